From an optimization exercise on the open Yosys and OpenROAD flow, aimed at small area; shortcuts taken in it are not production practice.
At most, simulation tests tie the RTL to the original design; equivalence was not proved.
Order is by start time. A run may have started before the one above it ended, and the first run may already hold edits.
Not every run is shown, and edits may drop behaviour that the tests do not exercise.
No functional check of the RTL was part of runs 3, 4 and 6 to 8.

==> flow/run.sh <==
#!/bin/bash
# synth_recipe.tcl (not shown) runs the flow's synth.tcl, then flattens the netlist and writes it again
# the make line also repeats each setting of config.mk as NAME=value (left out here)
make -C /OpenROAD-flow-scripts/flow DESIGN_CONFIG=/design/flow/config.mk WORK_HOME=/design/flow/orfs CLKGATE_MAP_FILE= SYNTH_SCRIPT=/design/flow/synth_recipe.tcl finish
==> flow/config.mk <==
export PLATFORM = sky130hd
export DESIGN_NAME = CPU
export DESIGN_NICKNAME = CPU
export VERILOG_FILES = /design/flow/design.v
export SDC_FILE = /design/flow/constraint.sdc
export NUM_CORES = 4
export LEC_CHECK = 0
export CAP_MARGIN = 20
export CORE_MARGIN = 2
export CORE_UTILIZATION = 40
export PLACE_DENSITY = 0.6
export SLEW_MARGIN = 20
==> flow/constraint.sdc <==
create_clock -name core_clock -period 30.0 [get_ports {clk}]
set_input_delay 6.0000 -clock core_clock [delete_from_list [all_inputs] [get_ports {clk}]]
set_output_delay 6.0000 -clock core_clock [all_outputs]
set_load 0.01 [all_outputs]
==> flow/design.v <==
module setHexValue (output reg [6:0] display, input [3:0] value);
always @(*)begin 
	case(value)
		0: display  <= 7'b0000001;
		1: display  <= 7'b1001111;
		2: display  <= 7'b0010010;
		3: display  <= 7'b0000110;
		4: display  <= 7'b1001100;
		5: display  <= 7'b0100100;
		6: display  <= 7'b0100000;
		7: display  <= 7'b0001111;
		8: display  <= 7'b0000000;
		9: display  <= 7'b0001100;
		10: display  <= 7'b0001000;
		11: display  <= 7'b1100000;
		12: display  <= 7'b0110001;
		14: display  <= 7'b0110000;
		15: display  <= 7'b0111000;
		default: display <= 7'b1111111;  
		endcase
end
endmodule
module displayHex(output [6:0] Out0, Out1, Out2, Out3, 
					output reg [6:0]Out4, Out5, 
					 Out6, Out7, Out8, Out9, Out10, Out11, Out12, Out13,
					 input [13:0] inputBinary);
reg [3:0] temp0, temp1, temp2, temp3;
wire [6:0] tempOut0, tempOut1, tempOut2, tempOut3;
always @(*)begin
	temp0 <= (inputBinary[0]*1) + (inputBinary[1]*2) +
			(inputBinary[2]*4)+ (inputBinary[3]*8);		
	temp1 <= (inputBinary[4]*1) + (inputBinary[5]*2) +
			(inputBinary[6]*4)+ (inputBinary[7]*8);			
	temp2 <= (inputBinary[8]*1) + (inputBinary[9]*2) +
			(inputBinary[10]*4)+ (inputBinary[11]*8);		
	temp3 <= (inputBinary[12]*1) + (inputBinary[13]*2);	
	Out4 <= 7'b1111111;
	Out5 <= 7'b1111111;
	Out6 <= 7'b1111111;
	Out7 <= 7'b1111111;
	Out8 <= 7'b1111111;
	Out9 <= 7'b1111111;
	Out10 <= 7'b1111111;
	Out11 <= 7'b1111111;
	Out12 <= 7'b1111111;
	Out13 <= 7'b1111111;	
end
setHexValue u1(tempOut0, temp0);
setHexValue u2(tempOut1, temp1);
setHexValue u3(tempOut2, temp2);
setHexValue u4(tempOut3, temp3);
assign Out0 = tempOut0;
assign Out1 = tempOut1;
assign Out2 = tempOut2;
assign Out3 = tempOut3;
endmodule
module displayBinary(output reg [6:0] Out0, Out1, Out2, Out3, Out4, Out5, 
					 Out6, Out7, Out8, Out9, Out10, Out11, Out12, Out13,
					input [13:0] inputBinary);
always @(*)begin
	Out0 <= (inputBinary[0] == 1'b0)?(7'b0000001):(7'b1001111);
	Out1 <= (inputBinary[1] == 1'b0)?(7'b0000001):(7'b1001111);
	Out2 <= (inputBinary[2] == 1'b0)?(7'b0000001):(7'b1001111);
	Out3 <= (inputBinary[3] == 1'b0)?(7'b0000001):(7'b1001111);
	Out4 <= (inputBinary[4] == 1'b0)?(7'b0000001):(7'b1001111);
	Out5 <= (inputBinary[5] == 1'b0)?(7'b0000001):(7'b1001111);
	Out6 <= (inputBinary[6] == 1'b0)?(7'b0000001):(7'b1001111);
	Out7 <= (inputBinary[7] == 1'b0)?(7'b0000001):(7'b1001111);
	Out8 <= (inputBinary[8] == 1'b0)?(7'b0000001):(7'b1001111);
	Out9 <= (inputBinary[9] == 1'b0)?(7'b0000001):(7'b1001111);
	Out10 <= (inputBinary[10] == 1'b0)?(7'b0000001):(7'b1001111);
	Out11 <= (inputBinary[11] == 1'b0)?(7'b0000001):(7'b1001111);
	Out12 <= (inputBinary[12] == 1'b0)?(7'b0000001):(7'b1001111);
	Out13 <= (inputBinary[13] == 1'b0)?(7'b0000001):(7'b1001111);
end 
endmodule
module mux21( 
output reg [6:0] disp0, disp1, disp2, disp3, disp4, disp5, disp6, disp7,  
				disp8, disp9, disp10, disp11, disp12, disp13,
input [13:0] inputBinary, 
input DispSelect);
wire [6:0]Out0, Out1, Out2, Out3, Out4, Out5, Out6, 
	Out7, Out8, Out9, Out10, Out11, Out12, Out13, 
	Out14, Out15, Out16, Out17, Out18, Out19, Out20, 
	Out21, Out22, Out23, Out24, Out25, Out26, Out27;
displayHex hex(Out0, Out1, Out2, Out3, Out4, Out5, Out6, Out7, Out8, 
			Out9, Out10, Out11, Out12, Out13,inputBinary);
displayBinary binary(Out14, Out15, Out16, Out17, Out18, Out19, Out20, 
			Out21, Out22, Out23, Out24, Out25, Out26, Out27, inputBinary);	
always@ (*)begin
	if (DispSelect == 1'b1)begin 
		disp0 <= Out0;
		disp1 <= Out1;
		disp2 <= Out2;
		disp3 <= Out3;
		disp4 <= Out4;
		disp5 <= Out5;
		disp6 <= Out6;
		disp7 <= Out7;
		disp8 <= Out8;
		disp9 <= Out9;
		disp10 <= Out10;
		disp11 <= Out11;
		disp12 <= Out12;
		disp13 <= Out13;
		end
	else begin 
		disp0 <= Out14;
		disp1 <= Out15;
		disp2 <= Out16;
		disp3 <= Out17;
		disp4 <= Out18;
		disp5 <= Out19;
		disp6 <= Out20;
		disp7 <= Out21;
		disp8 <= Out22;
		disp9 <= Out23;
		disp10 <= Out24;
		disp11 <= Out25;
		disp12 <= Out26;
		disp13 <= Out27;
		end
end
endmodule
module MUX81 (
    output reg [13:0] dout,
    input [2:0] sel,
    input [13:0] d1, d2, d3, d4, d5, d6, d7, d8,
    input clk);
    always @ (posedge clk) begin
        casez(sel)
            3'b000: dout <= d1;
            3'b001: dout <= d2;
            3'b010: dout <= d3;
            3'b011: dout <= d4;
            3'b100: dout <= d5;
            3'b101: dout <= d6;
            3'b110: dout <= d7;
            3'b111: dout <= d8;
            default: dout <= 14'bz;
        endcase
    end
endmodule
module register(
    output reg [13:0] q,
    input [13:0] R, ALUout,
    input clk, ldR, ldALU, rst);
    always @ (posedge clk) begin
        if (rst == 1'b1) q <= 14'b0;
        else if (ldR == 1'b1) q <= R;
        else if (ldALU == 1'b1) q <= ALUout;
    end
endmodule
module registerArray(
    output [13:0] rout1, rout2, ramOut,
    input [13:0] rin, ALUin,
    input [7:0] ldR, ldALU,
    input [2:0] selrd1, selrd2, selram,
    input clk, rst);
    wire [13:0] rd0, rd1, rd2, rd3, rd4, rd5, rd6, rd7;
    register R0 (rd0, rin, ALUin, clk, ldR[0], ldALU[0], rst);  
    register R1 (rd1, rin, ALUin, clk, ldR[1], ldALU[1], rst);  
    register R2 (rd2, rin, ALUin, clk, ldR[2], ldALU[2], rst);  
    register R3 (rd3, rin, ALUin, clk, ldR[3], ldALU[3], rst);  
    register R4 (rd4, rin, ALUin, clk, ldR[4], ldALU[4], rst);  
    register R5 (rd5, rin, ALUin, clk, ldR[5], ldALU[5], rst);  
    register R6 (rd6, rin, ALUin, clk, ldR[6], ldALU[6], rst);  
    register R7 (rd7, rin, ALUin, clk, ldR[7], ldALU[7], rst);  
    MUX81 M1 (rout1, selrd1, rd0, rd1, rd2, rd3, rd4, rd5, rd6, rd7, clk);
    MUX81 M2 (rout2, selrd2, rd0, rd1, rd2, rd3, rd4, rd5, rd6, rd7, clk);
    MUX81 M3 (ramOut, selram, rd0, rd1, rd2, rd3, rd4, rd5, rd6, rd7, clk);
endmodule
module ALU (ALU_OUTPUT, ALU_FLAGS, A, B, ALU_OpCode, en, rstFlags, clk);
	output reg [13:0] ALU_OUTPUT;
	output reg [2:0] ALU_FLAGS;
	input [13:0] A, B;
	input [4:0] ALU_OpCode;
	input en, rstFlags, clk;
	reg [27:0] tempMult;
	reg [14:0] tempOver;
	always @(posedge clk or posedge rstFlags) begin
		if (rstFlags == 1'b1) begin  
			ALU_OUTPUT <= 14'd0;
			ALU_FLAGS <= 2'd0;
			tempMult <= 15'd0;
			tempOver <= 15'd0;
		end
		else if (en) case (ALU_OpCode)
			5'b00000: ALU_OUTPUT <= 14'b0;  
			5'b00001: ALU_OUTPUT <= 14'b0;  
			5'b00010: ALU_OUTPUT <= 14'b0;  
			5'b00011: begin  
					tempOver = A + B;
					if (tempOver[14] == 1'b1) ALU_FLAGS <= 3'd3;  
					ALU_OUTPUT <= tempOver[13:0];
			end
			5'b00100: begin  
					if (A < B) begin
						ALU_FLAGS <= 3'd4;  
						ALU_OUTPUT <= 14'b0;
					end
					else ALU_OUTPUT <= A - B; 
			end
			5'b00101: begin  
					tempMult = A * B;
					if (tempMult > 14'd255) ALU_FLAGS <= 3'd3;  
					ALU_OUTPUT <= tempMult[13:0];
			end
			5'b00110: begin  
					if (B == 1'd0) begin
						ALU_FLAGS <= 3'd5;  
						ALU_OUTPUT <= A;
					end
					else ALU_OUTPUT <= A / B; 
			end
			5'b00111: ALU_FLAGS <= (A < B) ? 3'd1:3'd2;  
			5'b01000: ALU_FLAGS <= (A > B) ? 3'd1:3'd2;  
			5'b01001: ALU_FLAGS <= (A <= B) ? 3'd1:3'd2;  
			5'b01010: ALU_FLAGS <= (A >= B) ? 3'd1:3'd2;  
			5'b01011: ALU_FLAGS <= (A == B) ? 3'd1:3'd2;  
			5'b01100: ALU_FLAGS <= (A != B) ? 3'd1:3'd2;  
			5'b01101: ALU_OUTPUT <= A & B;  
			5'b01110: ALU_OUTPUT <= A | B;  
			5'b01111: ALU_OUTPUT <= ~A;  
			5'b10000: ALU_OUTPUT <= A ^ B;  
			5'b10001: begin  
					tempOver = (~A) + 1; 
					if (tempOver[14] == 1'b1) ALU_FLAGS <= 3'd3;  
					ALU_OUTPUT <= tempOver[13:0];
			end
			5'b10010: ALU_OUTPUT <= A << B;  
			5'b10011: ALU_OUTPUT <= A >> B;  
			5'b10100: ALU_OUTPUT <= A << 1;  
			5'b10101: ALU_OUTPUT <= A >> 1;  
			5'b10110: ALU_OUTPUT <= A <<< 1;  
			5'b10111: ALU_OUTPUT <= A >>> 1;  
			5'b11000: ALU_OUTPUT <= {A[12:0], A[13]};  
			5'b11001: ALU_OUTPUT <= {A[0], A[13:1]};  
			5'b11010: ALU_OUTPUT <= 14'b0;  
			5'b11011: ALU_OUTPUT <= 14'b0;  
			5'b11100: begin 
					if((A % 2'd2)== 0) ALU_FLAGS <= 3'd6;
					else ALU_FLAGS <= 3'd7;
			end	
			5'b11101: ALU_OUTPUT <= A;  
			5'b11110: ALU_OUTPUT <= 14'b0;  
			5'b11111: ALU_OUTPUT <= 14'b0;  
			default: ALU_FLAGS <= 3'd0;
		endcase
	end
endmodule
module controlUnit (
    output reg readRAM, writeRAM, ldA, ldB,
    output reg [5:0] address,
    output reg [4:0] opcode,
    output reg [7:0] ldALU, ldR,
    output reg [2:0] result, rega, regb, selram,
    output reg displaySelect,
    output aluEn, halted,
    input [13:0] RAMdata,
    input clk, rst);
    reg [3:0] state;
    reg [5:0] pc;
    reg [13:0] currentInstruction;
    assign aluEn = (state == 4'b0011) || (state == 4'b0110);
    assign halted = (state == 4'b1111);
    always @ (posedge clk, posedge rst) begin
        if (rst == 1'b1) begin
            state <= 4'b0000;
            readRAM <= 1'b0;
            writeRAM <= 1'b0;
            ldA <= 1'b0;
            ldB <= 1'b0;
            displaySelect <= 1'b0;
            selram <= 3'b000;
            opcode <= 5'b00000;
            address <= 6'b000000;
            result <= 3'b000;
            rega <= 3'b000;
            regb <= 3'b000;
            ldALU <= 8'b00000000;
            ldR <= 8'b00000000;
            pc <= 6'b000000;
            currentInstruction <= 14'b0;
        end
        else begin
            case(state)
                4'b0000: begin  
                    readRAM <= 1'b1;
                    state <= 4'b0001;
                    address <= pc;
                end
                4'b0001: begin  
                    readRAM <= 1'b0;
                    opcode <= RAMdata[13:9];
                    result <= RAMdata[8:6];
                    rega <= RAMdata[5:3];
                    regb <= RAMdata[2:0];
                    currentInstruction <= RAMdata[13:0];
                    state <= 4'b0010;
                end
                4'b0010: begin  
                    case (opcode)
                        5'b00000:     state <= 4'b0110;
                        5'b00001:       state <= 4'b0110;
                        5'b00010:      state <= 4'b0110;
                        5'b00011:       state <= 4'b0011;
                        5'b00100:       state <= 4'b0011;
                        5'b00101:       state <= 4'b0011;
                        5'b00110:       state <= 4'b0011;
                        5'b00111:     state <= 4'b0110;
                        5'b01000:     state <= 4'b0110;
                        5'b01001:     state <= 4'b0110;
                        5'b01010:     state <= 4'b0110;
                        5'b01011:     state <= 4'b0110;
                        5'b01100:     state <= 4'b0110;
                        5'b01101:      state <= 4'b0011;
                        5'b01110:       state <= 4'b0011;
                        5'b01111:      state <= 4'b0011;
                        5'b10000:      state <= 4'b0011;
                        5'b10001:   state <= 4'b0011;
                        5'b10010:      state <= 4'b0011;
                        5'b10011:      state <= 4'b0011;
                        5'b10100:       state <= 4'b0011;
                        5'b10101:       state <= 4'b0011;
                        5'b10110:       state <= 4'b0011;
                        5'b10111:       state <= 4'b0011;
                        5'b11000:       state <= 4'b0011;
                        5'b11001:       state <= 4'b0011;
                        5'b11010:     state <= 4'b1100;
                        5'b11011:     state <= 4'b1101;
                        5'b11100:       state <= 4'b0110;
                        5'b11101:       state <= 4'b0011;
                        5'b11110:       state <= 4'b0100;
                        5'b11111:       state <= 4'b0101;
                        default:    state <= 4'b0000;
                    endcase
                end
                4'b0011: begin  
                    case(result)
                        3'b000: ldALU <= 8'b00000001;
                        3'b001: ldALU <= 8'b00000010;
                        3'b010: ldALU <= 8'b00000100;
                        3'b011: ldALU <= 8'b00001000;
                        3'b100: ldALU <= 8'b00010000;
                        3'b101: ldALU <= 8'b00100000;
                        3'b110: ldALU <= 8'b01000000;
                        3'b111: ldALU <= 8'b10000000;
                        default: ldALU <= 8'b00000000;
                    endcase
                    state <= 4'b0111;
                end
                4'b0100: begin  
                    readRAM <= 1'b1;
                    address <= RAMdata[5:0];
                    case(result)
                        3'b000: ldR <= 8'b00000001;
                        3'b001: ldR <= 8'b00000010;
                        3'b010: ldR <= 8'b00000100;
                        3'b011: ldR <= 8'b00001000;
                        3'b100: ldR <= 8'b00010000;
                        3'b101: ldR <= 8'b00100000;
                        3'b110: ldR <= 8'b01000000;
                        3'b111: ldR <= 8'b10000000;
                        default: ldR <= 8'b00000000;
                    endcase
                    state <= 4'b0111;
                end
                4'b0101: begin  
                    address <= RAMdata[5:0];
                    selram <= result;
                    state <= 4'b0111;
                end
                4'b0110: begin  
                    if (opcode == 5'b00001) state <= 4'b1111;
                    else state <= 4'b0111;
                end
                4'b0111: begin  
                    if (opcode == 5'b11111) writeRAM <= 1'b1;
                    if (opcode == 5'b11010) displaySelect <= 1'b0;
                    if (opcode == 5'b11011) displaySelect <= 1'b1;
                    state <= 4'b1000;
                end 
                4'b1000: begin  
                    state <= 4'b1011;
                end
                4'b1001: begin
                end
                4'b1010: begin
                end
                4'b1011: begin  
                    ldALU <= 8'b00000000;
                    readRAM <= 1'b0;
                    ldR <= 8'b00000000;
                    writeRAM <= 1'b0;
                    ldA <= 1'b0;
                    pc <= pc + 1;
                    state <= 4'b0000;
                end
                4'b1100: begin  
                    ldA <= 1'b1;
                    state <= 4'b0111;
                end
                4'b1101: begin  
                    ldA <= 1'b1;
                    state <= 4'b0111;
                end
                4'b1111: begin  
                    state <= 4'b1111;
                end
                default: state <= 4'b0000;
            endcase
        end
    end
endmodule
module CPU (
    output [6:0] disp0, disp1, disp2, disp3, disp4, disp5, disp6, disp7, disp8, disp9, disp10, disp11, disp12, disp13,
    output [2:0] flags,
    output halted,
    output [5:0] mem_addr,
    output mem_wr,
    output [13:0] mem_wdata,
    input [13:0] mem_rdata,
    input clk, rst);
    wire [13:0] data_o, A, B, ALUout, ramOut, inputBinary;
    wire [7:0] ldR, ldALU;
    wire [5:0] address;
    wire [4:0] opcode;
    wire [2:0] result, rega, regb, selram;
    wire readRAM, writeRAM, displaySelect, ldA, ldB, aluEn;
    assign data_o = mem_rdata;
    assign mem_addr = address;
    assign mem_wr = writeRAM;
    assign mem_wdata = ramOut;
    registerArray RA1 (A, B, ramOut, data_o, ALUout, ldR, ldALU, rega, regb, selram, clk, rst);
    ALU A1 (ALUout, flags, A, B, opcode, aluEn, rst, clk);
    controlUnit CU1 (readRAM, writeRAM, ldA, ldB, address, opcode, ldALU, ldR, result, rega, regb, selram, displaySelect, aluEn, halted, data_o, clk, rst);
    register disreg (inputBinary, A, B, clk, ldA, ldB, rst);
    mux21 display (disp0, disp1, disp2, disp3, disp4, disp5, disp6, disp7, disp8, disp9, disp10, disp11, disp12, disp13, inputBinary, displaySelect); 
endmodule
==> impl_metrics.prom, run 1 <==
# TYPE chip_impl_metric gauge
chip_impl_metric{name="synth-seq-area-share",unit="%"} 17.3
chip_impl_info{name="critPathTopFamily",value="compound AO/OA/AOI/OAI gates"} 1
chip_impl_metric{name="num-fill-cells",unit=""} 7446
chip_impl_metric{name="design.final.nets",unit=""} 4077
chip_impl_info{name="netlist_top_cells_area",value="sky130_fd_sc_hd__dfxtp_1 11%, sky130_fd_sc_hd__ha_1 11%, sky130_fd_sc_hd__fa_1 9.7%, sky130_fd_sc_hd__nor2_1 7.0%, sky130_fd_sc_hd__dfrtp_1 5.9%"} 1
chip_impl_metric{name="gr-usage-all-layers",unit="%"} 27.8
chip_impl_metric{name="synthesis.area_per_instance",unit="um^2"} 7.84
chip_impl_metric{name="detail_route.iter0.violations",unit=""} 2619
chip_impl_info{name="cts_tree",value="built"} 1
chip_impl_metric{name="syn-instance-count",unit=""} 3753
chip_impl_info{name="endpoint_kind",value="flip-flop"} 1
chip_impl_metric{name="first_global_vias",unit=""} 26300
chip_impl_metric{name="yosysUniqueCellTypes",unit=""} 99
chip_impl_info{name="cell_occurring_most_often_along_the_worst_timing_path",value="sky130_fd_sc_hd__ha_1"} 1
chip_impl_metric{name="postSynthRegisterBits",unit=""} 237
chip_impl_metric{name="ios",unit=""} 139
chip_impl_metric{name="die_h",unit="um"} 275
chip_impl_metric{name="required",unit="ns"} 30.41
chip_impl_metric{name="ys.warnings.count",unit=""} 9
chip_impl_metric{name="worstPathMaxFanout",unit=""} 41
chip_impl_metric{name="wire_length_per_cell_after_detailed_routing",unit="um"} 23.2
chip_impl_metric{name="multi_input_area",unit="um^2"} 21900
chip_impl_metric{name="initial_utilization",unit="%"} 40.4
chip_impl_metric{name="tightestPinTransition",unit="ns"} 1.16
chip_impl_info{name="clock_tree.root_cell",value="sky130_fd_sc_hd__clkbuf_16"} 1
chip_impl_info{name="postSynth.topFlopCell",value="sky130_fd_sc_hd__dfxtp_1"} 1
chip_impl_metric{name="antennaDiodeCount",unit=""} 0
chip_impl_metric{name="post-synth-top-area-fraction",unit="%"} 11.4
chip_impl_metric{name="wirelength",unit="um"} 108000
chip_impl_metric{name="setup_viol_count_final",unit=""} 0
chip_impl_info{name="unrepaired_setup_endpoints_after_global_routing",value="false"} 1
chip_impl_info{name="cp_slowest_cell",value="sky130_fd_sc_hd__a41o_1"} 1
chip_impl_metric{name="number_of_buffers_inserted_during_clock_tree_synthesis",unit=""} 25
chip_impl_metric{name="final-hold-violation-count",unit=""} 0
chip_impl_info{name="run_status",value="complete, no violations"} 1
chip_impl_metric{name="cts_max_path_buffers",unit=""} 3
chip_impl_metric{name="clock_sinks",unit=""} 237
chip_impl_metric{name="critPathArrivalTime",unit="ns"} 26.61
chip_impl_metric{name="synth.cell_area",unit="um^2"} 29400
chip_impl_metric{name="fin_worst_skew",unit="ns"} 0.0151
chip_impl_metric{name="htreeDepth",unit=""} 1
chip_impl_metric{name="post-cts-setup-buffer-count",unit=""} 0
chip_impl_metric{name="synth_async_reset_ratio",unit="%"} 29.1
chip_impl_metric{name="fp.dieW",unit="um"} 275
chip_impl_metric{name="rows",unit=""} 99
chip_impl_metric{name="final_layout_size_suffix_gt1_share",unit="%"} 8.43
chip_impl_metric{name="cts-resized-gates",unit=""} 0
chip_impl_metric{name="finalCritPeriodShare",unit="%"} 87.3
chip_impl_info{name="setup.worst_path.class",value="reg -> reg"} 1
chip_impl_metric{name="detailroute.via_count",unit=""} 27800
chip_impl_info{name="critical_path.startpoint_type",value="flip-flop"} 1
chip_impl_metric{name="critical_path.max_stage_delay",unit="ns"} 0.71
chip_impl_metric{name="detailedRoute.firstPassIterationCount",unit=""} 6
chip_impl_metric{name="grt_pass1_wl",unit="um"} 163000
chip_impl_metric{name="die-area",unit="um^2"} 75700
chip_impl_metric{name="drc",unit=""} 0
chip_impl_metric{name="numPlacedInstances",unit=""} 4590
chip_impl_metric{name="hold_fix_buffer_count_after_cts",unit=""} 0
chip_impl_metric{name="number_of_max_capacitance_violations_reported",unit=""} 0
chip_impl_metric{name="syn_to_final_growth",unit="%"} 8.37
chip_impl_metric{name="clock_latency_late_sink",unit="ns"} 0.56
chip_impl_metric{name="gp_routability_congestion",unit=""} 1.01
chip_impl_metric{name="fmaxAchievable",unit="MHz"} 38.2
chip_impl_metric{name="detailedPlacementHpwl",unit="um"} 76700
chip_impl_info{name="yosys.area.top_type",value="sky130_fd_sc_hd__dfxtp_1"} 1
chip_impl_metric{name="grt_overflow",unit=""} 0
chip_impl_metric{name="worst-path-buf-inv",unit=""} 7
chip_impl_metric{name="period_needed",unit="ns"} 26.20
chip_impl_metric{name="regArea",unit="um^2"} 5090
chip_impl_metric{name="drtAntennaViolNets",unit=""} 0
chip_impl_info{name="synth.most_common_cell",value="sky130_fd_sc_hd__nor2_1"} 1
chip_impl_metric{name="fin_worst_hold_slack",unit="ns"} 0.466
chip_impl_metric{name="grt_start_max_net_pins",unit=""} 72
chip_impl_metric{name="setup-tns-final",unit="ns"} 0
chip_impl_metric{name="clk_pin_slew",unit="ns"} 0.07
chip_impl_metric{name="instances_no_fill",unit=""} 4636
chip_impl_metric{name="portBuffers",unit=""} 127
chip_impl_metric{name="via_per_inst",unit=""} 6.00
chip_impl_metric{name="worst_slew_margin_rel",unit="%"} 20.6
chip_impl_info{name="holdCritPathClass",value="reg -> reg"} 1
chip_impl_info{name="yosys-top-cells-count",value="550 x sky130_fd_sc_hd__nor2_1, 328 x sky130_fd_sc_hd__nand2_1, 270 x sky130_fd_sc_hd__a21oi_1"} 1
chip_impl_metric{name="core-area",unit="um^2"} 72800
chip_impl_metric{name="synth-edff-count",unit=""} 0
chip_impl_metric{name="final-max-slew-violation-count",unit=""} 0
chip_impl_metric{name="initial_antenna_violation_count",unit=""} 4
cells in the final DEF (no fill, tap or decap), types with 29 or more instances in the layout:
cell,netlist,final
sky130_fd_sc_hd__a21o_1,32,32
sky130_fd_sc_hd__a21oi_1,270,270
sky130_fd_sc_hd__a31oi_1,33,33
sky130_fd_sc_hd__buf_4,62,77
sky130_fd_sc_hd__clkdlybuf4s50_1,0,126
sky130_fd_sc_hd__dfrtp_1,69,67
sky130_fd_sc_hd__dfxtp_1,168,166
sky130_fd_sc_hd__fa_1,143,143
sky130_fd_sc_hd__ha_1,260,260
sky130_fd_sc_hd__inv_1,246,245
sky130_fd_sc_hd__mux2_2,66,66
sky130_fd_sc_hd__mux2i_1,166,166
sky130_fd_sc_hd__mux4_2,54,54
sky130_fd_sc_hd__nand2_1,328,328
sky130_fd_sc_hd__nand3_1,49,49
sky130_fd_sc_hd__nor2_1,550,550
sky130_fd_sc_hd__nor2b_1,35,35
sky130_fd_sc_hd__nor3_1,91,91
sky130_fd_sc_hd__o21a_1,55,55
sky130_fd_sc_hd__o21ai_0,191,190
sky130_fd_sc_hd__or2_2,32,32
sky130_fd_sc_hd__xnor2_1,47,47
sky130_fd_sc_hd__xor2_1,29,29
routing by layer:
| layer | global-route usage [%] | up-vias | routed length [um] |
|---|---|---|---|
| met5 | 0 | - | 17 |
| met4 | 12.0 | 2 | 5460 |
| met3 | 3.81 | 286 | 8560 |
| met2 | 44.7 | 1289 | 48400 |
| met1 | 37.2 | 13300 | 45100 |
| li1 | - | 12900 | - |
final cells by class:
| class | instances | area share [%] |
|---|---|---|
| multi-input combinational | 2931 | 68.7 |
| sequential | 237 | 16.0 |
| timing repair buffer | 203 | 5.77 |
| tap | 959 | 3.76 |
| inverter | 260 | 3.06 |
| clock buffer | 28 | 2.13 |
| clock inverter | 18 | 0.597 |
kinds of logic after synthesis:
logic type / count (synthesis) / synth area share (%)
buffers and inverters: 594 / 8.38
AOI/OAI and AO/OA: 904 / 20.0
other: 2 / 0.0255
muxes: 287 / 12.4
xor gates and xnor gates: 76 / 2.26
adders and majority gates: 403 / 20.8
and+or+nand+nor: 1250 / 18.8
DFF: 237 / 17.3
final timing paths:
path	startpoint	to	slack, ns	cells past startpoint
worst max-delay path	RA1.M2.dout[0]$_DFF_P_	A1.ALU_OUTPUT[0]$_DFFE_PP0P_	3.80	106
worst min-delay path	CU1.pc[5]$_DFFE_PP0P_	CU1.pc[5]$_DFFE_PP0P_	0.47	1
worst max register to register	RA1.M2.dout[0]$_DFF_P_	A1.ALU_OUTPUT[0]$_DFFE_PP0P_	3.80	106
worst min register to register	CU1.pc[5]$_DFFE_PP0P_	CU1.pc[5]$_DFFE_PP0P_	0.47	1
max in group asynchronous	rst	CU1.selram[1]$_DFFE_PP0P_	23.28	3
min in group asynchronous	rst	A1.ALU_FLAGS[0]$_DFFE_PP0P_	6.05	3
through the flow:
step | instance area, um^2 | setup WS (ns) | utilization, %
finish | 31900 | 3.80 | 43.8
global route | 31900 | 1.61 | 43.8
CTS | 31900 | 3.99 | 43.8
detailed placement | 31000 | 4.08 | 42.6
global placement | 31000 | 4.66 | 42.6
floorplan | 29400 | 6.11 | -
worst reg2reg max path: cells and delay by family, from the launching register on:
family / cells / cell delay (ns)
compound gates: 56 / 12.89
simple gates: 23 / 4.58
fa+ha+maj: 14 / 4.27
mux: 6 / 2.39
buf+inv: 7 / 1.62
flops: 1 / 0.31
Power of run 1 is left out: the tool's default activity adds up to more than one toggle a clock period on the data nets, which glitch-free logic cannot reach.
==> run 2: changes to the inputs <==
==> flow/design.v (replaced) <==
module CPU (
    output [6:0] disp0, disp1, disp2, disp3, disp4, disp5, disp6, disp7, disp8, disp9, disp10, disp11, disp12, disp13,
    output [2:0] flags,
    output halted,
    output [5:0] mem_addr,
    output mem_wr,
    output [13:0] mem_wdata,
    input [13:0] mem_rdata,
    input clk, rst);
    reg [2:0] ph;             
    reg [3:0] cnt;            
    reg clr;                  
    reg halt;
    reg mLD, mST;             
    reg [5:0] pc, ma;
    reg [2:0] flg;
    reg [13:0] dv;            
    reg dm;                   
    reg [111:0] rf;           
    reg [13:0] T, U;          
    reg c;                    
    reg z;                    
    reg dT, dU;               
    reg mb;                   
    wire ph0 = (ph == 3'd0);
    wire ph6 = (ph == 3'd6);
    wire msel = mLD | mST;
    wire act = ~clr & ~halt & ~msel;
    assign mem_addr = msel ? ma : pc;
    assign mem_wr = mST & ph0;
    assign mem_wdata = T;
    assign flags = flg;
    assign halted = halt;
    wire [4:0] op = mem_rdata[13:9];
    wire [2:0] fd = mem_rdata[8:6];
    wire [2:0] fa = mem_rdata[5:3];
    wire [2:0] fb = mem_rdata[2:0];
    wire oNOP  = (op == 5'b00000) | (op == 5'b00010);
    wire oEND  = (op == 5'b00001);
    wire oADD  = (op == 5'b00011);
    wire oSUB  = (op == 5'b00100);
    wire oMUL  = (op == 5'b00101);
    wire oDIV  = (op == 5'b00110);
    wire oLT   = (op == 5'b00111);
    wire oGT   = (op == 5'b01000);
    wire oLE   = (op == 5'b01001);
    wire oGE   = (op == 5'b01010);
    wire oEQ   = (op == 5'b01011);
    wire oNE   = (op == 5'b01100);
    wire oCMP  = oLT | oGT | oLE | oGE | oEQ | oNE;
    wire oAND  = (op == 5'b01101);
    wire oOR   = (op == 5'b01110);
    wire oNOT  = (op == 5'b01111);
    wire oXOR  = (op == 5'b10000);
    wire oTWO  = (op == 5'b10001);
    wire oLSLN = (op == 5'b10010);
    wire oLSRN = (op == 5'b10011);
    wire oSHN  = oLSLN | oLSRN;
    wire oSH1  = (op >= 5'b10100) & (op <= 5'b11001);
    wire oROT  = (op == 5'b11000) | (op == 5'b11001);
    wire oDISP = (op == 5'b11010) | (op == 5'b11011);
    wire oMOD  = (op == 5'b11100);
    wire oCPY  = (op == 5'b11101);
    wire oLDR  = (op == 5'b11110);
    wire oSTR  = (op == 5'b11111);
    wire oMD   = oMUL | oDIV;
    wire oLOG  = oAND | oOR | oNOT | oXOR | oCPY;
    wire c0  = (cnt == 4'd0);
    wire c1  = (cnt == 4'd1);
    wire [2:0] asel = oSTR ? fd : fa;
    reg [1:0] av, bv;
    integer i;
    always @(*) begin
        av = 2'b00;
        bv = 2'b00;
        for (i = 0; i < 8; i = i + 1) begin
            if (asel == i) av = rf[14*i +: 2];
            if (fb == i) bv = rf[14*i +: 2];
        end
    end
    wire shLeft = oMD | oLSLN | (oSH1 & ~op[0]);
    wire lin = oROT ? T[13] : (oDIV ? U[13] : 1'b0);
    wire [1:0] shl = {T[0], ph0 ? lin : dT};
    wire [1:0] shr = {(ph6 & ~oROT) ? 1'b0 : T[2], T[1]};
    wire [1:0] sh = shLeft ? shl : shr;
    wire [1:0] ushl = {U[0], ph0 ? (oDIV & ~mb) : dU};
    wire mbx = ph0 ? U[13] : mb;
    wire sub = ~mb;
    reg [1:0] x, y;
    reg yinv, cin0;
    always @(*) begin
        x = av; y = bv; yinv = 1'b1; cin0 = 1'b1;
        if (oADD) begin yinv = 1'b0; cin0 = 1'b0; end
        if (oGT | oLE) begin x = bv; y = av; end
        if (oTWO) begin x = 2'b00; y = av; end
        if (oMUL) begin x = shl; y = {2{mbx}} & bv; yinv = 1'b0; cin0 = 1'b0; end
        if (oDIV) begin x = shl; yinv = sub; cin0 = sub; end
    end
    wire cin = ph0 ? cin0 : c;
    wire [2:0] sum = {1'b0, x} + {1'b0, y ^ {2{yinv}}} + {2'b00, cin};
    wire [1:0] s = sum[1:0];
    wire co = sum[2];
    wire zbase = ph0 ? 1'b0 : z;
    wire big = (|U[13:4]) | (&U[3:1]);
    wire zcmp = zbase | (|(av ^ bv));
    wire zb = zbase | (|bv);
    reg z_n;
    always @(*) begin
        z_n = z;
        if (oEQ | oNE) z_n = zcmp;
        if ((oDIV | oSHN) & c0) z_n = zb;
        if (oSHN & ~c0 & ph0) z_n = big;
        if (oMUL) begin
            if (c0) z_n = 1'b0;
            else z_n = z | (ph6 & (co | T[1])) | ((cnt == 4'd14) & (ph >= 3'd4) & (|s));
        end
    end
    wire fin_act =
          (c0 & (oNOP | oADD | oLOG | oCMP | oMOD | oTWO | oDISP | (oSUB & co) | (oSHN & ~zb)))
        | (c1 & (oSUB | oSH1))
        | ((cnt == 4'd2) & oLDR)
        | ((cnt == 4'd14) & oMUL)
        | ((cnt == 4'd15) & oDIV)
        | (~c0 & oSHN & (z | (U[5:2] == cnt)));
    wire fin = mST | (act & fin_act);
    wire we_act =
          (c0 & (oADD | oSUB | oLOG | oTWO | oSHN))
        | (c1 & (oSUB | oSH1))
        | ((cnt == 4'd2) & oLDR)
        | ((cnt == 4'd14) & oMUL)
        | ((cnt == 4'd15) & oDIV)
        | (~c0 & oSHN);
    wire we = act & we_act;
    reg [1:0] wv;
    always @(*) begin
        wv = s;
        if (oAND) wv = av & bv;
        if (oOR)  wv = av | bv;
        if (oXOR) wv = av ^ bv;
        if (oNOT) wv = ~av;
        if (oCPY) wv = av;
        if (oSUB & c1) wv = 2'b00;
        if (oSH1) wv = sh;
        if (oSHN) wv = c0 ? av : ((ph0 ? big : z) ? 2'b00 : sh);
        if (oDIV) wv = z ? ushl : av;
        if (oLDR) wv = T[1:0];
        if (clr) wv = 2'b00;
    end
    reg [1:0] mbits;
    always @(*) begin
        case (ph)
            3'd0: mbits = mem_rdata[1:0];
            3'd1: mbits = mem_rdata[3:2];
            3'd2: mbits = mem_rdata[5:4];
            3'd3: mbits = mem_rdata[7:6];
            3'd4: mbits = mem_rdata[9:8];
            3'd5: mbits = mem_rdata[11:10];
            default: mbits = mem_rdata[13:12];
        endcase
    end
    reg [1:0] tin, uin;
    always @(*) begin
        tin = T[1:0];
        uin = U[1:0];
        if (mLD) tin = mbits;
        else if (act) begin
            if (c0) begin
                if (oMD) tin = 2'b00;
                else tin = av;
                if (oMD) uin = av;
                if (oSHN) uin = bv;
            end else begin
                if (oMD) begin tin = s; uin = ushl; end
                if (oSHN) tin = sh;
            end
        end
    end
    always @(posedge clk) begin
        for (i = 0; i < 8; i = i + 1)
            rf[14*i +: 14] <= {((we & (fd == i)) | clr) ? wv : rf[14*i +: 2], rf[14*i + 2 +: 12]};
        T <= {tin, T[13:2]};
        U <= {uin, U[13:2]};
        c <= co;
        dT <= T[1];
        dU <= U[1];
        if (act) z <= z_n;
        if (act & oMUL & ph0) mb <= U[13];
        if (act & oDIV & ph6) mb <= c0 ? 1'b0 : (T[1] ^ sub ^ co);
        if (~msel) ma <= mem_rdata[5:0];
    end
    always @(posedge clk or posedge rst) begin
        if (rst) begin
            ph <= 3'd0;
            cnt <= 4'd0;
            clr <= 1'b1;
            halt <= 1'b0;
            mLD <= 1'b0;
            mST <= 1'b0;
            pc <= 6'd0;
            flg <= 3'd0;
            dv <= 14'd0;
            dm <= 1'b0;
        end else begin
            ph <= ph6 ? 3'd0 : ph + 3'd1;
            if (act & oEND) halt <= 1'b1;
            if (ph6) begin
                if (clr) clr <= 1'b0;
                if (fin) begin
                    pc <= pc + 6'd1;
                    cnt <= 4'd0;
                end else if (~clr & ~halt) cnt <= cnt + 4'd1;
                mLD <= act & oLDR & c0;
                mST <= act & oSTR & c0;
            end
            if (act & ph6) begin
                if (c0 & oADD & co) flg <= 3'd3;
                if (c0 & oSUB & ~co) flg <= 3'd4;
                if (c0 & oTWO & ~co) flg <= 3'd3;
                if (c0 & oCMP) flg <= (((oLT | oGT) & ~co) | ((oLE | oGE) & co) | (oEQ & ~zcmp) | (oNE & zcmp)) ? 3'd1 : 3'd2;
                if ((cnt == 4'd14) & oMUL & z_n) flg <= 3'd3;
                if ((cnt == 4'd15) & oDIV & ~z) flg <= 3'd5;
            end
            if (act & ph0 & oMOD) flg <= av[0] ? 3'd7 : 3'd6;
            if (act & ph6 & oDISP) begin
                dv <= {av, T[13:2]};
                dm <= op[0];
            end
        end
    end
    function [6:0] hex7(input [3:0] v);
        case (v)
            4'h0: hex7 = 7'b0000001;
            4'h1: hex7 = 7'b1001111;
            4'h2: hex7 = 7'b0010010;
            4'h3: hex7 = 7'b0000110;
            4'h4: hex7 = 7'b1001100;
            4'h5: hex7 = 7'b0100100;
            4'h6: hex7 = 7'b0100000;
            4'h7: hex7 = 7'b0001111;
            4'h8: hex7 = 7'b0000000;
            4'h9: hex7 = 7'b0001100;
            4'hA: hex7 = 7'b0001000;
            4'hB: hex7 = 7'b1100000;
            4'hC: hex7 = 7'b0110001;
            4'hE: hex7 = 7'b0110000;
            4'hF: hex7 = 7'b0111000;
            default: hex7 = 7'b1111111;
        endcase
    endfunction
    function [6:0] bin7(input b, input h);
        bin7 = {b | h, h, h, b | h, b | h, b | h, 1'b1};
    endfunction
    assign disp0 = dm ? hex7(dv[3:0]) : bin7(dv[0], 1'b0);
    assign disp1 = dm ? hex7(dv[7:4]) : bin7(dv[1], 1'b0);
    assign disp2 = dm ? hex7(dv[11:8]) : bin7(dv[2], 1'b0);
    assign disp3 = dm ? hex7({2'b00, dv[13:12]}) : bin7(dv[3], 1'b0);
    assign disp4 = bin7(dv[4], dm);
    assign disp5 = bin7(dv[5], dm);
    assign disp6 = bin7(dv[6], dm);
    assign disp7 = bin7(dv[7], dm);
    assign disp8 = bin7(dv[8], dm);
    assign disp9 = bin7(dv[9], dm);
    assign disp10 = bin7(dv[10], dm);
    assign disp11 = bin7(dv[11], dm);
    assign disp12 = bin7(dv[12], dm);
    assign disp13 = bin7(dv[13], dm);
endmodule
==> impl_metrics.prom, run 2 <==
# TYPE chip_impl_metric gauge
chip_impl_info{name="run_status",value="complete, no violations"} 1
chip_impl_metric{name="hold_fix_buffer_count_after_cts",unit=""} 0
chip_impl_metric{name="clock_latency_late_sink",unit="ns"} 0.44
chip_impl_metric{name="yosysUniqueCellTypes",unit=""} 81
chip_impl_info{name="critPathTopFamily",value="compound AO/OA/AOI/OAI gates"} 1
chip_impl_info{name="synth.most_common_cell",value="sky130_fd_sc_hd__dfxtp_1"} 1
chip_impl_metric{name="ys.warnings.count",unit=""} 1
chip_impl_info{name="cell_occurring_most_often_along_the_worst_timing_path",value="sky130_fd_sc_hd__fa_1"} 1
chip_impl_info{name="holdCritPathClass",value="reg -> reg"} 1
chip_impl_metric{name="worstPathMaxFanout",unit=""} 28
chip_impl_metric{name="cts-resized-gates",unit=""} 0
chip_impl_info{name="clock_tree.root_cell",value="sky130_fd_sc_hd__clkbuf_16"} 1
chip_impl_metric{name="fin_worst_skew",unit="ns"} 0.0151
chip_impl_metric{name="htreeDepth",unit=""} 4
chip_impl_metric{name="detailedRoute.firstPassIterationCount",unit=""} 5
chip_impl_metric{name="grt_pass1_wl",unit="um"} 34000
chip_impl_info{name="cts_tree",value="built"} 1
chip_impl_metric{name="clock_sinks",unit=""} 186
chip_impl_metric{name="period_needed",unit="ns"} 11.47
chip_impl_metric{name="grt_overflow",unit=""} 0
chip_impl_metric{name="gr-usage-all-layers",unit="%"} 19.3
chip_impl_info{name="yosys.area.top_type",value="sky130_fd_sc_hd__dfxtp_1"} 1
chip_impl_metric{name="final-hold-violation-count",unit=""} 0
chip_impl_metric{name="worst-path-buf-inv",unit=""} 2
chip_impl_info{name="leading_cell_type_in_the_layout_fill_and_taps_excluded",value="sky130_fd_sc_hd__dfxtp_1"} 1
chip_impl_metric{name="synth.cell_area",unit="um^2"} 8700
chip_impl_metric{name="die-area",unit="um^2"} 22900
chip_impl_metric{name="syn-instance-count",unit=""} 928
chip_impl_metric{name="drc",unit=""} 0
chip_impl_metric{name="number_of_buffers_inserted_during_clock_tree_synthesis",unit=""} 17
chip_impl_metric{name="critical_path.max_stage_delay",unit="ns"} 0.52
chip_impl_info{name="worstHoldStart",value="rf[102]$_DFF_P_"} 1
chip_impl_metric{name="hold_depth",unit=""} 0
chip_impl_metric{name="postPlaceCellArea",unit="um^2"} 9710
chip_impl_metric{name="fmaxAchievable",unit="MHz"} 87.2
chip_impl_metric{name="post-synth-top-area-fraction",unit="%"} 32.9
chip_impl_metric{name="finalCritPeriodShare",unit="%"} 38.2
chip_impl_metric{name="syn_to_final_growth",unit="%"} 19.0
chip_impl_metric{name="portBuffers",unit=""} 127
chip_impl_metric{name="final_layout_size_suffix_gt1_share",unit="%"} 10.5
chip_impl_metric{name="ios",unit=""} 139
chip_impl_metric{name="detailroute.via_count",unit=""} 6873
chip_impl_info{name="critical_path.startpoint_type",value="input pin"} 1
chip_impl_metric{name="post-cts-setup-buffer-count",unit=""} 0
chip_impl_info{name="setup.worst_path.class",value="in -> reg"} 1
chip_impl_metric{name="clk_pin_slew",unit="ns"} 0.07
chip_impl_metric{name="synthesis.area_per_instance",unit="um^2"} 9.37
chip_impl_metric{name="initial_antenna_violation_count",unit=""} 0
chip_impl_metric{name="setup-tns-final",unit="ns"} 0
chip_impl_metric{name="required",unit="ns"} 30.32
chip_impl_metric{name="worst_slew_margin_rel",unit="%"} 29.7
chip_impl_metric{name="wirelength",unit="um"} 22300
chip_impl_metric{name="r2r.worst_path.cells",unit=""} 13
chip_impl_metric{name="num-fill-cells",unit=""} 1966
chip_impl_metric{name="design.final.nets",unit=""} 1017
chip_impl_info{name="max_flop_register",value="rf"} 1
chip_impl_info{name="worst_r2r_startpoint",value="ph[2]$_DFF_PP0_"} 1
chip_impl_info{name="endpoint_kind",value="flip-flop"} 1
chip_impl_metric{name="cts_max_path_buffers",unit=""} 2
chip_impl_metric{name="critPathArrivalTime",unit="ns"} 11.78
chip_impl_metric{name="wire_length_per_cell_after_detailed_routing",unit="um"} 17.6
chip_impl_metric{name="gp_routability_congestion",unit=""} 0.914
chip_impl_metric{name="design_area",unit="um^2"} 10400
chip_impl_metric{name="largest_register_ffs",unit=""} 112
chip_impl_info{name="reg2reg_to",value="pc[1]$_DFFE_PP0P_"} 1
chip_impl_metric{name="detail_route.iter0.violations",unit=""} 707
chip_impl_info{name="yosys-top-cells-count",value="143 x sky130_fd_sc_hd__dfxtp_1, 72 x sky130_fd_sc_hd__nand2_1, 71 x sky130_fd_sc_hd__nor2_1"} 1
chip_impl_metric{name="number_of_max_capacitance_violations_reported",unit=""} 0
chip_impl_info{name="netlist_top_cells_area",value="sky130_fd_sc_hd__dfxtp_1 33%, sky130_fd_sc_hd__dfrtp_1 9.8%, sky130_fd_sc_hd__buf_4 5.4%, sky130_fd_sc_hd__mux2_2 3.5%, sky130_fd_sc_hd__ha_1 3.3%"} 1
chip_impl_metric{name="drtAntennaViolNets",unit=""} 0
chip_impl_metric{name="rows",unit=""} 53
chip_impl_info{name="commonest_cells_after_routing_fill_and_taps_aside",value="143 x sky130_fd_sc_hd__dfxtp_1, 127 x sky130_fd_sc_hd__clkdlybuf4s50_1, 72 x sky130_fd_sc_hd__nand2_1"} 1
chip_impl_info{name="holdPathEnd",value="rf[100]$_DFF_P_"} 1
chip_impl_info{name="postSynth.topFlopCell",value="sky130_fd_sc_hd__dfxtp_1"} 1
chip_impl_metric{name="synth-edff-count",unit=""} 8
chip_impl_metric{name="synth_async_reset_ratio",unit="%"} 18.8
chip_impl_metric{name="die_h",unit="um"} 151
chip_impl_metric{name="final-max-slew-violation-count",unit=""} 0
chip_impl_info{name="unrepaired_setup_endpoints_after_global_routing",value="false"} 1
chip_impl_metric{name="setup_viol_count_final",unit=""} 0
chip_impl_metric{name="postSynthRegisterBits",unit=""} 186
chip_impl_metric{name="first_global_vias",unit=""} 6194
chip_impl_metric{name="grt_start_max_net_pins",unit=""} 60
chip_impl_metric{name="antennaDiodeCount",unit=""} 0
chip_impl_metric{name="reg2reg_slack",unit="ns"} 25.15
chip_impl_metric{name="detailedPlacementHpwl",unit="um"} 16100
chip_impl_metric{name="core-area",unit="um^2"} 21200
chip_impl_metric{name="synth-seq-area-share",unit="%"} 45.8
chip_impl_metric{name="via_per_inst",unit=""} 5.44
chip_impl_metric{name="tightestPinTransition",unit="ns"} 1.05
chip_impl_info{name="crit_path_cell_chain",value="clkdlybuf4s50_1 > buf_4 > and2_1 > a21boi_0 > o21a_1 > a2111o_1 > a31oi_4 > o22ai_1 > xnor2_1 > fa_1 > fa_1 > or2_2 > a21oi_1 > nor3_1 > o21ai_0 > a221oi_1 > o21bai_1 > nor2b_1 > mux2_2"} 1
chip_impl_metric{name="initial_utilization",unit="%"} 41.1
chip_impl_metric{name="fp.dieW",unit="um"} 151
chip_impl_info{name="cp_slowest_cell",value="sky130_fd_sc_hd__nor2b_1"} 1
## run 2: changes by cell type after synthesis, moves of 39 or more
| cell | previous run | this run |
|---|---|---|
| sky130_fd_sc_hd__clkbuf_1 | 233 | 40 |
| sky130_fd_sc_hd__inv_1 | 246 | 31 |
| sky130_fd_sc_hd__nor2_1 | 550 | 71 |
| sky130_fd_sc_hd__mux2_2 | 66 | 27 |
| sky130_fd_sc_hd__mux4_2 | 54 | 2 |
| sky130_fd_sc_hd__fa_1 | 143 | 2 |
| sky130_fd_sc_hd__o21a_1 | 55 | 1 |
| sky130_fd_sc_hd__nand2_1 | 328 | 72 |
| sky130_fd_sc_hd__ha_1 | 260 | 23 |
| sky130_fd_sc_hd__o21ai_0 | 191 | 56 |
| sky130_fd_sc_hd__mux2i_1 | 166 | 15 |
| sky130_fd_sc_hd__a21oi_1 | 270 | 51 |
| sky130_fd_sc_hd__nor3_1 | 91 | 23 |
## run 2: area by class of cell
class	instances	area (um^2)	area share [%]
Clock buffer	18	439	4.24
Clock inverter	14	203	1.96
Timing Repair Buffer	136	1340	12.9
Multi-Input combinational cell	602	3930	37.9
Sequential cell	186	3980	38.4
Tap cell	275	344	3.32
Inverter	33	124	1.20
## run 2: worst max-delay path by stage
stage | startpoint | cells past startpoint | endpoint | slack (ns)
after CTS | mem_rdata[10] | 19 | pc[1]$_DFFE_PP0P_ | 18.57
after global placement | mem_rdata[10] | 19 | pc[1]$_DFFE_PP0P_ | 18.20
after floorplan | mem_rdata[12] | 20 | pc[1]$_DFFE_PP0P_ | 19.64
final | mem_rdata[10] | 19 | pc[1]$_DFFE_PP0P_ | 18.53
after global routing | mem_rdata[10] | 19 | pc[1]$_DFFE_PP0P_ | 18.17
after detailed placement | mem_rdata[10] | 19 | pc[1]$_DFFE_PP0P_ | 18.14
## run 2: worst register-to-register path: cells and delay by family, from the launching register on
family / cells / cell delay [ns]
fa+ha+maj: 2 / 0.93
flops: 1 / 0.53
compound gates: 6 / 1.38
mux: 1 / 0.40
simple gates: 4 / 1.50
## run 2: cells by family (layout without fill, tap and decap cells)
family	Yosys count	count (layout)	synth area share, %
and+or+nand+nor	287	287	16.8
buffers and inverters	149	201	9.51
muxes	44	44	5.74
xor gates and xnor gates	19	19	1.91
other	2	11	0.0863
AOI/OAI and AO/OA	215	215	16.4
adders and majority gates	26	26	3.88
DFF	186	186	45.8
## run 2: per-stage QoR
step	utilization (%)	hold slack, ns	worst slack, ns	std cells
after CTS	48.9	0.326	18.57	1264
after global placement	45.9	0.310	18.20	1232
final	48.9	0.326	18.53	1264
after global routing	48.9	0.328	18.17	1264
after detailed placement	45.9	0.312	18.14	1232
after floorplan	-	0.310	19.64	937
## run 2: layer usage
layer / vias up / GRT usage [%] / wire length (um)
li1: 3278 / - / -
met1: 3200 / 26.5 / 9980
met2: 351 / 29.9 / 9790
met3: 44 / 3.74 / 1960
met4: 0 / 8.13 / 574
met5: - / 0 / 0
Power of run 2 is not shown: the default activity estimate is doubtful for this run.
==> run 3: changes to the inputs <==
--- a/flow/design.v
+++ b/flow/design.v
@@ -64,88 +64,92 @@
     wire oLDR  = (op == 5'b11110);
     wire oSTR  = (op == 5'b11111);
     wire oMD   = oMUL | oDIV;
-    wire oLOG  = oAND | oOR | oNOT | oXOR | oCPY;
+    wire oLOG  = oAND | oOR | oXOR;
     wire c0  = (cnt == 4'd0);
     wire c1  = (cnt == 4'd1);
-    wire [2:0] asel = oSTR ? fd : fa;
-    reg [1:0] av, bv;
+    wire c2  = (cnt == 4'd2);
+    wire c14 = (cnt == 4'd14);
+    wire c15 = (cnt == 4'd15);
+    wire [2:0] psel = oSTR ? fd : (c0 ? fa : fb);
+    reg [1:0] pv;
     integer i;
     always @(*) begin
-        av = 2'b00;
-        bv = 2'b00;
-        for (i = 0; i < 8; i = i + 1) begin
-            if (asel == i) av = rf[14*i +: 2];
-            if (fb == i) bv = rf[14*i +: 2];
-        end
-    end
+        pv = 2'b00;
+        for (i = 0; i < 8; i = i + 1)
+            if (psel == i) pv = rf[14*i +: 2];
+    end
+    wire [1:0] tv = T[1:0];
     wire shLeft = oMD | oLSLN | (oSH1 & ~op[0]);
     wire lin = oROT ? T[13] : (oDIV ? U[13] : 1'b0);
     wire [1:0] shl = {T[0], ph0 ? lin : dT};
     wire [1:0] shr = {(ph6 & ~oROT) ? 1'b0 : T[2], T[1]};
     wire [1:0] sh = shLeft ? shl : shr;
     wire [1:0] ushl = {U[0], ph0 ? (oDIV & ~mb) : dU};
+    wire big = (|U[13:4]) | (&U[3:1]);
+    wire zeff = ph0 ? big : z;
     wire mbx = ph0 ? U[13] : mb;
     wire sub = ~mb;
     reg [1:0] x, y;
     reg yinv, cin0;
     always @(*) begin
-        x = av; y = bv; yinv = 1'b1; cin0 = 1'b1;
-        if (oADD) begin yinv = 1'b0; cin0 = 1'b0; end
-        if (oGT | oLE) begin x = bv; y = av; end
-        if (oTWO) begin x = 2'b00; y = av; end
-        if (oMUL) begin x = shl; y = {2{mbx}} & bv; yinv = 1'b0; cin0 = 1'b0; end
-        if (oDIV) begin x = shl; yinv = sub; cin0 = sub; end
-    end
-    wire cin = ph0 ? cin0 : c;
-    wire [2:0] sum = {1'b0, x} + {1'b0, y ^ {2{yinv}}} + {2'b00, cin};
-    wire [1:0] s = sum[1:0];
-    wire co = sum[2];
+        x = tv; y = 2'b00; yinv = 1'b0; cin0 = 1'b0;
+        if (c0) begin
+            x = 2'b00;
+            y = oMD ? 2'b00 : pv;
+            if (oNOT | oTWO) yinv = 1'b1;
+            if (oTWO) cin0 = 1'b1;
+        end else begin
+            if (oADD | oSUB | oCMP | oLOG) y = pv;
+            if (oSUB | oCMP) begin yinv = 1'b1; cin0 = 1'b1; end
+            if (oGT | oLE) begin x = pv; y = tv; end
+            if (oSUB & c2) begin x = 2'b00; y = 2'b00; yinv = 1'b0; cin0 = 1'b0; end
+            if (oSH1) x = sh;
+            if (oSHN & ~c1) x = zeff ? 2'b00 : sh;
+            if (oMUL) begin x = sh; y = {2{mbx}} & pv; end
+            if (oDIV) begin
+                if (c15) x = z ? ushl : tv;
+                else begin x = sh; y = pv; yinv = sub; cin0 = sub; end
+            end
+        end
+    end
+    wire [1:0] yy = y ^ {2{yinv}};
+    wire [1:0] p = x ^ yy;
+    wire [1:0] g = x & yy;
+    wire ci = ph0 ? cin0 : c;
+    wire ci1 = g[0] | (p[0] & ci);
+    wire co = g[1] | (p[1] & ci1);
+    wire [1:0] s = p ^ {ci1, ci};
     wire zbase = ph0 ? 1'b0 : z;
-    wire big = (|U[13:4]) | (&U[3:1]);
-    wire zcmp = zbase | (|(av ^ bv));
-    wire zb = zbase | (|bv);
+    wire zcmp = zbase | ~(&p);       
+    wire zb = zbase | (|pv);
     reg z_n;
     always @(*) begin
         z_n = z;
         if (oEQ | oNE) z_n = zcmp;
-        if ((oDIV | oSHN) & c0) z_n = zb;
-        if (oSHN & ~c0 & ph0) z_n = big;
+        if ((oDIV | oSHN) & c1) z_n = zb;
+        if (oSHN & ~c0 & ~c1 & ph0) z_n = big;
         if (oMUL) begin
             if (c0) z_n = 1'b0;
-            else z_n = z | (ph6 & (co | T[1])) | ((cnt == 4'd14) & (ph >= 3'd4) & (|s));
+            else z_n = z | (ph6 & (co | T[1])) | (c14 & (ph >= 3'd4) & (|s));
         end
     end
     wire fin_act =
-          (c0 & (oNOP | oADD | oLOG | oCMP | oMOD | oTWO | oDISP | (oSUB & co) | (oSHN & ~zb)))
-        | (c1 & (oSUB | oSH1))
-        | ((cnt == 4'd2) & oLDR)
-        | ((cnt == 4'd14) & oMUL)
-        | ((cnt == 4'd15) & oDIV)
-        | (~c0 & oSHN & (z | (U[5:2] == cnt)));
+          (c0 & (oNOP | oNOT | oCPY | oMOD | oTWO | oDISP))
+        | (c1 & (oADD | oLOG | oCMP | (oSUB & co) | oSH1 | (oSHN & ~zb)))
+        | (c2 & (oSUB | oLDR))
+        | (c14 & oMUL)
+        | (c15 & oDIV)
+        | (~c0 & ~c1 & oSHN & (z | (U[5:2] + 4'd1 == cnt)));
     wire fin = mST | (act & fin_act);
     wire we_act =
-          (c0 & (oADD | oSUB | oLOG | oTWO | oSHN))
-        | (c1 & (oSUB | oSH1))
-        | ((cnt == 4'd2) & oLDR)
-        | ((cnt == 4'd14) & oMUL)
-        | ((cnt == 4'd15) & oDIV)
-        | (~c0 & oSHN);
+          (c0 & (oNOT | oCPY | oTWO))
+        | (c1 & (oADD | oSUB | oLOG | oSH1 | oSHN))
+        | (c2 & (oSUB | oLDR))
+        | (c14 & oMUL)
+        | (c15 & oDIV)
+        | (~c0 & ~c1 & oSHN);
     wire we = act & we_act;
-    reg [1:0] wv;
-    always @(*) begin
-        wv = s;
-        if (oAND) wv = av & bv;
-        if (oOR)  wv = av | bv;
-        if (oXOR) wv = av ^ bv;
-        if (oNOT) wv = ~av;
-        if (oCPY) wv = av;
-        if (oSUB & c1) wv = 2'b00;
-        if (oSH1) wv = sh;
-        if (oSHN) wv = c0 ? av : ((ph0 ? big : z) ? 2'b00 : sh);
-        if (oDIV) wv = z ? ushl : av;
-        if (oLDR) wv = T[1:0];
-        if (clr) wv = 2'b00;
-    end
+    wire [1:0] wv = clr ? 2'b00 : (oAND ? g : (oOR ? (p | g) : (oXOR ? p : s)));
     reg [1:0] mbits;
     always @(*) begin
         case (ph)
@@ -158,23 +162,11 @@
             default: mbits = mem_rdata[13:12];
         endcase
     end
-    reg [1:0] tin, uin;
-    always @(*) begin
-        tin = T[1:0];
-        uin = U[1:0];
-        if (mLD) tin = mbits;
-        else if (act) begin
-            if (c0) begin
-                if (oMD) tin = 2'b00;
-                else tin = av;
-                if (oMD) uin = av;
-                if (oSHN) uin = bv;
-            end else begin
-                if (oMD) begin tin = s; uin = ushl; end
-                if (oSHN) tin = sh;
-            end
-        end
-    end
+    wire thold = ~act | (oSH1 & c1);
+    wire [1:0] tin = mLD ? mbits : (thold ? T[1:0] : s);
+    wire uload = act & ((oMD & c0) | (oSHN & c1));
+    wire ushift = act & oMD & ~c0;
+    wire [1:0] uin = uload ? pv : (ushift ? ushl : U[1:0]);
     always @(posedge clk) begin
         for (i = 0; i < 8; i = i + 1)
             rf[14*i +: 14] <= {((we & (fd == i)) | clr) ? wv : rf[14*i +: 2], rf[14*i + 2 +: 12]};
@@ -213,16 +205,16 @@
                 mST <= act & oSTR & c0;
             end
             if (act & ph6) begin
-                if (c0 & oADD & co) flg <= 3'd3;
-                if (c0 & oSUB & ~co) flg <= 3'd4;
+                if (c1 & oADD & co) flg <= 3'd3;
+                if (c1 & oSUB & ~co) flg <= 3'd4;
                 if (c0 & oTWO & ~co) flg <= 3'd3;
-                if (c0 & oCMP) flg <= (((oLT | oGT) & ~co) | ((oLE | oGE) & co) | (oEQ & ~zcmp) | (oNE & zcmp)) ? 3'd1 : 3'd2;
-                if ((cnt == 4'd14) & oMUL & z_n) flg <= 3'd3;
-                if ((cnt == 4'd15) & oDIV & ~z) flg <= 3'd5;
-            end
-            if (act & ph0 & oMOD) flg <= av[0] ? 3'd7 : 3'd6;
+                if (c1 & oCMP) flg <= (((oLT | oGT) & ~co) | ((oLE | oGE) & co) | (oEQ & ~zcmp) | (oNE & zcmp)) ? 3'd1 : 3'd2;
+                if (c14 & oMUL & z_n) flg <= 3'd3;
+                if (c15 & oDIV & ~z) flg <= 3'd5;
+            end
+            if (act & ph0 & oMOD) flg <= pv[0] ? 3'd7 : 3'd6;
             if (act & ph6 & oDISP) begin
-                dv <= {av, T[13:2]};
+                dv <= {pv, T[13:2]};
                 dm <= op[0];
             end
         end
==> flow/flow/run.sh (new file) <==
#!/bin/bash
export BUFFER_PORTS_ARGS="-buffer_cell sky130_fd_sc_hd__buf_1"
export CTS_ARGS="-sink_clustering_enable -repair_clock_nets -buf_list {sky130_fd_sc_hd__clkbuf_8} -dont_use_dummy_load"
bash standard.sh > standard.log 2>&1
==> flow/standard.sh (new file) <==
#!/bin/bash
# synth_recipe.tcl (not shown) runs the flow's synth.tcl, then flattens the netlist and writes it again
# the make line also repeats each setting of config.mk as NAME=value (left out here)
make -C /OpenROAD-flow-scripts/flow DESIGN_CONFIG=/design/flow/config.mk WORK_HOME=/design/flow/orfs CLKGATE_MAP_FILE= SYNTH_SCRIPT=/design/flow/synth_recipe.tcl "${@:-finish}"
--- a/flow/config.mk
+++ b/flow/config.mk
@@ -5,6 +5,7 @@
 export SDC_FILE = /design/flow/constraint.sdc
 export NUM_CORES = 4
 export LEC_CHECK = 0
+export ABC_AREA = 1
 export CAP_MARGIN = 20
 export CORE_MARGIN = 2
 export CORE_UTILIZATION = 40
removed: flow/run.sh
==> impl_metrics.prom, run 3 <==
# TYPE chip_impl_metric gauge
chip_impl_info{name="unrepaired_setup_endpoints_after_global_routing",value="false"} 1
chip_impl_metric{name="drc",unit=""} 0
chip_impl_info{name="yosys.area.top_type",value="sky130_fd_sc_hd__dfxtp_1"} 1
chip_impl_metric{name="wire_length_per_cell_after_detailed_routing",unit="um"} 14.7
chip_impl_metric{name="syn-instance-count",unit=""} 982
chip_impl_metric{name="synth_mux_area_share",unit="%"} 0.415
chip_impl_metric{name="core-area",unit="um^2"} 20100
chip_impl_info{name="commonest_cells_after_routing_fill_and_taps_aside",value="212 x sky130_fd_sc_hd__nand2_1, 143 x sky130_fd_sc_hd__dfxtp_1, 127 x sky130_fd_sc_hd__buf_1"} 1
chip_impl_metric{name="gr-usage-all-layers",unit="%"} 18.3
chip_impl_metric{name="cts-resized-gates",unit=""} 0
chip_impl_metric{name="via_per_inst",unit=""} 4.93
chip_impl_metric{name="final_layout_size_suffix_gt1_share",unit="%"} 4.82
chip_impl_info{name="yosys-top-cells-count",value="212 x sky130_fd_sc_hd__nand2_1, 143 x sky130_fd_sc_hd__dfxtp_1, 107 x sky130_fd_sc_hd__inv_1"} 1
chip_impl_metric{name="synth-edff-count",unit=""} 8
chip_impl_metric{name="drtAntennaViolNets",unit=""} 0
chip_impl_metric{name="largest_register_ffs",unit=""} 112
chip_impl_metric{name="gp_routability_congestion",unit=""} 1.01
chip_impl_metric{name="number_of_max_capacitance_violations_reported",unit=""} 0
chip_impl_metric{name="detailedPlacementHpwl",unit="um"} 15100
chip_impl_info{name="critical_path.startpoint_type",value="input pin"} 1
chip_impl_info{name="worstHoldStart",value="rf[31]$_DFF_P_"} 1
chip_impl_metric{name="detailroute.via_count",unit=""} 6550
chip_impl_metric{name="worst_slew_margin_rel",unit="%"} 54.8
chip_impl_info{name="worst_r2r_startpoint",value="cnt[0]$_DFFE_PP0P_"} 1
chip_impl_metric{name="antennaDiodeCount",unit=""} 0
chip_impl_metric{name="clk_pin_slew",unit="ns"} 0.12
chip_impl_metric{name="post-cts-setup-buffer-count",unit=""} 0
chip_impl_metric{name="post-synth-top-area-fraction",unit="%"} 35.1
chip_impl_metric{name="die_h",unit="um"} 147
chip_impl_metric{name="grt_start_max_net_pins",unit=""} 47
chip_impl_metric{name="yosysUniqueCellTypes",unit=""} 52
chip_impl_metric{name="setup-tns-final",unit="ns"} 0
chip_impl_info{name="run_status",value="complete, no violations"} 1
chip_impl_metric{name="fp.dieW",unit="um"} 147
chip_impl_metric{name="synthSimpleGateAreaFrac",unit="%"} 21.1
chip_impl_metric{name="final-max-slew-violation-count",unit=""} 0
chip_impl_metric{name="final_util",unit="%"} 43.4
chip_impl_metric{name="finalCritPeriodShare",unit="%"} 34.9
chip_impl_metric{name="grt_overflow",unit=""} 0
chip_impl_info{name="synth.most_common_cell",value="sky130_fd_sc_hd__nand2_1"} 1
chip_impl_metric{name="clock_sinks",unit=""} 186
chip_impl_metric{name="tightestPinTransition",unit="ns"} 0.677
chip_impl_metric{name="postSynthRegisterBits",unit=""} 186
chip_impl_info{name="clock_tree.root_cell",value="sky130_fd_sc_hd__clkbuf_8"} 1
chip_impl_metric{name="grt_pass1_wl",unit="um"} 31200
chip_impl_info{name="netlist_top_cells_area",value="sky130_fd_sc_hd__dfxtp_1 35%, sky130_fd_sc_hd__dfrtp_1 10%, sky130_fd_sc_hd__nand2_1 9.8%, sky130_fd_sc_hd__buf_4 5.7%, sky130_fd_sc_hd__inv_1 4.9%"} 1
chip_impl_info{name="holdCritPathClass",value="reg -> reg"} 1
chip_impl_metric{name="detail_route.iter0.violations",unit=""} 423
chip_impl_metric{name="num-fill-cells",unit=""} 2103
chip_impl_metric{name="final-hold-violation-count",unit=""} 0
chip_impl_metric{name="synthAdderAreaFrac",unit="%"} 4.48
chip_impl_metric{name="die-area",unit="um^2"} 21500
chip_impl_metric{name="fin_worst_skew",unit="ns"} 0.0638
chip_impl_info{name="setup.worst_path.start",value="mem_rdata[13]"} 1
chip_impl_info{name="leading_cell_type_in_the_layout_fill_and_taps_excluded",value="sky130_fd_sc_hd__nand2_1"} 1
chip_impl_metric{name="synth.cell_area",unit="um^2"} 8150
chip_impl_metric{name="portBuffers",unit=""} 127
chip_impl_metric{name="cts_max_path_buffers",unit=""} 2
chip_impl_info{name="cts_tree",value="built"} 1
chip_impl_metric{name="synthesis.area_per_instance",unit="um^2"} 8.30
chip_impl_metric{name="detailedRoute.firstPassIterationCount",unit=""} 7
chip_impl_metric{name="fmaxAchievable",unit="MHz"} 95.6
chip_impl_metric{name="synth-compound-area-share",unit="%"} 11.8
chip_impl_metric{name="hold_fix_buffer_count_after_cts",unit=""} 0
chip_impl_metric{name="setup_viol_count_final",unit=""} 0
chip_impl_metric{name="first_global_vias",unit=""} 5867
chip_impl_metric{name="ys.warnings.count",unit=""} 1
chip_impl_metric{name="hold_depth",unit=""} 0
chip_impl_metric{name="ios",unit=""} 139
chip_impl_metric{name="rows",unit=""} 52
chip_impl_info{name="endpoint_kind",value="flip-flop"} 1
chip_impl_metric{name="initial_antenna_violation_count",unit=""} 0
chip_impl_metric{name="worstPathMaxFanout",unit=""} 14
chip_impl_metric{name="period_needed",unit="ns"} 10.46
chip_impl_metric{name="synth_xor_area_share",unit="%"} 1.29
chip_impl_metric{name="required",unit="ns"} 30.30
chip_impl_metric{name="htreeDepth",unit=""} 4
chip_impl_info{name="largest_family_of_logic_cells_by_synthesized_area",value="simple AND/OR/NAND/NOR gates"} 1
chip_impl_info{name="postSynth.topFlopCell",value="sky130_fd_sc_hd__dfxtp_1"} 1
chip_impl_metric{name="initial_utilization",unit="%"} 40.5
chip_impl_info{name="setup.worst_path.class",value="in -> reg"} 1
chip_impl_info{name="max_flop_register",value="rf"} 1
chip_impl_metric{name="number_of_buffers_inserted_during_clock_tree_synthesis",unit=""} 17
chip_impl_metric{name="synth_async_reset_ratio",unit="%"} 18.8
chip_impl_metric{name="clock_latency_late_sink",unit="ns"} 0.47
chip_impl_metric{name="synth-seq-area-share",unit="%"} 48.9
chip_impl_metric{name="critPathArrivalTime",unit="ns"} 10.76
chip_impl_metric{name="r2r.worst_path.cells",unit=""} 29
chip_impl_metric{name="design.final.nets",unit=""} 1105
chip_impl_metric{name="wirelength",unit="um"} 19600
chip_impl_metric{name="syn_to_final_growth",unit="%"} 7.00
-- run 3: kinds of logic (layout without fill, tap and decap cells) --
kind of cell               Yosys count  after routing
DFF                                186            186
adders and majority gates           28             28
other                                2             11
muxes                                3              3
and+or+nand+nor                    393            393
xor gates and xnor gates            12             12
buffers and inverters              191            259
AOI/OAI and AO/OA                  167            167
-- run 3: final timing paths --
kind                                      end  slack, ns
max in group asynchronous  flg[0]$_DFFE_PP0P_      24.00
min reg2reg                    rf[29]$_DFF_P_       0.31
min                            rf[29]$_DFF_P_       0.31
min in group asynchronous  cnt[0]$_DFFE_PP0P_       5.63
max                        flg[1]$_DFFE_PP0P_      19.54
max reg2reg                flg[1]$_DFFE_PP0P_      24.78
-- run 3: layer usage --
metal  vias up  wire length (um)  global-route usage (%)
li1       3267                 -                       -
met1      2979              8980                    24.5
met2       268              8870                    29.6
met3        36              1180                    3.17
met4         0               556                    7.14
met5         -                 0                       0
-- run 3: worst max-delay path: stages --
cell                      delay, ns
sky130_fd_sc_hd__buf_1         0.48
sky130_fd_sc_hd__inv_2         0.17
sky130_fd_sc_hd__nor2_4        0.20
sky130_fd_sc_hd__nand2_4       0.10
sky130_fd_sc_hd__a21oi_1       0.55
sky130_fd_sc_hd__inv_1         0.19
sky130_fd_sc_hd__nand2_1       0.11
sky130_fd_sc_hd__inv_1         0.05
sky130_fd_sc_hd__nand2_1       0.09
sky130_fd_sc_hd__inv_1         0.07
sky130_fd_sc_hd__nor3_4        0.31
sky130_fd_sc_hd__o21ai_0       0.20
sky130_fd_sc_hd__nand3_1       0.12
sky130_fd_sc_hd__nand2_1       0.10
sky130_fd_sc_hd__fa_1          0.42
sky130_fd_sc_hd__fa_1          0.53
sky130_fd_sc_hd__inv_1         0.06
sky130_fd_sc_hd__o21ai_0       0.19
sky130_fd_sc_hd__o21ai_0       0.10
sky130_fd_sc_hd__nand2_1       0.06
sky130_fd_sc_hd__inv_1         0.05
sky130_fd_sc_hd__nand2_1       0.05
sky130_fd_sc_hd__nand2_1       0.04
sky130_fd_sc_hd__inv_1         0.04
sky130_fd_sc_hd__a21oi_1       0.08
sky130_fd_sc_hd__nor2_1        0.14
sky130_fd_sc_hd__inv_1         0.07
sky130_fd_sc_hd__o21a_1        0.17
-- run 3: cell type report --
type | count | area [um^2] | share of cell area, %
inverters | 110 | 413 | 4.74
flip-flops and latches | 186 | 3980 | 45.7
repair buffers | 132 | 518 | 5.94
clock buffers | 17 | 234 | 2.68
well taps | 270 | 338 | 3.88
multi-input cells | 614 | 3230 | 37.1
-- run 3: per-stage QoR --
| step | worst slack (ns) | cell area [um^2] | hold slack [ns] | std cells |
|---|---|---|---|---|
| detailed placement | 19.14 | 8470 | 0.312 | 1311 |
| CTS | 19.59 | 8700 | 0.305 | 1328 |
| global route | 19.08 | 8720 | 0.302 | 1329 |
| floorplan | 20.46 | 8180 | 0.310 | 991 |
| finish | 19.54 | 8720 | 0.307 | 1329 |
| global placement | 19.31 | 8470 | 0.310 | 1311 |
Power of run 3 is not shown: the default activity estimate is doubtful for this run.
==> run 4: changes to the inputs <==
--- a/flow/config.mk
+++ b/flow/config.mk
@@ -8,6 +8,6 @@
 export ABC_AREA = 1
 export CAP_MARGIN = 20
 export CORE_MARGIN = 2
-export CORE_UTILIZATION = 40
-export PLACE_DENSITY = 0.6
+export CORE_UTILIZATION = 55
+export PLACE_DENSITY = 0.7
 export SLEW_MARGIN = 20
==> impl_metrics.prom, run 4 <==
# TYPE chip_impl_metric gauge
chip_impl_metric{name="first_global_vias",unit=""} 5919
chip_impl_metric{name="via_per_inst",unit=""} 5.26
chip_impl_metric{name="detailedPlacementHpwl",unit="um"} 14200
chip_impl_metric{name="yosysUniqueCellTypes",unit=""} 52
chip_impl_metric{name="portBuffers",unit=""} 127
chip_impl_metric{name="ys.warnings.count",unit=""} 1
chip_impl_metric{name="met1_usage",unit="%"} 32.5
chip_impl_metric{name="initial_utilization",unit="%"} 56.3
chip_impl_metric{name="fp.dieW",unit="um"} 126
chip_impl_metric{name="tightestPinTransition",unit="ns"} 0.689
chip_impl_metric{name="design.final.nets",unit=""} 1104
chip_impl_metric{name="setup_viol_count_final",unit=""} 0
chip_impl_metric{name="fmaxAchievable",unit="MHz"} 96.1
chip_impl_metric{name="wire_length_per_cell_after_detailed_routing",unit="um"} 15.0
chip_impl_metric{name="final-max-slew-violation-count",unit=""} 0
chip_impl_metric{name="critPathArrivalTime",unit="ns"} 10.75
chip_impl_info{name="cts_tree",value="built"} 1
chip_impl_metric{name="initial_antenna_violation_count",unit=""} 0
chip_impl_metric{name="syn_to_final_growth",unit="%"} 5.53
chip_impl_info{name="holdCritPathClass",value="reg -> reg"} 1
chip_impl_info{name="yosys.area.top_type",value="sky130_fd_sc_hd__dfxtp_1"} 1
chip_impl_info{name="worst_r2r_startpoint",value="cnt[0]$_DFFE_PP0P_"} 1
chip_impl_info{name="end_point_of_the_critical_path",value="flg[2]$_DFFE_PP0P_"} 1
chip_impl_info{name="commonest_cells_after_routing_fill_and_taps_aside",value="212 x sky130_fd_sc_hd__nand2_1, 143 x sky130_fd_sc_hd__dfxtp_1, 127 x sky130_fd_sc_hd__buf_1"} 1
chip_impl_metric{name="gp_routability_congestion",unit=""} 0.985
chip_impl_info{name="leading_cell_type_in_the_layout_fill_and_taps_excluded",value="sky130_fd_sc_hd__nand2_1"} 1
chip_impl_metric{name="detailedRoute.firstPassIterationCount",unit=""} 7
chip_impl_metric{name="gr-usage-all-layers",unit="%"} 24.1
chip_impl_metric{name="period_needed",unit="ns"} 10.40
chip_impl_metric{name="drtAntennaViolNets",unit=""} 0
chip_impl_info{name="reg2reg_to",value="flg[2]$_DFFE_PP0P_"} 1
chip_impl_info{name="max_flop_register",value="rf"} 1
chip_impl_metric{name="finalCritPeriodShare",unit="%"} 34.7
chip_impl_metric{name="fin_worst_skew",unit="ns"} 0.0506
chip_impl_metric{name="final_layout_size_suffix_gt1_share",unit="%"} 4.73
chip_impl_info{name="setup.worst_path.class",value="in -> reg"} 1
chip_impl_metric{name="number_of_buffers_inserted_during_clock_tree_synthesis",unit=""} 17
chip_impl_metric{name="synth-edff-count",unit=""} 8
chip_impl_metric{name="htreeDepth",unit=""} 4
chip_impl_metric{name="grt_use_met3",unit="%"} 4.93
chip_impl_info{name="endpoint_kind",value="flip-flop"} 1
chip_impl_metric{name="post-cts-setup-buffer-count",unit=""} 0
chip_impl_metric{name="cts-resized-gates",unit=""} 0
chip_impl_metric{name="multi_input_area",unit="um^2"} 3230
chip_impl_metric{name="postSynthRegisterBits",unit=""} 186
chip_impl_metric{name="number_of_max_capacitance_violations_reported",unit=""} 0
chip_impl_metric{name="grt_start_max_net_pins",unit=""} 47
chip_impl_metric{name="syn-instance-count",unit=""} 982
chip_impl_metric{name="setup-tns-final",unit="ns"} 0
chip_impl_metric{name="num-fill-cells",unit=""} 1352
chip_impl_metric{name="ios",unit=""} 139
chip_impl_info{name="synth.most_common_cell",value="sky130_fd_sc_hd__nand2_1"} 1
chip_impl_metric{name="die_h",unit="um"} 126
chip_impl_metric{name="post-synth-top-area-fraction",unit="%"} 35.1
chip_impl_info{name="yosys-top-cells-count",value="212 x sky130_fd_sc_hd__nand2_1, 143 x sky130_fd_sc_hd__dfxtp_1, 107 x sky130_fd_sc_hd__inv_1"} 1
chip_impl_info{name="run_status",value="complete, no violations"} 1
chip_impl_metric{name="cts_max_path_buffers",unit=""} 2
chip_impl_metric{name="required",unit="ns"} 30.35
chip_impl_metric{name="final-hold-violation-count",unit=""} 0
chip_impl_metric{name="wirelength",unit="um"} 18600
chip_impl_info{name="global_route.peak_usage_layer",value="met2"} 1
chip_impl_info{name="critical_path.startpoint_type",value="input pin"} 1
chip_impl_info{name="unrepaired_setup_endpoints_after_global_routing",value="false"} 1
chip_impl_metric{name="grtUsageMet2",unit="%"} 37.9
chip_impl_metric{name="reg2reg_slack",unit="ns"} 24.80
chip_impl_metric{name="r2r.worst_path.cells",unit=""} 28
chip_impl_metric{name="core-area",unit="um^2"} 14500
chip_impl_metric{name="synth-seq-area-share",unit="%"} 48.9
chip_impl_metric{name="drc",unit=""} 0
chip_impl_metric{name="worstPathMaxFanout",unit=""} 14
chip_impl_metric{name="detail_route.iter0.violations",unit=""} 587
chip_impl_info{name="setup.worst_path.start",value="mem_rdata[13]"} 1
chip_impl_metric{name="largest_register_ffs",unit=""} 112
chip_impl_metric{name="clk_pin_slew",unit="ns"} 0.09
chip_impl_metric{name="clock_sinks",unit=""} 186
chip_impl_metric{name="antennaDiodeCount",unit=""} 0
chip_impl_metric{name="worst_slew_margin_rel",unit="%"} 54.1
chip_impl_info{name="netlist_top_cells_area",value="sky130_fd_sc_hd__dfxtp_1 35%, sky130_fd_sc_hd__dfrtp_1 10%, sky130_fd_sc_hd__nand2_1 9.8%, sky130_fd_sc_hd__buf_4 5.7%, sky130_fd_sc_hd__inv_1 4.9%"} 1
chip_impl_metric{name="rows",unit=""} 44
chip_impl_metric{name="synthesis.area_per_instance",unit="um^2"} 8.30
chip_impl_metric{name="synth.cell_area",unit="um^2"} 8150
chip_impl_metric{name="clock_latency_late_sink",unit="ns"} 0.48
chip_impl_info{name="postSynth.topFlopCell",value="sky130_fd_sc_hd__dfxtp_1"} 1
chip_impl_metric{name="grt_pass1_wl",unit="um"} 30200
chip_impl_metric{name="die-area",unit="um^2"} 15800
chip_impl_metric{name="regArea",unit="um^2"} 3980
chip_impl_metric{name="hold_fix_buffer_count_after_cts",unit=""} 0
chip_impl_metric{name="synth_async_reset_ratio",unit="%"} 18.8
chip_impl_metric{name="grt_overflow",unit=""} 0
chip_impl_metric{name="detailroute.via_count",unit=""} 6538
chip_impl_info{name="clock_tree.root_cell",value="sky130_fd_sc_hd__clkbuf_8"} 1
## run 4: worst min-delay path by stage
stage	startpoint	endpoint	slack [ns]	depth (start not counted)
after global routing	rf[5]$_DFF_P_	rf[3]$_DFF_P_	0.32	0
after global placement	rf[36]$_DFF_P_	rf[34]$_DFF_P_	0.31	0
after floorplan	rf[2]$_DFF_P_	rf[0]$_DFF_P_	0.31	0
after CTS	rf[90]$_DFF_P_	rf[88]$_DFF_P_	0.32	0
final	rf[60]$_DFF_P_	rf[58]$_DFF_P_	0.31	0
after detailed placement	rf[37]$_DFF_P_	rf[35]$_DFF_P_	0.31	0
## run 4: kinds of logic after synthesis
family,after synthesis,share of synthesized area [%]
simple gates,393,21.1
buf+inv,191,11.9
flops,186,48.9
compound gates,167,11.8
fa+ha+maj,28,4.48
xor+xnor,12,1.29
mux,3,0.415
other cells,2,0.0922
## run 4: through the flow
stage,std cells,utilization (%),hold WS [ns],setup slack (ns),cell area (um^2)
final,1242,59.4,0.315,19.60,8600
after global routing,1242,59.4,0.320,19.06,8600
after CTS,1242,59.4,0.319,19.72,8590
after detailed placement,1225,57.7,0.312,19.24,8360
after global placement,1225,57.7,0.310,19.33,8360
after floorplan,991,-,0.310,20.46,8180
## run 4: worst max-delay path, cell delays in order
cell and delay, ns:
sky130_fd_sc_hd__buf_1 0.45, sky130_fd_sc_hd__inv_2 0.16, sky130_fd_sc_hd__nor2_4 0.20, sky130_fd_sc_hd__nand2_4 0.10, sky130_fd_sc_hd__a21oi_1 0.58, sky130_fd_sc_hd__inv_1 0.18
sky130_fd_sc_hd__nand2_1 0.12, sky130_fd_sc_hd__inv_1 0.05, sky130_fd_sc_hd__nand2_1 0.09, sky130_fd_sc_hd__inv_1 0.07, sky130_fd_sc_hd__nor3_4 0.32, sky130_fd_sc_hd__o21ai_0 0.21
sky130_fd_sc_hd__nand3_1 0.13, sky130_fd_sc_hd__nand2_1 0.09, sky130_fd_sc_hd__fa_1 0.41, sky130_fd_sc_hd__fa_1 0.47, sky130_fd_sc_hd__inv_1 0.09, sky130_fd_sc_hd__o21ai_0 0.08
sky130_fd_sc_hd__o21ai_0 0.16, sky130_fd_sc_hd__nand2_1 0.06, sky130_fd_sc_hd__inv_1 0.08, sky130_fd_sc_hd__nand2_1 0.05, sky130_fd_sc_hd__nand2_1 0.05, sky130_fd_sc_hd__inv_1 0.03
sky130_fd_sc_hd__a21oi_1 0.21, sky130_fd_sc_hd__inv_1 0.09, sky130_fd_sc_hd__o22a_1 0.20
## run 4: final cells by class
class / instances / area share [%]
sequential: 186 / 46.3
multi-input combinational: 614 / 37.6
timing repair buffer: 131 / 5.89
inverter: 110 / 4.80
clock buffer: 17 / 2.72
tap: 184 / 2.68
## run 4: per-layer routing
layer	vias to the layer above	wire (um)
met5	-	0
met4	0	555
met3	36	1430
met2	282	8430
met1	2956	8220
li1	3264	-
Power of run 4 is not shown: the default activity estimate is doubtful for this run.
==> run 5: changes to the inputs <==
--- a/flow/design.v
+++ b/flow/design.v
@@ -133,6 +133,13 @@
             else z_n = z | (ph6 & (co | T[1])) | (c14 & (ph >= 3'd4) & (|s));
         end
     end
+    wire fset = act & ((ph6 & ((c1 & ((oADD & co) | (oSUB & ~co) | oCMP)) | (c0 & oTWO & ~co)
+                                | (c14 & oMUL & z_n) | (c15 & oDIV & ~z)))
+                       | (ph0 & oMOD));
+    wire cond = ((oLT | oGT | oLE | oGE) & (co ^ (oLT | oGT))) | (oEQ & ~zcmp) | (oNE & zcmp);
+    wire [2:0] fv = {oSUB | oDIV | oMOD,
+                     oADD | oTWO | oMUL | (oCMP & ~cond) | oMOD,
+                     oADD | oTWO | oMUL | oDIV | (oCMP & cond) | (oMOD & pv[0])};
     wire fin_act =
           (c0 & (oNOP | oNOT | oCPY | oMOD | oTWO | oDISP))
         | (c1 & (oADD | oLOG | oCMP | (oSUB & co) | oSH1 | (oSHN & ~zb)))
@@ -204,15 +211,7 @@
                 mLD <= act & oLDR & c0;
                 mST <= act & oSTR & c0;
             end
-            if (act & ph6) begin
-                if (c1 & oADD & co) flg <= 3'd3;
-                if (c1 & oSUB & ~co) flg <= 3'd4;
-                if (c0 & oTWO & ~co) flg <= 3'd3;
-                if (c1 & oCMP) flg <= (((oLT | oGT) & ~co) | ((oLE | oGE) & co) | (oEQ & ~zcmp) | (oNE & zcmp)) ? 3'd1 : 3'd2;
-                if (c14 & oMUL & z_n) flg <= 3'd3;
-                if (c15 & oDIV & ~z) flg <= 3'd5;
-            end
-            if (act & ph0 & oMOD) flg <= pv[0] ? 3'd7 : 3'd6;
+            if (fset) flg <= fv;
             if (act & ph6 & oDISP) begin
                 dv <= {pv, T[13:2]};
                 dm <= op[0];
==> impl_metrics.prom, run 5 <==
# TYPE chip_impl_metric gauge
chip_impl_metric{name="final_util",unit="%"} 59.3
chip_impl_metric{name="post-cts-setup-buffer-count",unit=""} 0
chip_impl_metric{name="detail_route.iter0.violations",unit=""} 538
chip_impl_metric{name="tightestPinTransition",unit="ns"} 0.870
chip_impl_metric{name="ios",unit=""} 139
chip_impl_metric{name="required",unit="ns"} 30.34
chip_impl_metric{name="synth-edff-count",unit=""} 8
chip_impl_metric{name="via_per_inst",unit=""} 5.23
chip_impl_info{name="leading_cell_type_in_the_layout_fill_and_taps_excluded",value="sky130_fd_sc_hd__nand2_1"} 1
chip_impl_metric{name="syn-instance-count",unit=""} 963
chip_impl_metric{name="detailedPlacementHpwl",unit="um"} 14800
chip_impl_metric{name="rows",unit=""} 44
chip_impl_metric{name="detailedRoute.firstPassIterationCount",unit=""} 5
chip_impl_metric{name="clk_pin_slew",unit="ns"} 0.11
chip_impl_metric{name="first_global_vias",unit=""} 5845
chip_impl_metric{name="synth_async_reset_ratio",unit="%"} 18.8
chip_impl_metric{name="die-area",unit="um^2"} 15800
chip_impl_metric{name="synthesis.area_per_instance",unit="um^2"} 8.45
chip_impl_metric{name="setup-tns-final",unit="ns"} 0
chip_impl_metric{name="initial_utilization",unit="%"} 56.2
chip_impl_metric{name="final_layout_size_suffix_gt1_share",unit="%"} 6.54
chip_impl_metric{name="worstPathMaxFanout",unit=""} 13
chip_impl_info{name="global_route.peak_usage_layer",value="met2"} 1
chip_impl_metric{name="number_of_max_capacitance_violations_reported",unit=""} 0
chip_impl_metric{name="number_of_buffers_inserted_during_clock_tree_synthesis",unit=""} 17
chip_impl_info{name="max_flop_register",value="rf"} 1
chip_impl_metric{name="gp_routability_congestion",unit=""} 0.983
chip_impl_metric{name="period_needed",unit="ns"} 10.34
chip_impl_info{name="run_status",value="complete, no violations"} 1
chip_impl_info{name="postSynth.topFlopCell",value="sky130_fd_sc_hd__dfxtp_1"} 1
chip_impl_metric{name="final-max-slew-violation-count",unit=""} 0
chip_impl_metric{name="finalCritPeriodShare",unit="%"} 34.5
chip_impl_metric{name="post-synth-top-area-fraction",unit="%"} 35.2
chip_impl_info{name="yosys.area.top_type",value="sky130_fd_sc_hd__dfxtp_1"} 1
chip_impl_metric{name="die_h",unit="um"} 126
chip_impl_info{name="holdCritPathClass",value="reg -> reg"} 1
chip_impl_metric{name="wire_length_per_cell_after_detailed_routing",unit="um"} 15.7
chip_impl_metric{name="met1_usage",unit="%"} 32.2
chip_impl_metric{name="postPlaceCellArea",unit="um^2"} 8350
chip_impl_metric{name="initial_antenna_violation_count",unit=""} 0
chip_impl_metric{name="design_area",unit="um^2"} 8590
chip_impl_metric{name="grt_start_max_net_pins",unit=""} 45
chip_impl_metric{name="largest_register_ffs",unit=""} 112
chip_impl_metric{name="ys.warnings.count",unit=""} 1
chip_impl_metric{name="grt_pass1_wl",unit="um"} 30700
chip_impl_metric{name="portBuffers",unit=""} 127
chip_impl_info{name="synth.most_common_cell",value="sky130_fd_sc_hd__nand2_1"} 1
chip_impl_info{name="clock_tree.root_cell",value="sky130_fd_sc_hd__clkbuf_8"} 1
chip_impl_metric{name="grtUsageMet2",unit="%"} 40.3
chip_impl_metric{name="final-hold-violation-count",unit=""} 0
chip_impl_metric{name="wirelength",unit="um"} 19200
chip_impl_info{name="setup.worst_path.class",value="in -> reg"} 1
chip_impl_metric{name="fin_worst_hold_slack",unit="ns"} 0.290
chip_impl_metric{name="htreeDepth",unit=""} 4
chip_impl_info{name="cts_tree",value="built"} 1
chip_impl_metric{name="drc",unit=""} 0
chip_impl_metric{name="critPathArrivalTime",unit="ns"} 10.68
chip_impl_info{name="critical_path.startpoint_type",value="input pin"} 1
chip_impl_metric{name="grt_overflow",unit=""} 0
chip_impl_metric{name="postSynthRegisterBits",unit=""} 186
chip_impl_metric{name="hold_fix_buffer_count_after_cts",unit=""} 0
chip_impl_metric{name="gr-usage-all-layers",unit="%"} 24.8
chip_impl_metric{name="design.final.nets",unit=""} 1086
chip_impl_metric{name="clock_latency_late_sink",unit="ns"} 0.47
chip_impl_metric{name="grt_use_met3",unit="%"} 5.35
chip_impl_metric{name="fmaxAchievable",unit="MHz"} 96.7
chip_impl_metric{name="antennaDiodeCount",unit=""} 0
chip_impl_info{name="endpoint_kind",value="flip-flop"} 1
chip_impl_metric{name="cts-resized-gates",unit=""} 0
chip_impl_metric{name="setup_viol_count_final",unit=""} 0
chip_impl_metric{name="detailroute.via_count",unit=""} 6404
chip_impl_metric{name="yosysUniqueCellTypes",unit=""} 57
chip_impl_metric{name="syn_to_final_growth",unit="%"} 5.60
chip_impl_info{name="unrepaired_setup_endpoints_after_global_routing",value="false"} 1
chip_impl_metric{name="fp.dieW",unit="um"} 126
chip_impl_metric{name="synth.cell_area",unit="um^2"} 8130
chip_impl_metric{name="cts_max_path_buffers",unit=""} 2
chip_impl_metric{name="clock_sinks",unit=""} 186
chip_impl_metric{name="core-area",unit="um^2"} 14500
chip_impl_info{name="yosys-top-cells-count",value="174 x sky130_fd_sc_hd__nand2_1, 143 x sky130_fd_sc_hd__dfxtp_1, 113 x sky130_fd_sc_hd__inv_1"} 1
chip_impl_info{name="commonest_cells_after_routing_fill_and_taps_aside",value="174 x sky130_fd_sc_hd__nand2_1, 143 x sky130_fd_sc_hd__dfxtp_1, 127 x sky130_fd_sc_hd__buf_1"} 1
chip_impl_info{name="netlist_top_cells_area",value="sky130_fd_sc_hd__dfxtp_1 35%, sky130_fd_sc_hd__dfrtp_1 10%, sky130_fd_sc_hd__nand2_1 8.0%, sky130_fd_sc_hd__buf_4 5.7%, sky130_fd_sc_hd__inv_1 5.2%"} 1
chip_impl_metric{name="drtAntennaViolNets",unit=""} 0
chip_impl_metric{name="fin_worst_skew",unit="ns"} 0.0410
chip_impl_metric{name="worst_slew_margin_rel",unit="%"} 41.5
chip_impl_metric{name="synth-seq-area-share",unit="%"} 48.9
chip_impl_metric{name="reg2reg_slack",unit="ns"} 24.91
[run 5: layout make-up]
cell class / instances / area (um^2)
flip-flops and latches: 186 / 3980
fillers: 1374 / 5890
well taps: 184 / 230
clock buffers: 17 / 234
inverters: 119 / 447
repair buffers: 131 / 507
multi-input cells: 587 / 3190
[run 5: per-stage QoR]
step / std cells / worst slack, ns
after floorplan: 972 / 20.31
after global placement: 1207 / 19.44
after detailed placement: 1207 / 19.33
after CTS: 1224 / 19.79
after global routing: 1224 / 19.27
final: 1224 / 19.66
[run 5: path summary, 6_finish.rpt]
kind,from,endpoint,depth (start not counted)
setup reg to reg,cnt[0]$_DFFE_PP0P_,pc[4]$_DFFE_PP0P_,29
min in group asynchronous,rst,pc[4]$_DFFE_PP0P_,3
setup / recovery,mem_rdata[13],pc[4]$_DFFE_PP0P_,24
hold reg to reg,rf[55]$_DFF_P_,rf[53]$_DFF_P_,0
max in group asynchronous,rst,dv[8]$_DFFE_PP0P_,3
hold / removal,rf[55]$_DFF_P_,rf[53]$_DFF_P_,0
[run 5: worst max-delay path: stages]
cell and delay, ns:
sky130_fd_sc_hd__buf_1 0.16, sky130_fd_sc_hd__inv_1 0.33, sky130_fd_sc_hd__nand2_1 0.17, sky130_fd_sc_hd__nor2_1 0.44
sky130_fd_sc_hd__inv_1 0.21, sky130_fd_sc_hd__o221ai_1 0.20, sky130_fd_sc_hd__o21ai_0 0.10, sky130_fd_sc_hd__nand2_1 0.06
sky130_fd_sc_hd__o21ai_0 0.15, sky130_fd_sc_hd__a2111oi_0 0.48, sky130_fd_sc_hd__nand2_1 0.21, sky130_fd_sc_hd__fa_1 0.47
sky130_fd_sc_hd__fa_1 0.49, sky130_fd_sc_hd__inv_1 0.13, sky130_fd_sc_hd__a21oi_1 0.06, sky130_fd_sc_hd__nand3_1 0.09
sky130_fd_sc_hd__nand2_1 0.06, sky130_fd_sc_hd__o2111ai_1 0.09, sky130_fd_sc_hd__a21oi_1 0.13, sky130_fd_sc_hd__o21ai_4 0.15
sky130_fd_sc_hd__nand2_4 0.12, sky130_fd_sc_hd__nor2_4 0.14, sky130_fd_sc_hd__nand3_1 0.09, sky130_fd_sc_hd__xor2_1 0.14
[run 5: kinds of logic after synthesis]
logic type,count (synthesis),synth area share [%]
compound gates,167,12.0
buf+inv,199,12.3
other cells,2,0.0923
xor+xnor,15,1.62
flops,186,48.9
mux,6,0.908
fa+ha+maj,28,4.49
simple gates,360,19.7
[run 5: per-layer routing]
metal | up-vias | part of all wire, %
met2 | 259 | 47
met3 | 49 | 6.5
met4 | 0 | 3.4
li1 | 3192 | -
met5 | - | 0
met1 | 2904 | 43
Power of run 5 is not shown: the default activity estimate is doubtful for this run.
==> run 6: changes to the inputs <==
--- a/flow/design.v
+++ b/flow/design.v
@@ -9,7 +9,6 @@
     input clk, rst);
     reg [2:0] ph;             
     reg [3:0] cnt;            
-    reg clr;                  
     reg halt;
     reg mLD, mST;             
     reg [5:0] pc, ma;
@@ -25,9 +24,11 @@
     wire ph0 = (ph == 3'd0);
     wire ph6 = (ph == 3'd6);
     wire msel = mLD | mST;
+    wire clr = mLD & mST;
+    wire stw = mST & ~mLD;    
     wire act = ~clr & ~halt & ~msel;
     assign mem_addr = msel ? ma : pc;
-    assign mem_wr = mST & ph0;
+    assign mem_wr = stw & ph0;
     assign mem_wdata = T;
     assign flags = flg;
     assign halted = halt;
@@ -85,8 +86,6 @@
     wire [1:0] shr = {(ph6 & ~oROT) ? 1'b0 : T[2], T[1]};
     wire [1:0] sh = shLeft ? shl : shr;
     wire [1:0] ushl = {U[0], ph0 ? (oDIV & ~mb) : dU};
-    wire big = (|U[13:4]) | (&U[3:1]);
-    wire zeff = ph0 ? big : z;
     wire mbx = ph0 ? U[13] : mb;
     wire sub = ~mb;
     reg [1:0] x, y;
@@ -101,10 +100,9 @@
         end else begin
             if (oADD | oSUB | oCMP | oLOG) y = pv;
             if (oSUB | oCMP) begin yinv = 1'b1; cin0 = 1'b1; end
-            if (oGT | oLE) begin x = pv; y = tv; end
             if (oSUB & c2) begin x = 2'b00; y = 2'b00; yinv = 1'b0; cin0 = 1'b0; end
             if (oSH1) x = sh;
-            if (oSHN & ~c1) x = zeff ? 2'b00 : sh;
+            if (oSHN & ~c1) x = sh;
             if (oMUL) begin x = sh; y = {2{mbx}} & pv; end
             if (oDIV) begin
                 if (c15) x = z ? ushl : tv;
@@ -125,29 +123,29 @@
     reg z_n;
     always @(*) begin
         z_n = z;
-        if (oEQ | oNE) z_n = zcmp;
+        if (oCMP) z_n = zcmp;
         if ((oDIV | oSHN) & c1) z_n = zb;
-        if (oSHN & ~c0 & ~c1 & ph0) z_n = big;
         if (oMUL) begin
             if (c0) z_n = 1'b0;
             else z_n = z | (ph6 & (co | T[1])) | (c14 & (ph >= 3'd4) & (|s));
         end
     end
     wire fset = act & ((ph6 & ((c1 & ((oADD & co) | (oSUB & ~co) | oCMP)) | (c0 & oTWO & ~co)
-                                | (c14 & oMUL & z_n) | (c15 & oDIV & ~z)))
-                       | (ph0 & oMOD));
-    wire cond = ((oLT | oGT | oLE | oGE) & (co ^ (oLT | oGT))) | (oEQ & ~zcmp) | (oNE & zcmp);
+                                | (c14 & oMUL & z_n) | (c15 & oDIV & ~z) | (c0 & oMOD))));
+    wire cond = (oLT & ~co) | (oGE & co) | (oGT & co & zcmp) | (oLE & ~(co & zcmp)) | (oEQ & ~zcmp) | (oNE & zcmp);
     wire [2:0] fv = {oSUB | oDIV | oMOD,
                      oADD | oTWO | oMUL | (oCMP & ~cond) | oMOD,
-                     oADD | oTWO | oMUL | oDIV | (oCMP & cond) | (oMOD & pv[0])};
+                     oADD | oTWO | oMUL | oDIV | (oCMP & cond) | (oMOD & T[2])};
     wire fin_act =
           (c0 & (oNOP | oNOT | oCPY | oMOD | oTWO | oDISP))
         | (c1 & (oADD | oLOG | oCMP | (oSUB & co) | oSH1 | (oSHN & ~zb)))
         | (c2 & (oSUB | oLDR))
         | (c14 & oMUL)
         | (c15 & oDIV)
-        | (~c0 & ~c1 & oSHN & (z | (U[5:2] + 4'd1 == cnt)));
-    wire fin = mST | (act & fin_act);
+        | (~c0 & ~c1 & oSHN & (c15 | (~(|{U[13:6], U[1:0]}) & (U[5:2] + 4'd1 == cnt))));
+    wire fin = stw | (act & fin_act);
+    wire [6:0] pcc = {pcc[5:0] & pc, ph6 & fin};
+    wire [4:0] cntc = {cntc[3:0] & cnt, ~clr & ~halt};
     wire we_act =
           (c0 & (oNOT | oCPY | oTWO))
         | (c1 & (oADD | oSUB | oLOG | oSH1 | oSHN))
@@ -191,23 +189,20 @@
         if (rst) begin
             ph <= 3'd0;
             cnt <= 4'd0;
-            clr <= 1'b1;
             halt <= 1'b0;
-            mLD <= 1'b0;
-            mST <= 1'b0;
+            mLD <= 1'b1;
+            mST <= 1'b1;
             pc <= 6'd0;
             flg <= 3'd0;
             dv <= 14'd0;
             dm <= 1'b0;
         end else begin
             ph <= ph6 ? 3'd0 : ph + 3'd1;
+            pc <= pc ^ pcc[5:0];
             if (act & oEND) halt <= 1'b1;
             if (ph6) begin
-                if (clr) clr <= 1'b0;
-                if (fin) begin
-                    pc <= pc + 6'd1;
-                    cnt <= 4'd0;
-                end else if (~clr & ~halt) cnt <= cnt + 4'd1;
+                if (fin) cnt <= 4'd0;
+                else cnt <= cnt ^ cntc[3:0];
                 mLD <= act & oLDR & c0;
                 mST <= act & oSTR & c0;
             end
==> flow/flow/run.sh (replaced) <==
#!/bin/bash
export BUFFER_PORTS_ARGS="-buffer_cell sky130_fd_sc_hd__buf_1"
export CTS_ARGS="-sink_clustering_enable -repair_clock_nets -buf_list {sky130_fd_sc_hd__clkbuf_8} -sink_clustering_size 30 -sink_clustering_max_diameter 200 -dont_use_dummy_load"
bash standard.sh > standard.log 2>&1
==> impl_metrics.prom, run 6 <==
# TYPE chip_impl_metric gauge
chip_impl_info{name="worstHoldStart",value="rf[60]$_DFF_P_"} 1
chip_impl_info{name="cp_slowest_cell",value="sky130_fd_sc_hd__fa_1"} 1
chip_impl_metric{name="synth-seq-area-share",unit="%"} 50.3
chip_impl_metric{name="syn-instance-count",unit=""} 908
chip_impl_metric{name="grt_start_max_net_pins",unit=""} 35
chip_impl_metric{name="critPathArrivalTime",unit="ns"} 10.78
chip_impl_metric{name="worstPathMaxFanout",unit=""} 6
chip_impl_metric{name="initial_utilization",unit="%"} 56.5
chip_impl_metric{name="setup_viol_count_final",unit=""} 0
chip_impl_info{name="holdCritPathClass",value="reg -> reg"} 1
chip_impl_metric{name="final-max-slew-violation-count",unit=""} 0
chip_impl_metric{name="post-cts-setup-buffer-count",unit=""} 0
chip_impl_info{name="leading_cell_type_in_the_layout_fill_and_taps_excluded",value="sky130_fd_sc_hd__nand2_1"} 1
chip_impl_metric{name="fmaxAchievable",unit="MHz"} 95.7
chip_impl_metric{name="die-area",unit="um^2"} 15300
chip_impl_metric{name="rows",unit=""} 43
chip_impl_info{name="commonest_cells_after_routing_fill_and_taps_aside",value="172 x sky130_fd_sc_hd__nand2_1, 143 x sky130_fd_sc_hd__dfxtp_1, 127 x sky130_fd_sc_hd__buf_1"} 1
chip_impl_info{name="unrepaired_setup_endpoints_after_global_routing",value="false"} 1
chip_impl_metric{name="syn_to_final_growth",unit="%"} 5.66
chip_impl_metric{name="detail_route.iter0.violations",unit=""} 351
chip_impl_info{name="postSynth.topFlopCell",value="sky130_fd_sc_hd__dfxtp_1"} 1
chip_impl_metric{name="worst_slew_margin_rel",unit="%"} 50.1
chip_impl_metric{name="wire_length_per_cell_after_detailed_routing",unit="um"} 15.4
chip_impl_metric{name="grtUsageMet2",unit="%"} 38.9
chip_impl_info{name="netlist_top_cells_area",value="sky130_fd_sc_hd__dfxtp_1 36%, sky130_fd_sc_hd__dfrtp_1 10%, sky130_fd_sc_hd__nand2_1 8.2%, sky130_fd_sc_hd__buf_4 5.9%, sky130_fd_sc_hd__inv_1 4.7%"} 1
chip_impl_metric{name="final_layout_size_suffix_gt1_share",unit="%"} 6.19
chip_impl_metric{name="cts-resized-gates",unit=""} 0
chip_impl_metric{name="largest_register_ffs",unit=""} 112
chip_impl_metric{name="first_global_vias",unit=""} 5528
chip_impl_metric{name="fp.dieW",unit="um"} 124
chip_impl_metric{name="initial_antenna_violation_count",unit=""} 0
chip_impl_metric{name="drc",unit=""} 0
chip_impl_metric{name="instances_no_fill",unit=""} 1165
chip_impl_metric{name="fin_worst_hold_slack",unit="ns"} 0.297
chip_impl_metric{name="post-synth-top-area-fraction",unit="%"} 36.4
chip_impl_info{name="critical_path.startpoint_type",value="input pin"} 1
chip_impl_metric{name="synth.cell_area",unit="um^2"} 7870
chip_impl_metric{name="synth_async_reset_ratio",unit="%"} 18.4
chip_impl_metric{name="tightestPinTransition",unit="ns"} 0.745
chip_impl_info{name="setup.worst_path.class",value="in -> reg"} 1
chip_impl_metric{name="ys.warnings.count",unit=""} 1
chip_impl_info{name="critPathTopFamily",value="adder cells"} 1
chip_impl_metric{name="die_h",unit="um"} 124
chip_impl_metric{name="setup-tns-final",unit="ns"} 0
chip_impl_info{name="max_flop_register",value="rf"} 1
chip_impl_metric{name="drtAntennaViolNets",unit=""} 0
chip_impl_metric{name="clock_sinks",unit=""} 185
chip_impl_info{name="cts_tree",value="built"} 1
chip_impl_info{name="synth.most_common_cell",value="sky130_fd_sc_hd__nand2_1"} 1
chip_impl_metric{name="synthesis.area_per_instance",unit="um^2"} 8.66
chip_impl_metric{name="gr-usage-all-layers",unit="%"} 24.4
chip_impl_metric{name="ios",unit=""} 139
chip_impl_metric{name="number_of_buffers_inserted_during_clock_tree_synthesis",unit=""} 17
chip_impl_metric{name="design.final.nets",unit=""} 1034
chip_impl_metric{name="number_of_max_capacitance_violations_reported",unit=""} 0
chip_impl_metric{name="critical_path.max_stage_delay",unit="ns"} 0.48
chip_impl_info{name="run_status",value="complete, no violations"} 1
chip_impl_metric{name="antennaDiodeCount",unit=""} 0
chip_impl_info{name="yosys-top-cells-count",value="172 x sky130_fd_sc_hd__nand2_1, 143 x sky130_fd_sc_hd__dfxtp_1, 98 x sky130_fd_sc_hd__inv_1"} 1
chip_impl_metric{name="final-hold-violation-count",unit=""} 0
chip_impl_metric{name="grt_use_met3",unit="%"} 4.30
chip_impl_metric{name="postSynthRegisterBits",unit=""} 185
chip_impl_info{name="setup.worst_path.start",value="mem_rdata[12]"} 1
chip_impl_metric{name="wirelength",unit="um"} 17900
chip_impl_metric{name="grt_overflow",unit=""} 0
chip_impl_metric{name="synth-edff-count",unit=""} 8
chip_impl_info{name="yosys.area.top_type",value="sky130_fd_sc_hd__dfxtp_1"} 1
chip_impl_metric{name="grt_pass1_wl",unit="um"} 28200
chip_impl_metric{name="yosysUniqueCellTypes",unit=""} 55
chip_impl_metric{name="detailedPlacementHpwl",unit="um"} 13700
chip_impl_metric{name="gp_routability_congestion",unit=""} 1.06
chip_impl_info{name="global_route.peak_usage_layer",value="met2"} 1
chip_impl_metric{name="clk_pin_slew",unit="ns"} 0.11
chip_impl_metric{name="period_needed",unit="ns"} 10.45
chip_impl_metric{name="cts_max_path_buffers",unit=""} 2
chip_impl_metric{name="hold_fix_buffer_count_after_cts",unit=""} 0
chip_impl_metric{name="final_util",unit="%"} 59.6
chip_impl_metric{name="via_per_inst",unit=""} 5.25
chip_impl_metric{name="portBuffers",unit=""} 127
chip_impl_metric{name="fin_worst_skew",unit="ns"} 0.0485
chip_impl_metric{name="detailedRoute.firstPassIterationCount",unit=""} 5
chip_impl_info{name="clock_tree.root_cell",value="sky130_fd_sc_hd__clkbuf_8"} 1
chip_impl_metric{name="core-area",unit="um^2"} 13900
chip_impl_metric{name="worst-path-buf-inv",unit=""} 6
chip_impl_metric{name="detailroute.via_count",unit=""} 6111
chip_impl_metric{name="htreeDepth",unit=""} 4
chip_impl_info{name="endpoint_kind",value="flip-flop"} 1
chip_impl_metric{name="clock_latency_late_sink",unit="ns"} 0.48
chip_impl_metric{name="numPlacedInstances",unit=""} 1148
chip_impl_info{name="worst_r2r_startpoint",value="cnt[0]$_DFFE_PP0P_"} 1
chip_impl_metric{name="met1_usage",unit="%"} 33.1
chip_impl_metric{name="required",unit="ns"} 30.33
chip_impl_metric{name="finalCritPeriodShare",unit="%"} 34.8
-- run 6: cell types whose count changed after synthesis, sizes merged, moves of 3 or more --
| cell | delta |
|---|---|
| a21oi | -5 |
| nor2 | -20 |
| or2 | -3 |
| mux2 | -5 |
| nand2 | +3 |
| inv | -16 |
| o21ai | -7 |
| o2111ai | -3 |
| ha | +3 |
| nand4 | +4 |
| xor2 | -4 |
| a31oi | -3 |
-- run 6: kinds of logic (layout without fill, tap and decap cells) --
group,after synthesis,after routing,synth area share [%]
adders and majority gates,31,31,5.12
DFF,185,185,50.3
AOI/OAI and AO/OA,159,159,11.8
buffers and inverters,182,250,12.0
other,2,11,0.0955
xor gates and xnor gates,9,9,1.00
and+or+nand+nor,340,340,19.6
-- run 6: cell type report --
type | instances | area, um^2
well taps | 180 | 225
clock buffers | 17 | 234
multi-input cells | 550 | 3000
inverters | 103 | 392
repair buffers | 130 | 507
fillers | 1297 | 5620
flip-flops and latches | 185 | 3960
-- run 6: final timing paths --
path	end	slack, ns	depth (start not counted)
min reg2reg	rf[58]$_DFF_P_	0.30	0
max reg2reg	pc[5]$_DFF_PP0_	24.92	29
min	rf[58]$_DFF_P_	0.30	0
min in group asynchronous	dv[0]$_DFFE_PP0P_	5.63	3
max in group asynchronous	mST$_DFFE_PP1P_	24.02	3
max	pc[5]$_DFF_PP0_	19.55	30
-- run 6: worst register-to-register path, delay by kind of cell, from the launching register on --
family                   cells  cell delay (ns)
AND/OR/NAND/NOR             12             1.49
AO/OA/AOI/OAI                6             0.92
XOR/XNOR                     1             0.14
flip-flops                   1             0.48
buffers and inverters        3             0.29
adder cells (fa/ha/maj)      7             1.66
-- run 6: per-stage QoR --
step | setup slack [ns] | area, um^2
global placement | 19.32 | 8060
CTS | 19.64 | 8310
detailed placement | 19.16 | 8080
finish | 19.55 | 8310
global route | 19.11 | 8310
floorplan | 20.12 | 7900
-- run 6: metal layers --
| metal | vias up | wire length, um |
|---|---|---|
| li1 | 3049 | - |
| met1 | 2780 | 8200 |
| met2 | 243 | 8100 |
| met3 | 39 | 1140 |
| met4 | 0 | 476 |
| met5 | - | 0 |
Power of run 6 is not shown: the default activity estimate is doubtful for this run.
==> run 7: changes to the inputs <==
==> flow/flow/run.sh (replaced) <==
#!/bin/bash
export BUFFER_PORTS_ARGS="-buffer_cell sky130_fd_sc_hd__buf_1"
export CTS_ARGS="-sink_clustering_enable -repair_clock_nets -buf_list {sky130_fd_sc_hd__clkbuf_16} -sink_clustering_size 40 -sink_clustering_max_diameter 200 -dont_use_dummy_load"
bash standard.sh > standard.log 2>&1
==> impl_metrics.prom, run 7 <==
# TYPE chip_impl_metric gauge
chip_impl_info{name="run_status",value="complete, no violations"} 1
chip_impl_metric{name="antennaDiodeCount",unit=""} 0
chip_impl_metric{name="syn_to_final_growth",unit="%"} 8.10
chip_impl_metric{name="finalCritPeriodShare",unit="%"} 35.0
chip_impl_metric{name="drc",unit=""} 0
chip_impl_metric{name="number_of_buffers_inserted_during_clock_tree_synthesis",unit=""} 17
chip_impl_info{name="setup.worst_path.class",value="in -> reg"} 1
chip_impl_metric{name="ys.warnings.count",unit=""} 1
chip_impl_info{name="yosys.area.top_type",value="sky130_fd_sc_hd__dfxtp_1"} 1
chip_impl_metric{name="critical_path.max_stage_delay",unit="ns"} 0.49
chip_impl_metric{name="htreeDepth",unit=""} 4
chip_impl_metric{name="clk_pin_slew",unit="ns"} 0.08
chip_impl_metric{name="largest_register_ffs",unit=""} 112
chip_impl_metric{name="gr-usage-all-layers",unit="%"} 24.7
chip_impl_info{name="cts_tree",value="built"} 1
chip_impl_metric{name="synth-seq-area-share",unit="%"} 50.3
chip_impl_metric{name="grt_overflow",unit=""} 0
chip_impl_metric{name="clock_latency_late_sink",unit="ns"} 0.44
chip_impl_metric{name="synth_async_reset_ratio",unit="%"} 18.4
chip_impl_metric{name="fmaxAchievable",unit="MHz"} 95.2
chip_impl_metric{name="post-cts-setup-buffer-count",unit=""} 0
chip_impl_metric{name="required",unit="ns"} 30.30
chip_impl_metric{name="instances_no_fill",unit=""} 1165
chip_impl_metric{name="post-synth-top-area-fraction",unit="%"} 36.4
chip_impl_info{name="holdCritPathClass",value="reg -> reg"} 1
chip_impl_info{name="yosys-top-cells-count",value="172 x sky130_fd_sc_hd__nand2_1, 143 x sky130_fd_sc_hd__dfxtp_1, 98 x sky130_fd_sc_hd__inv_1"} 1
chip_impl_metric{name="detailroute.via_count",unit=""} 6112
chip_impl_metric{name="via_per_inst",unit=""} 5.25
chip_impl_metric{name="tightestPinTransition",unit="ns"} 0.758
chip_impl_info{name="endpoint_kind",value="flip-flop"} 1
chip_impl_metric{name="synthSimpleGateAreaFrac",unit="%"} 19.6
chip_impl_metric{name="design.final.nets",unit=""} 1034
chip_impl_info{name="leading_cell_type_in_the_layout_fill_and_taps_excluded",value="sky130_fd_sc_hd__nand2_1"} 1
chip_impl_metric{name="fp.dieW",unit="um"} 124
chip_impl_metric{name="wirelength",unit="um"} 18200
chip_impl_metric{name="synth_mux_area_share",unit="%"} 0
chip_impl_metric{name="setup_viol_count_final",unit=""} 0
chip_impl_metric{name="synth-compound-area-share",unit="%"} 11.8
chip_impl_metric{name="numPlacedInstances",unit=""} 1148
chip_impl_metric{name="postSynthRegisterBits",unit=""} 185
chip_impl_info{name="clock_tree.root_cell",value="sky130_fd_sc_hd__clkbuf_16"} 1
chip_impl_metric{name="synth_xor_area_share",unit="%"} 1.00
chip_impl_info{name="unrepaired_setup_endpoints_after_global_routing",value="false"} 1
chip_impl_metric{name="yosysUniqueCellTypes",unit=""} 55
chip_impl_metric{name="synth-edff-count",unit=""} 8
chip_impl_metric{name="detailedRoute.firstPassIterationCount",unit=""} 6
chip_impl_metric{name="worstPathMaxFanout",unit=""} 6
chip_impl_metric{name="core-area",unit="um^2"} 13900
chip_impl_metric{name="worst_slew_margin_rel",unit="%"} 49.3
chip_impl_metric{name="detail_route.iter0.violations",unit=""} 350
chip_impl_metric{name="wire_length_per_cell_after_detailed_routing",unit="um"} 15.6
chip_impl_metric{name="die-area",unit="um^2"} 15300
chip_impl_metric{name="fin_worst_hold_slack",unit="ns"} 0.305
chip_impl_metric{name="syn-instance-count",unit=""} 908
chip_impl_metric{name="grt_pass1_wl",unit="um"} 28500
chip_impl_metric{name="postLayoutSetupSlackWorst",unit="ns"} 19.50
chip_impl_metric{name="synthesis.area_per_instance",unit="um^2"} 8.66
chip_impl_metric{name="critPathArrivalTime",unit="ns"} 10.80
chip_impl_metric{name="cts-resized-gates",unit=""} 0
chip_impl_metric{name="portBuffers",unit=""} 127
chip_impl_info{name="largest_family_of_logic_cells_by_synthesized_area",value="simple AND/OR/NAND/NOR gates"} 1
chip_impl_metric{name="cts_max_path_buffers",unit=""} 2
chip_impl_info{name="commonest_cells_after_routing_fill_and_taps_aside",value="172 x sky130_fd_sc_hd__nand2_1, 143 x sky130_fd_sc_hd__dfxtp_1, 127 x sky130_fd_sc_hd__buf_1"} 1
chip_impl_metric{name="setup-tns-final",unit="ns"} 0
chip_impl_metric{name="number_of_max_capacitance_violations_reported",unit=""} 0
chip_impl_info{name="max_flop_register",value="rf"} 1
chip_impl_metric{name="grt_start_max_net_pins",unit=""} 35
chip_impl_info{name="cp_slowest_cell",value="sky130_fd_sc_hd__fa_1"} 1
chip_impl_metric{name="final_layout_size_suffix_gt1_share",unit="%"} 6.19
chip_impl_info{name="synth.most_common_cell",value="sky130_fd_sc_hd__nand2_1"} 1
chip_impl_metric{name="initial_antenna_violation_count",unit=""} 0
chip_impl_metric{name="period_needed",unit="ns"} 10.50
chip_impl_metric{name="ios",unit=""} 139
chip_impl_metric{name="first_global_vias",unit=""} 5556
chip_impl_info{name="netlist_top_cells_area",value="sky130_fd_sc_hd__dfxtp_1 36%, sky130_fd_sc_hd__dfrtp_1 10%, sky130_fd_sc_hd__nand2_1 8.2%, sky130_fd_sc_hd__buf_4 5.9%, sky130_fd_sc_hd__inv_1 4.7%"} 1
chip_impl_metric{name="final-hold-violation-count",unit=""} 0
chip_impl_metric{name="dpl_worst_slack",unit="ns"} 19.16
chip_impl_metric{name="detailedPlacementHpwl",unit="um"} 13700
chip_impl_metric{name="final-max-slew-violation-count",unit=""} 0
chip_impl_metric{name="hold_fix_buffer_count_after_cts",unit=""} 0
chip_impl_metric{name="drtAntennaViolNets",unit=""} 0
chip_impl_metric{name="synth.cell_area",unit="um^2"} 7870
chip_impl_metric{name="fin_worst_skew",unit="ns"} 0.0354
chip_impl_metric{name="clock_sinks",unit=""} 185
chip_impl_metric{name="initial_utilization",unit="%"} 56.5
chip_impl_metric{name="die_h",unit="um"} 124
chip_impl_info{name="postSynth.topFlopCell",value="sky130_fd_sc_hd__dfxtp_1"} 1
chip_impl_metric{name="gp_routability_congestion",unit=""} 1.06
chip_impl_info{name="critical_path.startpoint_type",value="input pin"} 1
chip_impl_metric{name="rows",unit=""} 43
chip_impl_metric{name="synthAdderAreaFrac",unit="%"} 5.12
==> run 7: routing by layer <==
layer | global-route usage (%) | up-vias | routed length, um
met5 | 0 | - | 0
li1 | - | 3051 | -
met1 | 33.6 | 2820 | 8450
met4 | 7.95 | 0 | 400
met2 | 39.9 | 205 | 8340
met3 | 4.81 | 36 | 970
==> run 7: worst paths after layout <==
check,startpoint,end,slack [ns],cells after the start
worst max-delay path,mem_rdata[12],pc[5]$_DFF_PP0_,19.50,30
worst min-delay path,rf[60]$_DFF_P_,rf[58]$_DFF_P_,0.31,0
worst max register to register,cnt[0]$_DFFE_PP0P_,pc[5]$_DFF_PP0_,24.91,29
worst min register to register,rf[60]$_DFF_P_,rf[58]$_DFF_P_,0.31,0
max in group asynchronous,rst,flg[2]$_DFFE_PP0P_,23.98,3
min in group asynchronous,rst,cnt[2]$_DFFE_PP0P_,5.65,3
==> run 7: critical path, delay by kind of cell <==
kind	cells	cell delay, ns
compound gates	7	1.27
xor+xnor	1	0.14
fa+ha+maj	7	1.67
buf+inv	6	0.63
simple gates	9	1.10
==> run 7: final cells by class <==
class,count,area [um^2]
fillers,1278,5430
flip-flops and latches,185,3960
inverters,103,392
repair buffers,130,507
well taps,180,225
clock buffers,17,425
multi-input cells,550,3000
==> run 7: through the flow <==
| stage | cell area [um^2] | utilization, % |
|---|---|---|
| after CTS | 8500 | 61.0 |
| final | 8500 | 61.0 |
| after floorplan | 7900 | - |
| after global routing | 8500 | 61.0 |
| after global placement | 8060 | 57.9 |
| after detailed placement | 8080 | 58.0 |
==> run 7: cell families after synthesis <==
kind of cell / Yosys count
and+or+nand+nor: 340
DFF: 185
buffers and inverters: 182
AOI/OAI and AO/OA: 159
adders and majority gates: 31
xor gates and xnor gates: 9
other: 2
Power of run 7 is not shown: the default activity estimate is doubtful for this run.
==> run 8: changes to the inputs <==
==> flow/flow/run.sh (replaced) <==
#!/bin/bash
set -uo pipefail
export BUFFER_PORTS_ARGS="-buffer_cell sky130_fd_sc_hd__buf_1"
export CTS_ARGS="-sink_clustering_enable -repair_clock_nets -buf_list {sky130_fd_sc_hd__clkbuf_8} -dont_use_dummy_load"
bash standard.sh synth > standard_synth.log 2>&1 || exit 1
R=orfs/results/sky130hd/CPU/base
if bash flow/resyn.sh $R/1_2_yosys.v $PWD/resyn_out.v $PWD/resyn_work > resyn.log 2>&1; then
  cp $R/1_2_yosys.v standard_1_2_yosys.v
  cp resyn_out.v $R/1_2_yosys.v
  rm -f $R/1_synth.odb
fi
bash standard.sh > standard.log 2>&1
==> flow/flow/abc_s2.script (new file) <==
strash
&get -n
&fraig -x
&put
scorr
dc2
strash
&get -n
&dch -f
&nf -R 1000
&put
topo
buffer -c
upsize -c
dnsize -c
==> flow/flow/abc_s4.script (new file) <==
strash
&get -n
&st
&dch -f
&nf -R 1000 -p
&put
==> flow/flow/abc_s5.script (new file) <==
strash
dc2
&get -n
&st
&synch2
&nf -R 1000 -p -F 8 -A 4
&put
==> flow/flow/abc_s6.script (new file) <==
strash
&get -n
&st
&syn2
&dch -f
&nf -R 1000 -p
&put
==> flow/flow/resyn.sh (new file) <==
#!/bin/bash
# Re-map the combinational logic of the standard synthesis netlist with
# stronger ABC scripts (area), keeping every flip-flop instance as it is.
# usage: resyn.sh IN.v OUT.v WORKDIR
# Writes OUT.v only if a candidate is smaller and formally equivalent to IN.v.
set -uo pipefail
IN=$1; OUT=$2; W=$3
HERE=$(cd "$(dirname "$0")" && pwd)
YOSYS=${YOSYS_EXE:-$FLOW_HOME/../tools/install/yosys/bin/yosys}
LIB=$FLOW_HOME/platforms/sky130hd/lib/sky130_fd_sc_hd__tt_025C_1v80.lib
mkdir -p $W
DU=$(sed -n '/export DONT_USE_CELLS += \\/,/[^\\]$/p' $FLOW_HOME/platforms/sky130hd/config.mk | tr -d '\\' | tr ' ' '\n' | grep sky130 | sed 's/^/-dont_use /' | tr '\n' ' ')
SEQ="sky130_fd_sc_hd__df* sky130_fd_sc_hd__edf* sky130_fd_sc_hd__sdf* sky130_fd_sc_hd__sedf* sky130_fd_sc_hd__dl* sky130_fd_sc_hd__sdl* sky130_fd_sc_hd__conb_1"
area() { grep "Chip area" $1 | tail -1 | awk '{print $NF}'; }
best=""; bestarea=""
for s in $HERE/abc_*.script; do
  n=$(basename $s .script)
  cat > $W/$n.ys <<EOS
read_liberty -ignore_miss_func $LIB
blackbox $SEQ
read_verilog $IN
hierarchy -top CPU
flatten
opt_clean
techmap
opt -fast
abc -liberty $LIB $DU -script $s -D 30000
opt_clean -purge
read_liberty -lib -overwrite $LIB
delete t:\$scopeinfo
hilomap -singleton -hicell sky130_fd_sc_hd__conb_1 HI -locell sky130_fd_sc_hd__conb_1 LO
insbuf -buf sky130_fd_sc_hd__buf_4 A X
opt_clean -purge
stat -liberty $LIB
check -assert
write_verilog -noattr -nohex -nodec $W/$n.v
EOS
  if $YOSYS -q -s $W/$n.ys -l $W/$n.log > /dev/null 2>&1; then
    a=$(area $W/$n.log)
    echo "$n: $a"
    if [[ -z "$bestarea" ]] || awk "BEGIN{exit !($a < $bestarea)}"; then best=$n; bestarea=$a; fi
  else
    echo "$n: failed"
  fi
done
# area of the input, measured the same way
cat > $W/in.ys <<EOS
read_liberty -ignore_miss_func $LIB
blackbox $SEQ
read_verilog $IN
hierarchy -top CPU
stat -liberty $LIB
EOS
$YOSYS -q -s $W/in.ys -l $W/in.log > /dev/null 2>&1
inarea=$(area $W/in.log)
echo "input: $inarea; best: $best $bestarea"
[[ -n "$best" ]] || exit 1
awk "BEGIN{exit !($bestarea < $inarea)}" || { echo "no gain"; exit 1; }
# formal equivalence of the candidate with the input (flip-flops modelled
# from the library, so both sides have the same state elements by name)
cat > $W/conb.v <<EOS
module sky130_fd_sc_hd__conb_1 (output HI, output LO);
  assign HI = 1'b1;
  assign LO = 1'b0;
endmodule
EOS
cat > $W/equiv.ys <<EOS
read_liberty -ignore_miss_func $LIB
read_verilog -overwrite $W/conb.v
read_verilog $IN
rename CPU gold
read_verilog $W/$best.v
rename CPU gate
hierarchy -check
flatten gold gate
async2sync
opt_clean
equiv_make gold gate equiv
hierarchy -top equiv
equiv_simple -seq 2
equiv_induct
equiv_status -assert
EOS
if $YOSYS -q -s $W/equiv.ys -l $W/equiv.log > /dev/null 2>&1; then
  echo "equivalent"
  cp $W/$best.v $OUT
  exit 0
fi
echo "equivalence check failed"
exit 1
==> impl_metrics.prom, run 8 <==
# TYPE chip_impl_metric gauge
chip_impl_metric{name="hold_fix_buffer_count_after_cts",unit=""} 0
chip_impl_metric{name="clk_pin_slew",unit="ns"} 0.10
chip_impl_metric{name="final-hold-violation-count",unit=""} 0
chip_impl_metric{name="grt_start_max_net_pins",unit=""} 60
chip_impl_metric{name="wirelength",unit="um"} 17400
chip_impl_metric{name="grt_pass1_wl",unit="um"} 26500
chip_impl_info{name="cp_slowest_cell",value="sky130_fd_sc_hd__mux4_2"} 1
chip_impl_metric{name="tightestPinTransition",unit="ns"} 0.964
chip_impl_metric{name="gp_routability_congestion",unit=""} 0.944
chip_impl_metric{name="detailroute.via_count",unit=""} 5579
chip_impl_metric{name="initial_utilization",unit="%"} 56.0
chip_impl_info{name="cell_occurring_most_often_along_the_worst_timing_path",value="sky130_fd_sc_hd__nor2_1"} 1
chip_impl_metric{name="instances_no_fill",unit=""} 1004
chip_impl_metric{name="postLayoutSetupSlackWorst",unit="ns"} 18.66
chip_impl_metric{name="initial_antenna_violation_count",unit=""} 0
chip_impl_metric{name="first_global_vias",unit=""} 4990
chip_impl_metric{name="design.final.nets",unit=""} 846
chip_impl_info{name="holdCritPathClass",value="reg -> reg"} 1
chip_impl_info{name="endpoint_kind",value="flip-flop"} 1
chip_impl_info{name="max_flop_register",value="rf"} 1
chip_impl_metric{name="detail_route.iter0.violations",unit=""} 467
chip_impl_info{name="global_route.peak_usage_layer",value="met2"} 1
chip_impl_metric{name="detailedPlacementHpwl",unit="um"} 12900
chip_impl_metric{name="clock_latency_late_sink",unit="ns"} 0.44
chip_impl_metric{name="cts_max_path_buffers",unit=""} 2
chip_impl_metric{name="post-cts-setup-buffer-count",unit=""} 0
chip_impl_metric{name="htreeDepth",unit=""} 4
chip_impl_metric{name="fmaxAchievable",unit="MHz"} 88.2
chip_impl_metric{name="grt_use_met3",unit="%"} 5.04
chip_impl_info{name="leading_cell_type_in_the_layout_fill_and_taps_excluded",value="sky130_fd_sc_hd__dfxtp_1"} 1
chip_impl_metric{name="setup-tns-final",unit="ns"} 0
chip_impl_metric{name="numPlacedInstances",unit=""} 987
chip_impl_metric{name="syn_to_final_growth",unit="%"} 5.85
chip_impl_metric{name="worstPathMaxFanout",unit=""} 14
chip_impl_metric{name="synthesis.area_per_instance",unit="um^2"} 9.84
chip_impl_metric{name="core-area",unit="um^2"} 13100
chip_impl_metric{name="fp.dieW",unit="um"} 120
chip_impl_info{name="clock_tree.root_cell",value="sky130_fd_sc_hd__clkbuf_8"} 1
chip_impl_info{name="critical_path.startpoint_type",value="input pin"} 1
chip_impl_info{name="commonest_cells_after_routing_fill_and_taps_aside",value="143 x sky130_fd_sc_hd__dfxtp_1, 127 x sky130_fd_sc_hd__buf_1, 90 x sky130_fd_sc_hd__nand2_1"} 1
chip_impl_metric{name="gr-usage-all-layers",unit="%"} 24.1
chip_impl_metric{name="antennaDiodeCount",unit=""} 0
chip_impl_metric{name="drc",unit=""} 0
chip_impl_metric{name="grt_overflow",unit=""} 0
chip_impl_info{name="cts_tree",value="built"} 1
chip_impl_metric{name="wire_length_per_cell_after_detailed_routing",unit="um"} 17.3
chip_impl_metric{name="die-area",unit="um^2"} 14300
chip_impl_metric{name="drtAntennaViolNets",unit=""} 0
chip_impl_metric{name="grtUsageMet2",unit="%"} 37.5
chip_impl_metric{name="fin_worst_hold_slack",unit="ns"} 0.301
chip_impl_metric{name="period_needed",unit="ns"} 11.34
chip_impl_metric{name="die_h",unit="um"} 120
chip_impl_metric{name="setup_viol_count_final",unit=""} 0
chip_impl_metric{name="final_layout_size_suffix_gt1_share",unit="%"} 3.50
chip_impl_metric{name="ys.warnings.count",unit=""} 1
chip_impl_metric{name="final-max-slew-violation-count",unit=""} 0
chip_impl_metric{name="critical_path.max_stage_delay",unit="ns"} 0.57
chip_impl_metric{name="ios",unit=""} 139
chip_impl_metric{name="worst_slew_margin_rel",unit="%"} 35.3
chip_impl_metric{name="via_per_inst",unit=""} 5.56
chip_impl_info{name="unrepaired_setup_endpoints_after_global_routing",value="false"} 1
chip_impl_metric{name="finalCritPeriodShare",unit="%"} 37.8
chip_impl_metric{name="synth.cell_area",unit="um^2"} 7350
chip_impl_metric{name="largest_register_ffs",unit=""} 112
chip_impl_metric{name="number_of_max_capacitance_violations_reported",unit=""} 0
chip_impl_metric{name="number_of_buffers_inserted_during_clock_tree_synthesis",unit=""} 17
chip_impl_metric{name="critPathArrivalTime",unit="ns"} 11.64
chip_impl_info{name="crit_path_cell_chain",value="buf_1 > nand2_1 > nor2_1 > nor2_1 > a21oi_1 > mux4_2 > mux2_1 > mux2i_1 > nor2_1 > xor2_1 > nor2b_1 > o21bai_1 > nor2_1 > nor2_1 > a2111oi_0 > o21ai_0 > o21ai_0 > o21ai_0 > buf_4 > nand3_1 > nor2_1 > nand2_1 > xnor2_1"} 1
chip_impl_metric{name="fin_worst_skew",unit="ns"} 0.0358
chip_impl_metric{name="syn-instance-count",unit=""} 747
chip_impl_metric{name="detailedRoute.firstPassIterationCount",unit=""} 5
chip_impl_info{name="run_status",value="complete, no violations"} 1
chip_impl_metric{name="dpl_worst_slack",unit="ns"} 18.35
chip_impl_metric{name="required",unit="ns"} 30.31
chip_impl_info{name="setup.worst_path.class",value="in -> reg"} 1
chip_impl_metric{name="cts-resized-gates",unit=""} 0
chip_impl_metric{name="rows",unit=""} 42
chip_impl_metric{name="portBuffers",unit=""} 127
chip_impl_metric{name="clock_sinks",unit=""} 185
chip_impl_metric{name="met1_usage",unit="%"} 33.8
-- run 8: cell type report --
class / instances / area (um^2)
clock buffer: 17 / 234
fill: 1150 / 5360
inverter: 14 / 52.6
multi-input combinational: 478 / 2790
sequential: 185 / 3960
tap: 176 / 220
timing repair buffer: 134 / 529
-- run 8: worst paths after layout --
check | start | to | slack, ns | cells past startpoint
setup / recovery | mem_rdata[10] | pc[5]$_DFF_PP0_ | 18.66 | 23
max in group asynchronous | rst | mST$_DFFE_PP1P_ | 23.99 | 3
setup reg to reg | cnt[1]$_DFFE_PP0P_ | pc[5]$_DFF_PP0_ | 24.02 | 23
min in group asynchronous | rst | flg[2]$_DFFE_PP0P_ | 5.65 | 3
hold reg to reg | rf[81]$_DFF_P_ | rf[79]$_DFF_P_ | 0.30 | 0
hold / removal | rf[81]$_DFF_P_ | rf[79]$_DFF_P_ | 0.30 | 0
-- run 8: metal layers --
| metal | share of wire (%) | vias to the layer above |
|---|---|---|
| li1 | - | 2677 |
| met3 | 6.5 | 18 |
| met5 | 0 | - |
| met2 | 46 | 239 |
| met4 | 1.8 | 0 |
| met1 | 45 | 2645 |
-- run 8: worst max-delay path, delay by kind of cell --
| family | cells | cell delay, ns |
|---|---|---|
| mux | 3 | 1.17 |
| xor+xnor | 2 | 0.29 |
| compound gates | 6 | 1.42 |
| buf+inv | 2 | 0.67 |
| simple gates | 10 | 2.09 |
-- run 8: metrics by stage --
stage | instance area (um^2) | utilization [%]
2_1_floorplan | 7390 | -
3_3_place_gp | 7550 | 57.5
3_5_place_dp | 7550 | 57.5
4_1_cts | 7780 | 59.2
5_1_grt | 7780 | 59.2
6_report | 7780 | 59.2
Power of run 8 is not shown: the default activity estimate is doubtful for this run.
==> run 9: changes to the inputs <==
--- a/flow/design.v
+++ b/flow/design.v
@@ -86,6 +86,8 @@
     wire [1:0] shr = {(ph6 & ~oROT) ? 1'b0 : T[2], T[1]};
     wire [1:0] sh = shLeft ? shl : shr;
     wire [1:0] ushl = {U[0], ph0 ? (oDIV & ~mb) : dU};
+    wire big = (|U[13:4]) | (&U[3:1]);
+    wire zeff = ph0 ? big : z;
     wire mbx = ph0 ? U[13] : mb;
     wire sub = ~mb;
     reg [1:0] x, y;
@@ -102,7 +104,7 @@
             if (oSUB | oCMP) begin yinv = 1'b1; cin0 = 1'b1; end
             if (oSUB & c2) begin x = 2'b00; y = 2'b00; yinv = 1'b0; cin0 = 1'b0; end
             if (oSH1) x = sh;
-            if (oSHN & ~c1) x = sh;
+            if (oSHN & ~c1) x = zeff ? 2'b00 : sh;
             if (oMUL) begin x = sh; y = {2{mbx}} & pv; end
             if (oDIV) begin
                 if (c15) x = z ? ushl : tv;
@@ -125,6 +127,7 @@
         z_n = z;
         if (oCMP) z_n = zcmp;
         if ((oDIV | oSHN) & c1) z_n = zb;
+        if (oSHN & ~c0 & ~c1 & ph0) z_n = big;
         if (oMUL) begin
             if (c0) z_n = 1'b0;
             else z_n = z | (ph6 & (co | T[1])) | (c14 & (ph >= 3'd4) & (|s));
@@ -142,7 +145,7 @@
         | (c2 & (oSUB | oLDR))
         | (c14 & oMUL)
         | (c15 & oDIV)
-        | (~c0 & ~c1 & oSHN & (c15 | (~(|{U[13:6], U[1:0]}) & (U[5:2] + 4'd1 == cnt))));
+        | (~c0 & ~c1 & oSHN & (z | (U[5:2] + 4'd1 == cnt)));
     wire fin = stw | (act & fin_act);
     wire [6:0] pcc = {pcc[5:0] & pc, ph6 & fin};
     wire [4:0] cntc = {cntc[3:0] & cnt, ~clr & ~halt};
==> flow/flow/abc_s13.script (new file) <==
strash
dc2
&get -n
&st
&synch2
&nf -R 1000 -p -F 8 -A 4
&put
strash
dc2
&get -n
&st
&synch2
&nf -R 1000 -p -F 8 -A 4
&put
--- a/flow/flow/resyn.sh
+++ b/flow/flow/resyn.sh
@@ -69,8 +69,10 @@
 read_verilog -overwrite $W/conb.v
 read_verilog $IN
 rename CPU gold
+rename -hide gold/w:_* gold/c:_*
 read_verilog $W/$best.v
 rename CPU gate
+rename -hide gate/w:_* gate/c:_*
 hierarchy -check
 flatten gold gate
 async2sync
==> impl_metrics.prom, run 9 <==
# TYPE chip_impl_metric gauge
chip_impl_metric{name="met3_length",unit="um"} 1100
chip_impl_metric{name="clock_latency_late_sink",unit="ns"} 0.46
chip_impl_metric{name="postLayoutSetupSlackWorst",unit="ns"} 19.23
chip_impl_metric{name="drtAntennaViolNets",unit=""} 0
chip_impl_metric{name="cts-resized-gates",unit=""} 0
chip_impl_metric{name="r2r.worst_path.cells",unit=""} 22
chip_impl_info{name="commonest_cells_after_routing_fill_and_taps_aside",value="143 x sky130_fd_sc_hd__dfxtp_1, 127 x sky130_fd_sc_hd__buf_1, 56 x sky130_fd_sc_hd__nand2_1"} 1
chip_impl_info{name="run_status",value="complete, no violations"} 1
chip_impl_metric{name="gr-usage-all-layers",unit="%"} 24.9
chip_impl_metric{name="rows",unit=""} 42
chip_impl_metric{name="drc",unit=""} 0
chip_impl_metric{name="number_of_buffers_inserted_during_clock_tree_synthesis",unit=""} 17
chip_impl_metric{name="wirelength",unit="um"} 17600
chip_impl_metric{name="via_per_inst",unit=""} 5.65
chip_impl_metric{name="cts_max_path_buffers",unit=""} 2
chip_impl_metric{name="dpl_worst_slack",unit="ns"} 18.86
chip_impl_metric{name="antennaDiodeCount",unit=""} 0
chip_impl_metric{name="required",unit="ns"} 30.32
chip_impl_metric{name="worst-path-buf-inv",unit=""} 2
chip_impl_metric{name="first_global_vias",unit=""} 5204
chip_impl_info{name="endpoint_kind",value="flip-flop"} 1
chip_impl_metric{name="wire_length_per_cell_after_detailed_routing",unit="um"} 18.1
chip_impl_metric{name="detailroute.via_count",unit=""} 5483
chip_impl_metric{name="detailedRoute.firstPassIterationCount",unit=""} 5
chip_impl_metric{name="initial_utilization",unit="%"} 55.8
chip_impl_metric{name="fin_worst_hold_slack",unit="ns"} 0.310
chip_impl_metric{name="hold_fix_buffer_count_after_cts",unit=""} 0
chip_impl_metric{name="met2WireLength",unit="um"} 8460
chip_impl_info{name="crit_path_cell_chain",value="buf_1 > nand2_1 > nor2_1 > nand2_1 > o21ai_1 > mux2_1 > o211ai_1 > o21ai_0 > and3_1 > xnor2_1 > and2_0 > nor2_1 > nor2_1 > o21ai_0 > buf_4 > nand2_1 > a41oi_1 > o41ai_1 > a21oi_1 > and3_1 > and3_1 > nand2_1 > xnor2_1"} 1
chip_impl_metric{name="clock_sinks",unit=""} 185
chip_impl_metric{name="final_layout_size_suffix_gt1_share",unit="%"} 3.77
chip_impl_metric{name="core-area",unit="um^2"} 13100
chip_impl_metric{name="fin_worst_skew",unit="ns"} 0.0432
chip_impl_metric{name="ios",unit=""} 139
chip_impl_metric{name="fmaxAchievable",unit="MHz"} 92.8
chip_impl_metric{name="met1Wirelength",unit="um"} 7300
chip_impl_metric{name="die_h",unit="um"} 119
chip_impl_info{name="setup.worst_path.class",value="in -> reg"} 1
chip_impl_metric{name="ys.warnings.count",unit=""} 1
chip_impl_metric{name="num-fill-cells",unit=""} 1157
chip_impl_metric{name="tightestPinTransition",unit="ns"} 0.917
chip_impl_metric{name="htreeDepth",unit=""} 4
chip_impl_metric{name="grt_overflow",unit=""} 0
chip_impl_info{name="cts_tree",value="built"} 1
chip_impl_metric{name="fp.dieW",unit="um"} 119
chip_impl_metric{name="critical_path.max_stage_delay",unit="ns"} 0.56
chip_impl_metric{name="final-hold-violation-count",unit=""} 0
chip_impl_metric{name="regArea",unit="um^2"} 3960
chip_impl_metric{name="hold_depth",unit=""} 0
chip_impl_info{name="cp_slowest_cell",value="sky130_fd_sc_hd__buf_1"} 1
chip_impl_metric{name="synthesis.area_per_instance",unit="um^2"} 10.3
chip_impl_metric{name="die-area",unit="um^2"} 14300
chip_impl_metric{name="worstPathMaxFanout",unit=""} 16
chip_impl_metric{name="detailedPlacementHpwl",unit="um"} 13100
chip_impl_metric{name="gp_routability_congestion",unit=""} 0.973
chip_impl_info{name="leading_cell_type_in_the_layout_fill_and_taps_excluded",value="sky130_fd_sc_hd__dfxtp_1"} 1
chip_impl_metric{name="largest_register_ffs",unit=""} 112
chip_impl_metric{name="grt_start_max_net_pins",unit=""} 45
chip_impl_metric{name="syn_to_final_growth",unit="%"} 5.90
chip_impl_metric{name="design.final.nets",unit=""} 813
chip_impl_info{name="max_flop_register",value="rf"} 1
chip_impl_metric{name="grt_pass1_wl",unit="um"} 27500
chip_impl_metric{name="period_needed",unit="ns"} 10.77
chip_impl_metric{name="detail_route.iter0.violations",unit=""} 476
chip_impl_metric{name="initial_antenna_violation_count",unit=""} 0
chip_impl_info{name="top_layer",value="met4"} 1
chip_impl_metric{name="number_of_max_capacitance_violations_reported",unit=""} 0
chip_impl_metric{name="setup-tns-final",unit="ns"} 0
chip_impl_info{name="critPathTopFamily",value="simple AND/OR/NAND/NOR gates"} 1
chip_impl_metric{name="worst_slew_margin_rel",unit="%"} 38.9
chip_impl_metric{name="final_util",unit="%"} 59.1
chip_impl_metric{name="post-cts-setup-buffer-count",unit=""} 0
chip_impl_info{name="cell_occurring_most_often_along_the_worst_timing_path",value="sky130_fd_sc_hd__nand2_1"} 1
chip_impl_info{name="clock_tree.root_cell",value="sky130_fd_sc_hd__clkbuf_8"} 1
chip_impl_metric{name="setup_viol_count_final",unit=""} 0
chip_impl_info{name="unrepaired_setup_endpoints_after_global_routing",value="false"} 1
chip_impl_metric{name="finalCritPeriodShare",unit="%"} 35.9
chip_impl_metric{name="portBuffers",unit=""} 127
chip_impl_info{name="holdCritPathClass",value="reg -> reg"} 1
chip_impl_metric{name="critPathArrivalTime",unit="ns"} 11.09
chip_impl_metric{name="synth.cell_area",unit="um^2"} 7330
chip_impl_metric{name="syn-instance-count",unit=""} 714
chip_impl_metric{name="clk_pin_slew",unit="ns"} 0.10
chip_impl_info{name="critical_path.startpoint_type",value="input pin"} 1
chip_impl_metric{name="worst-path-stages",unit=""} 23
chip_impl_metric{name="multi_input_area",unit="um^2"} 2790
chip_impl_metric{name="final-max-slew-violation-count",unit=""} 0
==> run 9: cell type report <==
type	instances	share of cell area, %
Sequential cell	185	50.9
Multi-Input combinational cell	447	35.9
Timing Repair Buffer	134	6.78
Clock buffer	17	3.01
Tap cell	176	2.84
Inverter	12	0.580
==> run 9: metal layers <==
metal | vias to the layer above | track usage (%)
met5 | - | 0
met4 | 0 | 11.6
met3 | 57 | 4.45
met2 | 239 | 41.0
met1 | 2594 | 31.9
li1 | 2593 | -
==> run 9: metrics by stage <==
step | cell area [um^2] | std cells
3_5_place_dp | 7530 | 953
5_1_grt | 7770 | 971
6_report | 7770 | 971
2_1_floorplan | 7370 | 723
3_3_place_gp | 7530 | 953
4_1_cts | 7760 | 970
==> run 9: path summary, 6_finish.rpt <==
| path | from | slack [ns] | end |
|---|---|---|---|
| hold reg to reg | rf[97]$_DFF_P_ | 0.31 | rf[95]$_DFF_P_ |
| hold / removal | rf[97]$_DFF_P_ | 0.31 | rf[95]$_DFF_P_ |
| setup reg to reg | cnt[0]$_DFFE_PP0P_ | 24.43 | pc[5]$_DFF_PP0_ |
| min in group asynchronous | rst | 5.64 | pc[4]$_DFF_PP0_ |
| max in group asynchronous | rst | 23.99 | mLD$_DFFE_PP1P_ |
| setup / recovery | mem_rdata[9] | 19.23 | pc[5]$_DFF_PP0_ |
==> run 9: worst register-to-register path, delay by kind of cell (launching register included) <==
family	cells	cell delay, ns
xor+xnor	2	0.26
buf+inv	1	0.18
flops	1	0.54
compound gates	7	1.63
simple gates	11	2.42
mux	1	0.41
Power of run 9 is not shown: the default activity estimate is doubtful for this run.
==> run 10: changes to the inputs <==
--- a/flow/design.v
+++ b/flow/design.v
@@ -11,7 +11,7 @@
     reg [3:0] cnt;            
     reg halt;
     reg mLD, mST;             
-    reg [5:0] pc, ma;
+    reg [5:0] pc;
     reg [2:0] flg;
     reg [13:0] dv;            
     reg dm;                   
@@ -27,7 +27,7 @@
     wire clr = mLD & mST;
     wire stw = mST & ~mLD;    
     wire act = ~clr & ~halt & ~msel;
-    assign mem_addr = msel ? ma : pc;
+    assign mem_addr = msel ? U[5:0] : pc;
     assign mem_wr = stw & ph0;
     assign mem_wdata = T;
     assign flags = flg;
@@ -83,7 +83,7 @@
     wire shLeft = oMD | oLSLN | (oSH1 & ~op[0]);
     wire lin = oROT ? T[13] : (oDIV ? U[13] : 1'b0);
     wire [1:0] shl = {T[0], ph0 ? lin : dT};
-    wire [1:0] shr = {(ph6 & ~oROT) ? 1'b0 : T[2], T[1]};
+    wire [1:0] shr = {ph6 ? (oROT & mb) : T[2], T[1]};
     wire [1:0] sh = shLeft ? shl : shr;
     wire [1:0] ushl = {U[0], ph0 ? (oDIV & ~mb) : dU};
     wire big = (|U[13:4]) | (&U[3:1]);
@@ -170,23 +170,23 @@
             default: mbits = mem_rdata[13:12];
         endcase
     end
-    wire thold = ~act | (oSH1 & c1);
-    wire [1:0] tin = mLD ? mbits : (thold ? T[1:0] : s);
+    wire [1:0] tin = mLD ? mbits : s;
     wire uload = act & ((oMD & c0) | (oSHN & c1));
     wire ushift = act & oMD & ~c0;
-    wire [1:0] uin = uload ? pv : (ushift ? ushl : U[1:0]);
+    wire usave = act & c0 & (oLDR | oSTR);
+    wire [1:0] uin = uload ? pv : (ushift ? ushl : (usave ? mbits : U[1:0]));
     always @(posedge clk) begin
         for (i = 0; i < 8; i = i + 1)
             rf[14*i +: 14] <= {((we & (fd == i)) | clr) ? wv : rf[14*i +: 2], rf[14*i + 2 +: 12]};
         T <= {tin, T[13:2]};
-        U <= {uin, U[13:2]};
+        U <= {uin, U[13:8], mLD ? U[5:0] : U[7:2]};
         c <= co;
         dT <= T[1];
         dU <= U[1];
         if (act) z <= z_n;
         if (act & oMUL & ph0) mb <= U[13];
+        if (act & oSH1 & ph0) mb <= T[0];
         if (act & oDIV & ph6) mb <= c0 ? 1'b0 : (T[1] ^ sub ^ co);
-        if (~msel) ma <= mem_rdata[5:0];
     end
     always @(posedge clk or posedge rst) begin
         if (rst) begin
==> flow/flow/abc_r4.script (new file) <==
strash
dc2
&get -n
&st
&synch2
&nf -R 1000 -p -F 8 -A 4
&put
strash
dc2
&get -n
&st
&synch2
&nf -R 1000 -p -F 8 -A 4
&put
strash
dc2
&get -n
&st
&synch2
&nf -R 1000 -p -F 8 -A 4
&put
strash
dc2
&get -n
&st
&synch2
&nf -R 1000 -p -F 8 -A 4
&put
==> flow/flow/abc_r6.script (new file) <==
strash
dc2
&get -n
&st
&synch2
&nf -R 1000 -p -F 8 -A 4
&put
strash
dc2
&get -n
&st
&synch2
&nf -R 1000 -p -F 8 -A 4
&put
strash
dc2
&get -n
&st
&synch2
&nf -R 1000 -p -F 8 -A 4
&put
strash
dc2
&get -n
&st
&synch2
&nf -R 1000 -p -F 8 -A 4
&put
strash
dc2
&get -n
&st
&synch2
&nf -R 1000 -p -F 8 -A 4
&put
strash
dc2
&get -n
&st
&synch2
&nf -R 1000 -p -F 8 -A 4
&put
==> impl_metrics.prom, run 10 <==
# TYPE chip_impl_metric gauge
chip_impl_info{name="run_status",value="complete, no violations"} 1
chip_impl_info{name="clock_tree.root_cell",value="sky130_fd_sc_hd__clkbuf_8"} 1
chip_impl_metric{name="cts-resized-gates",unit=""} 0
chip_impl_metric{name="ios",unit=""} 139
chip_impl_metric{name="final-max-slew-violation-count",unit=""} 0
chip_impl_metric{name="worst_slew_margin_rel",unit="%"} 43.7
chip_impl_metric{name="grt_pass1_wl",unit="um"} 27600
chip_impl_metric{name="postPlaceCellArea",unit="um^2"} 7380
chip_impl_metric{name="clock_latency_late_sink",unit="ns"} 0.45
chip_impl_info{name="crit_path_cell_chain",value="buf_1 > nand2_1 > nor2_1 > nand2_1 > a31oi_1 > a21oi_1 > a22oi_1 > nor2_1 > a31oi_1 > nand2_1 > xor2_1 > or2_0 > a21boi_0 > a21oi_1 > a211oi_1 > nor2_1 > o31ai_1 > o31ai_1 > and3_1 > and3_1 > nand2_1 > xnor2_1"} 1
chip_impl_metric{name="die_h",unit="um"} 118
chip_impl_info{name="endpoint_kind",value="flip-flop"} 1
chip_impl_info{name="leading_cell_type_in_the_layout_fill_and_taps_excluded",value="sky130_fd_sc_hd__dfxtp_1"} 1
chip_impl_metric{name="die-area",unit="um^2"} 14000
chip_impl_info{name="holdCritPathClass",value="reg -> reg"} 1
chip_impl_metric{name="post-cts-setup-buffer-count",unit=""} 0
chip_impl_metric{name="htreeDepth",unit=""} 4
chip_impl_metric{name="period_needed",unit="ns"} 11.05
chip_impl_metric{name="detail_route.iter0.violations",unit=""} 553
chip_impl_metric{name="largest_register_ffs",unit=""} 112
chip_impl_metric{name="ys.warnings.count",unit=""} 1
chip_impl_metric{name="drtAntennaViolNets",unit=""} 0
chip_impl_info{name="unrepaired_setup_endpoints_after_global_routing",value="false"} 1
chip_impl_info{name="cts_tree",value="built"} 1
chip_impl_metric{name="clk_pin_slew",unit="ns"} 0.09
chip_impl_info{name="max_flop_register",value="rf"} 1
chip_impl_metric{name="syn_to_final_growth",unit="%"} 5.72
chip_impl_info{name="critical_path.startpoint_type",value="input pin"} 1
chip_impl_info{name="cell_occurring_most_often_along_the_worst_timing_path",value="sky130_fd_sc_hd__nand2_1"} 1
chip_impl_metric{name="antennaDiodeCount",unit=""} 0
chip_impl_metric{name="via_per_inst",unit=""} 5.75
chip_impl_metric{name="design_area",unit="um^2"} 7610
chip_impl_metric{name="number_of_buffers_inserted_during_clock_tree_synthesis",unit=""} 17
chip_impl_metric{name="gp_routability_congestion",unit=""} 1.08
chip_impl_info{name="critPathTopFamily",value="compound AO/OA/AOI/OAI gates"} 1
chip_impl_metric{name="wirelength",unit="um"} 17700
chip_impl_metric{name="number_of_max_capacitance_violations_reported",unit=""} 0
chip_impl_metric{name="grt_overflow",unit=""} 0
chip_impl_metric{name="core-area",unit="um^2"} 12700
chip_impl_metric{name="worstPathMaxFanout",unit=""} 14
chip_impl_metric{name="cts_max_path_buffers",unit=""} 2
chip_impl_metric{name="detailedPlacementHpwl",unit="um"} 13200
chip_impl_metric{name="setup_viol_count_final",unit=""} 0
chip_impl_metric{name="detailedRoute.firstPassIterationCount",unit=""} 7
chip_impl_metric{name="fp.dieW",unit="um"} 118
chip_impl_metric{name="gr-usage-all-layers",unit="%"} 25.4
chip_impl_metric{name="drc",unit=""} 0
chip_impl_metric{name="fin_worst_skew",unit="ns"} 0.0303
chip_impl_metric{name="hold_fix_buffer_count_after_cts",unit=""} 0
chip_impl_metric{name="clock_sinks",unit=""} 179
chip_impl_metric{name="fin_worst_hold_slack",unit="ns"} 0.291
chip_impl_metric{name="synth.cell_area",unit="um^2"} 7200
chip_impl_metric{name="portBuffers",unit=""} 127
chip_impl_metric{name="final-hold-violation-count",unit=""} 0
chip_impl_metric{name="worst-path-buf-inv",unit=""} 1
chip_impl_metric{name="grt_start_max_net_pins",unit=""} 48
chip_impl_metric{name="wire_length_per_cell_after_detailed_routing",unit="um"} 17.8
chip_impl_metric{name="tightestPinTransition",unit="ns"} 0.840
chip_impl_metric{name="syn-instance-count",unit=""} 746
chip_impl_metric{name="final_layout_size_suffix_gt1_share",unit="%"} 3.39
chip_impl_metric{name="initial_utilization",unit="%"} 56.6
chip_impl_info{name="commonest_cells_after_routing_fill_and_taps_aside",value="137 x sky130_fd_sc_hd__dfxtp_1, 127 x sky130_fd_sc_hd__buf_1, 78 x sky130_fd_sc_hd__nand2_1"} 1
chip_impl_metric{name="initial_antenna_violation_count",unit=""} 0
chip_impl_metric{name="synthesis.area_per_instance",unit="um^2"} 9.65
chip_impl_metric{name="setup-tns-final",unit="ns"} 0
chip_impl_metric{name="design.final.nets",unit=""} 843
chip_impl_metric{name="critical_path.max_stage_delay",unit="ns"} 0.68
chip_impl_metric{name="critPathArrivalTime",unit="ns"} 11.40
chip_impl_metric{name="rows",unit=""} 41
chip_impl_metric{name="required",unit="ns"} 30.35
chip_impl_info{name="setup.worst_path.class",value="in -> reg"} 1
chip_impl_metric{name="first_global_vias",unit=""} 5218
chip_impl_info{name="cp_slowest_cell",value="sky130_fd_sc_hd__a31oi_1"} 1
chip_impl_metric{name="finalCritPeriodShare",unit="%"} 36.8
chip_impl_metric{name="detailroute.via_count",unit=""} 5737
chip_impl_metric{name="fmaxAchievable",unit="MHz"} 90.5
-- run 10: cell type report --
class                           count  area [um^2]
Sequential cell                   179         3840
Tap cell                          172          215
Multi-Input combinational cell    479         2740
Timing Repair Buffer              132          514
Clock buffer                       17          234
Inverter                           18         67.6
Fill cell                        1126         5110
-- run 10: metal layers --
layer | part of all wire [%] | routed length [um] | global-route usage [%] | vias to the layer above
li1 | - | - | - | 2673
met3 | 8.8 | 1560 | 6.08 | 59
met1 | 43 | 7720 | 33.9 | 2682
met5 | 0 | 0 | 0 | -
met4 | 4.0 | 716 | 11.7 | 0
met2 | 44 | 7750 | 39.2 | 323
-- run 10: path summary, 6_finish.rpt --
path | startpoint | endpoint | slack (ns) | cells past startpoint
worst min-delay path | rf[35]$_DFF_P_ | rf[33]$_DFF_P_ | 0.29 | 0
min in group asynchronous | rst | dv[7]$_DFFE_PP0P_ | 5.62 | 3
worst min register to register | rf[35]$_DFF_P_ | rf[33]$_DFF_P_ | 0.29 | 0
worst max register to register | cnt[1]$_DFFE_PP0P_ | pc[5]$_DFF_PP0_ | 24.49 | 21
worst max-delay path | mem_rdata[13] | pc[5]$_DFF_PP0_ | 18.95 | 22
max in group asynchronous | rst | mST$_DFFE_PP1P_ | 24.00 | 3
-- run 10: per-stage QoR --
stage | cells | setup slack [ns] | util [%]
2_1_floorplan | 755 | 20.07 | -
3_3_place_gp | 980 | 18.98 | 58.0
3_5_place_dp | 980 | 18.64 | 58.0
4_1_cts | 997 | 19.08 | 59.8
5_1_grt | 997 | 18.42 | 59.8
6_report | 997 | 18.95 | 59.8
Power of run 10 is not shown: the default activity estimate is doubtful for this run.
==> run 11: changes to the inputs <==
==> flow/flow/abc_r4m.script (new file) <==
strash
dc2
&get -n
&st
&synch2
&nf -R 1000 -p -F 8 -A 4
&put
strash
dc2
&get -n
&st
&synch2
&nf -R 1000 -p -F 8 -A 4
&put
strash
dc2
&get -n
&st
&synch2
&nf -R 1000 -p -F 8 -A 4
&put
strash
dc2
&get -n
&st
&synch2
&nf -R 1000 -p -F 8 -A 4
&put
topo
mfs3 -ae
==> flow/flow/abc_r6m.script (new file) <==
strash
dc2
&get -n
&st
&synch2
&nf -R 1000 -p -F 8 -A 4
&put
strash
dc2
&get -n
&st
&synch2
&nf -R 1000 -p -F 8 -A 4
&put
strash
dc2
&get -n
&st
&synch2
&nf -R 1000 -p -F 8 -A 4
&put
strash
dc2
&get -n
&st
&synch2
&nf -R 1000 -p -F 8 -A 4
&put
strash
dc2
&get -n
&st
&synch2
&nf -R 1000 -p -F 8 -A 4
&put
strash
dc2
&get -n
&st
&synch2
&nf -R 1000 -p -F 8 -A 4
&put
topo
mfs3 -ae
==> impl_metrics.prom, run 11 <==
# TYPE chip_impl_metric gauge
chip_impl_metric{name="cts_max_path_buffers",unit=""} 2
chip_impl_info{name="global_route.peak_usage_layer",value="met2"} 1
chip_impl_metric{name="largest_register_ffs",unit=""} 112
chip_impl_metric{name="num-fill-cells",unit=""} 1125
chip_impl_metric{name="die-area",unit="um^2"} 13900
chip_impl_info{name="critical_path.startpoint_type",value="input pin"} 1
chip_impl_metric{name="drtAntennaViolNets",unit=""} 0
chip_impl_metric{name="synthesis.area_per_instance",unit="um^2"} 9.67
chip_impl_info{name="setup.worst_path.class",value="in -> reg"} 1
chip_impl_metric{name="grtUsageMet2",unit="%"} 39.3
chip_impl_metric{name="grt_pass1_wl",unit="um"} 27600
chip_impl_metric{name="number_of_max_capacitance_violations_reported",unit=""} 0
chip_impl_info{name="setup.worst_path.start",value="mem_rdata[13]"} 1
chip_impl_metric{name="wire_length_per_cell_after_detailed_routing",unit="um"} 17.6
chip_impl_metric{name="die_h",unit="um"} 118
chip_impl_metric{name="setup_viol_count_final",unit=""} 0
chip_impl_info{name="run_status",value="complete, no violations"} 1
chip_impl_metric{name="cts-resized-gates",unit=""} 0
chip_impl_metric{name="worst_slew_margin_rel",unit="%"} 40.4
chip_impl_metric{name="required",unit="ns"} 30.31
chip_impl_metric{name="ios",unit=""} 139
chip_impl_metric{name="initial_utilization",unit="%"} 56.5
chip_impl_metric{name="detailedPlacementHpwl",unit="um"} 12900
chip_impl_metric{name="clk_pin_slew",unit="ns"} 0.08
chip_impl_metric{name="detailedRoute.firstPassIterationCount",unit=""} 6
chip_impl_metric{name="critPathArrivalTime",unit="ns"} 11.79
chip_impl_metric{name="grt_overflow",unit=""} 0
chip_impl_metric{name="gp_routability_congestion",unit=""} 0.938
chip_impl_info{name="unrepaired_setup_endpoints_after_global_routing",value="false"} 1
chip_impl_metric{name="synth.cell_area",unit="um^2"} 7160
chip_impl_metric{name="via_per_inst",unit=""} 5.56
chip_impl_metric{name="design.final.nets",unit=""} 839
chip_impl_metric{name="detailroute.via_count",unit=""} 5524
chip_impl_info{name="end_point_of_the_critical_path",value="pc[5]$_DFF_PP0_"} 1
chip_impl_metric{name="syn_to_final_growth",unit="%"} 5.94
chip_impl_metric{name="finalCritPeriodShare",unit="%"} 38.3
chip_impl_metric{name="antennaDiodeCount",unit=""} 0
chip_impl_info{name="max_flop_register",value="rf"} 1
chip_impl_metric{name="final-max-slew-violation-count",unit=""} 0
chip_impl_info{name="holdCritPathClass",value="reg -> reg"} 1
chip_impl_metric{name="wirelength",unit="um"} 17500
chip_impl_metric{name="hold_fix_buffer_count_after_cts",unit=""} 0
chip_impl_metric{name="syn-instance-count",unit=""} 740
chip_impl_metric{name="initial_antenna_violation_count",unit=""} 0
chip_impl_metric{name="ys.warnings.count",unit=""} 1
chip_impl_metric{name="reg2reg_slack",unit="ns"} 24.04
chip_impl_info{name="clock_tree.root_cell",value="sky130_fd_sc_hd__clkbuf_8"} 1
chip_impl_metric{name="fmaxAchievable",unit="MHz"} 87.1
chip_impl_metric{name="htreeDepth",unit=""} 4
chip_impl_metric{name="gr-usage-all-layers",unit="%"} 25.4
chip_impl_info{name="worst_r2r_startpoint",value="cnt[0]$_DFFE_PP0P_"} 1
chip_impl_metric{name="portBuffers",unit=""} 127
chip_impl_metric{name="clock_sinks",unit=""} 179
chip_impl_metric{name="fp.dieW",unit="um"} 118
chip_impl_metric{name="number_of_buffers_inserted_during_clock_tree_synthesis",unit=""} 17
chip_impl_metric{name="r2r.worst_path.cells",unit=""} 25
chip_impl_info{name="endpoint_kind",value="flip-flop"} 1
chip_impl_metric{name="fin_worst_skew",unit="ns"} 0.0370
chip_impl_metric{name="clock_latency_late_sink",unit="ns"} 0.45
chip_impl_info{name="reg2reg_to",value="pc[5]$_DFF_PP0_"} 1
chip_impl_metric{name="detail_route.iter0.violations",unit=""} 494
chip_impl_metric{name="period_needed",unit="ns"} 11.48
chip_impl_metric{name="grt_start_max_net_pins",unit=""} 48
chip_impl_info{name="worstHoldStart",value="rf[38]$_DFF_P_"} 1
chip_impl_metric{name="drc",unit=""} 0
chip_impl_metric{name="setup-tns-final",unit="ns"} 0
chip_impl_metric{name="core-area",unit="um^2"} 12700
chip_impl_metric{name="rows",unit=""} 41
chip_impl_metric{name="grt_use_met3",unit="%"} 5.47
chip_impl_metric{name="met1_usage",unit="%"} 35.3
chip_impl_metric{name="post-cts-setup-buffer-count",unit=""} 0
chip_impl_info{name="commonest_cells_after_routing_fill_and_taps_aside",value="137 x sky130_fd_sc_hd__dfxtp_1, 127 x sky130_fd_sc_hd__buf_1, 79 x sky130_fd_sc_hd__nand2_1"} 1
chip_impl_metric{name="tightestPinTransition",unit="ns"} 0.889
chip_impl_info{name="cts_tree",value="built"} 1
chip_impl_metric{name="final-hold-violation-count",unit=""} 0
chip_impl_info{name="leading_cell_type_in_the_layout_fill_and_taps_excluded",value="sky130_fd_sc_hd__dfxtp_1"} 1
chip_impl_metric{name="final_layout_size_suffix_gt1_share",unit="%"} 3.53
chip_impl_metric{name="first_global_vias",unit=""} 5066
chip_impl_metric{name="worstPathMaxFanout",unit=""} 12
==> run 11: final cells by class <==
type	instances	area, um^2	share of cell area, %
multi-input cells	472	2700	35.6
inverters	19	71.3	0.940
clock buffers	17	234	3.08
flip-flops and latches	179	3840	50.6
repair buffers	134	529	6.98
well taps	172	215	2.84
==> run 11: how the worst min path moves through the flow <==
stage,endpoint,slack [ns],cells after the start
6_report,rf[36]$_DFF_P_,0.31,0
5_1_grt,rf[36]$_DFF_P_,0.32,0
4_1_cts,rf[36]$_DFF_P_,0.31,0
3_5_place_dp,rf[25]$_DFF_P_,0.31,0
3_3_place_gp,rf[74]$_DFF_P_,0.31,0
2_1_floorplan,rf[0]$_DFF_P_,0.31,0
==> run 11: layer usage <==
layer,share of wire [%],wire [um]
met1,45,7840
met2,46,8080
met3,7.1,1250
met4,2.0,349
met5,0,0
==> run 11: worst max-delay path, stage by stage <==
cell                       delay [ns]
sky130_fd_sc_hd__buf_1           0.34
sky130_fd_sc_hd__nand2_1         0.21
sky130_fd_sc_hd__nor2_1          0.42
sky130_fd_sc_hd__nand2_1         0.19
sky130_fd_sc_hd__a31oi_1         0.71
sky130_fd_sc_hd__a21oi_1         0.08
sky130_fd_sc_hd__a22oi_1         0.20
sky130_fd_sc_hd__nor2_1          0.06
sky130_fd_sc_hd__a31oi_1         0.35
sky130_fd_sc_hd__nand2_1         0.11
sky130_fd_sc_hd__xor2_1          0.16
sky130_fd_sc_hd__or2_0           0.28
sky130_fd_sc_hd__nand2_1         0.14
sky130_fd_sc_hd__xnor2_1         0.19
sky130_fd_sc_hd__nand2b_1        0.15
sky130_fd_sc_hd__nand2_1         0.08
sky130_fd_sc_hd__o21bai_1        0.71
sky130_fd_sc_hd__a211oi_1        0.17
sky130_fd_sc_hd__nor2_1          0.13
sky130_fd_sc_hd__o31ai_1         0.08
sky130_fd_sc_hd__o31ai_1         0.26
sky130_fd_sc_hd__and3_1          0.32
sky130_fd_sc_hd__and3_1          0.23
sky130_fd_sc_hd__nand2_1         0.08
sky130_fd_sc_hd__xnor2_1         0.12
==> run 11: through the flow <==
| step | setup slack (ns) | util, % | hold slack (ns) | cell area (um^2) | instances |
|---|---|---|---|---|---|
| finish | 18.52 | 59.9 | 0.311 | 7580 | 993 |
| global route | 18.00 | 59.9 | 0.320 | 7580 | 993 |
| CTS | 18.68 | 59.9 | 0.314 | 7580 | 993 |
| detailed placement | 18.22 | 58.0 | 0.312 | 7350 | 976 |
| global placement | 18.55 | 58.0 | 0.310 | 7350 | 976 |
| floorplan | 19.77 | - | 0.310 | 7190 | 749 |
Power of run 11 is not shown: the default activity estimate is doubtful for this run.
==> run 12: changes to the inputs <==
--- a/flow/config.mk
+++ b/flow/config.mk
@@ -8,6 +8,6 @@
 export ABC_AREA = 1
 export CAP_MARGIN = 20
 export CORE_MARGIN = 2
-export CORE_UTILIZATION = 55
-export PLACE_DENSITY = 0.7
+export CORE_UTILIZATION = 70
+export PLACE_DENSITY = 0.8
 export SLEW_MARGIN = 20
==> impl_metrics.prom, run 12 <==
# TYPE chip_impl_metric gauge
chip_impl_metric{name="ios",unit=""} 139
chip_impl_metric{name="required",unit="ns"} 30.32
chip_impl_metric{name="syn-instance-count",unit=""} 740
chip_impl_metric{name="number_of_max_capacitance_violations_reported",unit=""} 0
chip_impl_metric{name="final-hold-violation-count",unit=""} 0
chip_impl_metric{name="worst_slew_margin_rel",unit="%"} 35.3
chip_impl_metric{name="detailroute.via_count",unit=""} 5860
chip_impl_metric{name="largest_register_ffs",unit=""} 112
chip_impl_info{name="holdPathEnd",value="rf[29]$_DFF_P_"} 1
chip_impl_metric{name="drtAntennaViolNets",unit=""} 0
chip_impl_metric{name="die_h",unit="um"} 105
chip_impl_metric{name="clock_sinks",unit=""} 179
chip_impl_info{name="run_status",value="complete, no violations"} 1
chip_impl_metric{name="antennaDiodeCount",unit=""} 0
chip_impl_metric{name="regArea",unit="um^2"} 3840
chip_impl_metric{name="multi_input_area",unit="um^2"} 2700
chip_impl_metric{name="tightestPinTransition",unit="ns"} 0.966
chip_impl_metric{name="via_per_inst",unit=""} 6.16
chip_impl_info{name="unrepaired_setup_endpoints_after_global_routing",value="false"} 1
chip_impl_metric{name="hold_fix_buffer_count_after_cts",unit=""} 0
chip_impl_metric{name="synth.cell_area",unit="um^2"} 7160
chip_impl_metric{name="synthesis.area_per_instance",unit="um^2"} 9.67
chip_impl_metric{name="wirelength",unit="um"} 19000
chip_impl_metric{name="syn_to_final_growth",unit="%"} 5.07
chip_impl_metric{name="setup-tns-final",unit="ns"} 0
chip_impl_info{name="setup.worst_path.class",value="in -> reg"} 1
chip_impl_metric{name="finalCritPeriodShare",unit="%"} 37.5
chip_impl_info{name="leading_cell_type_in_the_layout_fill_and_taps_excluded",value="sky130_fd_sc_hd__dfxtp_1"} 1
chip_impl_metric{name="fin_worst_hold_slack",unit="ns"} 0.318
chip_impl_info{name="critical_path.startpoint_type",value="input pin"} 1
chip_impl_metric{name="fin_worst_skew",unit="ns"} 0.0312
chip_impl_metric{name="r2r.worst_path.cells",unit=""} 26
chip_impl_info{name="worstHoldStart",value="rf[31]$_DFF_P_"} 1
chip_impl_metric{name="grt_overflow",unit=""} 0
chip_impl_metric{name="final_layout_size_suffix_gt1_share",unit="%"} 3.42
chip_impl_metric{name="cts-resized-gates",unit=""} 0
chip_impl_metric{name="rows",unit=""} 36
chip_impl_metric{name="design.final.nets",unit=""} 837
chip_impl_metric{name="gr-usage-all-layers",unit="%"} 34.6
chip_impl_metric{name="gp_routability_congestion",unit=""} 1.01
chip_impl_metric{name="num-fill-cells",unit=""} 664
chip_impl_metric{name="first_global_vias",unit=""} 5612
chip_impl_metric{name="reg2reg_slack",unit="ns"} 24.07
chip_impl_metric{name="number_of_buffers_inserted_during_clock_tree_synthesis",unit=""} 17
chip_impl_metric{name="period_needed",unit="ns"} 11.26
chip_impl_info{name="max_flop_register",value="rf"} 1
chip_impl_metric{name="critPathArrivalTime",unit="ns"} 11.58
chip_impl_metric{name="final-max-slew-violation-count",unit=""} 0
chip_impl_info{name="reg2reg_to",value="pc[5]$_DFF_PP0_"} 1
chip_impl_info{name="endpoint_kind",value="flip-flop"} 1
chip_impl_metric{name="worstPathMaxFanout",unit=""} 12
chip_impl_metric{name="wire_length_per_cell_after_detailed_routing",unit="um"} 19.9
chip_impl_metric{name="post-cts-setup-buffer-count",unit=""} 0
chip_impl_info{name="worst_r2r_startpoint",value="cnt[0]$_DFFE_PP0P_"} 1
chip_impl_metric{name="drc",unit=""} 0
chip_impl_info{name="holdCritPathClass",value="reg -> reg"} 1
chip_impl_info{name="cts_tree",value="built"} 1
chip_impl_metric{name="detailedRoute.firstPassIterationCount",unit=""} 7
chip_impl_info{name="clock_tree.root_cell",value="sky130_fd_sc_hd__clkbuf_8"} 1
chip_impl_metric{name="design_area",unit="um^2"} 7520
chip_impl_metric{name="fp.dieW",unit="um"} 105
chip_impl_metric{name="grt_pass1_wl",unit="um"} 29500
chip_impl_metric{name="initial_antenna_violation_count",unit=""} 0
chip_impl_metric{name="clk_pin_slew",unit="ns"} 0.07
chip_impl_info{name="commonest_cells_after_routing_fill_and_taps_aside",value="137 x sky130_fd_sc_hd__dfxtp_1, 127 x sky130_fd_sc_hd__buf_1, 79 x sky130_fd_sc_hd__nand2_1"} 1
chip_impl_metric{name="ys.warnings.count",unit=""} 1
chip_impl_metric{name="core-area",unit="um^2"} 9860
chip_impl_metric{name="postPlaceCellArea",unit="um^2"} 7290
chip_impl_metric{name="clock_latency_late_sink",unit="ns"} 0.46
chip_impl_metric{name="setup_viol_count_final",unit=""} 0
chip_impl_metric{name="grt_start_max_net_pins",unit=""} 48
chip_impl_metric{name="detail_route.iter0.violations",unit=""} 824
chip_impl_metric{name="detailedPlacementHpwl",unit="um"} 14000
chip_impl_metric{name="die-area",unit="um^2"} 11100
chip_impl_metric{name="initial_utilization",unit="%"} 72.6
chip_impl_metric{name="fmaxAchievable",unit="MHz"} 88.8
chip_impl_metric{name="cts_max_path_buffers",unit=""} 2
chip_impl_metric{name="portBuffers",unit=""} 127
chip_impl_metric{name="htreeDepth",unit=""} 4
chip_impl_metric{name="hold_depth",unit=""} 0
[run 12: through the flow]
step | utilization [%] | setup slack [ns] | instances
2_1_floorplan | - | 19.77 | 749
6_report | 76.3 | 18.74 | 952
4_1_cts | 76.2 | 18.93 | 952
3_5_place_dp | 73.9 | 18.54 | 935
5_1_grt | 76.3 | 18.28 | 952
3_3_place_gp | 73.9 | 19.14 | 935
[run 12: worst max path at each step]
| stage | slack [ns] | endpoint | cells past startpoint | startpoint |
|---|---|---|---|---|
| after floorplan | 19.77 | pc[5]$_DFF_PP0_ | 25 | mem_rdata[12] |
| after detailed placement | 18.54 | pc[5]$_DFF_PP0_ | 26 | mem_rdata[13] |
| after CTS | 18.93 | pc[5]$_DFF_PP0_ | 26 | mem_rdata[13] |
| after global placement | 19.14 | pc[5]$_DFF_PP0_ | 26 | mem_rdata[13] |
| final | 18.74 | pc[5]$_DFF_PP0_ | 26 | mem_rdata[13] |
| after global routing | 18.28 | pc[5]$_DFF_PP0_ | 26 | mem_rdata[13] |
[run 12: worst max-delay path: stages]
cell,delay (ns)
sky130_fd_sc_hd__buf_1,0.33
sky130_fd_sc_hd__nand2_1,0.24
sky130_fd_sc_hd__nor2_1,0.36
sky130_fd_sc_hd__nand2_1,0.18
sky130_fd_sc_hd__a31oi_1,0.76
sky130_fd_sc_hd__a21oi_1,0.12
sky130_fd_sc_hd__a22oi_1,0.22
sky130_fd_sc_hd__nor2_1,0.06
sky130_fd_sc_hd__a31oi_1,0.35
sky130_fd_sc_hd__nand2_1,0.13
sky130_fd_sc_hd__xor2_1,0.20
sky130_fd_sc_hd__or2_0,0.26
sky130_fd_sc_hd__nand2_1,0.15
sky130_fd_sc_hd__xnor2_1,0.30
sky130_fd_sc_hd__nand2b_1,0.16
sky130_fd_sc_hd__nand2_1,0.09
sky130_fd_sc_hd__o21bai_1,0.15
sky130_fd_sc_hd__buf_4,0.18
sky130_fd_sc_hd__a211oi_1,0.09
sky130_fd_sc_hd__nor2_1,0.12
sky130_fd_sc_hd__o31ai_1,0.07
sky130_fd_sc_hd__o31ai_1,0.25
sky130_fd_sc_hd__and3_1,0.32
sky130_fd_sc_hd__and3_1,0.24
sky130_fd_sc_hd__nand2_1,0.10
sky130_fd_sc_hd__xnor2_1,0.13
[run 12: cell type report]
type | count | share of cell area, %
well taps | 133 | 2.21
clock buffers | 17 | 3.11
flip-flops and latches | 179 | 51.0
multi-input cells | 472 | 35.9
repair buffers | 132 | 6.84
inverters | 19 | 0.948
[run 12: layer usage]
layer / share of wire [%] / global-route usage, % / vias up
met5: 0 / 0 / -
met4: 4.5 / 17.6 / 0
met3: 8.8 / 7.86 / 93
met2: 49 / 58.6 / 379
met1: 37 / 41.3 / 2739
li1: - / - / 2649
Power of run 12 is not shown: the default activity estimate is doubtful for this run.
==> run 13: changes to the inputs <==
--- a/flow/design.v
+++ b/flow/design.v
@@ -239,10 +239,10 @@
     function [6:0] bin7(input b, input h);
         bin7 = {b | h, h, h, b | h, b | h, b | h, 1'b1};
     endfunction
-    assign disp0 = dm ? hex7(dv[3:0]) : bin7(dv[0], 1'b0);
-    assign disp1 = dm ? hex7(dv[7:4]) : bin7(dv[1], 1'b0);
-    assign disp2 = dm ? hex7(dv[11:8]) : bin7(dv[2], 1'b0);
-    assign disp3 = dm ? hex7({2'b00, dv[13:12]}) : bin7(dv[3], 1'b0);
+    assign disp0 = hex7({dm & dv[3], dm & dv[2], dm & dv[1], dv[0]});
+    assign disp1 = hex7({dm & dv[7], dm & dv[6], dm & dv[5], dm ? dv[4] : dv[1]});
+    assign disp2 = hex7({dm & dv[11], dm & dv[10], dm & dv[9], dm ? dv[8] : dv[2]});
+    assign disp3 = hex7({2'b00, dm & dv[13], dm ? dv[12] : dv[3]});
     assign disp4 = bin7(dv[4], dm);
     assign disp5 = bin7(dv[5], dm);
     assign disp6 = bin7(dv[6], dm);
==> impl_metrics.prom, run 13 <==
# TYPE chip_impl_metric gauge
chip_impl_metric{name="period_needed",unit="ns"} 10.73
chip_impl_metric{name="grt_overflow",unit=""} 0
chip_impl_metric{name="core-area",unit="um^2"} 9820
chip_impl_metric{name="critPathArrivalTime",unit="ns"} 11.05
chip_impl_info{name="leading_cell_type_in_the_layout_fill_and_taps_excluded",value="sky130_fd_sc_hd__dfxtp_1"} 1
chip_impl_metric{name="detailroute.via_count",unit=""} 5972
chip_impl_metric{name="via_per_inst",unit=""} 6.20
chip_impl_metric{name="fp.dieW",unit="um"} 105
chip_impl_metric{name="hold_fix_buffer_count_after_cts",unit=""} 0
chip_impl_metric{name="detailedPlacementHpwl",unit="um"} 13600
chip_impl_info{name="unrepaired_setup_endpoints_after_global_routing",value="false"} 1
chip_impl_metric{name="postLayoutSetupSlackWorst",unit="ns"} 19.27
chip_impl_metric{name="initial_antenna_violation_count",unit=""} 0
chip_impl_metric{name="htreeDepth",unit=""} 4
chip_impl_metric{name="rows",unit=""} 36
chip_impl_metric{name="worstPathMaxFanout",unit=""} 12
chip_impl_metric{name="die_h",unit="um"} 105
chip_impl_metric{name="setup-tns-final",unit="ns"} 0
chip_impl_metric{name="fmaxAchievable",unit="MHz"} 93.2
chip_impl_metric{name="cts_max_path_buffers",unit=""} 2
chip_impl_metric{name="fin_worst_hold_slack",unit="ns"} 0.322
chip_impl_metric{name="wire_length_per_cell_after_detailed_routing",unit="um"} 19.4
chip_impl_info{name="setup.worst_path.class",value="in -> reg"} 1
chip_impl_metric{name="tightestPinTransition",unit="ns"} 0.838
chip_impl_metric{name="final-max-slew-violation-count",unit=""} 0
chip_impl_metric{name="final_layout_size_suffix_gt1_share",unit="%"} 3.25
chip_impl_metric{name="grt_pass1_wl",unit="um"} 29400
chip_impl_metric{name="syn-instance-count",unit=""} 751
chip_impl_info{name="endpoint_kind",value="flip-flop"} 1
chip_impl_metric{name="required",unit="ns"} 30.31
chip_impl_metric{name="postPlaceCellArea",unit="um^2"} 7260
chip_impl_metric{name="design_area",unit="um^2"} 7500
chip_impl_info{name="cts_tree",value="built"} 1
chip_impl_metric{name="detail_route.iter0.violations",unit=""} 517
chip_impl_metric{name="clk_pin_slew",unit="ns"} 0.09
chip_impl_metric{name="fin_worst_skew",unit="ns"} 0.0394
chip_impl_info{name="max_flop_register",value="rf"} 1
chip_impl_info{name="crit_path_cell_chain",value="buf_1 > nand2_1 > nor2_1 > nand2_1 > o21ai_0 > nor2_1 > a221o_1 > a221oi_1 > a31o_1 > nor2_1 > xor2_1 > nor2_1 > o21ai_0 > nand2_1 > a21oi_1 > nor3_1 > o211a_1 > o22ai_1 > and2_0 > and4_1 > nand2_1 > xnor2_1"} 1
chip_impl_info{name="clock_tree.root_cell",value="sky130_fd_sc_hd__clkbuf_8"} 1
chip_impl_metric{name="portBuffers",unit=""} 127
chip_impl_metric{name="syn_to_final_growth",unit="%"} 5.12
chip_impl_metric{name="critical_path.max_stage_delay",unit="ns"} 0.48
chip_impl_metric{name="cts-resized-gates",unit=""} 0
chip_impl_metric{name="finalCritPeriodShare",unit="%"} 35.8
chip_impl_info{name="commonest_cells_after_routing_fill_and_taps_aside",value="137 x sky130_fd_sc_hd__dfxtp_1, 127 x sky130_fd_sc_hd__buf_1, 110 x sky130_fd_sc_hd__nand2_1"} 1
chip_impl_metric{name="worst-path-buf-inv",unit=""} 1
chip_impl_metric{name="wirelength",unit="um"} 18700
chip_impl_metric{name="number_of_max_capacitance_violations_reported",unit=""} 0
chip_impl_metric{name="setup_viol_count_final",unit=""} 0
chip_impl_metric{name="ios",unit=""} 139
chip_impl_metric{name="number_of_buffers_inserted_during_clock_tree_synthesis",unit=""} 17
chip_impl_info{name="run_status",value="complete, no violations"} 1
chip_impl_metric{name="grt_start_max_net_pins",unit=""} 56
chip_impl_metric{name="ys.warnings.count",unit=""} 1
chip_impl_metric{name="drtAntennaViolNets",unit=""} 0
chip_impl_metric{name="antennaDiodeCount",unit=""} 0
chip_impl_metric{name="gr-usage-all-layers",unit="%"} 34.6
chip_impl_info{name="critical_path.startpoint_type",value="input pin"} 1
chip_impl_metric{name="worst_slew_margin_rel",unit="%"} 44.1
chip_impl_info{name="holdCritPathClass",value="reg -> reg"} 1
chip_impl_metric{name="final-hold-violation-count",unit=""} 0
chip_impl_metric{name="die-area",unit="um^2"} 11000
chip_impl_metric{name="synthesis.area_per_instance",unit="um^2"} 9.50
chip_impl_metric{name="initial_utilization",unit="%"} 72.6
chip_impl_metric{name="clock_latency_late_sink",unit="ns"} 0.47
chip_impl_metric{name="detailedRoute.firstPassIterationCount",unit=""} 7
chip_impl_metric{name="clock_sinks",unit=""} 179
chip_impl_info{name="cp_slowest_cell",value="sky130_fd_sc_hd__buf_1"} 1
chip_impl_info{name="critPathTopFamily",value="compound AO/OA/AOI/OAI gates"} 1
chip_impl_metric{name="dpl_worst_slack",unit="ns"} 19.07
chip_impl_metric{name="gp_routability_congestion",unit=""} 1.01
chip_impl_metric{name="first_global_vias",unit=""} 5631
chip_impl_metric{name="synth.cell_area",unit="um^2"} 7130
chip_impl_metric{name="post-cts-setup-buffer-count",unit=""} 0
chip_impl_metric{name="largest_register_ffs",unit=""} 112
chip_impl_metric{name="drc",unit=""} 0
chip_impl_metric{name="design.final.nets",unit=""} 848
[run 13: changes by cell type in the layout (fill, tap and decap cells not counted), sizes merged, moves of 3 or more]
| cell | previous run | this run |
|---|---|---|
| nand3 | 28 | 33 |
| o22ai | 2 | 9 |
| a31oi | 14 | 9 |
| xnor2 | 10 | 7 |
| nor2b | 7 | 11 |
| o211ai | 7 | 13 |
| nor2 | 76 | 59 |
| nand2 | 79 | 110 |
| and2 | 2 | 7 |
| mux2 | 15 | 8 |
| nand2b | 11 | 5 |
[run 13: cell type report]
class,count,area [um^2]
Clock buffer,17,234
Fill cell,656,2320
Inverter,20,75.1
Multi-Input combinational cell,482,2670
Sequential cell,179,3840
Tap cell,133,166
Timing Repair Buffer,132,514
[run 13: metrics by stage]
stage	cells	util [%]
after floorplan	760	-
after global placement	945	73.9
after detailed placement	946	74.0
after CTS	963	76.4
after global routing	963	76.4
final	963	76.4
[run 13: final timing paths]
check | from | endpoint | depth (start not counted) | slack [ns]
max | mem_rdata[13] | pc[5]$_DFF_PP0_ | 22 | 19.27
min | rf[82]$_DFF_P_ | rf[80]$_DFF_P_ | 0 | 0.32
max reg2reg | cnt[2]$_DFFE_PP0P_ | pc[5]$_DFF_PP0_ | 23 | 24.47
min reg2reg | rf[82]$_DFF_P_ | rf[80]$_DFF_P_ | 0 | 0.32
max in group asynchronous | rst | mLD$_DFFE_PP1P_ | 3 | 24.02
min in group asynchronous | rst | dv[13]$_DFFE_PP0P_ | 3 | 5.62
[run 13: routing by layer]
metal	wire length (um)	part of all wire, %	vias up	global-route usage [%]
met4	811	4.3	0	17.9
met2	9040	48	383	56.9
met3	1510	8.1	83	8.42
met1	7320	39	2826	42.2
li1	-	-	2680	-
met5	0	0	-	0
Power of run 13 is not shown: the default activity estimate is doubtful for this run.
==> run 14: changes to the inputs <==
==> flow/flow/abc_da.script (new file) <==
strash
dc2
&get -n
&st
&synch2
&deepsyn -T 120 -I 4 -t
&nf -R 1000 -p -F 8 -A 4
&put
topo
mfs3 -ae
==> flow/flow/abc_db.script (new file) <==
strash
dc2
&get -n
&st
&synch2
&deepsyn -T 60 -I 8
&nf -R 1000 -p -F 8 -A 4
&put
topo
mfs3 -ae
==> flow/flow/abc_dc.script (new file) <==
strash
dc2
&get -n
&st
&synch2
&deepsyn -T 60 -I 4 -t -S 2
&nf -R 1000 -p -F 8 -A 4
&put
topo
mfs3 -ae
--- a/flow/flow/resyn.sh
+++ b/flow/flow/resyn.sh
@@ -12,7 +12,8 @@
 DU=$(sed -n '/export DONT_USE_CELLS += \\/,/[^\\]$/p' $FLOW_HOME/platforms/sky130hd/config.mk | tr -d '\\' | tr ' ' '\n' | grep sky130 | sed 's/^/-dont_use /' | tr '\n' ' ')
 SEQ="sky130_fd_sc_hd__df* sky130_fd_sc_hd__edf* sky130_fd_sc_hd__sdf* sky130_fd_sc_hd__sedf* sky130_fd_sc_hd__dl* sky130_fd_sc_hd__sdl* sky130_fd_sc_hd__conb_1"
 area() { grep "Chip area" $1 | tail -1 | awk '{print $NF}'; }
-best=""; bestarea=""
+# run the candidate scripts in parallel (at most NUM_CORES at a time)
+jobs_max=${NUM_CORES:-4}
 for s in $HERE/abc_*.script; do
   n=$(basename $s .script)
   cat > $W/$n.ys <<EOS
@@ -35,14 +36,22 @@
 check -assert
 write_verilog -noattr -nohex -nodec $W/$n.v
 EOS
-  if $YOSYS -q -s $W/$n.ys -l $W/$n.log > /dev/null 2>&1; then
-    a=$(area $W/$n.log)
-    echo "$n: $a"
-    if [[ -z "$bestarea" ]] || awk "BEGIN{exit !($a < $bestarea)}"; then best=$n; bestarea=$a; fi
+  ( $YOSYS -q -s $W/$n.ys -l $W/$n.log > /dev/null 2>&1 && touch $W/$n.ok ) &
+  while [[ $(jobs -rp | wc -l) -ge $jobs_max ]]; do sleep 1; done
+done
+wait
+# candidates that built, smallest first
+: > $W/areas.txt
+for s in $HERE/abc_*.script; do
+  n=$(basename $s .script)
+  if [[ -f $W/$n.ok ]]; then
+    echo "$n $(area $W/$n.log)" >> $W/areas.txt
   else
     echo "$n: failed"
   fi
 done
+sort -k2 -g $W/areas.txt > $W/areas_sorted.txt
+cat $W/areas_sorted.txt
 # area of the input, measured the same way
 cat > $W/in.ys <<EOS
 read_liberty -ignore_miss_func $LIB
@@ -53,24 +62,25 @@
 EOS
 $YOSYS -q -s $W/in.ys -l $W/in.log > /dev/null 2>&1
 inarea=$(area $W/in.log)
-echo "input: $inarea; best: $best $bestarea"
-[[ -n "$best" ]] || exit 1
-awk "BEGIN{exit !($bestarea < $inarea)}" || { echo "no gain"; exit 1; }
-# formal equivalence of the candidate with the input (flip-flops modelled
-# from the library, so both sides have the same state elements by name)
+echo "input: $inarea"
 cat > $W/conb.v <<EOS
 module sky130_fd_sc_hd__conb_1 (output HI, output LO);
   assign HI = 1'b1;
   assign LO = 1'b0;
 endmodule
 EOS
-cat > $W/equiv.ys <<EOS
+# formal equivalence of a candidate with the input (flip-flops modelled
+# from the library, so both sides have the same state elements by name;
+# internal net and cell names are hidden so only those and the ports pair up)
+while read n a; do
+  awk "BEGIN{exit !($a < $inarea)}" || break
+  cat > $W/equiv_$n.ys <<EOS
 read_liberty -ignore_miss_func $LIB
 read_verilog -overwrite $W/conb.v
 read_verilog $IN
 rename CPU gold
 rename -hide gold/w:_* gold/c:_*
-read_verilog $W/$best.v
+read_verilog $W/$n.v
 rename CPU gate
 rename -hide gate/w:_* gate/c:_*
 hierarchy -check
@@ -83,10 +93,12 @@
 equiv_induct
 equiv_status -assert
 EOS
-if $YOSYS -q -s $W/equiv.ys -l $W/equiv.log > /dev/null 2>&1; then
-  echo "equivalent"
-  cp $W/$best.v $OUT
-  exit 0
-fi
-echo "equivalence check failed"
+  if $YOSYS -q -s $W/equiv_$n.ys -l $W/equiv_$n.log > /dev/null 2>&1; then
+    echo "chosen: $n ($a), proven equivalent"
+    cp $W/$n.v $OUT
+    exit 0
+  fi
+  echo "$n: equivalence not proven"
+done < $W/areas_sorted.txt
+echo "keeping the standard netlist"
 exit 1
removed: flow/flow/abc_r4.script
removed: flow/flow/abc_r6.script
removed: flow/flow/abc_s13.script
removed: flow/flow/abc_s2.script
removed: flow/flow/abc_s4.script
removed: flow/flow/abc_s5.script
removed: flow/flow/abc_s6.script
==> impl_metrics.prom, run 14 <==
# TYPE chip_impl_metric gauge
chip_impl_info{name="run_status",value="complete, no violations"} 1
chip_impl_metric{name="htreeDepth",unit=""} 4
chip_impl_metric{name="final_layout_size_suffix_gt1_share",unit="%"} 2.88
chip_impl_metric{name="drtAntennaViolNets",unit=""} 0
chip_impl_metric{name="synthesis.area_per_instance",unit="um^2"} 9.68
chip_impl_info{name="max_flop_register",value="rf"} 1
chip_impl_metric{name="regArea",unit="um^2"} 3840
chip_impl_metric{name="core-area",unit="um^2"} 9730
chip_impl_metric{name="hold_fix_buffer_count_after_cts",unit=""} 0
chip_impl_metric{name="detailroute.via_count",unit=""} 5768
chip_impl_metric{name="syn_to_final_growth",unit="%"} 4.95
chip_impl_metric{name="die_h",unit="um"} 104
chip_impl_metric{name="worst-path-buf-inv",unit=""} 2
chip_impl_metric{name="post-cts-setup-buffer-count",unit=""} 0
chip_impl_metric{name="antennaDiodeCount",unit=""} 0
chip_impl_metric{name="setup-tns-final",unit="ns"} 0
chip_impl_metric{name="largest_register_ffs",unit=""} 112
chip_impl_info{name="critPathTopFamily",value="compound AO/OA/AOI/OAI gates"} 1
chip_impl_metric{name="rows",unit=""} 36
chip_impl_metric{name="critPathArrivalTime",unit="ns"} 11.76
chip_impl_metric{name="fp.dieW",unit="um"} 104
chip_impl_info{name="unrepaired_setup_endpoints_after_global_routing",value="false"} 1
chip_impl_metric{name="gr-usage-all-layers",unit="%"} 35.1
chip_impl_metric{name="clock_sinks",unit=""} 179
chip_impl_metric{name="initial_utilization",unit="%"} 71.7
chip_impl_metric{name="required",unit="ns"} 30.34
chip_impl_metric{name="via_per_inst",unit=""} 6.20
chip_impl_metric{name="detailedRoute.firstPassIterationCount",unit=""} 8
chip_impl_metric{name="fmaxAchievable",unit="MHz"} 87.6
chip_impl_metric{name="syn-instance-count",unit=""} 720
chip_impl_metric{name="initial_antenna_violation_count",unit=""} 0
chip_impl_metric{name="period_needed",unit="ns"} 11.42
chip_impl_metric{name="drc",unit=""} 0
chip_impl_metric{name="clk_pin_slew",unit="ns"} 0.09
chip_impl_metric{name="num-fill-cells",unit=""} 667
chip_impl_metric{name="ios",unit=""} 139
chip_impl_metric{name="tightestPinTransition",unit="ns"} 0.834
chip_impl_info{name="critical_path.startpoint_type",value="input pin"} 1
chip_impl_metric{name="synth.cell_area",unit="um^2"} 6970
chip_impl_metric{name="number_of_buffers_inserted_during_clock_tree_synthesis",unit=""} 17
chip_impl_metric{name="portBuffers",unit=""} 127
chip_impl_metric{name="worst_slew_margin_rel",unit="%"} 44.4
chip_impl_info{name="holdCritPathClass",value="reg -> reg"} 1
chip_impl_metric{name="grt_overflow",unit=""} 0
chip_impl_metric{name="cts-resized-gates",unit=""} 0
chip_impl_info{name="setup.worst_path.class",value="in -> reg"} 1
chip_impl_metric{name="wirelength",unit="um"} 18900
chip_impl_info{name="leading_cell_type_in_the_layout_fill_and_taps_excluded",value="sky130_fd_sc_hd__dfxtp_1"} 1
chip_impl_metric{name="setup_viol_count_final",unit=""} 0
chip_impl_metric{name="gp_routability_congestion",unit=""} 0.957
chip_impl_metric{name="grt_start_max_net_pins",unit=""} 53
chip_impl_metric{name="final-max-slew-violation-count",unit=""} 0
chip_impl_info{name="crit_path_cell_chain",value="buf_1 > clkinv_1 > nor2_1 > nand2_1 > nor2_1 > nor2_1 > nand2_1 > nand2_1 > a21oi_1 > a222oi_1 > a32oi_1 > nand2_1 > xor2_1 > xor2_1 > a21boi_0 > o21bai_1 > o21a_1 > o21ai_0 > o21ai_0 > and2_0 > and3_1 > and2_0 > nand2_1 > xnor2_1"} 1
chip_impl_info{name="commonest_cells_after_routing_fill_and_taps_aside",value="137 x sky130_fd_sc_hd__dfxtp_1, 127 x sky130_fd_sc_hd__buf_1, 94 x sky130_fd_sc_hd__nand2_1"} 1
chip_impl_info{name="cell_occurring_most_often_along_the_worst_timing_path",value="sky130_fd_sc_hd__nand2_1"} 1
chip_impl_metric{name="ys.warnings.count",unit=""} 1
chip_impl_metric{name="detailedPlacementHpwl",unit="um"} 13200
chip_impl_metric{name="critical_path.max_stage_delay",unit="ns"} 0.62
chip_impl_info{name="clock_tree.root_cell",value="sky130_fd_sc_hd__clkbuf_8"} 1
chip_impl_metric{name="final-hold-violation-count",unit=""} 0
chip_impl_metric{name="cts_max_path_buffers",unit=""} 2
chip_impl_info{name="cp_slowest_cell",value="sky130_fd_sc_hd__o21bai_1"} 1
chip_impl_info{name="cts_tree",value="built"} 1
chip_impl_metric{name="number_of_max_capacitance_violations_reported",unit=""} 0
chip_impl_info{name="endpoint_kind",value="flip-flop"} 1
chip_impl_metric{name="first_global_vias",unit=""} 5568
chip_impl_metric{name="fin_worst_skew",unit="ns"} 0.0365
chip_impl_metric{name="multi_input_area",unit="um^2"} 2480
chip_impl_metric{name="worstPathMaxFanout",unit=""} 9
chip_impl_metric{name="finalCritPeriodShare",unit="%"} 38.1
chip_impl_metric{name="grt_pass1_wl",unit="um"} 29800
chip_impl_metric{name="postLayoutSetupSlackWorst",unit="ns"} 18.58
chip_impl_metric{name="detail_route.iter0.violations",unit=""} 730
chip_impl_metric{name="dpl_worst_slack",unit="ns"} 18.38
chip_impl_metric{name="design.final.nets",unit=""} 816
chip_impl_metric{name="die-area",unit="um^2"} 10800
chip_impl_metric{name="clock_latency_late_sink",unit="ns"} 0.46
chip_impl_metric{name="wire_length_per_cell_after_detailed_routing",unit="um"} 20.3
==> run 14: worst paths after layout <==
check | to | depth (start not counted) | from | slack, ns
max | pc[5]$_DFF_PP0_ | 24 | mem_rdata[12] | 18.58
min | rf[70]$_DFF_P_ | 0 | rf[72]$_DFF_P_ | 0.31
max reg2reg | pc[5]$_DFF_PP0_ | 20 | cnt[2]$_DFFE_PP0P_ | 24.08
min reg2reg | rf[70]$_DFF_P_ | 0 | rf[72]$_DFF_P_ | 0.31
max in group asynchronous | mLD$_DFFE_PP1P_ | 3 | rst | 24.04
min in group asynchronous | dv[1]$_DFFE_PP0P_ | 3 | rst | 5.59
==> run 14: cell type report <==
type | instances | share of cell area, %
Clock buffer | 17 | 3.20
Sequential cell | 179 | 52.4
Timing Repair Buffer | 131 | 6.89
Multi-Input combinational cell | 445 | 33.9
Tap cell | 133 | 2.27
Inverter | 26 | 1.33
==> run 14: per-stage QoR <==
stage,instance area (um^2),instances,util (%),hold WS (ns)
6_report,7320,931,75.2,0.308
5_1_grt,7320,931,75.2,0.305
4_1_cts,7310,930,75.2,0.307
3_5_place_dp,7080,913,72.8,0.312
3_3_place_gp,7080,913,72.8,0.311
2_1_floorplan,7010,729,-,0.310
==> run 14: per-layer routing <==
layer	wire length (um)	track usage [%]	vias to the layer above
met5	0	0	-
met4	678	16.4	0
met3	1870	7.11	71
met2	9200	57.2	413
met1	7130	45.2	2712
li1	-	-	2572
Power of run 14 is not shown: the default activity estimate is doubtful for this run.
==> run 15: changes to the inputs <==
==> flow/flow/abc_dd.script (new file) <==
strash
dc2
&get -n
&st
&synch2
&deepsyn -T 120 -I 4 -t
&dch -f
&nf -R 1000 -p -F 8 -A 4
&put
topo
mfs3 -ae
removed: flow/flow/abc_dc.script
removed: flow/flow/abc_r6m.script
==> impl_metrics.prom, run 15 <==
# TYPE chip_impl_metric gauge
chip_impl_metric{name="critPathArrivalTime",unit="ns"} 11.75
chip_impl_metric{name="ys.warnings.count",unit=""} 1
chip_impl_info{name="clock_tree.root_cell",value="sky130_fd_sc_hd__clkbuf_8"} 1
chip_impl_info{name="leading_cell_type_in_the_layout_fill_and_taps_excluded",value="sky130_fd_sc_hd__dfxtp_1"} 1
chip_impl_metric{name="number_of_max_capacitance_violations_reported",unit=""} 0
chip_impl_info{name="unrepaired_setup_endpoints_after_global_routing",value="false"} 1
chip_impl_metric{name="post-cts-setup-buffer-count",unit=""} 0
chip_impl_metric{name="clock_latency_late_sink",unit="ns"} 0.46
chip_impl_metric{name="drtAntennaViolNets",unit=""} 0
chip_impl_info{name="max_flop_register",value="rf"} 1
chip_impl_metric{name="die-area",unit="um^2"} 10700
chip_impl_metric{name="final-hold-violation-count",unit=""} 0
chip_impl_info{name="setup.worst_path.class",value="in -> reg"} 1
chip_impl_metric{name="hold_fix_buffer_count_after_cts",unit=""} 0
chip_impl_metric{name="syn_to_final_growth",unit="%"} 4.91
chip_impl_metric{name="clock_sinks",unit=""} 179
chip_impl_metric{name="synth.cell_area",unit="um^2"} 6940
chip_impl_metric{name="clk_pin_slew",unit="ns"} 0.10
chip_impl_metric{name="grt_pass1_wl",unit="um"} 29600
chip_impl_metric{name="period_needed",unit="ns"} 11.43
chip_impl_metric{name="grt_start_max_net_pins",unit=""} 51
chip_impl_metric{name="wirelength",unit="um"} 18700
chip_impl_info{name="cts_tree",value="built"} 1
chip_impl_metric{name="wire_length_per_cell_after_detailed_routing",unit="um"} 20.5
chip_impl_metric{name="final_layout_size_suffix_gt1_share",unit="%"} 2.82
chip_impl_metric{name="initial_antenna_violation_count",unit=""} 0
chip_impl_metric{name="grt_overflow",unit=""} 0
chip_impl_metric{name="cts-resized-gates",unit=""} 0
chip_impl_metric{name="syn-instance-count",unit=""} 702
chip_impl_metric{name="initial_utilization",unit="%"} 71.6
chip_impl_metric{name="synthesis.area_per_instance",unit="um^2"} 9.88
chip_impl_metric{name="drc",unit=""} 0
chip_impl_metric{name="core-area",unit="um^2"} 9680
chip_impl_info{name="critical_path.startpoint_type",value="input pin"} 1
chip_impl_metric{name="antennaDiodeCount",unit=""} 0
chip_impl_info{name="holdCritPathClass",value="reg -> reg"} 1
chip_impl_info{name="commonest_cells_after_routing_fill_and_taps_aside",value="137 x sky130_fd_sc_hd__dfxtp_1, 127 x sky130_fd_sc_hd__buf_1, 61 x sky130_fd_sc_hd__nand2_1, 61 x sky130_fd_sc_hd__o21ai_0, 45 x sky130_fd_sc_hd__nor2_1"} 1
chip_impl_metric{name="die_h",unit="um"} 104
chip_impl_metric{name="gr-usage-all-layers",unit="%"} 35.4
chip_impl_metric{name="detailedPlacementHpwl",unit="um"} 13200
chip_impl_metric{name="htreeDepth",unit=""} 4
chip_impl_metric{name="first_global_vias",unit=""} 5457
chip_impl_metric{name="num-fill-cells",unit=""} 667
chip_impl_metric{name="fmaxAchievable",unit="MHz"} 87.5
chip_impl_metric{name="gp_routability_congestion",unit=""} 1.01
chip_impl_info{name="endpoint_kind",value="flip-flop"} 1
chip_impl_metric{name="setup_viol_count_final",unit=""} 0
chip_impl_metric{name="fin_worst_skew",unit="ns"} 0.0390
chip_impl_metric{name="portBuffers",unit=""} 127
chip_impl_metric{name="detailroute.via_count",unit=""} 5736
chip_impl_metric{name="cts_max_path_buffers",unit=""} 2
chip_impl_metric{name="multi_input_area",unit="um^2"} 2460
chip_impl_metric{name="ios",unit=""} 139
chip_impl_metric{name="fp.dieW",unit="um"} 104
chip_impl_metric{name="required",unit="ns"} 30.32
chip_impl_metric{name="regArea",unit="um^2"} 3840
chip_impl_metric{name="final-max-slew-violation-count",unit=""} 0
chip_impl_metric{name="largest_register_ffs",unit=""} 112
chip_impl_metric{name="design.final.nets",unit=""} 797
chip_impl_metric{name="setup-tns-final",unit="ns"} 0
chip_impl_metric{name="worst_slew_margin_rel",unit="%"} 32.3
chip_impl_metric{name="finalCritPeriodShare",unit="%"} 38.1
chip_impl_metric{name="tightestPinTransition",unit="ns"} 0.990
chip_impl_metric{name="worstPathMaxFanout",unit=""} 15
chip_impl_metric{name="detail_route.iter0.violations",unit=""} 648
chip_impl_metric{name="rows",unit=""} 36
chip_impl_info{name="run_status",value="complete, no violations"} 1
chip_impl_metric{name="via_per_inst",unit=""} 6.29
chip_impl_metric{name="number_of_buffers_inserted_during_clock_tree_synthesis",unit=""} 17
chip_impl_metric{name="detailedRoute.firstPassIterationCount",unit=""} 9
[run 15: cell count changes in the layout (fill, tap and decap cells not counted), moves of 4 or more]
cell | previous run | this run
sky130_fd_sc_hd__nand3_1 | 22 | 40
sky130_fd_sc_hd__and2_0 | 12 | 5
sky130_fd_sc_hd__a21oi_1 | 39 | 34
sky130_fd_sc_hd__nor2_1 | 50 | 45
sky130_fd_sc_hd__o32ai_1 | 4 | 0
sky130_fd_sc_hd__a31o_1 | 6 | 2
sky130_fd_sc_hd__nand2_1 | 94 | 61
sky130_fd_sc_hd__and3_1 | 4 | 8
[run 15: worst max-delay path: stages]
cell and delay (ns):
sky130_fd_sc_hd__buf_1 0.41, sky130_fd_sc_hd__and3_1 0.29, sky130_fd_sc_hd__nand2_1 0.15, sky130_fd_sc_hd__nor2_1 0.45, sky130_fd_sc_hd__nor2_1 0.16, sky130_fd_sc_hd__nand2_1 0.15, sky130_fd_sc_hd__nand2_1 0.11, sky130_fd_sc_hd__a21oi_1 0.36
sky130_fd_sc_hd__a222oi_1 0.15, sky130_fd_sc_hd__and3_1 0.21, sky130_fd_sc_hd__a21oi_1 0.21, sky130_fd_sc_hd__nand2_1 0.10, sky130_fd_sc_hd__xor2_1 0.16, sky130_fd_sc_hd__nand2_1 0.14, sky130_fd_sc_hd__o21ai_0 0.20, sky130_fd_sc_hd__o31ai_1 0.34
sky130_fd_sc_hd__nand2_1 0.10, sky130_fd_sc_hd__nand2_1 0.32, sky130_fd_sc_hd__o21ai_0 0.13, sky130_fd_sc_hd__a2111o_1 0.42, sky130_fd_sc_hd__o21ai_0 0.24, sky130_fd_sc_hd__and2_0 0.30, sky130_fd_sc_hd__and3_1 0.23, sky130_fd_sc_hd__and2_0 0.18
sky130_fd_sc_hd__nand2_1 0.08, sky130_fd_sc_hd__xnor2_1 0.13
[run 15: routing by layer]
metal  wire length, um  GRT usage [%]
met1              7060           44.0
met3              1710           8.37
met5                 0              0
met4               789           16.5
met2              9160           58.7
[run 15: stage by stage]
| step | area, um^2 | utilization (%) | hold slack (ns) | instances | setup slack [ns] |
|---|---|---|---|---|---|
| after detailed placement | 7040 | 72.7 | 0.312 | 895 | 18.37 |
| after CTS | 7280 | 75.2 | 0.313 | 912 | 18.81 |
| after global routing | 7280 | 75.2 | 0.313 | 912 | 18.01 |
| after global placement | 7040 | 72.7 | 0.310 | 895 | 18.82 |
| after floorplan | 6970 | - | 0.310 | 711 | 19.86 |
| final | 7280 | 75.2 | 0.311 | 912 | 18.57 |
[run 15: final timing paths]
kind                                    start               to  slack, ns  cells after the start
hold / removal                  rf[8]$_DFF_P_    rf[6]$_DFF_P_       0.31                      0
min in group asynchronous                 rst  ph[1]$_DFF_PP0_       5.62                      3
setup reg to reg           cnt[1]$_DFFE_PP0P_  pc[5]$_DFF_PP0_      24.14                     23
max in group asynchronous                 rst  mLD$_DFFE_PP1P_      23.99                      3
hold reg to reg                 rf[8]$_DFF_P_    rf[6]$_DFF_P_       0.31                      0
setup / recovery                mem_rdata[11]  pc[5]$_DFF_PP0_      18.57                     26
[run 15: layout make-up]
type,instances,share of cell area [%]
flip-flops and latches,179,52.7
multi-input cells,430,33.7
repair buffers,130,6.86
clock buffers,17,3.21
well taps,133,2.29
inverters,23,1.19
Power of run 15 is not shown: the default activity estimate is doubtful for this run.

==> static timing again, ports no longer ideal <==
In the flow no input, the clock included, has a driving cell. The finished layouts below were timed again as built, in two steps. Step 1: set_driving_cell puts a clkbuf_16 on clk and a buf_2 on each other input, an assumption about the parent block. Step 2 adds t to the input delays and takes it off the output delays; t is the mean of the earliest and latest rising clock arrival at the registers after step 1. Input paths then give back, and output paths get back, about the clock's delay inside the block. a / b / c = no drivers / after step 1 / after step 2; a / b = the first two.
| run | t, ns | setup slack, ns | hold slack, ns | worst register clock-pin slew, ns | cell pins on the clock port's net |
|---|---|---|---|---|---|
| run 1 | 0.599 | 3.797 / 3.797 / 3.797 | 0.466 / 0.466 / 0.466 | 0.07 / 0.07 | 1 |
| run 2 | 0.470 | 18.533 / 18.544 / 18.075 | 0.326 / 0.326 / 0.326 | 0.08 / 0.08 | 1 |
| run 3 | 0.481 | 19.537 / 19.525 / 19.044 | 0.307 / 0.307 / 0.307 | 0.12 / 0.12 | 1 |
| run 4 | 0.491 | 19.596 / 19.585 / 19.095 | 0.315 / 0.315 / 0.315 | 0.11 / 0.11 | 1 |
| run 5 | 0.482 | 19.663 / 19.678 / 19.196 | 0.290 / 0.290 / 0.290 | 0.11 / 0.11 | 1 |
| run 6 | 0.490 | 19.548 / 19.546 / 19.057 | 0.297 / 0.297 / 0.297 | 0.11 / 0.11 | 1 |
| run 7 | 0.461 | 19.497 / 19.502 / 19.041 | 0.305 / 0.305 / 0.305 | 0.08 / 0.08 | 1 |
| run 8 | 0.459 | 18.664 / 18.676 / 18.217 | 0.301 / 0.301 / 0.301 | 0.10 / 0.10 | 1 |
| run 9 | 0.468 | 19.229 / 19.237 / 18.769 | 0.310 / 0.310 / 0.310 | 0.11 / 0.11 | 1 |
| run 10 | 0.475 | 18.946 / 18.959 / 18.485 | 0.291 / 0.291 / 0.291 | 0.09 / 0.09 | 1 |
| run 11 | 0.467 | 18.516 / 18.522 / 18.056 | 0.311 / 0.311 / 0.311 | 0.11 / 0.11 | 1 |
| run 12 | 0.475 | 18.739 / 18.749 / 18.275 | 0.318 / 0.318 / 0.318 | 0.09 / 0.09 | 1 |
| run 13 | 0.485 | 19.267 / 19.268 / 18.783 | 0.322 / 0.322 / 0.322 | 0.10 / 0.10 | 1 |
| run 14 | 0.483 | 18.584 / 18.596 / 18.113 | 0.308 / 0.308 / 0.308 | 0.10 / 0.10 | 1 |
| run 15 | 0.481 | 18.568 / 18.577 / 18.097 | 0.311 / 0.311 / 0.311 | 0.10 / 0.10 | 1 |
After both steps setup and hold are still met in every run listed. For run 4, which loses most, drivers alone change the setup slack by -0.011 ns; drivers and shift together by -0.501 ns.
